Background: an optimization exercise with open tools, aiming at small area. Do not read the settings as production practice.
Where RTL was checked, it was by simulation tests only, not by an equivalence proof against the original.
The runs stand in the order in which they began. Some may have run side by side, so a run need not build on the results above it, and the first need not be the original design.
The series may have gaps, and a smaller design here may also do less where the tests do not look.
For runs 2 and 4 to 9, only the layout was checked, not whether the RTL still works.
No driver is modelled on the clock port, so clock power and skew are understated where the tree is cut down; a real chip needs a root buffer or a tree.
Power figures rest on the tool's default switching activity, not on a simulated workload.

$ cat flow/config.mk
export PLATFORM = sky130hd
export DESIGN_NAME = sync
export DESIGN_NICKNAME = sync
export VERILOG_FILES = /design/flow/design.v
export SDC_FILE = /design/flow/constraint.sdc
export NUM_CORES = 4
export LEC_CHECK = 0
export CAP_MARGIN = 20
export CORE_MARGIN = 2
export CORE_UTILIZATION = 40
export SLEW_MARGIN = 20
$ cat flow/constraint.sdc
create_clock -name core_clock -period 10.0 [get_ports {clk}]
set_input_delay 2.0000 -clock core_clock [delete_from_list [all_inputs] [get_ports {clk}]]
set_output_delay 2.0000 -clock core_clock [all_outputs]
set_load 0.01 [all_outputs]
$ cat flow/design.v
module sync (
  input  wire       clk,
  output reg        hs,
  output reg        vs,
  input  wire       reset,    
  output reg  [3:0] R,
  output reg  [3:0] G,
  output reg  [3:0] B,
  input  wire       btn       
);
  localparam [1:0] HORIZ_FP = 2'd0, H_SYNC = 2'd1, HORIZ_BP = 2'd2, H_DATA = 2'd3;
  localparam [1:0] VERT_FP = 2'd0, V_SYNC = 2'd1, VERT_BP = 2'd2, V_DATA = 2'd3;
  localparam [2:0] IDLE = 3'd0, COUNT = 3'd1, COUNT2 = 3'd2, TRIG = 3'd3, ACC = 3'd4;
  localparam [2:0] FRANCE = 3'd0, ITALY = 3'd1, IRELAND = 3'd2, BELGIUM = 3'd3,
                   MALI = 3'd4, CHAD = 3'd5, NIGERIA = 3'd6, IVORY_COAST = 3'd7;
  localparam [11:0] RED    = 12'hF00;
  localparam [11:0] WHITE  = 12'hFFF;
  localparam [11:0] BLUE   = 12'h00F;
  localparam [11:0] GREEN  = 12'h0F0;
  localparam [11:0] BLACK  = 12'h000;
  localparam [11:0] ORANGE = 12'hFA0;
  localparam [11:0] YELLOW = 12'hFF0;
  reg  signed [31:0] pixelCount;
  reg  signed [31:0] npixelCount;
  reg  signed [31:0] pixelCount2;
  reg  signed [31:0] npixelCount2;
  reg  signed [31:0] lineCount;
  reg         [1:0]  phs, nhs;
  reg         [1:0]  pvs, nvs;
  reg         [2:0]  flag;
  reg         [2:0]  PS, NS;
  reg         [31:0] timer;
  always @(posedge clk or negedge reset) begin
    if (!reset)
      PS <= IDLE;
    else
      PS <= NS;
  end
  always @(*) begin
    case (PS)
      IDLE:    NS = (btn == 1'b0) ? COUNT : IDLE;
      COUNT:   NS = (timer == 32'h0000FFFF) ? TRIG : COUNT;
      TRIG:    NS = (btn == 1'b1) ? COUNT2 : TRIG;
      COUNT2:  NS = (timer == 32'h0000FFFF) ? ACC : COUNT2;
      ACC:     NS = IDLE;
      default: NS = IDLE;
    endcase
  end
  always @(posedge clk or negedge reset) begin
    if (!reset)
      flag <= FRANCE;
    else if (PS == ACC)
      flag <= flag + 3'd1;
  end
  always @(posedge clk) begin
    if (PS == COUNT || PS == COUNT2) begin
      if (timer != 32'h0000FFFF)
        timer <= timer + 32'd1;
    end else begin
      timer <= 32'd0;
    end
  end
  always @(posedge clk or negedge reset) begin
    if (!reset) begin
      phs         <= HORIZ_FP;
      pvs         <= VERT_FP;
      pixelCount  <= 0;
      lineCount   <= 0;
      pixelCount2 <= 0;
    end else begin
      phs         <= nhs;
      pvs         <= nvs;
      pixelCount  <= npixelCount;
      pixelCount2 <= npixelCount2;
      if (phs == H_DATA && nhs == HORIZ_FP) begin
        if (pvs == V_DATA) begin
          if (lineCount < 480)
            lineCount <= lineCount + 1;
          else
            lineCount <= 0;
        end else begin
          lineCount <= 0;
        end
      end
    end
  end
  always @(posedge clk) begin
    if (reset) begin
      if (phs == H_DATA && pvs == V_DATA) begin
        case (flag)
          FRANCE:      {R, G, B} <= (pixelCount < 213) ? BLUE   : (pixelCount < 426) ? WHITE  : RED;
          ITALY:       {R, G, B} <= (pixelCount < 213) ? GREEN  : (pixelCount < 426) ? WHITE  : RED;
          IRELAND:     {R, G, B} <= (pixelCount < 213) ? GREEN  : (pixelCount < 426) ? WHITE  : ORANGE;
          BELGIUM:     {R, G, B} <= (pixelCount < 213) ? BLACK  : (pixelCount < 426) ? YELLOW : RED;
          MALI:        {R, G, B} <= (pixelCount < 213) ? GREEN  : (pixelCount < 426) ? YELLOW : RED;
          CHAD:        {R, G, B} <= (pixelCount < 213) ? BLUE   : (pixelCount < 426) ? YELLOW : RED;
          NIGERIA:     {R, G, B} <= (pixelCount < 213) ? GREEN  : (pixelCount < 426) ? WHITE  : GREEN;
          default:     {R, G, B} <= (pixelCount < 213) ? ORANGE : (pixelCount < 426) ? WHITE  : GREEN;
        endcase
      end else begin
        {R, G, B} <= 12'h000;
      end
      hs <= (phs == H_SYNC) ? 1'b0 : 1'b1;
      vs <= (pvs == V_SYNC) ? 1'b0 : 1'b1;
    end
  end
  always @(*) begin
    case (phs)
      HORIZ_FP: begin
        if (pixelCount < 16) begin nhs = HORIZ_FP; npixelCount = pixelCount + 1; end
        else                 begin nhs = H_SYNC;   npixelCount = 0; end
      end
      H_SYNC: begin
        if (pixelCount < 96) begin nhs = H_SYNC;   npixelCount = pixelCount + 1; end
        else                 begin nhs = HORIZ_BP; npixelCount = 0; end
      end
      HORIZ_BP: begin
        if (pixelCount < 48) begin nhs = HORIZ_BP; npixelCount = pixelCount + 1; end
        else                 begin nhs = H_DATA;   npixelCount = 0; end
      end
      default: begin
        if (pixelCount < 640) begin nhs = H_DATA;   npixelCount = pixelCount + 1; end
        else                  begin nhs = HORIZ_FP; npixelCount = 0; end
      end
    endcase
    case (pvs)
      VERT_FP: begin
        if (pixelCount2 < 8000) begin nvs = VERT_FP; npixelCount2 = pixelCount2 + 1; end
        else                    begin nvs = V_SYNC;  npixelCount2 = 0; end
      end
      V_SYNC: begin
        if (pixelCount2 < 1600) begin nvs = V_SYNC;  npixelCount2 = pixelCount2 + 1; end
        else                    begin nvs = VERT_BP; npixelCount2 = 0; end
      end
      VERT_BP: begin
        if (pixelCount2 < 26400) begin nvs = VERT_BP; npixelCount2 = pixelCount2 + 1; end
        else                     begin nvs = V_DATA;  npixelCount2 = 0; end
      end
      default: begin
        npixelCount2 = 0;
        nvs = (lineCount < 480) ? V_DATA : VERT_FP;
      end
    endcase
  end
endmodule
$ cat flow/run.sh
#!/bin/bash
# synth_recipe.tcl (not shown) runs the flow's synth.tcl, then flattens the netlist and writes it again
# the make line also repeats each setting of config.mk as NAME=value (left out here)
make -C /OpenROAD-flow-scripts/flow DESIGN_CONFIG=/design/flow/config.mk WORK_HOME=/design/flow/orfs CLKGATE_MAP_FILE= SYNTH_SCRIPT=/design/flow/synth_recipe.tcl finish
==> metrics.md, run 1 <==
| Metric | Value |
|---|---|
| CTS buffer count | `17` |
| Crit path launch type | `primary input` |
| Cells after Synth | `879` |
| Cell variety after synth | `63` |
| Ys Warns | `1` |
| Yosys top cell by area | `dfrtp_1` |
| Pins over their slew limit | `0` |
| Total GRT Usage | `17.6%` |
| I/O pin cnt | `17` |
| Most frequent cells in the layout | `106 x dfrtp_1, 81 x nor3_1, 59 x nor2_1` |
| Worst slew margin | `28.9%` |
| Setup Skew | `0.0102 ns` |
| Async SR Flop Fraction | `73.6%` |
| DR vias | `6,442` |
| CTS HTree Levels | `4` |
| Congestion Overflow GR | `0` |
| Post-CTS Resized | `0` |
| Initial Util | `40.8%` |
| Reg-to-Reg End | `B[2]` |
| Die width | `145 um` |
| Outcome | `no timing/DRC/antenna violations` |
| Syn_area_per_cell | `8.99 um^2` |
| Worst-path clk slew | `0.06 ns` |
| CTS tree | `yes` |
| First drt pass iteration count | `4` |
| Pin count of the biggest net entering global routing | `57` |
| Hold Startpoint | `timer[4]` |
| Initial antenna violation count | `0` |
| Die H | `145 um` |
| Routed wire length | `17,100 um` |
| Hold Path Stages | `2` |
| Layout Cells excl Fill | `1,147` |
| Setup bufs post-CTS | `0` |
| Vias in the first global route | `6,058` |
| Hold_buf cts | `0` |
| Worst r2r path cells | `5` |
| Placed cells | `1,115` |
| Core Region | `0.0194 mm^2` |
| Commonest non-fill, non-tap cell in the layout | `dfrtp_1` |
| Setup repair after global routing missed its margin | `false` |
| DRC viols | `0` |
| Worst Hold Slack | `0.490 ns` |
| HP Class | `reg2reg` |
| Req. time, crit path | `10.06 ns` |
| Final TNS setup | `0 ns` |
| Avg WL per Cell | `14.9 um` |
| CP max FO | `56` |
| Vias/cell | `5.62` |
| Origin of the critical flop-to-flop path | `pixelCount[16]` |
| Post-DP HPWL | `11,100 um` |
| Syn_nets | `892` |
| Clock root buffer | `clkbuf_16` |
| Worst slew pin tran | `1.04 ns` |
| Sequential area share after synthesis | `43.9%` |
| Area of the mapped netlist | `0.00791 mm^2` |
| Post-synth top area share | `33.6%` |
| # diodes | `0` |
| Area of the die | `0.0209 mm^2` |
| Post-layout util | `45.7%` |
| Period utilisation layout | `34.1%` |
| Max-cap viol count | `0` |
| Top_reg_cell synth | `dfrtp_1` |
| Area contributors post-synth | `dfrtp_1 34%, dfxtp_1 8.1%, xnor2_1 5.4%, nor3_1 5.1%, nand4_1 3.3%` |
| Worst setup startpoint | `reset` |
| Ratio of cells with drive above 1 in the final layout | `7.03%` |
| PortBufs | `16` |
| First-pass GRT wire length | `29,800 um` |
| Final Hold Viols | `0` |
| Setup crit end kind | `flop` |
| Upper clock frequency limit | `294 MHz` |
| GPL Wtd Cong | `0.798` |
| Setup-failing EPs final | `0` |
| CP Class | `in2reg` |
| Clock latency (worst-skew pair) | `0.42 ns` |
| CTS sink count | `144` |
| ANT nets after route | `0` |
| Row cnt | `51` |
| Crit path time final | `3.41 ns` |
| Initial DRC Count | `416` |
| CTS max path bufs | `2` |
| Hold EP | `timer[4]` |
| Number of synthesized register bits | `144` |
| EDFF count, synth | `6` |
| Area growth from synthesis to layout | `12.1%` |
| R2R setup slack | `7.33 ns` |
| CP arrival | `3.47 ns` |
| Nets | `882` |
==> flip-flops by register name, indices dropped and copies added (netlist names) <==
| register | flops |
|---|---|
| pixelCount | 32 |
| PS | 3 |
| pvs | 2 |
| vs | 1 |
| flag | 3 |
| R | 1 |
| G | 2 |
| pixelCount2 | 32 |
| B | 1 |
| timer | 32 |
| phs | 2 |
| lineCount | 32 |
| hs | 1 |
==> worst max-delay path, cell delays in order <==
cell,delay [ns]
buf_4,0.17
buf_4,0.60
buf_4,0.64
==> Yosys cell counts, types with 4 or more instances <==
master and instances:
mux2i_1 10, xor2_1 26, o21a_1 4, and4_1 12
nand3_1 39, mux2_2 5, dfxtp_1 32, nor2_1 59
buf_4 9, o21ai_0 41, or4_1 11, nor3_1 81
buf_2 6, nor4_1 36, a211oi_1 11, inv_1 36
nor2b_1 5, dfrtp_1 106, a22o_1 9, and3_1 26
ha_1 10, or3_1 19, a21oi_1 31, o31ai_1 9
xnor2_1 49, clkbuf_1 36, nand2_1 51, a31oi_1 6
edfxtp_1 6, and2_1 6, nand4_1 42, or2_2 4
==> layer usage <==
layer / GRT usage [%] / share of wire (%) / up-vias
li1: - / - / 3206
met5: 0 / 0 / -
met1: 24.8 / 51 / 3164
met4: 4.70 / 0.78 / 0
met3: 3.68 / 2.2 / 10
met2: 27.6 / 46 / 62
==> through the flow <==
step	setup WS, ns	instance area [um^2]
after global placement	6.06	8250
after global routing	6.35	8860
after CTS	6.51	8860
final	6.59	8860
after detailed placement	6.06	8250
after floorplan	7.39	7910
==> worst max-delay path by stage <==
stage | endpoint | slack (ns) | cells past startpoint
after CTS | B[2] | 6.51 | 3
final | B[2] | 6.59 | 3
after global placement | B[2] | 6.06 | 3
after global routing | B[2] | 6.35 | 3
after floorplan | B[1] | 7.39 | 1
after detailed placement | B[2] | 6.06 | 3
==> area by class of cell <==
class	count	area, um^2
inverter	36	135
tap	265	332
clock inverter	9	63.8
clock buffer	23	543
fill	1940	10500
multi-input combinational	645	4090
sequential	144	3470
timing repair buffer	25	225
==> logic make-up (layout without fill, tap and decap cells) <==
logic type                 Yosys count  in the layout  synth area share (%)
buffers and inverters               90             93                  4.89
xor gates and xnor gates            75             75                  8.31
DFF                                144            144                  43.9
muxes                               15             15                  1.98
AOI/OAI and AO/OA                  140            140                  11.4
adders and majority gates           11             11                  1.71
and+or+nand+nor                    404            404                  27.7
Power of run 1 is not shown: the default activity estimate is doubtful for this run.
==> run 2, diff against run 1 <==
==> flow/design.v (replaced) <==
module sync (
  input  wire       clk,
  output reg        hs,
  output reg        vs,
  input  wire       reset,    
  output wire [3:0] R,
  output wire [3:0] G,
  output wire [3:0] B,
  input  wire       btn       
);
  localparam [2:0] S_FP = 3'd0, S_SY = 3'd1, S_BP = 3'd2, S_D0 = 3'd4, S_D1 = 3'd5, S_D2 = 3'd6;
  localparam [1:0] V_FP = 2'd0, V_SY = 2'd1, V_BP = 2'd2, V_DA = 2'd3;
  reg [2:0]  seg;
  reg [7:0]  hc;      
  reg [1:0]  pvs;
  reg [14:0] vc;      
  reg        cnt, ph, acc;    
  reg [15:0] timer;   
  reg [2:0]  flag;
  reg        r_q, gh_q, gl_q, b_q;
  assign R = {4{r_q}};
  assign G = {gh_q, gl_q, gh_q, gl_q};
  assign B = {4{b_q}};
  reg h_end;
  always @(*) begin
    case (seg)
      S_FP:    h_end = (hc == 8'b00111001);
      S_SY:    h_end = (hc == 8'b01001111);
      S_BP:    h_end = (hc == 8'b00111111);
      S_D2:    h_end = (hc == 8'b10101110);
      default: h_end = (hc == 8'b00101011);
    endcase
  end
  wire line_end = h_end & (seg == S_D2);
  always @(posedge clk or negedge reset) begin
    if (!reset) begin
      seg <= S_FP;
      hc  <= 8'd0;
    end else begin
      if (h_end) begin
        hc <= 8'd0;
        case (seg)
          S_FP:    seg <= S_SY;
          S_SY:    seg <= S_BP;
          S_BP:    seg <= S_D0;
          S_D0:    seg <= S_D1;
          S_D1:    seg <= S_D2;
          default: seg <= S_FP;
        endcase
      end else begin
        hc <= {hc[6:0], ~(hc[7] ^ hc[5] ^ hc[4] ^ hc[3])};
      end
    end
  end
  reg v_end;
  always @(*) begin
    case (pvs)
      V_FP:    v_end = (vc == 15'b010101010111001);
      V_SY:    v_end = (vc == 15'b110101101010001);
      V_BP:    v_end = (vc == 15'b011111110100000);
      default: v_end = (vc == 15'b000000000001100);
    endcase
  end
  always @(posedge clk or negedge reset) begin
    if (!reset) begin
      pvs <= V_FP;
      vc  <= 15'd0;
    end else begin
      if (v_end) begin
        vc  <= 15'd0;
        pvs <= pvs + 2'd1;
      end else if (pvs != V_DA || line_end) begin
        vc  <= {vc[13:0], ~(vc[14] ^ vc[13])};
      end
    end
  end
  wire t_zero = (timer[14:0] == 15'd0);
  wire t_end  = timer[15] & t_zero;
  always @(posedge clk or negedge reset) begin
    if (!reset) begin
      cnt <= 1'b0; ph <= 1'b0; acc <= 1'b0;
    end else begin
      acc <= cnt & ph & t_end;
      if (cnt) begin
        if (t_end) begin cnt <= 1'b0; ph <= ~ph; end
      end else if (!acc && (btn == ph)) begin
        cnt <= 1'b1;
      end
    end
  end
  always @(posedge clk) begin
    if (cnt)
      timer <= {timer[14:0], timer[15] ^ timer[14] ^ timer[12] ^ timer[3] ^ t_zero};
    else
      timer <= 16'd0;
  end
  always @(posedge clk or negedge reset) begin
    if (!reset)
      flag <= 3'd0;
    else if (acc)
      flag <= flag + 3'd1;
  end
  localparam [3:0] C_RED = 4'b1000, C_WHITE = 4'b1111, C_BLUE = 4'b0001, C_GREEN = 4'b0110,
                   C_BLACK = 4'b0000, C_ORANGE = 4'b1100, C_YELLOW = 4'b1110;
  reg [3:0] col;
  always @(*) begin
    col = C_BLACK;
    if (pvs == V_DA && seg[2]) begin
      case (flag)
        3'd0: col = (seg == S_D0) ? C_BLUE   : (seg == S_D1) ? C_WHITE  : C_RED;
        3'd1: col = (seg == S_D0) ? C_GREEN  : (seg == S_D1) ? C_WHITE  : C_RED;
        3'd2: col = (seg == S_D0) ? C_GREEN  : (seg == S_D1) ? C_WHITE  : C_ORANGE;
        3'd3: col = (seg == S_D0) ? C_BLACK  : (seg == S_D1) ? C_YELLOW : C_RED;
        3'd4: col = (seg == S_D0) ? C_GREEN  : (seg == S_D1) ? C_YELLOW : C_RED;
        3'd5: col = (seg == S_D0) ? C_BLUE   : (seg == S_D1) ? C_YELLOW : C_RED;
        3'd6: col = (seg == S_D0) ? C_GREEN  : (seg == S_D1) ? C_WHITE  : C_GREEN;
        default: col = (seg == S_D0) ? C_ORANGE : (seg == S_D1) ? C_WHITE : C_GREEN;
      endcase
    end
  end
  always @(posedge clk) begin
    r_q  <= col[3] | (~reset & r_q);
    gh_q <= col[2] | (~reset & gh_q);
    gl_q <= col[1] | (~reset & gl_q);
    b_q  <= col[0] | (~reset & b_q);
    hs   <= (seg != S_SY) & (reset | hs);
    vs   <= (pvs != V_SY) & (reset | vs);
  end
endmodule
==> run 2 against run 1 <==
Register-to-register slack gained 0.12 ns. Critical path depth shrank 2. Die area shrank 65%. Clock skew shrank 0.0017 ns. Synthesized cell count shrank 71%. Area after synthesis shrank 67%. Sequential share of layout area grew 6.0 points. Maximum frequency grew 4.8%. Wire length shrank 75%. Core utilization shrank 0.68 points. Critical path type is now reg2out.
==> metrics.md, run 2 <==
| Metric | Value |
|---|---|
| Reg power frac | `60.6%` |
| Post-synth top area share | `32.3%` |
| Largest family of logic cells by synthesized area | `simple AND/OR/NAND/NOR gates` |
| Outcome | `no timing/DRC/antenna violations` |
| Area of the mapped netlist | `0.00264 mm^2` |
| CTS sink count | `56` |
| GPL Wtd Cong | `0.739` |
| Pwr Total | `461 uW` |
| Setup crit end kind | `output port` |
| Syn_area_per_cell | `10.2 um^2` |
| Top_reg_cell synth | `dfrtp_1` |
| Final Hold Viols | `0` |
| Area contributors post-synth | `dfrtp_1 32%, dfxtp_1 17%, and2_1 5.5%, mux2i_1 5.3%, nor2_1 5.0%` |
| Initial DRC Count | `76` |
| Async SR Flop Fraction | `60.7%` |
| Reg-to-Reg End | `vc[2]` |
| Worst r2r path cells | `6` |
| Yosys top cell by area | `dfrtp_1` |
| Die H | `85.2 um` |
| Routed wire length | `4270 um` |
| # diodes | `0` |
| Switching pwr | `113 uW` |
| Worst Hold Slack | `0.469 ns` |
| Most common cell in the synthesized netlist | `nor2_1` |
| R2R setup slack | `7.45 ns` |
| Area of the die | `0.00726 mm^2` |
| Syn_nets | `271` |
| Part of the power in combinational logic | `10.8%` |
| First drt pass iteration count | `4` |
| Ratio of cells with drive above 1 in the final layout | `6.06%` |
| Ys Warns | `1` |
| PwrDens | `161 mW/mm^2` |
| Congestion Overflow GR | `0` |
| CTS tree | `yes` |
| CP Class | `reg2out` |
| Req. time, crit path | `8.00 ns` |
| Area growth from synthesis to layout | `8.30%` |
| Most frequent cells in the layout | `35 x nor2_1, 34 x dfrtp_1, 23 x and2_1` |
| Mux share of post-synthesis cell area | `7.02%` |
| Crit path launch type | `flop` |
| Synth Area in Compound Gates | `7.92%` |
| CTS max path bufs | `2` |
| Filler cells | `594` |
| Row cnt | `29` |
| First-pass GRT wire length | `7470 um` |
| Adder-Cell Fraction of Synth Area | `4.27%` |
| Worst setup startpoint | `b_q` |
| CTS buffer count | `5` |
| Hold_buf cts | `0` |
| Family with the most delay on the worst path | `buffers and inverters` |
| Sum of buffers and inverters on the critical path | `1` |
| Setup-failing EPs final | `0` |
| Crit path time final | `3.25 ns` |
| P_leak | `0.00127 uW` |
| Cells after Synth | `259` |
| WP depth | `1` |
| Worst slew margin | `36.7%` |
| DR vias | `1,672` |
| HP Class | `reg2reg` |
| Post-Synth XOR/XNOR Area | `4.98%` |
| I/O pin cnt | `17` |
| Sequential area share after synthesis | `49.0%` |
| Synth Area in Simple Gates | `20.1%` |
| Most flop-heavy register | `timer` |
| Origin of the critical flop-to-flop path | `pvs[0]` |
| EDFF count, synth | `0` |
| Max reg flops | `16` |
| Upper clock frequency limit | `308 MHz` |
| CP cell instances | `clkdlybuf4s50_1` |
| Post-DP HPWL | `2870 um` |
| Worst slew pin tran | `0.942 ns` |
| Setup repair after global routing missed its margin | `false` |
| Clock power frac | `28.6%` |
| Top flop regs | `timer x16, vc x15, hc x8` |
| Slowest stage cell, crit path | `clkdlybuf4s50_1` |
| DRC viols | `0` |
| Core Region | `0.00635 mm^2` |
| Total GRT Usage | `12.8%` |
| Number of synthesized register bits | `56` |
| CP max FO | `5` |
| Clock root buffer | `clkbuf_8` |
| Post-CTS Resized | `0` |
| Period utilisation layout | `32.5%` |
| Pins over their slew limit | `0` |
| Clock latency (worst-skew pair) | `0.31 ns` |
| ANT nets after route | `0` |
| P_int | `348 uW` |
| Leading cell types by count after synthesis | `35 x nor2_1, 34 x dfrtp_1, 23 x and2_1` |
| CP arrival | `1.25 ns` |
| Hold Startpoint | `timer[6]` |
| Worst-path clk slew | `0.10 ns` |
| Die width | `85.2 um` |
| Max-cap viol count | `0` |
| Initial antenna violation count | `0` |
| Final TNS setup | `0 ns` |
| Pin count of the biggest net entering global routing | `41` |
| Commonest non-fill, non-tap cell in the layout | `nor2_1` |
| Sw frac | `24.5%` |
| Vias in the first global route | `1,573` |
| Critical path's largest stage delay | `0.56 ns` |
| Initial Util | `41.5%` |
| Peak VDD IR | `102 uV` |
| CTS HTree Levels | `2` |
| PortBufs | `16` |
| Setup Skew | `0.00842 ns` |
| Vias/cell | `4.90` |
| Avg WL per Cell | `12.5 um` |
| End point of the critical path | `B[0]` |
| Nets | `275` |
| Cell variety after synth | `43` |
| Setup bufs post-CTS | `0` |
[run 2: changes by cell type in the layout (fill, tap and decap cells not counted), moves of 25 or more]
cell	before	now
nand4_1	42	1
xnor2_1	49	6
nand3_1	39	3
nand2_1	51	10
nor4_1	36	4
o21ai_0	40	7
nor3_1	81	5
dfrtp_1	106	34
a21oi_1	31	5
inv_1	36	11
[run 2: cell type report]
cell class,instances,area (um^2),area share (%)
sequential,56,1290,45.2
multi-input combinational,172,1170,40.9
timing repair buffer,17,163,5.69
tap,77,96.3,3.37
clock buffer,6,82.6,2.89
inverter,11,41.3,1.45
clock inverter,2,13.8,0.482
[run 2: how the worst min path moves through the flow]
stage,slack (ns),depth (start not counted),endpoint
2_1_floorplan,0.43,1,timer[2]
3_3_place_gp,0.44,1,timer[7]
3_5_place_dp,0.45,1,timer[3]
4_1_cts,0.47,1,timer[3]
5_1_grt,0.49,1,timer[14]
6_report,0.47,1,timer[7]
[run 2: power groups by stage]
stage	logic (uW)	registers (uW)	clock network [uW]
after global placement	49.1	285	0
after detailed placement	51.2	283	0
after global routing	57.8	284	146
final	49.7	279	132
after CTS	51.0	280	139
after floorplan	41.3	278	0
[run 2: cell families after synthesis]
group	Yosys count
compound gates	31
xor+xnor	15
fa+ha+maj	9
buf+inv	31
flops	56
mux	18
simple gates	99
[run 2: through the flow]
stage	setup slack [ns]	area, um^2	std cells	utilization, %
finish	6.75	2860	341	45.0
global route	6.69	2860	341	45.0
CTS	6.72	2860	341	45.0
detailed placement	7.08	2760	333	43.5
global placement	7.08	2760	333	43.5
floorplan	7.52	2640	259	-
[run 2: routing by layer]
metal  global-route usage, %  up-vias  wire length, um
met5                       0        -                0
met4                    4.76        0               59
met3                    2.92        5              129
met2                    20.1       23             1930
met1                    17.3      776             2140
li1                        -      868                -
==> run 3, diff against run 2 <==
==> flow/design.v (replaced) <==
module sync (
  input  wire       clk,
  output reg        hs,
  output reg        vs,
  input  wire       reset,    
  output wire [3:0] R,
  output wire [3:0] G,
  output wire [3:0] B,
  input  wire       btn       
);
  localparam [2:0] S_FP = 3'b000;
  localparam [2:0] S_SY = 3'b001;
  localparam [2:0] S_BP = 3'b011;
  localparam [2:0] S_D0 = 3'b111;
  localparam [2:0] S_D1 = 3'b110;
  localparam [2:0] S_D2 = 3'b100;
  localparam [1:0] V_FP = 2'b00;
  localparam [1:0] V_SY = 2'b01;
  localparam [1:0] V_BP = 2'b11;
  localparam [1:0] V_DA = 2'b10;
  reg [2:0]  seg;
  reg [7:0]  hc;
  reg [1:0]  pvs;
  reg [14:0] vc;
  reg        cnt, ph, acc;    
  reg [15:0] timer;   
  reg [2:0]  flag;
  reg        r_q, gh_q, gl_q, b_q;    
  assign R = {4{r_q}};
  assign G = {gh_q, gl_q, gh_q, gl_q};
  assign B = {4{b_q}};
  wire s_fp = ~seg[2] & ~seg[0];
  wire s_sy = seg[0] & ~seg[1];
  wire s_bp = seg[1] & ~seg[2];
  wire s_d0 = seg[2] & seg[0];
  wire s_d1 = ~seg[0] & seg[1];
  wire s_d2 = ~seg[1] & seg[2];
  wire h_end = (s_fp & (hc == 8'b10000000))
    | (s_sy & (hc == 8'b10000000))
    | (s_bp & (hc == 8'b10000000))
    | (s_d0 & (hc == 8'b10000000))
    | (s_d1 & (hc == 8'b10000000))
    | (s_d2 & (hc == 8'b10000000));
  wire hc_ld0 = 1'b0;
  wire hc_ld1 = s_fp | s_d1 | s_d2;
  wire hc_ld2 = s_fp | s_sy | s_d2;
  wire hc_ld3 = s_sy | s_bp | s_d0 | s_d1;
  wire hc_ld4 = s_fp | s_d1;
  wire hc_ld5 = s_bp | s_d0;
  wire hc_ld6 = s_sy | s_bp | s_d0 | s_d1;
  wire hc_ld7 = s_fp | s_sy | s_d1;
  wire [7:0] hc_ld = {hc_ld7, hc_ld6, hc_ld5, hc_ld4, hc_ld3, hc_ld2, hc_ld1, hc_ld0};
  wire line_end = s_d2 & (hc == 8'b10000000);
  always @(posedge clk or negedge reset) begin
    if (!reset) begin
      seg <= S_FP;
      hc  <= 8'b00000110;
    end else if (h_end) begin
      seg <= {seg[1:0], ~seg[2]};
      hc <= hc_ld;
    end else begin
      hc  <= {hc[6:0], ~(hc[7] ^ hc[5] ^ hc[4] ^ hc[3])};
    end
  end
  wire v_fp = ~pvs[0] & ~pvs[1];
  wire v_sy = pvs[0] & ~pvs[1];
  wire v_bp = pvs[0] & pvs[1];
  wire v_da = ~pvs[0] & pvs[1];
  wire v_end = (v_fp & (vc == 15'b010101010111001))
    | (v_sy & (vc == 15'b110101101010001))
    | (v_bp & (vc == 15'b011111110100000))
    | (v_da & (vc == 15'b000000000001100));
  always @(posedge clk or negedge reset) begin
    if (!reset) begin
      pvs <= V_FP;
      vc  <= 15'b000000000000000;
    end else if (v_end) begin
      pvs <= {pvs[0], ~pvs[1]};
      vc <= 15'd0;
    end else if (~v_da | line_end) begin
      vc  <= {vc[13:0], ~(vc[14] ^ vc[13])};
    end
  end
  wire t_zero = (timer[14:0] == 15'd0);
  wire t_end  = timer[15] & t_zero;
  always @(posedge clk or negedge reset) begin
    if (!reset) begin
      cnt <= 1'b0; ph <= 1'b0; acc <= 1'b0;
    end else begin
      acc <= cnt & ph & t_end;
      if (cnt) begin
        if (t_end) begin cnt <= 1'b0; ph <= ~ph; end
      end else if (!acc && (btn == ph)) begin
        cnt <= 1'b1;
      end
    end
  end
  always @(posedge clk) begin
    if (cnt)
      timer <= {timer[14:0], timer[15] ^ timer[14] ^ timer[12] ^ timer[3] ^ t_zero};
    else
      timer <= 16'd0;
  end
  always @(posedge clk or negedge reset) begin
    if (!reset)
      flag <= 3'd0;
    else if (acc)
      flag <= flag + 3'd1;
  end
  localparam [3:0] C_RED = 4'b1000, C_WHITE = 4'b1111, C_BLUE = 4'b0001, C_GREEN = 4'b0110,
                   C_BLACK = 4'b0000, C_ORANGE = 4'b1100, C_YELLOW = 4'b1110;
  wire st0 = seg[0];             
  wire st1 = seg[1] & ~seg[0];   
  reg [3:0] col;
  always @(*) begin
    col = C_BLACK;
    if (v_da & seg[2]) begin
      case (flag)
        3'd0: col = st0 ? C_BLUE   : st1 ? C_WHITE  : C_RED;
        3'd1: col = st0 ? C_GREEN  : st1 ? C_WHITE  : C_RED;
        3'd2: col = st0 ? C_GREEN  : st1 ? C_WHITE  : C_ORANGE;
        3'd3: col = st0 ? C_BLACK  : st1 ? C_YELLOW : C_RED;
        3'd4: col = st0 ? C_GREEN  : st1 ? C_YELLOW : C_RED;
        3'd5: col = st0 ? C_BLUE   : st1 ? C_YELLOW : C_RED;
        3'd6: col = st0 ? C_GREEN  : st1 ? C_WHITE  : C_GREEN;
        default: col = st0 ? C_ORANGE : st1 ? C_WHITE : C_GREEN;
      endcase
    end
  end
  always @(posedge clk) begin
    r_q  <= col[3] | (~reset & r_q);
    gh_q <= col[2] | (~reset & gh_q);
    gl_q <= col[1] | (~reset & gl_q);
    b_q  <= col[0] | (~reset & b_q);
    hs   <= ~s_sy & (reset | hs);
    vs   <= ~v_sy & (reset | vs);
  end
endmodule
==> run 3 against run 2 <==
Combinational power is essentially flat. Cell count shrank 5.6%. First-iteration DRC count grew 1.3%. Hold slack gained 0.0017 ns. Core utilization shrank 1.1 points. Synthesized cell count shrank 7.3%. Highest routed layer unchanged. Sequential share of layout area grew 1.7 points. Clock power shrank 6%. Global-route usage shrank 0.27 points. Power shrank 1.6%.
==> metrics.md, run 3 <==
| Metric | Value |
|---|---|
| Outcome | `no timing/DRC/antenna violations` |
| Initial DRC Count | `77` |
| Post-synth top area share | `31.2%` |
| Most flop-heavy register | `timer` |
| Setup crit end kind | `output port` |
| Period utilisation layout | `32.6%` |
| ANT nets after route | `0` |
| # diodes | `0` |
| Nets | `252` |
| HP Class | `reg2reg` |
| Setup repair after global routing missed its margin | `false` |
| Final TNS setup | `0 ns` |
| Worst slew pin tran | `0.855 ns` |
| PortBufs | `16` |
| CP max FO | `5` |
| Sum of buffers and inverters on the critical path | `1` |
| First drt pass iteration count | `4` |
| Req. time, crit path | `8.00 ns` |
| Post-CTS Resized | `0` |
| CTS sink count | `56` |
| Vias in the first global route | `1,633` |
| DRC viols | `0` |
| Congestion Overflow GR | `0` |
| CTS tree | `yes` |
| Post-layout util | `43.9%` |
| Leading cell types by count after synthesis | `32 x dfrtp_1, 24 x nor2_1, 22 x dfxtp_1` |
| Cell variety after synth | `47` |
| CTS buffer count | `5` |
| Setup bufs post-CTS | `0` |
| P_leak | `0.00104 uW` |
| Routed wire length | `4090 um` |
| EDFF count, synth | `0` |
| First-pass GRT wire length | `7310 um` |
| Area of the die | `0.00707 mm^2` |
| Area of the mapped netlist | `0.00257 mm^2` |
| Yosys top cell by area | `dfrtp_1` |
| Pins over their slew limit | `0` |
| Most common cell in the synthesized netlist | `dfrtp_1` |
| Syn_nets | `248` |
| Clock latency (worst-skew pair) | `0.30 ns` |
| Setup Skew | `0.00567 ns` |
| Crit path time final | `3.26 ns` |
| Pwr Total | `453 uW` |
| Pin count of the biggest net entering global routing | `41` |
| Initial Util | `40.9%` |
| I/O pin cnt | `17` |
| Total GRT Usage | `12.5%` |
| Top flop regs | `timer x16, vc x15, hc x8` |
| Slowest stage cell, crit path | `clkdlybuf4s50_1` |
| Vias/cell | `5.13` |
| PwrDens | `164 mW/mm^2` |
| Avg WL per Cell | `12.7 um` |
| Number of synthesized register bits | `56` |
| GPL Wtd Cong | `0.802` |
| Area growth from synthesis to layout | `7.41%` |
| CTS max path bufs | `2` |
| Commonest non-fill, non-tap cell in the layout | `dfrtp_1` |
| Max reg flops | `16` |
| Sequential area share after synthesis | `50.4%` |
| Setup WS post-layout | `6.74 ns` |
| Critical path's largest stage delay | `0.56 ns` |
| CP cell instances | `clkdlybuf4s50_1` |
| Cells after Synth | `240` |
| Peak VDD IR | `106 uV` |
| Clock root buffer | `clkbuf_8` |
| DR vias | `1,653` |
| Upper clock frequency limit | `307 MHz` |
| Pre-CTS setup slack | `6.92 ns` |
| Syn_area_per_cell | `10.7 um^2` |
| Finished Cell Area | `0.00276 mm^2` |
| Worst slew margin | `43.0%` |
| Filler cells | `601` |
| Worst-path clk slew | `0.10 ns` |
| Post-DP HPWL | `2760 um` |
| CP arrival | `1.26 ns` |
| Most frequent cells in the layout | `32 x dfrtp_1, 24 x nor2_1, 22 x dfxtp_1` |
| Hold_buf cts | `0` |
| Row cnt | `29` |
| Ratio of cells with drive above 1 in the final layout | `8.57%` |
| Family with the most delay on the worst path | `buffers and inverters` |
| Max-cap viol count | `0` |
| Async SR Flop Fraction | `60.7%` |
| Crit path launch type | `flop` |
| Core Region | `0.00628 mm^2` |
| Ys Warns | `1` |
| CP Class | `reg2out` |
| Die width | `84.1 um` |
| Setup-failing EPs final | `0` |
| Die H | `84.1 um` |
| Final Hold Viols | `0` |
| CTS HTree Levels | `2` |
| Initial antenna violation count | `0` |
| Area contributors post-synth | `dfrtp_1 31%, dfxtp_1 17%, mux2i_1 6.6%, and2_1 3.9%, buf_4 3.8%` |
| Top_reg_cell synth | `dfrtp_1` |
| DP Area | `0.00267 mm^2` |
-- run 3: cell types whose count changed in the layout (fill, tap and decap cells not counted), moves of 3 or more --
| cell | change |
|---|---|
| o211ai_1 | -5 |
| xor2_1 | -5 |
| mux2i_1 | +3 |
| and2_1 | -7 |
| nor2_1 | -11 |
| a21oi_1 | +5 |
| nand3_1 | -3 |
| nand4_1 | +4 |
| ha_1 | -4 |
| o21ai_0 | +3 |
| o21bai_1 | +4 |
-- run 3: area by class of cell --
class                   count  area, um^2  share of cell area [%]
repair buffers             16         155                    5.63
inverters                  11        41.3                    1.50
clock inverters             3        21.3                   0.772
clock buffers               5        68.8                    2.50
multi-input cells         154        1080                    39.2
well taps                  77        96.3                    3.50
flip-flops and latches     56        1290                    46.9
-- run 3: worst paths after layout --
path	startpoint	end	slack, ns	depth (start not counted)
min reg2reg	gl_q	gl_q	0.47	2
min in group asynchronous	reset	hc[0]	1.79	1
max in group asynchronous	reset	vc[10]	7.67	1
min	gl_q	gl_q	0.47	2
max	b_q	B[2]	6.74	1
max reg2reg	vc[4]	vc[4]	7.91	4
-- run 3: per-layer routing --
metal  part of all wire, %  track usage, %  up-vias
li1                      -               -      823
met1                    49            15.9      786
met2                    46            20.5       37
met3                   3.7            3.26        7
met4                   1.2            4.55        0
met5                     0               0        -
-- run 3: report_power, final --
part | leakage [uW] | internal (uW) | switching [uW]
clock | 0.0000490 | 50.2 | 73.6
sequential | 0.000560 | 260 | 19.6
combinational | 0.000436 | 31.4 | 18.1
total | 0.00104 | 342 | 111
-- run 3: logic make-up after synthesis --
group / Yosys count / share of synthesized area (%)
XOR/XNOR: 9 / 3.07
multiplexers: 19 / 7.51
AND/OR/NAND/NOR: 83 / 19.4
adder cells (fa/ha/maj): 5 / 2.44
flip-flops: 56 / 50.4
buffers and inverters: 30 / 7.51
AO/OA/AOI/OAI: 38 / 9.65
-- run 3: per-stage QoR --
stage | hold slack, ns | cells
floorplan | 0.435 | 240
CTS | 0.475 | 322
global route | 0.502 | 322
finish | 0.471 | 322
global placement | 0.446 | 314
detailed placement | 0.450 | 314
==> run 4, diff against run 3 <==
==> flow/design.v (replaced) <==
module sync (
  input  wire       clk,
  output reg        hs,
  output reg        vs,
  input  wire       reset,    
  output wire [3:0] R,
  output wire [3:0] G,
  output wire [3:0] B,
  input  wire       btn       
);
  reg        r_q, gh_q, gl_q, b_q;
  assign R = {4{r_q}};
  assign G = {gh_q, gl_q, gh_q, gl_q};
  assign B = {4{b_q}};
  reg jr;
  always @(posedge clk or negedge reset)
    if (!reset) jr <= 1'b1;
    else        jr <= 1'b0;
  reg [2:0] seg;
  reg [7:0] hc;
  wire s_fp = ~seg[0] & ~seg[2];
  wire s_sy = ~seg[1] & seg[0];
  wire s_bp = ~seg[2] & seg[1];
  wire s_d0 = seg[0] & seg[2];
  wire s_d1 = seg[1] & ~seg[0];
  wire s_d2 = seg[2] & ~seg[1];
  wire h_end = (~hc[7] & ~hc[6] & ~hc[4] & hc[3] & hc[2] & hc[1] & hc[0]);    
  wire line_end = s_d2 & h_end;
  reg [7:0] h_ld;    
  always @(*) begin
    case (seg)
      3'b000: h_ld = 8'b11011101;
      3'b001: h_ld = 8'b10010101;
      3'b011: h_ld = 8'b00011111;
      3'b111: h_ld = 8'b00011111;
      3'b110: h_ld = 8'b01000111;
      3'b100: h_ld = 8'b11010111;
      default: h_ld = 8'bx;
    endcase
  end
  always @(posedge clk or negedge reset) begin
    if (!reset) begin
      seg <= 3'b000;
      hc  <= 8'b11010111;
    end else if (h_end) begin
      seg <= {seg[1:0], ~seg[2]};
      hc  <= h_ld;
    end else begin
      hc  <= {hc[6:0], ~(hc[7] ^ hc[5] ^ hc[4] ^ hc[3])};
    end
  end
  reg [1:0] pvs;    
  wire v_fp = ~pvs[1] & ~pvs[0];
  wire v_sy = ~pvs[1] &  pvs[0];
  wire v_bp =  pvs[1] &  pvs[0];
  wire v_da =  pvs[1] & ~pvs[0];
  reg [9:0] lc;    
  reg f1;              
  wire at_vs = v_fp & (lc[8]) & s_d2 & (f1 ? (hc[7] & ~hc[6] & hc[4] & hc[3] & hc[2] & hc[1] & hc[0]) : (~hc[7] & ~hc[6] & hc[4] & hc[3] & hc[2] & hc[1] & ~hc[0]));
  wire at_bp = v_sy & (lc[0]) & s_d2 & (f1 ? (~hc[7] & hc[6] & ~hc[5] & hc[4] & hc[2] & hc[1] & hc[0]) : (hc[7] & hc[5] & ~hc[4] & hc[3] & hc[2] & hc[1] & ~hc[0]));
  wire at_da = v_bp & (lc[8] & lc[2] & ~lc[1] & ~lc[0]) & s_d2 & (f1 ? (~hc[7] & hc[6] & ~hc[5] & ~hc[4] & hc[3] & ~hc[2] & ~hc[1] & hc[0]) : (hc[7] & ~hc[6] & ~hc[5] & hc[4] & ~hc[3] & ~hc[2] & hc[1] & ~hc[0]));
  wire at_fp = v_da & (~lc[7] & ~lc[6] & ~lc[5] & lc[4] & ~lc[2] & ~lc[1] & lc[0]) & line_end;
  always @(posedge clk or negedge reset) begin
    if (!reset) begin
      pvs <= 2'b00;
      f1  <= 1'b1;
    end else begin
      if (at_vs | at_bp | at_da | at_fp) pvs <= {pvs[0], ~pvs[1]};
      if (at_da) f1 <= 1'b0;
    end
  end
  always @(posedge clk) begin
    if (jr | at_fp) lc <= 10'd0;
    else if (line_end) lc <= {lc[8:0], ~(lc[9] ^ lc[6])};
  end
  reg        cnt, ph, acc;    
  reg [15:0] timer;
  wire t_zero = ~|timer[14:0];
  wire t_end  = timer[15] & t_zero;
  always @(posedge clk or negedge reset) begin
    if (!reset) begin
      cnt <= 1'b0; ph <= 1'b0; acc <= 1'b0;
    end else begin
      acc <= cnt & ph & t_end;
      if (cnt) begin
        if (t_end) begin cnt <= 1'b0; ph <= ~ph; end
      end else if (~acc & (btn == ph)) begin
        cnt <= 1'b1;
      end
    end
  end
  always @(posedge clk) begin
    if (cnt) timer <= {timer[14:0], timer[15] ^ timer[14] ^ timer[12] ^ timer[3] ^ t_zero};
    else     timer <= 16'd0;
  end
  reg [2:0] flag;    
  always @(posedge clk or negedge reset) begin
    if (!reset) flag <= 3'b000;
    else if (acc)
      case (flag)
        3'b000: flag <= 3'b001;
        3'b001: flag <= 3'b010;
        3'b010: flag <= 3'b011;
        3'b011: flag <= 3'b100;
        3'b100: flag <= 3'b101;
        3'b101: flag <= 3'b110;
        3'b110: flag <= 3'b111;
        3'b111: flag <= 3'b000;
      endcase
  end
  reg [3:0] c0, c1, c2;    
  always @(*) begin
    case (flag)
      3'b000: begin c0 = 4'b0001; c1 = 4'b1111; c2 = 4'b1000; end
      3'b001: begin c0 = 4'b0110; c1 = 4'b1111; c2 = 4'b1000; end
      3'b010: begin c0 = 4'b0110; c1 = 4'b1111; c2 = 4'b1100; end
      3'b011: begin c0 = 4'b0000; c1 = 4'b1110; c2 = 4'b1000; end
      3'b100: begin c0 = 4'b0110; c1 = 4'b1110; c2 = 4'b1000; end
      3'b101: begin c0 = 4'b0001; c1 = 4'b1110; c2 = 4'b1000; end
      3'b110: begin c0 = 4'b0110; c1 = 4'b1111; c2 = 4'b0110; end
      3'b111: begin c0 = 4'b1100; c1 = 4'b1111; c2 = 4'b0110; end
      default: begin c0 = 4'bx; c1 = 4'bx; c2 = 4'bx; end
    endcase
  end
  wire vis = v_da & seg[2];
  wire [3:0] col = {4{vis}} & (s_d0 ? c0 : s_d1 ? c1 : c2);
  always @(posedge clk) begin
    r_q  <= col[3] | (~reset & r_q);
    gh_q <= col[2] | (~reset & gh_q);
    gl_q <= col[1] | (~reset & gl_q);
    b_q  <= col[0] | (~reset & b_q);
    hs   <= ~s_sy & (reset | hs);
    vs   <= ~v_sy & (reset | vs);
  end
endmodule
==> flow/flow/run.sh (new file) <==
#!/bin/bash
# Standard ORFS flow (standard.sh, unchanged synthesis), with:
#  - port buffers of the smallest buffer cell (buf_1) instead of the tool's pick
#  - power recovery (downsizing off-critical-path cells) after global routing
#  - CTS without dummy loads
set -o pipefail
bash standard.sh \
  BUFFER_PORTS_ARGS="-buffer_cell sky130_fd_sc_hd__buf_1" \
  RECOVER_POWER=100 \
  CTS_ARGS="-sink_clustering_enable -repair_clock_nets -dont_use_dummy_load" \
  finish > standard.log 2>&1
==> flow/standard.sh (new file) <==
#!/bin/bash
# synth_recipe.tcl (not shown) runs the flow's synth.tcl, then flattens the netlist and writes it again
# the make line also repeats each setting of config.mk as NAME=value (left out here)
make -C /OpenROAD-flow-scripts/flow DESIGN_CONFIG=/design/flow/config.mk WORK_HOME=/design/flow/orfs CLKGATE_MAP_FILE= SYNTH_SCRIPT=/design/flow/synth_recipe.tcl "${@:-finish}"
removed: flow/run.sh
==> run 4 against run 3 <==
Setup slack better by 0.038 ns. Hold slack got worse by 0.026 ns. Highest routed layer unchanged. Clock skew up 0.0077 ns. First-iteration DRC count increased by 18%. Synthesized cell count did not move. Largest cell class unchanged. Non-clock buffer count rose by 1. Global-route usage grew 0.72 points. Register-to-register slack worse by 0.44 ns. Wire length fell by 4.7%. Clock-buffer cell count did not move.
==> metrics.md, run 4 <==
| Metric | Value |
|---|---|
| Outcome | `no timing/DRC/antenna violations` |
| Crit path launch type | `primary input` |
| Leading cell types by count after synthesis | `32 x dfxtp_1, 19 x nand2_1, 18 x nor2_1` |
| Worst slew margin | `9.15%` |
| DP Area | `0.00243 mm^2` |
| Hold EP | `hc[2]` |
| Req. time, crit path | `10.20 ns` |
| Hold Startpoint | `hc[1]` |
| Cell variety after synth | `53` |
| Initial Util | `40.9%` |
| ANT nets after route | `0` |
| Setup Skew | `0.0134 ns` |
| Most common cell in the synthesized netlist | `dfxtp_1` |
| Area of the mapped netlist | `0.00241 mm^2` |
| Core Region | `0.00589 mm^2` |
| Top_reg_cell synth | `dfxtp_1` |
| CP max FO | `27` |
| Pins over their slew limit | `0` |
| Worst-path clk slew | `0.09 ns` |
| Worst r2r path cells | `5` |
| Top flop regs | `timer x16, lc x10, hc x8` |
| Clock root buffer | `clkbuf_8` |
| Number of synthesized register bits | `53` |
| Setup crit end kind | `flop` |
| Nets | `253` |
| Vias in the first global route | `1,446` |
| Max reg flops | `16` |
| Reg-to-Reg End | `lc[6]` |
| Post-synth top area share | `26.6%` |
| Max-cap viol count | `0` |
| Peak VDD IR | `132 uV` |
| Area growth from synthesis to layout | `2.65%` |
| Hold_buf cts | `0` |
| Pin count of the biggest net entering global routing | `28` |
| Upper clock frequency limit | `310 MHz` |
| Die width | `81.6 um` |
| Setup WS post-layout | `6.78 ns` |
| First drt pass iteration count | `4` |
| Hold Path Stages | `0` |
| Avg WL per Cell | `12.3 um` |
| R2R setup slack | `7.47 ns` |
| Filler cells | `591` |
| CTS tree | `yes` |
| Ys Warns | `1` |
| Period utilisation layout | `32.2%` |
| Pre-CTS setup slack | `7.18 ns` |
| Crit path time final | `3.22 ns` |
| Total GRT Usage | `13.2%` |
| Final Hold Viols | `0` |
| CTS buffer count | `5` |
| Worst slew pin tran | `1.36 ns` |
| CP arrival | `3.42 ns` |
| Syn_nets | `249` |
| Area of the die | `0.00666 mm^2` |
| EDFF count, synth | `0` |
| Initial antenna violation count | `0` |
| Area contributors post-synth | `dfxtp_1 27%, dfrtp_1 14%, dfstp_2 8.7%, and2_1 4.2%, mux2i_1 4.2%` |
| Die H | `81.6 um` |
| P_leak | `0.00104 uW` |
| Clock latency (worst-skew pair) | `0.30 ns` |
| Finished Cell Area | `0.00247 mm^2` |
| Origin of the critical flop-to-flop path | `hc[1]` |
| PortBufs | `16` |
| DR vias | `1,590` |
| Post-DP HPWL | `2750 um` |
| CTS sink count | `53` |
| Commonest non-fill, non-tap cell in the layout | `dfxtp_1` |
| Syn_area_per_cell | `10.0 um^2` |
| Async SR Flop Fraction | `39.6%` |
| First-pass GRT wire length | `6760 um` |
| Yosys top cell by area | `dfxtp_1` |
| PwrDens | `171 mW/mm^2` |
| Cells after Synth | `240` |
| Most flop-heavy register | `timer` |
| Row cnt | `28` |
| Sequential area share after synthesis | `48.8%` |
| Final TNS setup | `0 ns` |
| DRC viols | `0` |
| CTS HTree Levels | `2` |
| HP Class | `reg2reg` |
| Routed wire length | `3900 um` |
| I/O pin cnt | `17` |
| Setup repair after global routing missed its margin | `false` |
| Most frequent cells in the layout | `32 x dfxtp_1, 19 x nand2_1, 18 x nor2_1` |
| CTS max path bufs | `2` |
| CP Class | `in2reg` |
| Setup-failing EPs final | `0` |
| Congestion Overflow GR | `0` |
| GPL Wtd Cong | `0.740` |
| Post-CTS Resized | `0` |
| # diodes | `0` |
| Ratio of cells with drive above 1 in the final layout | `6.61%` |
| Initial DRC Count | `91` |
| Setup bufs post-CTS | `0` |
| Vias/cell | `5.02` |
| Worst Hold Slack | `0.445 ns` |
## run 4: changes by cell type in the layout (fill, tap and decap cells not counted), sizes merged, moves of 4 or more
cell,previous run,this run
nor2,24,18
o21ai,11,15
dfstp,2,8
dfrtp,32,13
nand2,10,20
dfxtp,22,32
clkdlybuf4s50,15,0
buf,1,16
o21bai,4,0
mux2i,17,10
## run 4: cell type report
class	instances	area, um^2	share of cell area (%)
inverters	10	37.5	1.52
clock buffers	5	68.8	2.78
multi-input cells	157	1030	41.8
repair buffers	17	63.8	2.58
well taps	75	93.8	3.80
flip-flops and latches	53	1180	47.6
## run 4: per-stage QoR
| step | util, % | cells | total power [uW] |
|---|---|---|---|
| after floorplan | - | 240 | 309 |
| after global placement | 41.4 | 312 | 321 |
| after detailed placement | 41.4 | 312 | 322 |
| after CTS | 42.5 | 317 | 430 |
| after global routing | 42.0 | 317 | 450 |
| final | 42.0 | 317 | 423 |
## run 4: report_power, final
group | switching (uW) | internal [uW] | leakage, uW
Combinational | 17.8 | 30.4 | 0.000486
Clock | 62.0 | 45.3 | 0.0000359
Sequential | 19.5 | 248 | 0.000513
## run 4: worst max path at each step
stage                from   end  cells after the start
floorplan             r_q  R[0]                      1
global placement    reset   b_q                      4
detailed placement  reset   b_q                      4
CTS                   b_q  B[2]                      1
global route        reset   b_q                      4
finish              reset   b_q                      4
## run 4: cell families (layout without fill, tap and decap cells)
family	Yosys count	after routing	share of synthesized area (%)
and+or+nand+nor	92	92	23.2
DFF	53	53	48.8
AOI/OAI and AO/OA	39	39	9.97
buffers and inverters	30	32	7.17
muxes	11	11	4.62
xor gates and xnor gates	8	8	2.91
adders and majority gates	6	6	3.12
other	1	1	0.156
## run 4: layer usage
layer / up-vias / wire length [um] / GRT usage (%)
li1: 810 / - / -
met1: 749 / 1950 / 17.8
met4: 0 / 73 / 5.50
met3: 8 / 145 / 3.30
met5: - / 0 / 0
met2: 23 / 1730 / 20.4
## run 4: critical path, stage by stage
cell	delay (ns)
buf_1	0.06
clkbuf_1	0.99
nor2b_1	0.12
a41o_1	0.25
==> run 5, diff against run 4 <==
==> flow/flow/run.sh (replaced) <==
#!/bin/bash
set -o pipefail
bash standard.sh \
  BUFFER_PORTS_ARGS="-buffer_cell sky130_fd_sc_hd__buf_1" \
  RECOVER_POWER=100 \
  CTS_ARGS="-sink_clustering_enable -repair_clock_nets -dont_use_dummy_load -sink_clustering_size 30 -buf_list {sky130_fd_sc_hd__clkbuf_4 sky130_fd_sc_hd__clkbuf_8}" \
  finish > standard.log 2>&1
==> run 5 against run 4 <==
Still clean. Setup slack stayed put. Flip-flop and latch count is the same. Area after synthesis stayed put. Power stayed put. Synthesized cell count did not move. Non-clock buffer count did not move. Maximum frequency unchanged. Clock power hardly changed. Cell count did not move.
==> metrics.md, run 5 <==
| Metric | Value |
|---|---|
| Outcome | `no timing/DRC/antenna violations` |
| Worst slew pin tran | `1.36 ns` |
| Crit path time final | `3.22 ns` |
| Req. time, crit path | `10.20 ns` |
| Clock power frac | `25.4%` |
| Top flop regs | `timer x16, lc x10, hc x8` |
| CTS buffer count | `5` |
| Total GRT Usage | `13.2%` |
| Worst slew margin | `9.15%` |
| Peak VDD IR | `132 uV` |
| Setup Skew | `0.0134 ns` |
| Pins over their slew limit | `0` |
| Max reg flops | `16` |
| Core Region | `0.00589 mm^2` |
| Pre-CTS setup slack | `7.18 ns` |
| Initial antenna violation count | `0` |
| Row cnt | `28` |
| First-pass GRT wire length | `6760 um` |
| Period utilisation layout | `32.2%` |
| # diodes | `0` |
| Final TNS setup | `0 ns` |
| Yosys top cell by area | `dfxtp_1` |
| Most flop-heavy register | `timer` |
| Clock latency (worst-skew pair) | `0.30 ns` |
| Setup-failing EPs final | `0` |
| Hold_buf cts | `0` |
| P_leak | `0.00104 uW` |
| Setup crit end kind | `flop` |
| P_int | `324 uW` |
| Congestion Overflow GR | `0` |
| Sequential area share after synthesis | `48.8%` |
| Cells after Synth | `240` |
| Cell variety after synth | `53` |
| WL met2 | `1730 um` |
| GPL Wtd Cong | `0.740` |
| Clock root buffer | `clkbuf_8` |
| Max-cap viol count | `0` |
| Nets | `253` |
| Die H | `81.6 um` |
| Ys Warns | `1` |
| CP max FO | `27` |
| Routed wire length | `3900 um` |
| Sw frac | `23.5%` |
| DRC viols | `0` |
| ANT nets after route | `0` |
| Die width | `81.6 um` |
| PwrDens | `171 mW/mm^2` |
| DR vias | `1,590` |
| EDFF count, synth | `0` |
| CP arrival | `3.42 ns` |
| Syn_nets | `249` |
| Initial Util | `40.9%` |
| Post-synth top area share | `26.6%` |
| WL met1 | `1950 um` |
| Area of the die | `0.00666 mm^2` |
| Critical path's largest stage delay | `0.99 ns` |
| Worst-path clk slew | `0.09 ns` |
| Syn_area_per_cell | `10.0 um^2` |
| Initial DRC Count | `91` |
| CTS max path bufs | `2` |
| Leading cell types by count after synthesis | `32 x dfxtp_1, 19 x nand2_1, 18 x nor2_1` |
| HP Class | `reg2reg` |
| Avg WL per Cell | `12.3 um` |
| Area of the mapped netlist | `0.00241 mm^2` |
| CTS tree | `yes` |
| CP cell instances | `buf_1 -> clkbuf_1 -> nor2b_1 -> a41o_1` |
| Final Hold Viols | `0` |
| Most common cell in the synthesized netlist | `dfxtp_1` |
| I/O pin cnt | `17` |
| Pin count of the biggest net entering global routing | `28` |
| Post-CTS Resized | `0` |
| Reg power frac | `63.2%` |
| Vias in the first global route | `1,446` |
| Ratio of cells with drive above 1 in the final layout | `6.61%` |
| Number of synthesized register bits | `53` |
| Async SR Flop Fraction | `39.6%` |
| Most frequent cells in the layout | `32 x dfxtp_1, 19 x nand2_1, 18 x nor2_1` |
| Setup WS post-layout | `6.78 ns` |
| Upper clock frequency limit | `310 MHz` |
| Commonest non-fill, non-tap cell in the layout | `dfxtp_1` |
| CTS sink count | `53` |
| Setup repair after global routing missed its margin | `false` |
| DR WL met3 | `145 um` |
| Area growth from synthesis to layout | `2.65%` |
| Crit path launch type | `primary input` |
| Switching pwr | `99.4 uW` |
| CP Class | `in2reg` |
| Area contributors post-synth | `dfxtp_1 27%, dfrtp_1 14%, dfstp_2 8.7%, and2_1 4.2%, mux2i_1 4.2%` |
| PortBufs | `16` |
| CTS HTree Levels | `2` |
| Top_reg_cell synth | `dfxtp_1` |
| Part of the power in combinational logic | `11.4%` |
| Worst Hold Slack | `0.445 ns` |
| Highest Signal Layer | `met4` |
| Setup bufs post-CTS | `0` |
| First drt pass iteration count | `4` |
| Slowest stage cell, crit path | `clkbuf_1` |
| Vias/cell | `5.02` |
| Post-DP HPWL | `2750 um` |
-- run 5: cell counts after synthesis --
No cell type changed its count.
-- run 5: stage by stage --
stage               area, um^2  std cells  util (%)  total power [uW]
finish                    2470        317      42.0               423
floorplan                 2410        240         -               309
global route              2470        317      42.0               450
global placement          2430        312      41.4               321
detailed placement        2430        312      41.4               322
CTS                       2500        317      42.5               430
-- run 5: worst paths after layout --
| path | slack (ns) | start | cells past startpoint | end |
|---|---|---|---|---|
| max | 6.78 | reset | 4 | b_q |
| min | 0.44 | hc[1] | 0 | hc[2] |
| max reg2reg | 7.47 | hc[1] | 5 | lc[6] |
| min reg2reg | 0.44 | hc[1] | 0 | hc[2] |
| max in group asynchronous | 7.12 | reset | 2 | pvs[1] |
| min in group asynchronous | 2.07 | reset | 2 | ph |
-- run 5: worst max-delay path: cells and delay by family --
| family | cells | cell delay, ns |
|---|---|---|
| AOI/OAI and AO/OA | 1 | 0.25 |
| buffers and inverters | 2 | 1.05 |
| and+or+nand+nor | 1 | 0.12 |
-- run 5: power by group through the flow --
stage               Clock, uW  Sequential [uW]  Combinational [uW]
floorplan                   0              266                43.6
global placement            0              272                48.8
detailed placement          0              272                50.2
CTS                       112              268                50.3
global route              122              272                56.0
finish                    107              268                48.2
-- run 5: cell families (layout without fill, tap and decap cells) --
kind of cell               count (synthesis)  in the layout  share of synthesized area, %
muxes                                     11             11                          4.62
DFF                                       53             53                          48.8
xor gates and xnor gates                   8              8                          2.91
AOI/OAI and AO/OA                         39             39                          9.97
other                                      1              1                         0.156
and+or+nand+nor                           92             92                          23.2
buffers and inverters                     30             32                          7.17
adders and majority gates                  6              6                          3.12
-- run 5: final cells by class --
type / count / area (um^2)
flip-flops and latches: 53 / 1180
fillers: 591 / 3410
well taps: 75 / 93.8
repair buffers: 17 / 63.8
multi-input cells: 157 / 1030
inverters: 10 / 37.5
clock buffers: 5 / 68.8
-- run 5: metal layers --
| metal | track usage, % | up-vias |
|---|---|---|
| met5 | 0 | - |
| met4 | 5.50 | 0 |
| met3 | 3.30 | 8 |
| met2 | 20.4 | 23 |
| met1 | 17.8 | 749 |
| li1 | - | 810 |
==> run 6, diff against run 5 <==
==> flow/flow/run.sh (replaced) <==
#!/bin/bash
set -o pipefail
bash standard.sh \
  BUFFER_PORTS_ARGS="-buffer_cell sky130_fd_sc_hd__buf_1" \
  RECOVER_POWER=100 \
  CTS_ARGS="-sink_clustering_enable -repair_clock_nets -dont_use_dummy_load -sink_clustering_size 60 -buf_list {sky130_fd_sc_hd__clkbuf_8 sky130_fd_sc_hd__clkbuf_16}" \
  finish > standard.log 2>&1
==> run 6 against run 5 <==
Non-clock buffer count stayed put. Clock power is essentially flat. Combinational power about the same. Critical endpoint unchanged. Flip-flop and latch count stayed put. Still clean on timing, DRC and antenna. Critical path type unchanged. Synthesized cell count unchanged. Clock-buffer cell count unchanged.
==> metrics.md, run 6 <==
| Metric | Value |
|---|---|
| Max reg flops | `16` |
| Ratio of cells with drive above 1 in the final layout | `6.61%` |
| Hold_buf cts | `0` |
| Leading cell types by count after synthesis | `32 x dfxtp_1, 19 x nand2_1, 18 x nor2_1` |
| Worst-path clk slew | `0.09 ns` |
| CTS sink count | `53` |
| Total GRT Usage | `13.2%` |
| First-pass GRT wire length | `6760 um` |
| DRC viols | `0` |
| Outcome | `no timing/DRC/antenna violations` |
| CTS max path bufs | `2` |
| PwrDens | `171 mW/mm^2` |
| Most flop-heavy register | `timer` |
| Worst slew margin | `9.15%` |
| Upper clock frequency limit | `310 MHz` |
| I/O pin cnt | `17` |
| Area of the mapped netlist | `0.00241 mm^2` |
| HP Class | `reg2reg` |
| Routed wire length | `3900 um` |
| CTS buffer count | `5` |
| Post-CTS Resized | `0` |
| GPL Wtd Cong | `0.740` |
| Commonest non-fill, non-tap cell in the layout | `dfxtp_1` |
| Critical path's largest stage delay | `0.99 ns` |
| Async SR Flop Fraction | `39.6%` |
| Clock latency (worst-skew pair) | `0.30 ns` |
| Slowest stage cell, crit path | `clkbuf_1` |
| CP cell instances | `buf_1 -> clkbuf_1 -> nor2b_1 -> a41o_1` |
| Req. time, crit path | `10.20 ns` |
| Area of the die | `0.00666 mm^2` |
| Ys Warns | `1` |
| PortBufs | `16` |
| CP Class | `in2reg` |
| Initial Util | `40.9%` |
| Sum of buffers and inverters on the critical path | `2` |
| Setup WS post-layout | `6.78 ns` |
| Most frequent cells in the layout | `32 x dfxtp_1, 19 x nand2_1, 18 x nor2_1` |
| CP arrival | `3.42 ns` |
| Die width | `81.6 um` |
| Vias/cell | `5.02` |
| Setup bufs post-CTS | `0` |
| Congestion Overflow GR | `0` |
| Syn_area_per_cell | `10.0 um^2` |
| Nets | `253` |
| Die H | `81.6 um` |
| Cells after Synth | `240` |
| Area growth from synthesis to layout | `2.65%` |
| Period utilisation layout | `32.2%` |
| Clock root buffer | `clkbuf_8` |
| Crit path time final | `3.22 ns` |
| Number of synthesized register bits | `53` |
| Max-cap viol count | `0` |
| Initial antenna violation count | `0` |
| Pin count of the biggest net entering global routing | `28` |
| Final TNS setup | `0 ns` |
| Setup Skew | `0.0134 ns` |
| Post-layout util | `42.0%` |
| Most common cell in the synthesized netlist | `dfxtp_1` |
| First drt pass iteration count | `4` |
| Pins over their slew limit | `0` |
| Setup repair after global routing missed its margin | `false` |
| Post-synth top area share | `26.6%` |
| Cell variety after synth | `53` |
| Peak VDD IR | `132 uV` |
| Setup-failing EPs final | `0` |
| Worst slew pin tran | `1.36 ns` |
| EDFF count, synth | `0` |
| Top flop regs | `timer x16, lc x10, hc x8` |
| Avg WL per Cell | `12.3 um` |
| P_leak | `0.00104 uW` |
| ANT nets after route | `0` |
| Syn_nets | `249` |
| Post-DP HPWL | `2750 um` |
| Sequential area share after synthesis | `48.8%` |
| Pwr Total | `423 uW` |
| CTS HTree Levels | `2` |
| Final Hold Viols | `0` |
| Row cnt | `28` |
| Setup crit end kind | `flop` |
| CTS tree | `yes` |
| Top_reg_cell synth | `dfxtp_1` |
| Initial DRC Count | `91` |
| Yosys top cell by area | `dfxtp_1` |
| Area contributors post-synth | `dfxtp_1 27%, dfrtp_1 14%, dfstp_2 8.7%, and2_1 4.2%, mux2i_1 4.2%` |
| DR vias | `1,590` |
| Crit path launch type | `primary input` |
| Vias in the first global route | `1,446` |
| # diodes | `0` |
| CP max FO | `27` |
| Pre-CTS setup slack | `7.18 ns` |
| Family with the most delay on the worst path | `buffers and inverters` |
| Core Region | `0.00589 mm^2` |
-- run 6: report_power, final --
group | total, uW | switching [uW] | internal, uW
combinational | 48.2 | 17.8 | 30.4
clock | 107 | 62.0 | 45.3
sequential | 268 | 19.5 | 248
total | 423 | 99.4 | 324
-- run 6: per-layer routing --
metal  track usage (%)  vias to the layer above  part of all wire, %
met3              3.30                        8                  3.7
met4              5.50                        0                  1.9
met2              20.4                       23                   44
li1                  -                      810                    -
met5                 0                        -                    0
met1              17.8                      749                   50
-- run 6: path summary, 6_finish.rpt --
check                            from  cells past startpoint      to  slack, ns
worst max-delay path            reset                      4     b_q       6.78
worst min-delay path            hc[1]                      0   hc[2]       0.44
worst max register to register  hc[1]                      5   lc[6]       7.47
worst min register to register  hc[1]                      0   hc[2]       0.44
max in group asynchronous       reset                      2  pvs[1]       7.12
min in group asynchronous       reset                      2      ph       2.07
-- run 6: cell type report --
type,instances,area [um^2]
Timing Repair Buffer,17,63.8
Sequential cell,53,1180
Clock buffer,5,68.8
Fill cell,591,3410
Tap cell,75,93.8
Inverter,10,37.5
Multi-Input combinational cell,157,1030
-- run 6: logic make-up (layout without fill, tap and decap cells) --
logic type	Yosys count	count (layout)	synth area share, %
AOI/OAI and AO/OA	39	39	9.97
xor gates and xnor gates	8	8	2.91
adders and majority gates	6	6	3.12
buffers and inverters	30	32	7.17
DFF	53	53	48.8
muxes	11	11	4.62
other	1	1	0.156
and+or+nand+nor	92	92	23.2
-- run 6: metrics by stage --
stage          area (um^2)  hold WS [ns]  instances
2_1_floorplan         2410         0.435        240
3_3_place_gp          2430         0.394        312
3_5_place_dp          2430         0.397        312
4_1_cts               2500         0.410        317
5_1_grt               2470         0.464        317
6_report              2470         0.445        317
==> run 7, diff against run 6 <==
--- a/flow/design.v
+++ b/flow/design.v
@@ -13,10 +13,7 @@
   assign G = {gh_q, gl_q, gh_q, gl_q};
   assign B = {4{b_q}};
-  reg jr;
-  always @(posedge clk or negedge reset)
-    if (!reset) jr <= 1'b1;
-    else        jr <= 1'b0;
   reg [2:0] seg;
-  reg [7:0] hc;
+  reg [7:0] hc_p;    
+  wire [7:0] hc = hc_p ^ 8'b10101010;
   wire s_fp = ~seg[0] & ~seg[2];
   wire s_sy = ~seg[1] & seg[0];
@@ -25,28 +22,16 @@
   wire s_d1 = seg[1] & ~seg[0];
   wire s_d2 = seg[2] & ~seg[1];
-  wire h_end = (~hc[7] & ~hc[6] & ~hc[4] & hc[3] & hc[2] & hc[1] & hc[0]);    
-  wire line_end = s_d2 & h_end;
-  reg [7:0] h_ld;    
-  always @(*) begin
-    case (seg)
-      3'b000: h_ld = 8'b11011101;
-      3'b001: h_ld = 8'b10010101;
-      3'b011: h_ld = 8'b00011111;
-      3'b111: h_ld = 8'b00011111;
-      3'b110: h_ld = 8'b01000111;
-      3'b100: h_ld = 8'b11010111;
-      default: h_ld = 8'bx;
-    endcase
+  wire line_end = s_d2 & (~hc[6] & ~hc[5] & ~hc[4] & ~hc[3] & hc[1] & hc[0]);
+  wire h_end = (s_fp & (~hc[4] & ~hc[1])) | (s_sy & (~hc[4] & hc[3] & ~hc[2] & hc[1] & hc[0])) | (s_bp & (~hc[7] & ~hc[4] & hc[3] & hc[1]))
+             | (seg[2] & seg[1] & (hc[7] & ~hc[6] & ~hc[4] & ~hc[3] & ~hc[2] & ~hc[1] & ~hc[0])) | line_end;
+  wire [7:0] h_ld = 8'b10111111;
+  always @(posedge clk or negedge reset) begin
+    if (!reset) seg <= 3'b000;
+    else if (h_end) seg <= {seg[1:0], ~seg[2]};
   end
   always @(posedge clk or negedge reset) begin
-    if (!reset) begin
-      seg <= 3'b000;
-      hc  <= 8'b11010111;
-    end else if (h_end) begin
-      seg <= {seg[1:0], ~seg[2]};
-      hc  <= h_ld;
-    end else begin
-      hc  <= {hc[6:0], ~(hc[7] ^ hc[5] ^ hc[4] ^ hc[3])};
-    end
+    if (!reset)     hc_p <= 8'b00010101;
+    else if (h_end) hc_p <= h_ld ^ 8'b10101010;
+    else            hc_p <= {hc[6:0], ~(hc[7] ^ hc[5] ^ hc[4] ^ hc[3])} ^ 8'b10101010;
   end
   reg [1:0] pvs;    
@@ -57,23 +42,29 @@
   reg [9:0] lc;    
   reg f1;              
-  wire at_vs = v_fp & (lc[8]) & s_d2 & (f1 ? (hc[7] & ~hc[6] & hc[4] & hc[3] & hc[2] & hc[1] & hc[0]) : (~hc[7] & ~hc[6] & hc[4] & hc[3] & hc[2] & hc[1] & ~hc[0]));
-  wire at_bp = v_sy & (lc[0]) & s_d2 & (f1 ? (~hc[7] & hc[6] & ~hc[5] & hc[4] & hc[2] & hc[1] & hc[0]) : (hc[7] & hc[5] & ~hc[4] & hc[3] & hc[2] & hc[1] & ~hc[0]));
-  wire at_da = v_bp & (lc[8] & lc[2] & ~lc[1] & ~lc[0]) & s_d2 & (f1 ? (~hc[7] & hc[6] & ~hc[5] & ~hc[4] & hc[3] & ~hc[2] & ~hc[1] & hc[0]) : (hc[7] & ~hc[6] & ~hc[5] & hc[4] & ~hc[3] & ~hc[2] & hc[1] & ~hc[0]));
+  wire at_vs = v_fp & (lc[8]) & s_d2 & (~hc[7] & ~hc[6] & ~hc[5] & ~hc[4] & ~hc[3] & hc[1]);
+  wire at_bp = v_sy & (lc[0]) & s_d2 & (hc[7] & hc[6] & ~hc[5] & ~hc[4] & ~hc[3] & ~hc[2] & ~hc[0]);
+  wire at_da = v_bp & (lc[8] & lc[2] & ~lc[1] & ~lc[0]) & s_d2 & (hc[6] & hc[5] & ~hc[4] & hc[3] & hc[2] & ~hc[1] & ~hc[0]);
   wire at_fp = v_da & (~lc[7] & ~lc[6] & ~lc[5] & lc[4] & ~lc[2] & ~lc[1] & lc[0]) & line_end;
+  wire at_x = at_vs | at_bp | at_da;
+  reg pend;
   always @(posedge clk or negedge reset) begin
     if (!reset) begin
-      pvs <= 2'b00;
-      f1  <= 1'b1;
+      pvs  <= 2'b00;
+      f1   <= 1'b1;
+      pend <= 1'b0;
     end else begin
-      if (at_vs | at_bp | at_da | at_fp) pvs <= {pvs[0], ~pvs[1]};
+      if ((at_x & f1) | pend | at_fp) pvs <= {pvs[0], ~pvs[1]};
+      pend <= at_x & ~f1;
       if (at_da) f1 <= 1'b0;
     end
   end
-  always @(posedge clk) begin
-    if (jr | at_fp) lc <= 10'd0;
+  always @(posedge clk or negedge reset) begin
+    if (!reset) lc <= 10'd0;
+    else if (at_fp) lc <= 10'd0;
     else if (line_end) lc <= {lc[8:0], ~(lc[9] ^ lc[6])};
   end
   reg        cnt, ph, acc;    
-  reg [15:0] timer;
+  reg [15:0] timer_p;    
+  wire [15:0] timer = timer_p ^ 16'haaaa;
   wire t_zero = ~|timer[14:0];
   wire t_end  = timer[15] & t_zero;
@@ -91,6 +82,5 @@
   end
   always @(posedge clk) begin
-    if (cnt) timer <= {timer[14:0], timer[15] ^ timer[14] ^ timer[12] ^ timer[3] ^ t_zero};
-    else     timer <= 16'd0;
+    timer_p <= ({16{cnt}} & {timer[14:0], timer[15] ^ timer[14] ^ timer[12] ^ timer[3] ^ t_zero}) ^ 16'haaaa;
   end
   reg [2:0] flag;    
==> flow/flow/run.sh (replaced) <==
#!/bin/bash
set -o pipefail
bash standard.sh \
  BUFFER_PORTS_ARGS="-buffer_cell sky130_fd_sc_hd__buf_1" \
  RECOVER_POWER=100 \
  CTS_ARGS="-sink_clustering_enable -repair_clock_nets -dont_use_dummy_load" \
  finish > standard.log 2>&1
==> run 7 against run 6 <==
The layout now fails its checks (max-capacitance violations, max-slew violations). Register-to-register slack worse by 0.14 ns. Power about the same. Area after synthesis down 2.0%. Critical path depth unchanged. Clock-buffer cell count unchanged. Setup slack worse by 0.49 ns. Sequential share of layout area up 2.4 points. Sequential power about the same. Non-clock buffer count unchanged. Clock power about the same. Global-route usage up 0.13 points. Via count down 4.2%. Critical endpoint is now gl_q. Highest routed layer unchanged.
==> metrics.md, run 7 <==
| Metric | Value |
|---|---|
| Outcome | `failed layout checks` |
| Violated checks | `max-capacitance violations, max-slew violations` |
| Syn_nets | `231` |
| CP cell instances | `clkbuf_2 -> clkbuf_1 -> nor2b_1 -> a41o_1` |
| Nets | `236` |
| Pre-CTS setup slack | `7.03 ns` |
| Initial Util | `42.1%` |
| Syn_area_per_cell | `10.6 um^2` |
| Post-DP HPWL | `2750 um` |
| Most frequent cells in the layout | `27 x dfrtp_1, 22 x dfxtp_1, 18 x nand2_1` |
| Routed wire length | `3960 um` |
| Setup bufs post-CTS | `0` |
| Sum of buffers and inverters on the critical path | `2` |
| Slowest stage cell, crit path | `clkbuf_1` |
| Worst-path clk slew | `0.10 ns` |
| Area contributors post-synth | `dfrtp_1 29%, dfxtp_1 19%, dfstp_2 4.5%, buf_4 3.8%, nor2b_1 3.2%` |
| Post-synth top area share | `28.6%` |
| Pin count of the biggest net entering global routing | `38` |
| Top_reg_cell synth | `dfrtp_1` |
| Ratio of cells with drive above 1 in the final layout | `6.64%` |
| Die H | `80.8 um` |
| # diodes | `0` |
| Placed cells | `293` |
| Vias in the first global route | `1,411` |
| Initial DRC Count | `52` |
| Sequential area share after synthesis | `51.7%` |
| Synth Area in Simple Gates | `20.1%` |
| End point of the critical path | `gl_q` |
| GPL Wtd Cong | `0.797` |
| Setup crit end kind | `flop` |
| Reg-to-Reg End | `seg[2]` |
| Layout Cells excl Fill | `298` |
| CTS tree | `yes` |
| Setup repair after global routing missed its margin | `false` |
| PwrDens | `173 mW/mm^2` |
| Largest family of logic cells by synthesized area | `simple AND/OR/NAND/NOR gates` |
| Async SR Flop Fraction | `58.5%` |
| Final TNS setup | `0 ns` |
| Mux share of post-synthesis cell area | `4.29%` |
| Area growth from synthesis to layout | `3.50%` |
| Cell variety after synth | `52` |
| Pwr Total | `423 uW` |
| Setup WS post-layout | `6.29 ns` |
| Origin of the critical flop-to-flop path | `hc_p[3]` |
| Post-CTS Resized | `0` |
| CTS HTree Levels | `2` |
| Worst slew margin | `-29.1%` |
| Row cnt | `27` |
| Number of synthesized register bits | `53` |
| Worst setup startpoint | `reset` |
| Worst slew pin tran | `1.94 ns` |
| Clock latency (worst-skew pair) | `0.31 ns` |
| Setup-failing EPs final | `0` |
| Upper clock frequency limit | `270 MHz` |
| Peak VDD IR | `136 uV` |
| Setup Skew | `0.0236 ns` |
| DR vias | `1,524` |
| Avg WL per Cell | `13.3 um` |
| Worst r2r path cells | `4` |
| P_leak | `0.00102 uW` |
| Pins over their slew limit | `38` |
| ANT nets after route | `0` |
| Initial antenna violation count | `0` |
| CTS sink count | `53` |
| Leading cell types by count after synthesis | `27 x dfrtp_1, 22 x dfxtp_1, 18 x nand2_1` |
| Max-cap viol count | `1` |
| Core Region | `0.00561 mm^2` |
| Critical path's largest stage delay | `1.38 ns` |
| HP Class | `reg2reg` |
| CTS buffer count | `5` |
| Crit path time final | `3.71 ns` |
| Clock root buffer | `clkbuf_8` |
| Congestion Overflow GR | `0` |
| Area of the mapped netlist | `0.00236 mm^2` |
| First-pass GRT wire length | `6780 um` |
| Final Hold Viols | `0` |
| Cells after Synth | `223` |
| Max reg flops | `16` |
| CP Class | `in2reg` |
| Commonest non-fill, non-tap cell in the layout | `dfrtp_1` |
| Crit path launch type | `primary input` |
| Req. time, crit path | `10.18 ns` |
| Family with the most delay on the worst path | `buffers and inverters` |
| DRC viols | `0` |
| First drt pass iteration count | `4` |
| EDFF count, synth | `0` |
| Most flop-heavy register | `timer_p` |
| Vias/cell | `5.11` |
| Finished Cell Area | `0.00244 mm^2` |
| Die width | `80.8 um` |
| Period utilisation layout | `37.1%` |
| Yosys top cell by area | `dfrtp_1` |
| I/O pin cnt | `17` |
| Total GRT Usage | `13.4%` |
| Area of the die | `0.00653 mm^2` |
| Ys Warns | `1` |
| DP Area | `0.00239 mm^2` |
| Top flop regs | `timer_p x16, lc x10, hc_p x8` |
| PortBufs | `16` |
| CP arrival | `3.89 ns` |
| Most common cell in the synthesized netlist | `dfrtp_1` |
| CP max FO | `37` |
| Synth Area in Compound Gates | `10.3%` |
| Post-Synth XOR/XNOR Area | `4.08%` |
| Hold_buf cts | `0` |
| CTS max path bufs | `2` |
| Adder-Cell Fraction of Synth Area | `2.65%` |
| R2R setup slack | `7.33 ns` |
| WP depth | `4` |
-- run 7: cell types whose count changed after synthesis, sizes merged, moves of 6 or more --
cell	change
dfxtp	-10
nor2b	+6
mux2i	-7
o21ai	-8
dfrtp	+14
and2	-14
-- run 7: through the flow --
stage          util (%)  hold slack (ns)
5_1_grt            43.6            0.394
4_1_cts            43.9            0.393
3_3_place_gp       42.7            0.366
6_report           43.6            0.389
3_5_place_dp       42.7            0.369
2_1_floorplan         -            0.361
-- run 7: how the worst min path moves through the flow --
stage	cells past startpoint	slack [ns]	to	start
2_1_floorplan	1	0.36	timer_p[11]	timer_p[10]
3_3_place_gp	1	0.37	timer_p[3]	timer_p[2]
3_5_place_dp	1	0.37	timer_p[3]	timer_p[2]
4_1_cts	1	0.39	timer_p[2]	timer_p[1]
5_1_grt	1	0.39	timer_p[2]	timer_p[1]
6_report	1	0.39	timer_p[2]	timer_p[1]
-- run 7: metal layers --
layer / share of wire [%] / vias up / track usage (%)
met5: 0 / - / 0
met4: 0.91 / 0 / 4.58
met3: 3.1 / 6 / 3.00
met2: 45 / 22 / 20.1
met1: 51 / 724 / 19.0
li1: - / 772 / -
-- run 7: cells by family after synthesis --
family,count (synthesis)
mux,9
xor+xnor,11
compound gates,34
fa+ha+maj,5
buf+inv,29
simple gates,82
flops,53
-- run 7: where the power goes --
| part | switching, uW | internal [uW] | total [uW] |
|---|---|---|---|
| Sequential | 20.0 | 249 | 269 |
| Combinational | 19.2 | 29.1 | 48.3 |
| Clock | 60.7 | 45.3 | 106 |
| Total | 99.8 | 323 | 423 |
-- run 7: cell type report --
cell class              instances  area, um^2
clock buffers                   5        68.8
repair buffers                 17        65.1
well taps                      72        90.1
multi-input cells             141         960
flip-flops and latches         53        1220
inverters                      10        37.5
fillers                       571        3170
==> run 8, diff against run 7 <==
==> flow/flow/run.sh (replaced) <==
#!/bin/bash
set -o pipefail
bash standard.sh \
  BUFFER_PORTS_ARGS="-buffer_cell sky130_fd_sc_hd__buf_1" \
  POST_GLOBAL_PLACE_TCL="$PWD/flow/reset_buf.tcl" \
  RECOVER_POWER=100 \
  CTS_ARGS="-sink_clustering_enable -repair_clock_nets -dont_use_dummy_load" \
  finish > standard.log 2>&1
==> flow/flow/reset_buf.tcl (new file) <==
# The reset input fans out to every asynchronously reset flip-flop: give its
# port buffer (inserted by buffer_ports) more drive than the other ports' buf_1.
foreach port {reset} {
  foreach pin [get_pins -of_objects [get_nets -of_objects [get_ports $port]]] {
    set inst [get_cells -of_objects $pin]
    puts "port $port: [get_full_name $inst] [get_property $inst ref_name] -> sky130_fd_sc_hd__buf_4"
    replace_cell $inst sky130_fd_sc_hd__buf_4
  }
}
==> run 8 against run 7 <==
The flow now stops in global placement. Synthesized cell count stayed put. Area after synthesis stayed put.
==> metrics.md, run 8 <==
| Metric | Value |
|---|---|
| Ys Warns | `1` |
| Syn_area_per_cell | `10.6 um^2` |
| Post-synth top area share | `28.6%` |
| Die width | `80.8 um` |
| Leading cell types by count after synthesis | `27 x dfrtp_1, 22 x dfxtp_1, 18 x nand2_1` |
| Number of synthesized register bits | `53` |
| Top_reg_cell synth | `dfrtp_1` |
| Cell variety after synth | `52` |
| Initial Util | `42.1%` |
| Yosys top cell by area | `dfrtp_1` |
| Row cnt | `27` |
| Area of the mapped netlist | `0.00236 mm^2` |
| PortBufs | `16` |
| Syn_nets | `231` |
| Most common cell in the synthesized netlist | `dfrtp_1` |
| Stopping stage | `global placement` |
| I/O pin cnt | `17` |
| EDFF count, synth | `0` |
| Outcome | `did not finish` |
| Sequential area share after synthesis | `51.7%` |
| Die H | `80.8 um` |
| Area contributors post-synth | `dfrtp_1 29%, dfxtp_1 19%, dfstp_2 4.5%, buf_4 3.8%, nor2b_1 3.2%` |
| Cells after Synth | `223` |
| Stop err | `[ERROR STA-0100] unsupported object type Port.` |
| Async SR Flop Fraction | `58.5%` |
## run 8: cell families after synthesis
logic type | after synthesis | synth area share (%)
DFF | 53 | 51.7
adders and majority gates | 5 | 2.65
AOI/OAI and AO/OA | 34 | 10.3
buffers and inverters | 29 | 6.84
muxes | 9 | 4.29
xor gates and xnor gates | 11 | 4.08
and+or+nand+nor | 82 | 20.1
==> run 9, diff against run 8 <==
==> flow/flow/reset_buf.tcl (replaced) <==
# The reset input fans out to every asynchronously reset flip-flop: give its
# port buffer (inserted by buffer_ports) more drive than the other ports' buf_1.
foreach pin [get_pins -of_objects [get_nets reset]] {
  if {[get_property $pin direction] != "input"} { continue }
  set inst [get_cells -of_objects $pin]
  puts "reset port buffer [get_full_name $inst] [get_property $inst ref_name] -> sky130_fd_sc_hd__buf_4"
  replace_cell $inst sky130_fd_sc_hd__buf_4
}
==> run 9 against run 8 <==
Now fails the layout checks on max-capacitance violations, max-slew violations. Area after synthesis unchanged. Synthesized cell count unchanged.
==> metrics.md, run 9 <==
| Metric | Value |
|---|---|
| Setup-failing EPs final | `0` |
| DRC viols | `0` |
| Leading cell types by count after synthesis | `27 x dfrtp_1, 22 x dfxtp_1, 18 x nand2_1` |
| Worst-path clk slew | `0.10 ns` |
| Core Region | `0.00561 mm^2` |
| Largest family of logic cells by synthesized area | `simple AND/OR/NAND/NOR gates` |
| CTS sink count | `53` |
| Setup crit end kind | `flop` |
| Total GRT Usage | `13.4%` |
| Yosys top cell by area | `dfrtp_1` |
| Final Hold Viols | `0` |
| Initial antenna violation count | `0` |
| Hold EP | `timer_p[9]` |
| Post-synth top area share | `28.6%` |
| ANT nets after route | `0` |
| Pre-CTS setup slack | `7.03 ns` |
| Hold Startpoint | `timer_p[8]` |
| Nets | `236` |
| Initial Util | `42.1%` |
| Synth Area in Simple Gates | `20.1%` |
| CTS HTree Levels | `2` |
| EDFF count, synth | `0` |
| Post-CTS Resized | `0` |
| Most flop-heavy register | `timer_p` |
| Period utilisation layout | `37.0%` |
| Clock latency (worst-skew pair) | `0.31 ns` |
| I/O pin cnt | `17` |
| Outcome | `failed layout checks` |
| R2R setup slack | `7.38 ns` |
| Setup WS post-layout | `6.30 ns` |
| Setup Skew | `0.0167 ns` |
| Finished Cell Area | `0.00244 mm^2` |
| Die H | `80.8 um` |
| Pin count of the biggest net entering global routing | `38` |
| Post-DP HPWL | `2720 um` |
| Max reg flops | `16` |
| Peak VDD IR | `131 uV` |
| Most common cell in the synthesized netlist | `dfrtp_1` |
| Violated checks | `max-capacitance violations, max-slew violations` |
| Upper clock frequency limit | `270 MHz` |
| Hold_buf cts | `0` |
| Req. time, crit path | `10.19 ns` |
| Cells after Synth | `223` |
| Top flop regs | `timer_p x16, lc x10, hc_p x8` |
| Clock root buffer | `clkbuf_8` |
| CTS tree | `yes` |
| CP Class | `in2reg` |
| Top_reg_cell synth | `dfrtp_1` |
| CP max FO | `37` |
| Ys Warns | `1` |
| Async SR Flop Fraction | `58.5%` |
| CTS max path bufs | `2` |
| HP Class | `reg2reg` |
| CP arrival | `3.89 ns` |
| Mux share of post-synthesis cell area | `4.29%` |
| # diodes | `0` |
| Ratio of cells with drive above 1 in the final layout | `6.19%` |
| Worst slew margin | `-27.8%` |
| PwrDens | `174 mW/mm^2` |
| Final TNS setup | `0 ns` |
| Reg area | `0.00122 mm^2` |
| Row cnt | `27` |
| Area of the mapped netlist | `0.00236 mm^2` |
| Vias in the first global route | `1,406` |
| DP Area | `0.00240 mm^2` |
| P_leak | `0.00102 uW` |
| Max-cap viol count | `1` |
| Post-layout util | `43.6%` |
| Avg WL per Cell | `13.3 um` |
| Area of the die | `0.00653 mm^2` |
| Setup repair after global routing missed its margin | `false` |
| Crit path time final | `3.70 ns` |
| Cell variety after synth | `52` |
| First drt pass iteration count | `4` |
| Area growth from synthesis to layout | `3.61%` |
| Sequential area share after synthesis | `51.7%` |
| Initial DRC Count | `57` |
| First-pass GRT wire length | `6710 um` |
| CTS buffer count | `5` |
| Area occupied by multi-input gates | `960 um^2` |
| Most frequent cells in the layout | `27 x dfrtp_1, 22 x dfxtp_1, 18 x nand2_1` |
| Post-Synth XOR/XNOR Area | `4.08%` |
| Syn_area_per_cell | `10.6 um^2` |
| Worst slew pin tran | `1.92 ns` |
| Origin of the critical flop-to-flop path | `hc_p[1]` |
| Synth Area in Compound Gates | `10.3%` |
| Reg-to-Reg End | `seg[2]` |
| Number of synthesized register bits | `53` |
| Routed wire length | `3980 um` |
| Adder-Cell Fraction of Synth Area | `2.65%` |
| Commonest non-fill, non-tap cell in the layout | `dfrtp_1` |
| Crit path launch type | `primary input` |
| Filler cells | `566` |
| Die width | `80.8 um` |
| Congestion Overflow GR | `0` |
| Syn_nets | `231` |
| DR vias | `1,539` |
| Area contributors post-synth | `dfrtp_1 29%, dfxtp_1 19%, dfstp_2 4.5%, buf_4 3.8%, nor2b_1 3.2%` |
| Setup bufs post-CTS | `0` |
| Hold Path Stages | `1` |
| PortBufs | `16` |
| Worst r2r path cells | `4` |
| Vias/cell | `5.16` |
| Pins over their slew limit | `38` |
[run 9: through the flow]
stage | hold slack, ns | instances | power (uW)
6_report | 0.393 | 298 | 426
5_1_grt | 0.409 | 298 | 448
3_3_place_gp | 0.366 | 293 | 322
4_1_cts | 0.394 | 298 | 434
3_5_place_dp | 0.369 | 293 | 324
2_1_floorplan | 0.361 | 223 | 310
[run 9: cell families after synthesis]
group                      count (synthesis)
and+or+nand+nor                           82
AOI/OAI and AO/OA                         34
DFF                                       53
muxes                                      9
adders and majority gates                  5
buffers and inverters                     29
xor gates and xnor gates                  11
[run 9: layout make-up]
cell class | instances | share of cell area [%]
Tap cell | 72 | 3.68
Inverter | 10 | 1.54
Timing Repair Buffer | 17 | 2.76
Clock buffer | 5 | 2.81
Sequential cell | 53 | 49.9
Multi-Input combinational cell | 141 | 39.3
[run 9: critical path, cell delays in order]
cell      delay [ns]
clkbuf_4        0.09
clkbuf_1        1.37
nor2b_1         0.13
a41o_1          0.28
[run 9: worst max path at each step]
stage          start    to  slack, ns
6_report       reset  gl_q       6.30
4_1_cts          r_q  R[3]       7.14
5_1_grt        reset  gl_q       5.93
3_5_place_dp   reset  gl_q       7.03
3_3_place_gp   reset  gl_q       7.08
2_1_floorplan    b_q  B[0]       7.52
[run 9: per-layer routing]
layer / global-route usage [%] / share of wire [%]
met2: 19.9 / 43
met4: 5.08 / 1.5
met5: 0 / 0
met3: 3.00 / 3.0
met1: 18.9 / 52
[run 9: power by group]
group / switching (uW) / internal, uW
Sequential: 20.1 / 249
Combinational: 18.9 / 29.8
Clock: 62.7 / 45.3
Total: 102 / 324
==> run 10, diff against run 9 <==
==> flow/design.v (replaced) <==
module sync (
  input  wire       clk,
  output reg        hs,
  output reg        vs,
  input  wire       reset,    
  output wire [3:0] R,
  output wire [3:0] G,
  output wire [3:0] B,
  input  wire       btn       
);
  reg        r_q, gl_q, c0_q;
  wire gh_q = gl_q | (r_q & c0_q);
  wire b_q  = c0_q & (gl_q | ~r_q);
  assign R = {4{r_q}};
  assign G = {gh_q, gl_q, gh_q, gl_q};
  assign B = {4{b_q}};
  reg [2:0] seg;
  reg [7:0] hc_p;    
  wire [7:0] hc = hc_p ^ 8'b10101010;
  wire s_fp = ~seg[0] & ~seg[2];
  wire s_sy = ~seg[1] & seg[0];
  wire s_bp = ~seg[2] & seg[1];
  wire s_d0 = seg[0] & seg[2];
  wire s_d1 = seg[1] & ~seg[0];
  wire s_d2 = seg[2] & ~seg[1];
  wire h_end = (~hc[7] & ~hc[6] & ~hc[4] & hc[3] & hc[2] & hc[1] & hc[0]);    
  wire line_end = s_d2 & h_end;
  reg [7:0] h_ld;    
  always @(*) begin
    case (seg)
      3'b000: h_ld = 8'b11011101;
      3'b001: h_ld = 8'b10010101;
      3'b011: h_ld = 8'b00011111;
      3'b111: h_ld = 8'b00011111;
      3'b110: h_ld = 8'b01000111;
      3'b100: h_ld = 8'b11010111;
      default: h_ld = 8'bx;
    endcase
  end
  always @(posedge clk or negedge reset) begin
    if (!reset) seg <= 3'b000;
    else if (h_end) seg <= {seg[1:0], ~seg[2]};
  end
  always @(posedge clk or negedge reset) begin
    if (!reset)     hc_p <= 8'b01111101;
    else if (h_end) hc_p <= h_ld ^ 8'b10101010;
    else            hc_p <= {hc[6:0], ~(hc[7] ^ hc[5] ^ hc[4] ^ hc[3])} ^ 8'b10101010;
  end
  reg [1:0] pvs;    
  wire v_fp = ~pvs[1] & ~pvs[0];
  wire v_sy = ~pvs[1] &  pvs[0];
  wire v_bp =  pvs[1] &  pvs[0];
  wire v_da =  pvs[1] & ~pvs[0];
  reg [8:0] lc;    
  reg f1;              
  wire at_vs = v_fp & (lc[8]) & s_d2 & (hc[7] & ~hc[6] & hc[4] & hc[3] & hc[2] & hc[1] & hc[0]);    
  wire at_bp = v_sy & (lc[1]) & s_d2 & (~hc[7] & hc[6] & ~hc[5] & hc[4] & hc[2] & hc[1] & hc[0]);    
  wire at_da = v_bp & (lc[5] & lc[2] & lc[0]) & s_d2 & (~hc[7] & hc[6] & ~hc[5] & ~hc[4] & hc[3] & ~hc[2] & ~hc[1] & hc[0]);    
  wire at_fp = v_da & (~lc[8] & ~lc[7] & ~lc[6] & ~lc[5] & lc[4] & ~lc[3] & ~lc[2] & lc[1] & ~lc[0]) & line_end;    
  wire at_x = at_vs | at_bp | at_da;
  reg pend;
  wire v_adv = (at_x & f1) | pend | at_fp;
  always @(posedge clk or negedge reset) begin
    if (!reset) begin
      pvs  <= 2'b00;
      f1   <= 1'b1;
      pend <= 1'b0;
    end else begin
      if (v_adv) pvs <= {pvs[0], ~pvs[1]};
      pend <= at_x & ~f1;
      if (at_da) f1 <= 1'b0;
    end
  end
  always @(posedge clk or negedge reset) begin
    if (!reset) lc <= 9'd0;
    else if (v_adv) lc <= 9'd0;
    else if (line_end) lc <= {lc[7:0], ~(lc[8] ^ lc[4])};
  end
  reg        cnt, ph, acc;    
  reg [15:0] timer_p;    
  wire [15:0] timer = timer_p ^ 16'haaaa;
  wire t_zero = ~|timer[14:0];
  wire t_end  = timer[15] & t_zero;
  always @(posedge clk or negedge reset) begin
    if (!reset) begin
      cnt <= 1'b0; ph <= 1'b0; acc <= 1'b0;
    end else begin
      acc <= cnt & ph & t_end;
      if (cnt) begin
        if (t_end) begin cnt <= 1'b0; ph <= ~ph; end
      end else if (~acc & (btn == ph)) begin
        cnt <= 1'b1;
      end
    end
  end
  always @(posedge clk) begin
    timer_p <= ({16{cnt}} & {timer[14:0], timer[15] ^ timer[14] ^ timer[12] ^ timer[3] ^ t_zero}) ^ 16'haaaa;
  end
  reg [2:0] flag;    
  always @(posedge clk or negedge reset) begin
    if (!reset) flag <= 3'b000;
    else if (acc)
      case (flag)
        3'b000: flag <= 3'b011;
        3'b011: flag <= 3'b101;
        3'b101: flag <= 3'b010;
        3'b010: flag <= 3'b111;
        3'b111: flag <= 3'b110;
        3'b110: flag <= 3'b001;
        3'b001: flag <= 3'b100;
        3'b100: flag <= 3'b000;
      endcase
  end
  reg [3:0] c0, c1, c2;    
  always @(*) begin
    case (flag)
      3'b000: begin c0 = 4'b0001; c1 = 4'b1111; c2 = 4'b1000; end
      3'b011: begin c0 = 4'b0110; c1 = 4'b1111; c2 = 4'b1000; end
      3'b101: begin c0 = 4'b0110; c1 = 4'b1111; c2 = 4'b1100; end
      3'b010: begin c0 = 4'b0000; c1 = 4'b1110; c2 = 4'b1000; end
      3'b111: begin c0 = 4'b0110; c1 = 4'b1110; c2 = 4'b1000; end
      3'b110: begin c0 = 4'b0001; c1 = 4'b1110; c2 = 4'b1000; end
      3'b001: begin c0 = 4'b0110; c1 = 4'b1111; c2 = 4'b0110; end
      3'b100: begin c0 = 4'b1100; c1 = 4'b1111; c2 = 4'b0110; end
      default: begin c0 = 4'bx; c1 = 4'bx; c2 = 4'bx; end
    endcase
  end
  wire vis = v_da & seg[2];
  wire [3:0] col = {4{vis}} & (s_d0 ? c0 : s_d1 ? c1 : c2);
  always @(posedge clk) begin
    r_q  <= col[3] | (~reset & r_q);
    gl_q <= col[1] | (~reset & gl_q);
    c0_q <= (col[3] & ~col[1] ? col[2] : col[0]) | (~reset & c0_q);
    hs   <= ~s_sy & (reset | hs);
    vs   <= ~v_sy & (reset | vs);
  end
endmodule
==> flow/flow/run.sh (replaced) <==
#!/bin/bash
# The standard layout (standard.sh: the standard synthesis and ORFS flow,
# unchanged), with two changes given on the make command line:
#  - every port buffer is the smallest buffer cell, buf_1, instead of the
#    tool's own pick (each input and output port still gets its buffer); the
#    reset input, which fans out to every asynchronously reset flip-flop,
#    then has its buffer upsized to buf_4 (flow/reset_buf.tcl, run right
#    after buffer_ports and global placement)
#  - the clock tree is built without dummy loads
# ORFS writes each step's full log under orfs/logs; make's output goes to
# standard.log.
set -o pipefail
bash standard.sh \
  BUFFER_PORTS_ARGS="-buffer_cell sky130_fd_sc_hd__buf_1" \
  POST_GLOBAL_PLACE_TCL="$PWD/flow/reset_buf.tcl" \
  CTS_ARGS="-sink_clustering_enable -repair_clock_nets -dont_use_dummy_load" \
  finish > standard.log 2>&1
==> run 10 against run 9 <==
Now clean on timing, DRC and antenna. Area after synthesis is 6.1% lower. Power is 2.1% lower. First-iteration DRC count is 46% higher. Clock skew is 0.010 ns higher. Cell count is 2.7% lower. Clock-buffer cell count stayed put. Highest routed layer unchanged. Largest power group unchanged. Flip-flop and latch count is 2 lower. Sequential share of layout area is 1.4 points higher. Combinational power is 5.3% higher. Synthesized cell count is 2.2% lower.
==> metrics.md, run 10 <==
| Metric | Value |
|---|---|
| Post-synth top area share | `26.0%` |
| PortBufs | `16` |
| Routed wire length | `3470 um` |
| Crit path time final | `3.16 ns` |
| Congestion Overflow GR | `0` |
| Setup crit end kind | `output port` |
| Total GRT Usage | `12.7%` |
| Vias in the first global route | `1,362` |
| Upper clock frequency limit | `317 MHz` |
| Avg WL per Cell | `12.0 um` |
| Worst-path clk slew | `0.10 ns` |
| First-pass GRT wire length | `6060 um` |
| Area of the mapped netlist | `0.00222 mm^2` |
| Die width | `78.4 um` |
| Clock latency (worst-skew pair) | `0.31 ns` |
| CP max FO | `6` |
| Syn_nets | `221` |
| Final Hold Viols | `0` |
| Largest family of logic cells by synthesized area | `simple AND/OR/NAND/NOR gates` |
| P_leak | `0.00101 uW` |
| Ys Warns | `1` |
| Post-CTS Resized | `0` |
| EDFF count, synth | `0` |
| WL met2 | `1580 um` |
| Initial antenna violation count | `0` |
| ANT nets after route | `0` |
| Crit path launch type | `flop` |
| Setup WS post-layout | `6.84 ns` |
| Syn_area_per_cell | `10.2 um^2` |
| Yosys top cell by area | `dfrtp_1` |
| DRC viols | `0` |
| CTS HTree Levels | `2` |
| Most flop-heavy register | `timer_p` |
| Worst slew margin | `59.0%` |
| Most frequent cells in the layout | `23 x nor2_1, 23 x dfrtp_1, 21 x dfxtp_1` |
| Async SR Flop Fraction | `58.8%` |
| Post-Synth XOR/XNOR Area | `4.35%` |
| Die H | `78.4 um` |
| Top flop regs | `timer_p x16, lc x9, hc_p x8` |
| Setup Skew | `0.0271 ns` |
| Pins over their slew limit | `0` |
| Hold_buf cts | `0` |
| Req. time, crit path | `8.00 ns` |
| CTS buffer count | `5` |
| CP Class | `reg2out` |
| Area contributors post-synth | `dfrtp_1 26%, dfxtp_1 19%, dfstp_2 8.3%, buf_4 4.1%, nor2_1 3.9%` |
| CTS tree | `yes` |
| Leading cell types by count after synthesis | `23 x dfrtp_1, 23 x nor2_1, 21 x dfxtp_1` |
| Pre-CTS setup slack | `7.15 ns` |
| Highest Signal Layer | `met4` |
| Row cnt | `27` |
| Synth Area in Compound Gates | `8.87%` |
| Worst slew pin tran | `0.614 ns` |
| Max reg flops | `16` |
| Final TNS setup | `0 ns` |
| Core Region | `0.00544 mm^2` |
| DR vias | `1,425` |
| DR WL met3 | `104 um` |
| CP arrival | `1.16 ns` |
| Max-cap viol count | `0` |
| Adder-Cell Fraction of Synth Area | `0%` |
| First drt pass iteration count | `4` |
| Outcome | `no timing/DRC/antenna violations` |
| CTS sink count | `51` |
| Nets | `223` |
| # diodes | `0` |
| WL met1 | `1720 um` |
| CTS max path bufs | `2` |
| PwrDens | `181 mW/mm^2` |
| Top_reg_cell synth | `dfrtp_1` |
| Area growth from synthesis to layout | `3.67%` |
| Initial Util | `40.7%` |
| Ratio of cells with drive above 1 in the final layout | `8.72%` |
| Number of synthesized register bits | `51` |
| Setup bufs post-CTS | `0` |
| HP Class | `reg2reg` |
| Cell variety after synth | `43` |
| Pin count of the biggest net entering global routing | `36` |
| Peak VDD IR | `124 uV` |
| Initial DRC Count | `83` |
| Synth Area in Simple Gates | `20.2%` |
| Setup repair after global routing missed its margin | `false` |
| Area of the die | `0.00615 mm^2` |
| Sequential area share after synthesis | `53.2%` |
| Clock root buffer | `clkbuf_8` |
| Post-DP HPWL | `2370 um` |
| I/O pin cnt | `17` |
| Vias/cell | `4.91` |
| Setup-failing EPs final | `0` |
| Cells after Synth | `218` |
| Period utilisation layout | `31.6%` |
| Mux share of post-synthesis cell area | `5.31%` |
## run 10: cell count changes after synthesis, sizes merged, moves of 4 or more
| cell | before | now |
|---|---|---|
| a21oi | 6 | 11 |
| a22o | 5 | 0 |
| dfrtp | 27 | 23 |
| ha | 5 | 0 |
| mux2i | 3 | 8 |
| nor2 | 13 | 23 |
| o21ai | 7 | 12 |
## run 10: metal layers
| layer | vias to the layer above | track usage, % |
|---|---|---|
| li1 | 722 | - |
| met1 | 676 | 15.9 |
| met2 | 21 | 19.9 |
| met3 | 6 | 3.10 |
| met4 | 0 | 7.54 |
| met5 | - | 0 |
## run 10: power by group
part / leakage (uW) / internal [uW] / switching (uW)
logic: 0.000428 / 29.9 / 21.5
clock network: 0.0000359 / 45.2 / 59.1
registers: 0.000549 / 241 / 20.1
## run 10: final cells by class
type                            instances  area [um^2]
Fill cell                             553         3140
Multi-Input combinational cell        136          857
Clock buffer                            5         68.8
Inverter                               10         37.5
Timing Repair Buffer                   16         63.8
Sequential cell                        51         1180
Tap cell                               72         90.1
## run 10: metrics by stage
| step | total power, uW | cells | hold slack, ns | area [um^2] | util, % |
|---|---|---|---|---|---|
| after detailed placement | 316 | 285 | 0.375 | 2230 | 41.0 |
| after CTS | 423 | 290 | 0.397 | 2300 | 42.2 |
| after global placement | 315 | 285 | 0.364 | 2230 | 40.9 |
| after floorplan | 302 | 218 | 0.361 | 2220 | - |
| final | 417 | 290 | 0.398 | 2300 | 42.2 |
| after global routing | 438 | 290 | 0.401 | 2300 | 42.2 |
## run 10: critical path, cell delays in order, from the launching register on
cell     delay [ns]
dfxtp_1        0.40
inv_1          0.07
o21ai_0        0.21
buf_1          0.17
## run 10: cell families (layout without fill, tap and decap cells)
logic type,count (synthesis),count (layout)
AND/OR/NAND/NOR,80,80
flip-flops,51,51
AO/OA/AOI/OAI,34,34
buffers and inverters,31,31
XOR/XNOR,11,11
multiplexers,11,11
## run 10: final timing paths
path | endpoint | cells after the start | startpoint | slack [ns]
max | G[3] | 3 | r_q | 6.84
min reg2reg | timer_p[5] | 1 | timer_p[4] | 0.40
max reg2reg | pvs[0] | 5 | seg[2] | 7.53
min in group asynchronous | ph | 1 | reset | 1.62
min | timer_p[5] | 1 | timer_p[4] | 0.40
max in group asynchronous | hc_p[2] | 1 | reset | 8.02
==> run 11, diff against run 10 <==
==> flow/run.sh (new file) <==
#!/bin/bash
# synth_recipe.tcl (not shown) runs the flow's synth.tcl, then flattens the netlist and writes it again
# the make line also repeats each setting of config.mk as NAME=value (left out here)
make -C /OpenROAD-flow-scripts/flow DESIGN_CONFIG=/design/flow/config.mk WORK_HOME=/design/flow/orfs CLKGATE_MAP_FILE= SYNTH_SCRIPT=/design/flow/synth_recipe.tcl finish
removed: flow/flow/run.sh
removed: flow/flow/reset_buf.tcl
removed: flow/standard.sh
==> run 11 against run 10 <==
Critical endpoint is now B[3]. Wire length is 0.98% higher. Core utilization rose by 2.4 points. Largest cell class unchanged. Combinational power is 2% lower. Largest power group unchanged. Clock power grew 24%. Non-clock buffer count is 1 higher. Cell area up 5.8%. Clock-buffer cell count unchanged. First-iteration DRC count increased by 4.8%. Still clean.
==> metrics.md, run 11 <==
| Metric | Value |
|---|---|
| Ys Warns | `1` |
| Cells after Synth | `218` |
| P_leak | `0.00107 uW` |
| Placed cells | `286` |
| Setup-failing EPs final | `0` |
| Top_reg_cell synth | `dfrtp_1` |
| DRC viols | `0` |
| Ratio of cells with drive above 1 in the final layout | `9.91%` |
| PwrDens | `181 mW/mm^2` |
| PortBufs | `16` |
| Max reg flops | `16` |
| Initial DRC Count | `87` |
| Crit path time final | `3.59 ns` |
| Area of the die | `0.00615 mm^2` |
| Syn_nets | `221` |
| # diodes | `0` |
| Post-CTS Resized | `0` |
| Layout Cells excl Fill | `294` |
| Clock power frac | `29.2%` |
| CTS buffer count | `5` |
| Worst slew pin tran | `0.611 ns` |
| Crit path launch type | `flop` |
| I/O pin cnt | `17` |
| CTS tree | `yes` |
| Post-synth top area share | `26.0%` |
| Most frequent cells in the layout | `23 x nor2_1, 23 x dfrtp_1, 21 x dfxtp_1` |
| GPL Wtd Cong | `0.760` |
| Met2 Usage GRT | `21.1%` |
| Area growth from synthesis to layout | `9.66%` |
| Sw frac | `26.3%` |
| Reg power frac | `59.2%` |
| Max-cap viol count | `0` |
| Leading cell types by count after synthesis | `23 x dfrtp_1, 23 x nor2_1, 21 x dfxtp_1` |
| Pins over their slew limit | `0` |
| First drt pass iteration count | `4` |
| Pin count of the biggest net entering global routing | `36` |
| CTS sink count | `51` |
| EDFF count, synth | `0` |
| Hold_buf cts | `0` |
| Met3 usage | `3.10%` |
| Initial Util | `40.7%` |
| Setup Skew | `0.0115 ns` |
| CP Class | `reg2out` |
| Vias/cell | `4.92` |
| Final TNS setup | `0 ns` |
| Switching pwr | `115 uW` |
| Area of the mapped netlist | `0.00222 mm^2` |
| Worst-path clk slew | `0.11 ns` |
| Family with the most delay on the worst path | `buffers and inverters` |
| Worst slew margin | `59.1%` |
| Critical path's largest stage delay | `0.60 ns` |
| Upper clock frequency limit | `278 MHz` |
| Sequential area share after synthesis | `53.2%` |
| Syn_area_per_cell | `10.2 um^2` |
| Setup bufs post-CTS | `0` |
| Vias in the first global route | `1,424` |
| Nets | `224` |
| Die width | `78.4 um` |
| Slowest stage cell, crit path | `clkdlybuf4s50_1` |
| Yosys top cell by area | `dfrtp_1` |
| Area contributors post-synth | `dfrtp_1 26%, dfxtp_1 19%, dfstp_2 8.3%, buf_4 4.1%, nor2_1 3.9%` |
| P_int | `324 uW` |
| Cell variety after synth | `43` |
| Outcome | `no timing/DRC/antenna violations` |
| Avg WL per Cell | `11.9 um` |
| CP arrival | `1.59 ns` |
| Setup repair after global routing missed its margin | `false` |
| Number of synthesized register bits | `51` |
| Async SR Flop Fraction | `58.8%` |
| Part of the power in combinational logic | `11.5%` |
| Clock root buffer | `clkbuf_8` |
| Core Region | `0.00544 mm^2` |
| HP Class | `reg2reg` |
| Met1 Resource Use GR | `15.8%` |
| Req. time, crit path | `8.00 ns` |
| Peak VDD IR | `121 uV` |
| First-pass GRT wire length | `6210 um` |
| Top flop regs | `timer_p x16, lc x9, hc_p x8` |
| Total GRT Usage | `12.8%` |
| Sum of buffers and inverters on the critical path | `2` |
| CP max FO | `4` |
| Congestion Overflow GR | `0` |
| Most flop-heavy register | `timer_p` |
| Routed wire length | `3510 um` |
| Row cnt | `27` |
| CTS HTree Levels | `2` |
| Clock latency (worst-skew pair) | `0.31 ns` |
| CP cell instances | `inv_1 -> a21oi_1 -> clkdlybuf4s50_1` |
| Initial antenna violation count | `0` |
| Period utilisation layout | `35.9%` |
| DR vias | `1,446` |
| Die H | `78.4 um` |
| Final Hold Viols | `0` |
| CTS max path bufs | `2` |
| Setup crit end kind | `output port` |
| ANT nets after route | `0` |
| GR peak layer | `met2` |
| Post-DP HPWL | `2400 um` |
-- run 11: cell count changes in the layout (fill, tap and decap cells not counted) --
cell / previous run / this run
clkdlybuf4s50_1: 0 / 16
buf_1: 15 / 0
inv_6: 0 / 2
inv_8: 0 / 1
-- run 11: cell type report --
class / count / area (um^2)
sequential: 51 / 1180
timing repair buffer: 17 / 168
clock buffer: 5 / 68.8
tap: 72 / 90.1
inverter: 10 / 37.5
multi-input combinational: 136 / 857
fill: 504 / 3010
clock inverter: 3 / 28.8
-- run 11: final timing paths --
check	startpoint	endpoint	slack, ns	cells after the start
max	gl_q	B[3]	6.41	3
min	timer_p[10]	timer_p[11]	0.39	1
max reg2reg	seg[2]	pvs[0]	7.57	5
min reg2reg	timer_p[10]	timer_p[11]	0.39	1
max in group asynchronous	reset	hc_p[3]	7.59	2
min in group asynchronous	reset	pend	2.08	2
-- run 11: routing by layer --
layer  routed length, um  share of wire, %
met1                1700                49
met2                1640                47
met3                 108               3.1
met4                  52               1.5
met5                   0                 0
-- run 11: power groups by stage --
stage               Combinational, uW  Clock (uW)  Sequential, uW
finish                           50.6         129             260
global route                     57.8         142             266
CTS                              52.8         134             261
detailed placement               52.0           0             265
global placement                 50.6           0             266
floorplan                        42.9           0             259
-- run 11: through the flow --
step | cell area, um^2 | power [uW] | setup WS [ns] | utilization, % | hold WS [ns]
global placement | 2330 | 316 | 6.79 | 42.9 | 0.369
finish | 2430 | 440 | 6.41 | 44.7 | 0.394
CTS | 2430 | 448 | 6.37 | 44.7 | 0.402
global route | 2430 | 465 | 6.27 | 44.7 | 0.412
detailed placement | 2330 | 317 | 6.72 | 42.9 | 0.373
floorplan | 2220 | 302 | 7.22 | - | 0.361
-- run 11: kinds of logic (layout without fill, tap and decap cells) --
family,after synthesis,in the layout,share of synthesized area [%]
buffers and inverters,31,35,8.07
DFF,51,51,53.2
and+or+nand+nor,80,80,20.2
xor gates and xnor gates,11,11,4.35
muxes,11,11,5.31
AOI/OAI and AO/OA,34,34,8.87
==> run 12, diff against run 11 <==
==> flow/flow/run.sh (new file) <==
#!/bin/bash
set -o pipefail
bash standard.sh \
  BUFFER_PORTS_ARGS="-buffer_cell sky130_fd_sc_hd__buf_1" \
  POST_GLOBAL_PLACE_TCL="$PWD/flow/reset_buf.tcl" \
  POST_CTS_TCL="$PWD/flow/clk_root.tcl" \
  CTS_ARGS="-sink_clustering_enable -repair_clock_nets -dont_use_dummy_load" \
  finish > standard.log 2>&1
==> flow/flow/clk_root.tcl (new file) <==
set root_pins [get_pins -of_objects [get_nets clk] -filter "direction==input"]
if {[llength $root_pins] == 1} {
  set root [get_cells -of_objects $root_pins]
  set outnet [get_nets -of_objects [get_pins -of_objects $root -filter "direction==output"]]
  set loads [get_pins -of_objects $outnet -filter "direction==input"]
  set ok [expr {[llength $loads] <= 4}]
  foreach pin $loads {
    if {![string match "sky130_fd_sc_hd__clkbuf_*" [get_property [get_cells -of_objects $pin] ref_name]]} { set ok 0 }
  }
  if {$ok} {
    puts "removing clock root buffer [get_full_name $root] ([llength $loads] loads)"
    remove_buffers $root
  } else {
    puts "keeping clock root buffer [get_full_name $root]"
  }
}
==> flow/flow/reset_buf.tcl (new file) <==
# The reset input fans out to every asynchronously reset flip-flop: give its
# port buffer (inserted by buffer_ports) more drive than the other ports' buf_1.
foreach pin [get_pins -of_objects [get_nets reset]] {
  if {[get_property $pin direction] != "input"} { continue }
  set inst [get_cells -of_objects $pin]
  puts "reset port buffer [get_full_name $inst] [get_property $inst ref_name] -> sky130_fd_sc_hd__buf_4"
  replace_cell $inst sky130_fd_sc_hd__buf_4
}
==> flow/standard.sh (new file) <==
#!/bin/bash
# synth_recipe.tcl (not shown) runs the flow's synth.tcl, then flattens the netlist and writes it again
# the make line also repeats each setting of config.mk as NAME=value (left out here)
make -C /OpenROAD-flow-scripts/flow DESIGN_CONFIG=/design/flow/config.mk WORK_HOME=/design/flow/orfs CLKGATE_MAP_FILE= SYNTH_SCRIPT=/design/flow/synth_recipe.tcl "${@:-finish}"
removed: flow/run.sh
==> run 12 against run 11 <==
Still clean. Cell count down 1.7%. Die area unchanged. Sequential share of layout area up 3.1 points. Non-clock buffer count down 1. Clock-buffer cell count down 1. Wire length down 2.1%. Register-to-register slack worse by 0.05 ns. Critical path type unchanged. Largest cell class unchanged.
==> metrics.md, run 12 <==
| Metric | Value |
|---|---|
| Outcome | `no timing/DRC/antenna violations` |
| Final TNS setup | `0 ns` |
| Crit path launch type | `flop` |
| First drt pass iteration count | `4` |
| Area occupied by multi-input gates | `857 um^2` |
| Die H | `78.4 um` |
| Filler cells | `553` |
| ANT nets after route | `0` |
| Vias in the first global route | `1,357` |
| CP Class | `reg2out` |
| Sw frac | `22.8%` |
| Initial Util | `40.7%` |
| P_leak | `0.00101 uW` |
| Setup crit end kind | `output port` |
| Pins over their slew limit | `0` |
| Met2 Usage GRT | `19.9%` |
| Die width | `78.4 um` |
| Async SR Flop Fraction | `58.8%` |
| Worst slew pin tran | `0.626 ns` |
| Area contributors post-synth | `dfrtp_1 26%, dfxtp_1 19%, dfstp_2 8.3%, buf_4 4.1%, nor2_1 3.9%` |
| Worst-path clk slew | `0.10 ns` |
| Row cnt | `27` |
| DR vias | `1,419` |
| Peak VDD IR | `124 uV` |
| Routed wire length | `3440 um` |
| Most frequent cells in the layout | `23 x nor2_1, 23 x dfrtp_1, 21 x dfxtp_1` |
| CP max FO | `6` |
| CTS sink count | `51` |
| Ratio of cells with drive above 1 in the final layout | `8.29%` |
| EDFF count, synth | `0` |
| Sequential area share after synthesis | `53.2%` |
| Pin count of the biggest net entering global routing | `36` |
| Ys Warns | `1` |
| Crit path time final | `3.00 ns` |
| Max-cap viol count | `0` |
| Initial antenna violation count | `0` |
| Total GRT Usage | `12.3%` |
| Met3 usage | `2.41%` |
| Req. time, crit path | `8.00 ns` |
| Area growth from synthesis to layout | `3.05%` |
| Number of synthesized register bits | `51` |
| Reg power frac | `65.5%` |
| Reg area | `0.00118 mm^2` |
| Vias/cell | `4.91` |
| Yosys top cell by area | `dfrtp_1` |
| Congestion Overflow GR | `0` |
| Max reg flops | `16` |
| Final Hold Viols | `0` |
| Clock power frac | `21.6%` |
| Worst slew margin | `58.1%` |
| Leading cell types by count after synthesis | `23 x dfrtp_1, 23 x nor2_1, 21 x dfxtp_1` |
| Top_reg_cell synth | `dfrtp_1` |
| Pwr Total | `398 uW` |
| # diodes | `0` |
| PwrDens | `174 mW/mm^2` |
| First-pass GRT wire length | `6010 um` |
| Avg WL per Cell | `11.9 um` |
| Setup-failing EPs final | `0` |
| Most flop-heavy register | `timer_p` |
| Area of the mapped netlist | `0.00222 mm^2` |
| Part of the power in combinational logic | `12.9%` |
| DRC viols | `0` |
| Syn_nets | `221` |
| Upper clock frequency limit | `333 MHz` |
| I/O pin cnt | `17` |
| Cells after Synth | `218` |
| PortBufs | `16` |
| Post-DP HPWL | `2370 um` |
| Area of the die | `0.00615 mm^2` |
| Post-synth top area share | `26.0%` |
| Initial DRC Count | `69` |
| Met1 Resource Use GR | `15.9%` |
| Switching pwr | `91.0 uW` |
| CP arrival | `1.00 ns` |
| Setup Skew | `0.0273 ns` |
| Nets | `222` |
| P_int | `307 uW` |
| Setup repair after global routing missed its margin | `false` |
| Cell variety after synth | `43` |
| Syn_area_per_cell | `10.2 um^2` |
| Clock latency (worst-skew pair) | `0.15 ns` |
| Core Region | `0.00544 mm^2` |
| Period utilisation layout | `30.0%` |
| GR peak layer | `met2` |
| Top flop regs | `timer_p x16, lc x9, hc_p x8` |
| HP Class | `reg2reg` |
run 12: cells by family (layout without fill, tap and decap cells):
group,count (synthesis),after routing,share of synthesized area (%)
multiplexers,11,11,5.31
flip-flops,51,51,53.2
buffers and inverters,31,30,8.07
AO/OA/AOI/OAI,34,34,8.87
XOR/XNOR,11,11,4.35
AND/OR/NAND/NOR,80,80,20.2
run 12: power by group through the flow:
stage / registers, uW / clock network [uW] / logic (uW)
floorplan: 259 / 0 / 42.9
global placement: 266 / 0 / 49.0
detailed placement: 265 / 0 / 51.2
global route: 265 / 96.8 / 57.1
finish: 261 / 86.2 / 51.3
run 12: layer usage:
metal  wire length (um)  part of all wire, %
met5                  0                    0
met4                 59                  1.7
met3                 88                  2.6
met2               1570                   46
met1               1720                   50
run 12: worst paths after layout:
check	depth (start not counted)	slack (ns)	from	end
worst max-delay path	3	7.00	r_q	G[3]
worst max register to register	5	7.52	seg[2]	pvs[0]
max in group asynchronous	1	7.87	reset	hc_p[2]
worst min register to register	1	0.40	timer_p[4]	timer_p[5]
min in group asynchronous	1	1.78	reset	ph
worst min-delay path	1	0.40	timer_p[4]	timer_p[5]
run 12: metrics by stage:
step | area (um^2) | utilization [%] | setup slack, ns | hold slack (ns) | cells
3_3_place_gp | 2230 | 40.9 | 7.02 | 0.364 | 285
2_1_floorplan | 2220 | - | 7.22 | 0.361 | 218
3_5_place_dp | 2230 | 41.0 | 7.15 | 0.375 | 285
5_1_grt | 2280 | 42.0 | 6.85 | 0.401 | 289
6_report | 2280 | 42.0 | 7.00 | 0.398 | 289
run 12: critical path, stage by stage, from the launching register on:
cell     delay (ns)
dfxtp_1        0.40
inv_1          0.07
o21ai_0        0.21
buf_1          0.17
run 12: final cells by class:
type	count	share of cell area, %
tap	72	3.95
multi-input combinational	136	37.5
timing repair buffer	16	2.79
inverter	10	1.64
sequential	51	51.7
clock buffer	4	2.41
==> run 13, diff against run 12 <==
==> flow/flow/run.sh (replaced) <==
#!/bin/bash
# The standard layout (standard.sh: the standard synthesis script and the
# ORFS flow), with these changes given on the make command line:
#  - synthesis runs synth_recipe.tcl unchanged except that its final
#    technology mapping (ORFS synth.tcl's "abc" call, after dfflibmap, so the
#    registers are exactly the standard synthesis's) uses an area-oriented
#    ABC script, flow/abc_area.script, instead of ORFS's speed script
#  - every port buffer is the smallest buffer cell, buf_1, instead of the
#    tool's own pick (each input and output port still gets its buffer); the
#    reset input, which fans out to every asynchronously reset flip-flop,
#    then has its buffer upsized to buf_4 (flow/reset_buf.tcl, run right
#    after buffer_ports and global placement)
set -o pipefail
here=$PWD
{
  cat <<TCL
# synth_recipe.tcl with the final abc mapping redirected to flow/abc_area.script
proc abc {args} {
  set i [lsearch -exact \$args -script]
  if {\$i >= 0} { set args [lreplace \$args \$i [expr {\$i + 1}]] }
  yosys abc -script $here/flow/abc_area.script {*}\$args
}
TCL
  cat synth_recipe.tcl
} > synth_area.tcl
bash standard.sh \
  SYNTH_SCRIPT="$here/synth_area.tcl" \
  BUFFER_PORTS_ARGS="-buffer_cell sky130_fd_sc_hd__buf_1" \
  POST_GLOBAL_PLACE_TCL="$here/flow/reset_buf.tcl" \
  POST_CTS_TCL="$here/flow/clk_root.tcl" \
  CTS_ARGS="-sink_clustering_enable -repair_clock_nets -dont_use_dummy_load" \
  finish > standard.log 2>&1
==> flow/flow/abc_area.script (new file) <==
strash
dch
map -a
strash
dch
map -a
topo
stime -c
==> run 13 against run 12 <==
Sequential share of layout area is 2.8 points higher. Power is 6.8% lower. Clock power hardly changed. Non-clock buffer count stayed put. Wire length is 1.0% higher. Critical endpoint is now pvs[0]. Via count is 3.6% higher. Sequential power is 8.4% lower. Critical path type is now reg2reg.
==> metrics.md, run 13 <==
| Metric | Value |
|---|---|
| Outcome | `no timing/DRC/antenna violations` |
| WL met2 | `1580 um` |
| Highest Signal Layer | `met4` |
| Most common cell in the synthesized netlist | `nand2_1` |
| DP Area | `0.00211 mm^2` |
| Worst slew pin tran | `0.836 ns` |
| Critical path's largest stage delay | `0.64 ns` |
| Placed cells | `300` |
| WL met1 | `1760 um` |
| Congestion Overflow GR | `0` |
| Core Region | `0.00504 mm^2` |
| Reg area | `0.00118 mm^2` |
| Final Hold Viols | `0` |
| Finished Cell Area | `0.00217 mm^2` |
| Yosys top cell by area | `dfrtp_1` |
| Hold Startpoint | `timer_p[6]` |
| Peak VDD IR | `101 uV` |
| Setup Skew | `0.0313 ns` |
| Worst slew margin | `43.9%` |
| Vias in the first global route | `1,392` |
| Row cnt | `26` |
| PwrDens | `171 mW/mm^2` |
| CP arrival | `3.38 ns` |
| Syn_nets | `229` |
| Layout Cells excl Fill | `304` |
| Area occupied by multi-input gates | `691 um^2` |
| Syn_area_per_cell | `9.07 um^2` |
| Most flop-heavy register | `timer_p` |
| Top_reg_cell synth | `dfrtp_1` |
| EDFF count, synth | `0` |
| Setup repair after global routing missed its margin | `false` |
| Sequential area share after synthesis | `57.5%` |
| Total GRT Usage | `14.1%` |
| Post-layout util | `43.0%` |
| P_leak | `0.000851 uW` |
| Vias/cell | `4.84` |
| First drt pass iteration count | `4` |
| CP Class | `reg2reg` |
| Worst-path clk slew | `0.10 ns` |
| Routed wire length | `3470 um` |
| DRC viols | `0` |
| CTS sink count | `51` |
| Pins over their slew limit | `0` |
| I/O pin cnt | `17` |
| Die width | `75.6 um` |
| Max-cap viol count | `0` |
| Sum of buffers and inverters on the critical path | `2` |
| Post-synth top area share | `28.1%` |
| Async SR Flop Fraction | `58.8%` |
| Area of the die | `0.00572 mm^2` |
| Hold Path Stages | `1` |
| Worst r2r path cells | `9` |
| # diodes | `0` |
| Ys Warns | `1` |
| PortBufs | `16` |
| Initial antenna violation count | `0` |
| Reg-to-Reg End | `pvs[0]` |
| Number of synthesized register bits | `51` |
| Initial DRC Count | `76` |
| Upper clock frequency limit | `295 MHz` |
| Crit path launch type | `flop` |
| Cell variety after synth | `28` |
| Slowest stage cell, crit path | `nor2_1` |
| Setup WS post-layout | `6.61 ns` |
| Origin of the critical flop-to-flop path | `hc_p[0]` |
| Leading cell types by count after synthesis | `38 x nand2_1, 30 x nor2_1, 24 x clkinv_1` |
| CP max FO | `13` |
| Max reg flops | `16` |
| Hold EP | `timer_p[7]` |
| Setup-failing EPs final | `0` |
| Area growth from synthesis to layout | `5.67%` |
| Filler cells | `513` |
| R2R setup slack | `6.61 ns` |
| Area of the mapped netlist | `0.00205 mm^2` |
| Commonest non-fill, non-tap cell in the layout | `nand2_1` |
| DR vias | `1,470` |
| Family with the most delay on the worst path | `simple AND/OR/NAND/NOR gates` |
| Initial Util | `40.7%` |
| Req. time, crit path | `9.99 ns` |
| Pre-CTS setup slack | `6.65 ns` |
| CP cell instances | `clkinv_1 -> nor2_1 -> nand2_1 -> nor4_1 -> clkinv_1 -> nor2_1 -> a41oi_1 -> o21ai_1 -> a21oi_1` |
| Setup crit end kind | `flop` |
| Final TNS setup | `0 ns` |
| DR WL met3 | `102 um` |
| Clock latency (worst-skew pair) | `0.16 ns` |
| Most frequent cells in the layout | `38 x nand2_1, 30 x nor2_1, 24 x clkinv_1` |
| Avg WL per Cell | `11.4 um` |
| Cells after Synth | `226` |
| Post-DP HPWL | `2540 um` |
| Crit path time final | `3.39 ns` |
| Nets | `239` |
| Die H | `75.6 um` |
| Area contributors post-synth | `dfrtp_1 28%, dfxtp_1 21%, dfstp_2 9.0%, nand2_1 7.0%, nor2_1 5.5%` |
| Period utilisation layout | `33.9%` |
| Top flop regs | `timer_p x16, lc x9, hc_p x8` |
| ANT nets after route | `0` |
| HP Class | `reg2reg` |
| Pin count of the biggest net entering global routing | `36` |
| Ratio of cells with drive above 1 in the final layout | `5.56%` |
| First-pass GRT wire length | `6140 um` |
==> run 13: kinds of logic after synthesis <==
logic type	synth area share (%)
DFF	57.5
xor gates and xnor gates	2.99
buffers and inverters	8.79
AOI/OAI and AO/OA	13.2
and+or+nand+nor	17.4
==> run 13: where the power goes <==
part | internal, uW | switching, uW | total, uW
clock | 36.7 | 49.3 | 85.9
combinational | 21.6 | 25.2 | 46.8
sequential | 224 | 14.3 | 239
==> run 13: routing by layer <==
metal	global-route usage, %	vias to the layer above
li1	-	758
met1	19.1	692
met2	22.4	17
met3	3.57	3
met4	4.09	0
met5	0	-
==> run 13: final cells by class <==
cell class	instances	share of cell area, %
Tap cell	70	4.04
Sequential cell	51	54.4
Multi-Input combinational cell	139	31.9
Clock buffer	4	2.54
Timing Repair Buffer	16	2.94
Inverter	24	4.16
==> run 13: through the flow <==
| step | hold slack [ns] | total power, uW |
|---|---|---|
| after global routing | 0.415 | 393 |
| after detailed placement | 0.376 | 289 |
| after global placement | 0.373 | 290 |
| final | 0.400 | 371 |
| after floorplan | 0.366 | 277 |
==> run 13: worst max-delay path by stage <==
stage	startpoint	slack [ns]	to	cells after the start
final	hc_p[0]	6.61	pvs[0]	9
after global routing	hc_p[0]	5.98	pvs[0]	10
after detailed placement	hc_p[0]	6.65	pvs[1]	9
after global placement	hc_p[0]	6.74	pvs[1]	9
after floorplan	hc_p[0]	7.16	pvs[1]	9
==> run 14, diff against run 13 <==
--- a/flow/design.v
+++ b/flow/design.v
@@ -15,4 +15,8 @@
   assign G = {gh_q, gl_q, gh_q, gl_q};
   assign B = {4{b_q}};
+  reg jr;
+  always @(posedge clk or negedge reset)
+    if (!reset) jr <= 1'b1;
+    else        jr <= 1'b0;
   reg [2:0] seg;
   reg [7:0] hc_p;    
@@ -72,7 +76,6 @@
     end
   end
-  always @(posedge clk or negedge reset) begin
-    if (!reset) lc <= 9'd0;
-    else if (v_adv) lc <= 9'd0;
+  always @(posedge clk) begin
+    if (jr | v_adv) lc <= 9'd0;
     else if (line_end) lc <= {lc[7:0], ~(lc[8] ^ lc[4])};
   end
==> run 14 against run 13 <==
Still clean. Clock-buffer cell count did not move. Via count increased by 3.8%. Sequential power grew 13%. Cell count rose by 5.6%. Critical endpoint is now lc[0].
==> metrics.md, run 14 <==
| Metric | Value |
|---|---|
| Most common cell in the synthesized netlist | `nand2_1` |
| Setup Skew | `0.0262 ns` |
| Post-DP HPWL | `2690 um` |
| Initial DRC Count | `53` |
| Ratio of cells with drive above 1 in the final layout | `7.17%` |
| CP arrival | `3.13 ns` |
| Hold Path Stages | `1` |
| Cell variety after synth | `27` |
| Crit path time final | `3.10 ns` |
| Vias/cell | `4.75` |
| Worst-path clk slew | `0.10 ns` |
| Critical path's largest stage delay | `0.60 ns` |
| Leading cell types by count after synthesis | `43 x nand2_1, 32 x nor2_1, 30 x clkinv_1, 30 x dfxtp_1, 17 x a21oi_1` |
| Total GRT Usage | `13.6%` |
| Peak VDD IR | `181 uV` |
| Post-synth top area share | `28.9%` |
| Vias in the first global route | `1,475` |
| Number of synthesized register bits | `52` |
| Routed wire length | `3620 um` |
| Yosys top cell by area | `dfxtp_1` |
| Syn_area_per_cell | `8.60 um^2` |
| Avg WL per Cell | `11.3 um` |
| Final Hold Viols | `0` |
| Finished Cell Area | `0.00220 mm^2` |
| Final TNS setup | `0 ns` |
| CP max FO | `11` |
| Die width | `76.1 um` |
| Upper clock frequency limit | `322 MHz` |
| Slowest stage cell, crit path | `nor4_1` |
| Setup-failing EPs final | `0` |
| Max-cap viol count | `0` |
| # diodes | `0` |
| Async SR Flop Fraction | `42.3%` |
| P_leak | `0.000849 uW` |
| Die H | `76.1 um` |
| Max reg flops | `16` |
| DRC viols | `0` |
| Cells after Synth | `242` |
| Area of the die | `0.00580 mm^2` |
| Most frequent cells in the layout | `43 x nand2_1, 32 x nor2_1, 30 x clkinv_1, 30 x dfxtp_1, 17 x a21oi_1` |
| CTS sink count | `52` |
| Worst slew pin tran | `0.777 ns` |
| Layout Cells excl Fill | `321` |
| Pin count of the biggest net entering global routing | `28` |
| Crit path launch type | `flop` |
| CP cell instances | `clkinv_1 -> nor2_1 -> nand2_1 -> nor4_1 -> clkinv_1 -> nor2_1 -> nand2_1 -> clkinv_1 -> a221o_2 -> or2_2 -> a211oi_1` |
| Req. time, crit path | `10.02 ns` |
| Top flop regs | `timer_p x16, lc x9, hc_p x8` |
| PwrDens | `181 mW/mm^2` |
| Nets | `256` |
| Top_reg_cell synth | `dfxtp_1` |
| EDFF count, synth | `0` |
| Ys Warns | `1` |
| Core Region | `0.00507 mm^2` |
| HP Class | `reg2reg` |
| Area of the mapped netlist | `0.00208 mm^2` |
| Worst r2r path cells | `11` |
| Syn_nets | `245` |
| Area growth from synthesis to layout | `5.95%` |
| Period utilisation layout | `31.0%` |
| DP Area | `0.00215 mm^2` |
| ANT nets after route | `0` |
| Sequential area share after synthesis | `55.8%` |
| PortBufs | `16` |
| Pins over their slew limit | `0` |
| Area contributors post-synth | `dfxtp_1 29%, dfrtp_1 17%, dfstp_2 10%, nand2_1 7.8%, nor2_1 5.8%` |
| Setup WS post-layout | `6.90 ns` |
| Most flop-heavy register | `timer_p` |
| Setup repair after global routing missed its margin | `false` |
| Outcome | `no timing/DRC/antenna violations` |
| Placed cells | `317` |
| Congestion Overflow GR | `0` |
| First drt pass iteration count | `4` |
| Worst slew margin | `47.7%` |
| Clock latency (worst-skew pair) | `0.16 ns` |
| Commonest non-fill, non-tap cell in the layout | `nand2_1` |
| CP dominant cell by count | `clkinv_1` |
| Row cnt | `26` |
| DR vias | `1,526` |
| First-pass GRT wire length | `6410 um` |
| CP Class | `reg2reg` |
| Setup crit end kind | `flop` |
| Initial antenna violation count | `0` |
| I/O pin cnt | `17` |
| Initial Util | `41.0%` |
| Pre-CTS setup slack | `6.95 ns` |
[run 14: layer usage]
metal,share of wire [%],vias up,GRT usage (%)
met5,0,-,0
met3,3.1,9,2.96
met1,48,688,16.4
li1,-,802,-
met4,2.4,0,6.00
met2,46,27,23.4
[run 14: kinds of logic after synthesis]
group	count (synthesis)	synth area share, %
AOI/OAI and AO/OA	44	12.2
xor gates and xnor gates	6	2.53
buffers and inverters	42	9.74
DFF	52	55.8
other	1	0.180
and+or+nand+nor	97	19.5
[run 14: area by class of cell]
type | count | area, um^2
repair buffers | 17 | 71.3
multi-input cells | 148 | 717
flip-flops and latches | 52 | 1160
well taps | 70 | 87.6
fillers | 533 | 2870
clock buffers | 4 | 55.1
inverters | 30 | 113
[run 14: final timing paths]
kind	start	end	slack, ns
max	hc_p[0]	lc[0]	6.90
min	timer_p[7]	timer_p[8]	0.40
max reg2reg	hc_p[0]	lc[0]	6.90
min reg2reg	timer_p[7]	timer_p[8]	0.40
max in group asynchronous	reset	jr	7.87
min in group asynchronous	reset	acc	1.81
[run 14: worst max-delay path: cells and delay by family (launching register included)]
| family | cells | cell delay [ns] |
|---|---|---|
| compound gates | 2 | 0.28 |
| flops | 1 | 0.53 |
| buf+inv | 3 | 0.66 |
| simple gates | 6 | 1.51 |
[run 14: stage by stage]
| stage | util [%] | power, uW | hold slack, ns |
|---|---|---|---|
| after global routing | 43.4 | 425 | 0.414 |
| after floorplan | - | 304 | 0.366 |
| after global placement | 42.3 | 316 | 0.372 |
| final | 43.4 | 400 | 0.400 |
| after detailed placement | 42.4 | 319 | 0.379 |
[run 14: power breakdown]
group          switching [uW]  internal [uW]  total [uW]
clock                    50.7           36.7        87.4
sequential               22.9            246         269
combinational            22.0           22.0        44.0
==> run 15, diff against run 14 <==
--- a/flow/design.v
+++ b/flow/design.v
@@ -15,8 +15,4 @@
   assign G = {gh_q, gl_q, gh_q, gl_q};
   assign B = {4{b_q}};
-  reg jr;
-  always @(posedge clk or negedge reset)
-    if (!reset) jr <= 1'b1;
-    else        jr <= 1'b0;
   reg [2:0] seg;
   reg [7:0] hc_p;    
@@ -58,8 +54,8 @@
   reg [8:0] lc;    
   reg f1;              
-  wire at_vs = v_fp & (lc[8]) & s_d2 & (hc[7] & ~hc[6] & hc[4] & hc[3] & hc[2] & hc[1] & hc[0]);    
-  wire at_bp = v_sy & (lc[1]) & s_d2 & (~hc[7] & hc[6] & ~hc[5] & hc[4] & hc[2] & hc[1] & hc[0]);    
-  wire at_da = v_bp & (lc[5] & lc[2] & lc[0]) & s_d2 & (~hc[7] & hc[6] & ~hc[5] & ~hc[4] & hc[3] & ~hc[2] & ~hc[1] & hc[0]);    
-  wire at_fp = v_da & (~lc[8] & ~lc[7] & ~lc[6] & ~lc[5] & lc[4] & ~lc[3] & ~lc[2] & lc[1] & ~lc[0]) & line_end;    
+  wire at_vs = (~pvs[1] & lc[8]) & s_d2 & (hc[7] & ~hc[6] & hc[4] & hc[3] & hc[2] & hc[1] & hc[0]);    
+  wire at_bp = (~pvs[1] & pvs[0] & lc[1]) & s_d2 & (~hc[7] & hc[6] & ~hc[5] & hc[4] & hc[2] & hc[1] & hc[0]);    
+  wire at_da = (pvs[0] & lc[5] & lc[2] & lc[0]) & s_d2 & (~hc[7] & hc[6] & ~hc[5] & ~hc[4] & hc[3] & ~hc[2] & ~hc[1] & hc[0]);    
+  wire at_fp = (~lc[8] & ~lc[7] & ~lc[6] & ~lc[5] & lc[4] & ~lc[3] & ~lc[2] & lc[1] & ~lc[0]) & line_end;    
   wire at_x = at_vs | at_bp | at_da;
   reg pend;
@@ -76,6 +72,7 @@
     end
   end
-  always @(posedge clk) begin
-    if (jr | v_adv) lc <= 9'd0;
+  always @(posedge clk or negedge reset) begin
+    if (!reset) lc <= 9'd0;
+    else if (v_adv) lc <= 9'd0;
     else if (line_end) lc <= {lc[7:0], ~(lc[8] ^ lc[4])};
   end
==> flow/flow/abc_area.script (replaced) <==
strash
dch
amap
strash
dch
amap
topo
stime -c
==> run 15 against run 14 <==
Still clean. Global-route usage rose by 0.40 points. Die area fell by 3.3%. Hold slack worse by 0.0058 ns. Cell area fell by 3.7%. Clock-buffer cell count stayed put. Cell count shrank 9.7%. Power fell by 3.8%. Critical endpoint is now lc[6]. Largest power group unchanged. Highest routed layer unchanged.
==> metrics.md, run 15 <==
| Metric | Value |
|---|---|
| Avg WL per Cell | `12.1 um` |
| Syn_area_per_cell | `9.35 um^2` |
| Sw frac | `23.5%` |
| Die width | `74.9 um` |
| Cells after Synth | `215` |
| Commonest non-fill, non-tap cell in the layout | `clkinv_1` |
| CP max FO | `9` |
| Nets | `228` |
| Crit path time final | `3.22 ns` |
| Most flop-heavy register | `timer_p` |
| Hold Path Stages | `1` |
| Worst slew margin | `55.6%` |
| Crit path launch type | `flop` |
| Clock latency (worst-skew pair) | `0.16 ns` |
| R2R setup slack | `6.78 ns` |
| Setup crit end kind | `flop` |
| DR vias | `1,458` |
| Sequential area share after synthesis | `58.7%` |
| Switching pwr | `90.4 uW` |
| Die H | `74.9 um` |
| Part of the power in combinational logic | `9.5%` |
| Reg power frac | `67.9%` |
| P_leak | `0.000850 uW` |
| Async SR Flop Fraction | `58.8%` |
| Total GRT Usage | `14.0%` |
| Area growth from synthesis to layout | `5.60%` |
| Ratio of cells with drive above 1 in the final layout | `5.38%` |
| Number of synthesized register bits | `51` |
| Worst-path clk slew | `0.08 ns` |
| Peak VDD IR | `136 uV` |
| Vias in the first global route | `1,304` |
| Most common cell in the synthesized netlist | `clkinv_1` |
| Post-synth top area share | `28.6%` |
| Setup repair after global routing missed its margin | `false` |
| Initial DRC Count | `126` |
| First drt pass iteration count | `4` |
| Setup-failing EPs final | `0` |
| Pin count of the biggest net entering global routing | `36` |
| Area of the die | `0.00561 mm^2` |
| CP Class | `reg2reg` |
| Core Region | `0.00479 mm^2` |
| Final TNS setup | `0 ns` |
| Cell variety after synth | `25` |
| I/O pin cnt | `17` |
| Top flop regs | `timer_p x16, lc x9, hc_p x8` |
| Final Hold Viols | `0` |
| P_int | `295 uW` |
| Initial antenna violation count | `0` |
| Worst slew pin tran | `0.661 ns` |
| Yosys top cell by area | `dfrtp_1` |
| Outcome | `no timing/DRC/antenna violations` |
| ANT nets after route | `0` |
| Clock power frac | `22.5%` |
| Max-cap viol count | `0` |
| Top_reg_cell synth | `dfrtp_1` |
| # diodes | `0` |
| Leading cell types by count after synthesis | `31 x clkinv_1, 28 x nor2_1, 23 x dfrtp_1` |
| Syn_nets | `218` |
| Filler cells | `473` |
| Vias/cell | `5.03` |
| First-pass GRT wire length | `6020 um` |
| DRC viols | `0` |
| Pins over their slew limit | `0` |
| CTS sink count | `51` |
| EDFF count, synth | `0` |
| Area contributors post-synth | `dfrtp_1 29%, dfxtp_1 21%, dfstp_2 9.2%, clkinv_1 5.8%, nor2_1 5.2%` |
| PwrDens | `181 mW/mm^2` |
| Setup Skew | `0.0276 ns` |
| CP arrival | `3.22 ns` |
| Post-DP HPWL | `2500 um` |
| Worst r2r path cells | `11` |
| Initial Util | `42.0%` |
| Req. time, crit path | `10.00 ns` |
| Max reg flops | `16` |
| PortBufs | `16` |
| Ys Warns | `1` |
| Area of the mapped netlist | `0.00201 mm^2` |
| Congestion Overflow GR | `0` |
| HP Class | `reg2reg` |
| Routed wire length | `3520 um` |
| Upper clock frequency limit | `311 MHz` |
| Most frequent cells in the layout | `31 x clkinv_1, 28 x nor2_1, 23 x dfrtp_1` |
| Period utilisation layout | `32.2%` |
| Post-layout util | `44.3%` |
| Row cnt | `25` |
[run 15: cell count changes in the layout (fill, tap and decap cells not counted), moves of 3 or more]
cell     previous run  this run
nor2_1             32        28
o22ai_1             5        15
nand2_1            43        20
a21oi_1            17        12
dfxtp_1            30        21
dfrtp_1            14        23
xor2_1              4         1
[run 15: through the flow]
stage	worst slack (ns)	cell area [um^2]	hold WS, ns	std cells	total power, uW
6_report	6.78	2120	0.394	290	385
5_1_grt	6.39	2120	0.414	290	410
3_5_place_dp	6.80	2070	0.378	286	303
3_3_place_gp	6.92	2060	0.378	286	303
2_1_floorplan	7.18	2010	0.366	215	289
[run 15: logic make-up (layout without fill, tap and decap cells)]
| kind of cell | after synthesis | count (layout) | share of synthesized area [%] |
|---|---|---|---|
| AOI/OAI and AO/OA | 53 | 53 | 15.9 |
| xor gates and xnor gates | 1 | 1 | 0.436 |
| buffers and inverters | 43 | 51 | 10.3 |
| DFF | 51 | 51 | 58.7 |
| and+or+nand+nor | 67 | 67 | 14.6 |
[run 15: worst paths after layout]
path / from / to
setup / recovery: hc_p[0] / lc[6]
max in group asynchronous: reset / hc_p[6]
hold reg to reg: timer_p[2] / timer_p[3]
setup reg to reg: hc_p[0] / lc[6]
hold / removal: timer_p[2] / timer_p[3]
min in group asynchronous: reset / flag[2]
[run 15: layout make-up]
type	instances	area [um^2]	share of cell area, %
clock buffer	4	55.1	2.59
sequential	51	1180	55.6
timing repair buffer	16	63.8	3.01
tap	67	83.8	3.95
multi-input combinational	121	623	29.4
inverter	31	116	5.48
[run 15: per-layer routing]
layer / wire length [um] / vias to the layer above / GRT usage [%]
met1: 1800 / 675 / 20.2
li1: - / 749 / -
met5: 0 / - / 0
met4: 46 / 0 / 4.17
met3: 161 / 5 / 3.88
met2: 1510 / 29 / 20.7
[run 15: power by group through the flow]
| stage | Clock (uW) | Combinational (uW) | Sequential, uW |
|---|---|---|---|
| after floorplan | 0 | 29.8 | 260 |
| after global placement | 0 | 36.2 | 267 |
| after detailed placement | 0 | 37.8 | 265 |
| after global routing | 97.9 | 45.5 | 266 |
| final | 86.7 | 36.7 | 262 |
[run 15: worst max-delay path, stage by stage, from the launching register on]
cell,delay (ns)
dfstp_2,0.55
nand2_1,0.07
nor3_1,0.57
clkinv_1,0.41
nor2_1,0.28
clkinv_1,0.12
nor2_1,0.13
a31oi_1,0.08
o21ai_0,0.20
clkinv_1,0.25
nand2_1,0.30
o22ai_1,0.13
==> run 16, diff against run 15 <==
--- a/flow/design.v
+++ b/flow/design.v
@@ -24,15 +24,15 @@
   wire s_d1 = seg[1] & ~seg[0];
   wire s_d2 = seg[2] & ~seg[1];
-  wire h_end = (~hc[7] & ~hc[6] & ~hc[4] & hc[3] & hc[2] & hc[1] & hc[0]);    
+  wire h_end = (hc[6] & ~hc[5] & hc[4] & hc[3] & ~hc[2] & ~hc[1] & hc[0]);    
   wire line_end = s_d2 & h_end;
   reg [7:0] h_ld;    
   always @(*) begin
     case (seg)
-      3'b000: h_ld = 8'b11011101;
-      3'b001: h_ld = 8'b10010101;
-      3'b011: h_ld = 8'b00011111;
-      3'b111: h_ld = 8'b00011111;
-      3'b110: h_ld = 8'b01000111;
-      3'b100: h_ld = 8'b11010111;
+      3'b000: h_ld = 8'b00000110;
+      3'b001: h_ld = 8'b10000010;
+      3'b011: h_ld = 8'b00101000;
+      3'b111: h_ld = 8'b00101000;
+      3'b110: h_ld = 8'b00001010;
+      3'b100: h_ld = 8'b00000010;
       default: h_ld = 8'bx;
     endcase
@@ -43,7 +43,7 @@
   end
   always @(posedge clk or negedge reset) begin
-    if (!reset)     hc_p <= 8'b01111101;
+    if (!reset)     hc_p <= 8'b10101000;
     else if (h_end) hc_p <= h_ld ^ 8'b10101010;
-    else            hc_p <= {hc[6:0], ~(hc[7] ^ hc[5] ^ hc[4] ^ hc[3])} ^ 8'b10101010;
+    else            hc_p <= {hc[6:0], ~(hc[7] ^ hc[5] ^ hc[4] ^ hc[1])} ^ 8'b10101010;
   end
   reg [1:0] pvs;    
@@ -54,7 +54,7 @@
   reg [8:0] lc;    
   reg f1;              
-  wire at_vs = (~pvs[1] & lc[8]) & s_d2 & (hc[7] & ~hc[6] & hc[4] & hc[3] & hc[2] & hc[1] & hc[0]);    
-  wire at_bp = (~pvs[1] & pvs[0] & lc[1]) & s_d2 & (~hc[7] & hc[6] & ~hc[5] & hc[4] & hc[2] & hc[1] & hc[0]);    
-  wire at_da = (pvs[0] & lc[5] & lc[2] & lc[0]) & s_d2 & (~hc[7] & hc[6] & ~hc[5] & ~hc[4] & hc[3] & ~hc[2] & ~hc[1] & hc[0]);    
+  wire at_vs = (~pvs[1] & lc[8]) & s_d2 & (~hc[6] & hc[5] & ~hc[4] & hc[3] & ~hc[2] & hc[1] & hc[0]);    
+  wire at_bp = (~pvs[1] & pvs[0] & lc[1]) & s_d2 & (~hc[7] & ~hc[6] & ~hc[4] & hc[3] & ~hc[2] & hc[1] & hc[0]);    
+  wire at_da = (pvs[0] & lc[5] & lc[2] & lc[0]) & s_d2 & (hc[6] & hc[5] & ~hc[4] & hc[3] & ~hc[2] & ~hc[1] & ~hc[0]);    
   wire at_fp = (~lc[8] & ~lc[7] & ~lc[6] & ~lc[5] & lc[4] & ~lc[3] & ~lc[2] & lc[1] & ~lc[0]) & line_end;    
   wire at_x = at_vs | at_bp | at_da;
@@ -77,14 +77,15 @@
     else if (line_end) lc <= {lc[7:0], ~(lc[8] ^ lc[4])};
   end
-  reg        cnt, ph, acc;    
-  reg [15:0] timer_p;    
-  wire [15:0] timer = timer_p ^ 16'haaaa;
+  reg        cnt, ph;    
+  reg [15:1] timer_h;
+  reg        timer_0;
+  wire [15:0] timer = {timer_h, timer_0} ^ 16'haaaa;
   wire t_zero = ~|timer[14:0];
   wire t_end  = timer[15] & t_zero;
+  wire acc = ~cnt & ~ph & timer[0];
   always @(posedge clk or negedge reset) begin
     if (!reset) begin
-      cnt <= 1'b0; ph <= 1'b0; acc <= 1'b0;
+      cnt <= 1'b0; ph <= 1'b0;
     end else begin
-      acc <= cnt & ph & t_end;
       if (cnt) begin
         if (t_end) begin cnt <= 1'b0; ph <= ~ph; end
@@ -94,7 +95,9 @@
     end
   end
-  always @(posedge clk) begin
-    timer_p <= ({16{cnt}} & {timer[14:0], timer[15] ^ timer[14] ^ timer[12] ^ timer[3] ^ t_zero}) ^ 16'haaaa;
-  end
+  always @(posedge clk)
+    timer_h <= ({15{cnt}} & timer[14:0]) ^ 15'h5555;
+  always @(posedge clk or negedge reset)
+    if (!reset) timer_0 <= 1'b0;
+    else        timer_0 <= (cnt & ((timer[15] ^ timer[14] ^ timer[12] ^ timer[3] ^ t_zero) | t_end)) ^ 1'b0;
   reg [2:0] flag;    
   always @(posedge clk or negedge reset) begin
==> flow/flow/run.sh (replaced) <==
#!/bin/bash
# The standard layout (standard.sh: the standard synthesis script and the
# ORFS flow), with these changes given on the make command line:
#  - synthesis runs synth_recipe.tcl unchanged except for its final technology
#    mapping (ORFS synth.tcl's "abc" call, after dfflibmap, so the registers
#    are exactly the standard synthesis's): instead of ORFS's speed script it
#    maps with each area-oriented ABC script in flow/abc and keeps the
#    smallest result (flow/abc_best.tcl)
#  - every port buffer is the smallest buffer cell, buf_1, instead of the
#    tool's own pick (each input and output port still gets its buffer); the
#    reset input, which fans out to every asynchronously reset flip-flop,
#    then has its buffer upsized to buf_4 (flow/reset_buf.tcl, run right
#    after buffer_ports and global placement)
set -o pipefail
here=$PWD
{
  echo "set ::abc_scripts_dir $here/flow/abc"
  echo "set ::abc_area_file $here/abc_area.txt"
  cat flow/abc_best.tcl
  cat synth_recipe.tcl
} > synth_best.tcl
bash standard.sh \
  SYNTH_SCRIPT="$here/synth_best.tcl" \
  BUFFER_PORTS_ARGS="-buffer_cell sky130_fd_sc_hd__buf_1" \
  POST_GLOBAL_PLACE_TCL="$here/flow/reset_buf.tcl" \
  POST_CTS_TCL="$here/flow/clk_root.tcl" \
  CTS_ARGS="-sink_clustering_enable -repair_clock_nets -dont_use_dummy_load" \
  finish > standard.log 2>&1
==> flow/flow/abc/b.script (new file) <==
strash
dch
map -a
topo
stime -c
==> flow/flow/abc/g.script (new file) <==
strash
dch
map -a
strash
dch
map -a
topo
stime -c
==> flow/flow/abc/i.script (new file) <==
strash
dch
map -a
strash
dch
map -a
strash
dch
map -a
topo
stime -c
==> flow/flow/abc/m1.script (new file) <==
strash
dch
amap
topo
stime -c
==> flow/flow/abc/m2.script (new file) <==
strash
dch
amap
strash
dch
amap
topo
stime -c
==> flow/flow/abc/m7.script (new file) <==
strash
dch -f
amap
strash
dch -f
amap
topo
stime -c
==> flow/flow/abc/m8.script (new file) <==
strash
dc2
dch
amap
strash
dc2
dch
amap
topo
stime -c
==> flow/flow/abc/m9.script (new file) <==
strash
dch
amap
strash
dch
amap
strash
dch
amap
strash
dch
amap
topo
stime -c
==> flow/flow/abc/n1.script (new file) <==
strash
dc2
dch
amap
strash
dch
amap
topo
stime -c
==> flow/flow/abc/n2.script (new file) <==
strash
balance
rewrite
refactor
balance
rewrite
rewrite -z
balance
refactor -z
rewrite -z
balance
dch
amap
strash
dch
amap
topo
stime -c
==> flow/flow/abc/n3.script (new file) <==
strash
dch -f
amap
strash
dch -f
map -a
strash
dch
amap
topo
stime -c
==> flow/flow/abc/n4.script (new file) <==
strash
fraig
dch
amap
strash
dch -f
amap
strash
dch
amap
topo
stime -c
==> flow/flow/abc/n5.script (new file) <==
strash
dch
amap
strash
dch
amap
strash
dch
amap
strash
dch
amap
strash
dch
amap
topo
stime -c
==> flow/flow/abc_best.tcl (new file) <==
# Replaces the "abc" command used by ORFS synth.tcl for its final technology
# mapping (after dfflibmap, so the registers stay exactly as in the standard
# synthesis): map with each ABC script in flow/abc and keep the smallest result.
proc abc {args} {
  set i [lsearch -exact $args -script]
  if {$i >= 0} { set args [lreplace $args $i [expr {$i + 1}]] }
  set lib [lindex $args [expr {[lsearch -exact $args -liberty] + 1}]]
  yosys design -save before_abc
  set best ""; set best_area 1e30
  foreach s [lsort [glob $::abc_scripts_dir/*.script]] {
    yosys design -load before_abc
    yosys abc -script $s {*}$args
    yosys tee -q -o $::abc_area_file stat -liberty $lib
    set f [open $::abc_area_file]; set t [read $f]; close $f
    regexp {Chip area for module '[^']*': ([0-9.]+)} $t -> area
    puts "abc script [file tail $s]: area $area"
    if {$area < $best_area} { set best_area $area; set best $s }
  }
  puts "abc script chosen: [file tail $best] (area $best_area)"
  yosys design -load before_abc
  yosys abc -script $best {*}$args
}
removed: flow/flow/abc_area.script
==> run 16 against run 15 <==
First-iteration DRC count down 32%. Cell area down 1.7%. Still clean on timing, DRC and antenna. Largest cell class unchanged. Maximum frequency down 4.4%. Clock-buffer cell count unchanged. Flip-flop and latch count down 1. Largest power group unchanged.
==> metrics.md, run 16 <==
| Metric | Value |
|---|---|
| Outcome | `no timing/DRC/antenna violations` |
| Yosys top cell by area | `dfrtp_1` |
| ANT nets after route | `0` |
| Commonest non-fill, non-tap cell in the layout | `nor2_1` |
| CP dominant cell by count | `clkinv_1` |
| Post-DP HPWL | `2450 um` |
| CP arrival | `3.43 ns` |
| Max reg flops | `15` |
| Met1 Resource Use GR | `20.2%` |
| Row cnt | `25` |
| R2R setup slack | `6.63 ns` |
| Cells after Synth | `208` |
| Filler cells | `457` |
| Die width | `74.1 um` |
| Core Region | `0.00472 mm^2` |
| CP Class | `reg2reg` |
| Initial Util | `41.6%` |
| Most frequent cells in the layout | `33 x nor2_1, 26 x dfrtp_1, 23 x clkinv_1` |
| Avg WL per Cell | `12.2 um` |
| Post-synth top area share | `33.1%` |
| Crit path launch type | `flop` |
| Met3 usage | `3.66%` |
| Async SR Flop Fraction | `60.0%` |
| Most common cell in the synthesized netlist | `nor2_1` |
| Peak VDD IR | `119 uV` |
| Setup Skew | `0.0192 ns` |
| Number of synthesized register bits | `50` |
| Die H | `74.1 um` |
| Initial DRC Count | `86` |
| Origin of the critical flop-to-flop path | `hc_p[5]` |
| PortBufs | `16` |
| PwrDens | `178 mW/mm^2` |
| Hold Startpoint | `timer_h[8]` |
| CP max FO | `12` |
| Hold Path Stages | `1` |
| Setup repair after global routing missed its margin | `false` |
| CP cell instances | `clkinv_1 -> nor3_1 -> nand4_1 -> nor3_1 -> clkinv_1 -> nor2_1 -> a41oi_1 -> o21ai_0 -> buf_4 -> clkinv_1 -> o22ai_1` |
| Ratio of cells with drive above 1 in the final layout | `4.61%` |
| Initial antenna violation count | `0` |
| DRC viols | `0` |
| Critical path's largest stage delay | `0.80 ns` |
| Ys Warns | `1` |
| Top_reg_cell synth | `dfrtp_1` |
| Sequential area share after synthesis | `58.8%` |
| CTS sink count | `50` |
| Crit path time final | `3.37 ns` |
| P_leak | `0.000852 uW` |
| Met2 Usage GRT | `22.2%` |
| Pins over their slew limit | `0` |
| HP Class | `reg2reg` |
| Setup crit end kind | `flop` |
| Vias/cell | `5.16` |
| Req. time, crit path | `10.06 ns` |
| Most flop-heavy register | `timer_h` |
| Syn_area_per_cell | `9.45 um^2` |
| Area growth from synthesis to layout | `6.11%` |
| Cell variety after synth | `23` |
| Max-cap viol count | `0` |
| Top flop regs | `timer_h x15, lc x9, hc_p x8` |
| DP Area | `0.00203 mm^2` |
| Switching pwr | `86.1 uW` |
| Worst slew pin tran | `0.925 ns` |
| Routed wire length | `3460 um` |
| Vias in the first global route | `1,356` |
| Slowest stage cell, crit path | `nor3_1` |
| Period utilisation layout | `33.7%` |
| Total GRT Usage | `14.4%` |
| Family with the most delay on the worst path | `simple AND/OR/NAND/NOR gates` |
| Sum of buffers and inverters on the critical path | `4` |
| Area of the mapped netlist | `0.00197 mm^2` |
| Syn_nets | `211` |
| Final Hold Viols | `0` |
| Hold EP | `timer_h[9]` |
| EDFF count, synth | `0` |
| Clock latency (worst-skew pair) | `0.15 ns` |
| First-pass GRT wire length | `6160 um` |
| Worst r2r path cells | `11` |
| # diodes | `0` |
| Final TNS setup | `0 ns` |
| Nets | `222` |
| GR peak layer | `met2` |
| Clock power frac | `23.0%` |
| DR vias | `1,465` |
| Part of the power in combinational logic | `8.2%` |
| P_int | `286 uW` |
| Congestion Overflow GR | `0` |
| Setup-failing EPs final | `0` |
| Worst slew margin | `37.9%` |
| Upper clock frequency limit | `297 MHz` |
| Leading cell types by count after synthesis | `33 x nor2_1, 26 x dfrtp_1, 23 x clkinv_1` |
| Reg power frac | `68.7%` |
| Worst-path clk slew | `0.09 ns` |
| Pin count of the biggest net entering global routing | `36` |
| First drt pass iteration count | `4` |
| I/O pin cnt | `17` |
| Area contributors post-synth | `dfrtp_1 33%, dfxtp_1 20%, nor2_1 6.3%, o22ai_1 5.7%, dfstp_2 5.3%` |
| Reg-to-Reg End | `pvs[0]` |
| Area of the die | `0.00549 mm^2` |
| Finished Cell Area | `0.00209 mm^2` |
| Sw frac | `23.2%` |
-- run 16: how the worst max path moves through the flow --
stage / start / end / depth (start not counted)
floorplan: hc_p[5] / pvs[0] / 10
global placement: hc_p[5] / pvs[1] / 11
detailed placement: hc_p[5] / pvs[0] / 11
global route: hc_p[5] / pvs[0] / 11
finish: hc_p[5] / pvs[0] / 11
-- run 16: cell families (layout without fill, tap and decap cells) --
family,count (synthesis),after routing,synth area share (%)
AOI/OAI and AO/OA,54,54,16.7
and+or+nand+nor,69,69,15.5
buffers and inverters,35,44,8.98
DFF,50,50,58.8
-- run 16: power groups by stage --
stage	Clock, uW	Combinational, uW	Sequential (uW)
detailed placement	0	30.9	259
floorplan	0	24.3	254
global route	96.6	37.9	261
finish	85.6	30.6	256
global placement	0	29.9	260
-- run 16: per-stage QoR --
stage               util [%]  std cells  worst slack (ns)  hold WS (ns)  power [uW]
floorplan                  -        208              6.94         0.361         278
global placement        42.9        280              6.91         0.370         290
detailed placement      43.0        280              6.73         0.374         290
global route            44.2        284              6.28         0.406         396
finish                  44.2        284              6.63         0.391         372
-- run 16: cell type report --
cell class	instances	area [um^2]	area share, %
Clock buffer	4	55.1	2.64
Inverter	23	86.3	4.14
Multi-Input combinational cell	123	633	30.4
Sequential cell	50	1160	55.4
Tap cell	67	83.8	4.02
Timing Repair Buffer	17	71.3	3.42
-- run 16: metal layers --
layer | vias up | share of wire (%)
met3 | 5 | 4.4
li1 | 742 | -
met4 | 0 | 1.2
met5 | - | 0
met1 | 680 | 50
met2 | 38 | 44
==> run 17, diff against run 16 <==
--- a/flow/flow/run.sh
+++ b/flow/flow/run.sh
@@ -25,4 +25,4 @@
   POST_GLOBAL_PLACE_TCL="$here/flow/reset_buf.tcl" \
   POST_CTS_TCL="$here/flow/clk_root.tcl" \
-  CTS_ARGS="-sink_clustering_enable -repair_clock_nets -dont_use_dummy_load" \
+  CTS_ARGS="-sink_clustering_enable -repair_clock_nets -dont_use_dummy_load -buf_list {sky130_fd_sc_hd__clkbuf_8} -sink_buffer_max_cap_derate 0.5" \
   finish > standard.log 2>&1
==> run 17 against run 16 <==
Still clean on timing, DRC and antenna. Setup slack unchanged. Die area unchanged. Power unchanged. Largest cell class unchanged.
==> metrics.md, run 17 <==
| Metric | Value |
|---|---|
| Outcome | `no timing/DRC/antenna violations` |
| Final Hold Viols | `0` |
| Die width | `74.1 um` |
| First-pass GRT wire length | `6160 um` |
| Row cnt | `25` |
| Number of synthesized register bits | `50` |
| Setup repair after global routing missed its margin | `false` |
| Switching pwr | `86.1 uW` |
| Max reg flops | `15` |
| Total GRT Usage | `14.4%` |
| Core Region | `0.00472 mm^2` |
| P_int | `286 uW` |
| Upper clock frequency limit | `297 MHz` |
| Worst slew margin | `37.9%` |
| CTS sink count | `50` |
| Post-Synth XOR/XNOR Area | `0%` |
| Worst slew pin tran | `0.925 ns` |
| DR vias | `1,465` |
| Nets | `222` |
| Worst Hold Slack | `0.391 ns` |
| Clock latency (worst-skew pair) | `0.15 ns` |
| Cells after Synth | `208` |
| Reg area | `0.00116 mm^2` |
| Syn_nets | `211` |
| Max-cap viol count | `0` |
| Final TNS setup | `0 ns` |
| Ratio of cells with drive above 1 in the final layout | `4.61%` |
| Filler cells | `457` |
| Req. time, crit path | `10.06 ns` |
| Congestion Overflow GR | `0` |
| Setup-failing EPs final | `0` |
| First drt pass iteration count | `4` |
| Synth Area in Compound Gates | `16.7%` |
| Top flop regs | `timer_h x15, lc x9, hc_p x8` |
| Commonest non-fill, non-tap cell in the layout | `nor2_1` |
| P_leak | `0.000852 uW` |
| CP max FO | `12` |
| Async SR Flop Fraction | `60.0%` |
| Syn_area_per_cell | `9.45 um^2` |
| CP Class | `reg2reg` |
| CP arrival | `3.43 ns` |
| Synth Area in Simple Gates | `15.5%` |
| Post-DP HPWL | `2450 um` |
| Pins over their slew limit | `0` |
| Most frequent cells in the layout | `33 x nor2_1, 26 x dfrtp_1, 23 x clkinv_1` |
| DRC viols | `0` |
| Area contributors post-synth | `dfrtp_1 33%, dfxtp_1 20%, nor2_1 6.3%, o22ai_1 5.7%, dfstp_2 5.3%` |
| PortBufs | `16` |
| Leading cell types by count after synthesis | `33 x nor2_1, 26 x dfrtp_1, 23 x clkinv_1` |
| PwrDens | `178 mW/mm^2` |
| Cell variety after synth | `23` |
| Clock power frac | `23.0%` |
| Top_reg_cell synth | `dfrtp_1` |
| ANT nets after route | `0` |
| Ys Warns | `1` |
| Sw frac | `23.2%` |
| Initial Util | `41.6%` |
| Setup crit end kind | `flop` |
| Mux share of post-synthesis cell area | `0%` |
| Most flop-heavy register | `timer_h` |
| Largest family of logic cells by synthesized area | `compound AO/OA/AOI/OAI gates` |
| Setup Skew | `0.0192 ns` |
| # diodes | `0` |
| Avg WL per Cell | `12.2 um` |
| Yosys top cell by area | `dfrtp_1` |
| Die H | `74.1 um` |
| Period utilisation layout | `33.7%` |
| Worst-path clk slew | `0.09 ns` |
| Peak VDD IR | `119 uV` |
| Area of the die | `0.00549 mm^2` |
| Area growth from synthesis to layout | `6.11%` |
| Most common cell in the synthesized netlist | `nor2_1` |
| Initial antenna violation count | `0` |
| Vias in the first global route | `1,356` |
| Crit path launch type | `flop` |
| EDFF count, synth | `0` |
| Routed wire length | `3460 um` |
| I/O pin cnt | `17` |
| Part of the power in combinational logic | `8.2%` |
| Crit path time final | `3.37 ns` |
| Sequential area share after synthesis | `58.8%` |
| Adder-Cell Fraction of Synth Area | `0%` |
| Initial DRC Count | `86` |
| Pin count of the biggest net entering global routing | `36` |
| Vias/cell | `5.16` |
| Area of the mapped netlist | `0.00197 mm^2` |
| Area occupied by multi-input gates | `633 um^2` |
| Reg power frac | `68.7%` |
| Post-synth top area share | `33.1%` |
| HP Class | `reg2reg` |
run 17: metal layers:
layer	up-vias	track usage, %	wire length, um
met4	0	4.04	40
met2	38	22.2	1540
met5	-	0	0
met3	5	3.66	153
li1	742	-	-
met1	680	20.2	1730
run 17: worst paths after layout:
path | slack, ns | start | to | depth (start not counted)
setup / recovery | 6.63 | hc_p[5] | pvs[0] | 11
hold / removal | 0.39 | timer_h[8] | timer_h[9] | 1
setup reg to reg | 6.63 | hc_p[5] | pvs[0] | 11
hold reg to reg | 0.39 | timer_h[8] | timer_h[9] | 1
max in group asynchronous | 7.87 | reset | hc_p[7] | 1
min in group asynchronous | 1.78 | reset | lc[3] | 1
run 17: cells by family after synthesis:
| kind of cell | after synthesis |
|---|---|
| flip-flops | 50 |
| AO/OA/AOI/OAI | 54 |
| AND/OR/NAND/NOR | 69 |
| buffers and inverters | 35 |
run 17: power groups by stage:
stage                     registers [uW]  logic, uW  clock network (uW)
final                                256       30.6                85.6
after floorplan                      254       24.3                   0
after global placement               260       29.9                   0
after global routing                 261       37.9                96.6
after detailed placement             259       30.9                   0
run 17: final cells by class:
class | count | area share, %
Clock buffer | 4 | 2.64
Inverter | 23 | 4.14
Multi-Input combinational cell | 123 | 30.4
Sequential cell | 50 | 55.4
Tap cell | 67 | 4.02
Timing Repair Buffer | 17 | 3.42
run 17: critical path: stages (launching register included):
cell	delay [ns]
dfstp_2	0.55
clkinv_1	0.09
nor3_1	0.18
nand4_1	0.29
nor3_1	0.80
clkinv_1	0.49
nor2_1	0.24
a41oi_1	0.13
o21ai_0	0.10
buf_4	0.20
clkinv_1	0.09
o22ai_1	0.12
run 17: through the flow:
stage,power (uW),util [%],area (um^2),std cells,setup slack (ns)
final,372,44.2,2090,284,6.63
after global placement,290,42.9,2030,280,6.91
after detailed placement,290,43.0,2030,280,6.73
after global routing,396,44.2,2090,284,6.28
after floorplan,278,-,1970,208,6.94
==> run 18, diff against run 17 <==
--- a/flow/flow/run.sh
+++ b/flow/flow/run.sh
@@ -25,4 +25,4 @@
   POST_GLOBAL_PLACE_TCL="$here/flow/reset_buf.tcl" \
   POST_CTS_TCL="$here/flow/clk_root.tcl" \
-  CTS_ARGS="-sink_clustering_enable -repair_clock_nets -dont_use_dummy_load -buf_list {sky130_fd_sc_hd__clkbuf_8} -sink_buffer_max_cap_derate 0.5" \
+  CTS_ARGS="-sink_clustering_enable -repair_clock_nets -dont_use_dummy_load -buf_list {sky130_fd_sc_hd__clkbuf_8} -sink_buffer_max_cap_derate 0.8" \
   finish > standard.log 2>&1
==> run 18 against run 17 <==
Still clean on timing, DRC and antenna. Clock-buffer cell count did not move. Cell area stayed put. Clock skew did not move. Register-to-register slack barely moved. Area after synthesis unchanged. Cell count did not move. Clock power about the same. Sequential share of layout area stayed put.
==> metrics.md, run 18 <==
| Metric | Value |
|---|---|
| GR peak layer | `met2` |
| Area of the mapped netlist | `0.00197 mm^2` |
| Total GRT Usage | `14.4%` |
| Avg WL per Cell | `12.2 um` |
| Setup crit end kind | `flop` |
| Final Hold Viols | `0` |
| Worst r2r path cells | `11` |
| Vias in the first global route | `1,356` |
| CTS sink count | `50` |
| First-pass GRT wire length | `6160 um` |
| Vias/cell | `5.16` |
| Reg-to-Reg End | `pvs[0]` |
| Sequential area share after synthesis | `58.8%` |
| Area of the die | `0.00549 mm^2` |
| Met1 Resource Use GR | `20.2%` |
| Sw frac | `23.2%` |
| DR vias | `1,465` |
| Commonest non-fill, non-tap cell in the layout | `nor2_1` |
| Cell variety after synth | `23` |
| Upper clock frequency limit | `297 MHz` |
| Async SR Flop Fraction | `60.0%` |
| Most common cell in the synthesized netlist | `nor2_1` |
| Initial DRC Count | `86` |
| Clock latency (worst-skew pair) | `0.15 ns` |
| HP Class | `reg2reg` |
| Leading cell types by count after synthesis | `33 x nor2_1, 26 x dfrtp_1, 23 x clkinv_1` |
| Setup Skew | `0.0192 ns` |
| Yosys top cell by area | `dfrtp_1` |
| Hold Path Stages | `1` |
| Routed wire length | `3460 um` |
| Ys Warns | `1` |
| R2R setup slack | `6.63 ns` |
| Crit path time final | `3.37 ns` |
| Peak VDD IR | `119 uV` |
| PwrDens | `178 mW/mm^2` |
| Crit path launch type | `flop` |
| Initial Util | `41.6%` |
| P_leak | `0.000852 uW` |
| First drt pass iteration count | `4` |
| Number of synthesized register bits | `50` |
| Part of the power in combinational logic | `8.2%` |
| EDFF count, synth | `0` |
| Hold Startpoint | `timer_h[8]` |
| Cells after Synth | `208` |
| Area growth from synthesis to layout | `6.11%` |
| Area contributors post-synth | `dfrtp_1 33%, dfxtp_1 20%, nor2_1 6.3%, o22ai_1 5.7%, dfstp_2 5.3%` |
| Syn_nets | `211` |
| Congestion Overflow GR | `0` |
| Met2 Usage GRT | `22.2%` |
| Core Region | `0.00472 mm^2` |
| Row cnt | `25` |
| Die width | `74.1 um` |
| Setup repair after global routing missed its margin | `false` |
| Hold EP | `timer_h[9]` |
| Final TNS setup | `0 ns` |
| Req. time, crit path | `10.06 ns` |
| Top flop regs | `timer_h x15, lc x9, hc_p x8` |
| Most flop-heavy register | `timer_h` |
| CP max FO | `12` |
| Switching pwr | `86.1 uW` |
| Worst slew pin tran | `0.925 ns` |
| Clock power frac | `23.0%` |
| Pins over their slew limit | `0` |
| Post-synth top area share | `33.1%` |
| Max reg flops | `15` |
| Origin of the critical flop-to-flop path | `hc_p[5]` |
| DRC viols | `0` |
| Pin count of the biggest net entering global routing | `36` |
| Reg power frac | `68.7%` |
| Syn_area_per_cell | `9.45 um^2` |
| Worst slew margin | `37.9%` |
| PortBufs | `16` |
| P_int | `286 uW` |
| Initial antenna violation count | `0` |
| Top_reg_cell synth | `dfrtp_1` |
| Layout Cells excl Fill | `284` |
| Max-cap viol count | `0` |
| ANT nets after route | `0` |
| Die H | `74.1 um` |
| CP arrival | `3.43 ns` |
| CP Class | `reg2reg` |
| Ratio of cells with drive above 1 in the final layout | `4.61%` |
| Most frequent cells in the layout | `33 x nor2_1, 26 x dfrtp_1, 23 x clkinv_1` |
| Placed cells | `280` |
| Setup-failing EPs final | `0` |
| Outcome | `no timing/DRC/antenna violations` |
| Met3 usage | `3.66%` |
| Period utilisation layout | `33.7%` |
| Nets | `222` |
| I/O pin cnt | `17` |
| # diodes | `0` |
| Post-DP HPWL | `2450 um` |
| Worst-path clk slew | `0.09 ns` |
run 18: worst max-delay path by stage:
stage / from / to / cells past startpoint
floorplan: hc_p[5] / pvs[0] / 10
global placement: hc_p[5] / pvs[1] / 11
detailed placement: hc_p[5] / pvs[0] / 11
global route: hc_p[5] / pvs[0] / 11
finish: hc_p[5] / pvs[0] / 11
run 18: metal layers:
| metal | wire, um | share of wire [%] |
|---|---|---|
| met5 | 0 | 0 |
| met3 | 153 | 4.4 |
| met2 | 1540 | 44 |
| met4 | 40 | 1.2 |
| met1 | 1730 | 50 |
run 18: final cells by class:
cell class	instances	area [um^2]
multi-input combinational	123	633
sequential	50	1160
inverter	23	86.3
clock buffer	4	55.1
tap	67	83.8
fill	457	2640
timing repair buffer	17	71.3
run 18: power by group through the flow:
stage	clock [uW]	combinational (uW)	sequential, uW
6_report	85.6	30.6	256
5_1_grt	96.6	37.9	261
3_5_place_dp	0	30.9	259
3_3_place_gp	0	29.9	260
2_1_floorplan	0	24.3	254
run 18: kinds of logic after synthesis:
logic type             share of synthesized area, %
flip-flops                                     58.8
AND/OR/NAND/NOR                                15.5
buffers and inverters                          8.98
AO/OA/AOI/OAI                                  16.7
run 18: worst max-delay path: stages (launching register included):
cell      delay [ns]
dfstp_2         0.55
clkinv_1        0.09
nor3_1          0.18
nand4_1         0.29
nor3_1          0.80
clkinv_1        0.49
nor2_1          0.24
a41oi_1         0.13
o21ai_0         0.10
buf_4           0.20
clkinv_1        0.09
o22ai_1         0.12
run 18: metrics by stage:
step                hold WS, ns  area, um^2  utilization (%)  power (uW)  worst slack, ns
floorplan                 0.361        1970                -         278             6.94
global placement          0.370        2030             42.9         290             6.91
detailed placement        0.374        2030             43.0         290             6.73
global route              0.406        2090             44.2         396             6.28
finish                    0.391        2090             44.2         372             6.63
==> run 19, diff against run 18 <==
--- a/flow/flow/run.sh
+++ b/flow/flow/run.sh
@@ -25,4 +25,4 @@
   POST_GLOBAL_PLACE_TCL="$here/flow/reset_buf.tcl" \
   POST_CTS_TCL="$here/flow/clk_root.tcl" \
-  CTS_ARGS="-sink_clustering_enable -repair_clock_nets -dont_use_dummy_load -buf_list {sky130_fd_sc_hd__clkbuf_8} -sink_buffer_max_cap_derate 0.8" \
+  CTS_ARGS="-repair_clock_nets -dont_use_dummy_load" \
   finish > standard.log 2>&1
==> run 19 against run 18 <==
Via count unchanged. Wire length stayed put. Die area stayed put. Register-to-register slack about the same. Maximum frequency stayed put. Combinational power about the same. Core utilization unchanged. Sequential power about the same. Still clean on timing, DRC and antenna. Cell count is the same. Synthesized cell count unchanged.
==> metrics.md, run 19 <==
| Metric | Value |
|---|---|
| Outcome | `no timing/DRC/antenna violations` |
| P_leak | `0.000852 uW` |
| Pin count of the biggest net entering global routing | `36` |
| End point of the critical path | `pvs[0]` |
| Filler cells | `457` |
| Upper clock frequency limit | `297 MHz` |
| Max-cap viol count | `0` |
| R2R setup slack | `6.63 ns` |
| Die width | `74.1 um` |
| Initial DRC Count | `86` |
| Setup repair after global routing missed its margin | `false` |
| Period utilisation layout | `33.7%` |
| Post-DP HPWL | `2450 um` |
| Total GRT Usage | `14.4%` |
| Syn_area_per_cell | `9.45 um^2` |
| Ratio of cells with drive above 1 in the final layout | `4.61%` |
| Sequential area share after synthesis | `58.8%` |
| Worst-path clk slew | `0.09 ns` |
| Worst slew margin | `37.9%` |
| CP arrival | `3.43 ns` |
| Core Region | `0.00472 mm^2` |
| CTS sink count | `50` |
| Setup Skew | `0.0192 ns` |
| CP Class | `reg2reg` |
| Worst setup startpoint | `hc_p[5]` |
| Initial antenna violation count | `0` |
| DR vias | `1,465` |
| Area of the mapped netlist | `0.00197 mm^2` |
| Nets | `222` |
| Final Hold Viols | `0` |
| Crit path time final | `3.37 ns` |
| Post-synth top area share | `33.1%` |
| Setup WS post-layout | `6.63 ns` |
| Setup-failing EPs final | `0` |
| Hold Path Stages | `1` |
| Pins over their slew limit | `0` |
| Vias in the first global route | `1,356` |
| Pre-CTS setup slack | `6.73 ns` |
| Most flop-heavy register | `timer_h` |
| PortBufs | `16` |
| Ys Warns | `1` |
| ANT nets after route | `0` |
| Number of synthesized register bits | `50` |
| Worst slew pin tran | `0.925 ns` |
| Setup crit end kind | `flop` |
| Congestion Overflow GR | `0` |
| Most frequent cells in the layout | `33 x nor2_1, 26 x dfrtp_1, 23 x clkinv_1` |
| Avg WL per Cell | `12.2 um` |
| Initial Util | `41.6%` |
| EDFF count, synth | `0` |
| Area contributors post-synth | `dfrtp_1 33%, dfxtp_1 20%, nor2_1 6.3%, o22ai_1 5.7%, dfstp_2 5.3%` |
| CP max FO | `12` |
| Cell variety after synth | `23` |
| Reg-to-Reg End | `pvs[0]` |
| Async SR Flop Fraction | `60.0%` |
| PwrDens | `178 mW/mm^2` |
| First drt pass iteration count | `4` |
| Clock latency (worst-skew pair) | `0.15 ns` |
| Routed wire length | `3460 um` |
| Req. time, crit path | `10.06 ns` |
| Crit path launch type | `flop` |
| Top_reg_cell synth | `dfrtp_1` |
| # diodes | `0` |
| Area of the die | `0.00549 mm^2` |
| Commonest non-fill, non-tap cell in the layout | `nor2_1` |
| HP Class | `reg2reg` |
| Final TNS setup | `0 ns` |
| Row cnt | `25` |
| Worst Hold Slack | `0.391 ns` |
| Worst r2r path cells | `11` |
| Area growth from synthesis to layout | `6.11%` |
| Most common cell in the synthesized netlist | `nor2_1` |
| Yosys top cell by area | `dfrtp_1` |
| Peak VDD IR | `119 uV` |
| Vias/cell | `5.16` |
| I/O pin cnt | `17` |
| Die H | `74.1 um` |
| Max reg flops | `15` |
| First-pass GRT wire length | `6160 um` |
| Cells after Synth | `208` |
| Leading cell types by count after synthesis | `33 x nor2_1, 26 x dfrtp_1, 23 x clkinv_1` |
| Origin of the critical flop-to-flop path | `hc_p[5]` |
| Top flop regs | `timer_h x15, lc x9, hc_p x8` |
| Syn_nets | `211` |
| DRC viols | `0` |
==> run 19: cell counts after synthesis <==
Identical to the previous run, type by type.
==> run 19: metal layers <==
| layer | global-route usage, % | wire [um] | vias to the layer above |
|---|---|---|---|
| met2 | 22.2 | 1540 | 38 |
| met5 | 0 | 0 | - |
| met4 | 4.04 | 40 | 0 |
| met3 | 3.66 | 153 | 5 |
| li1 | - | - | 742 |
| met1 | 20.2 | 1730 | 680 |
==> run 19: logic make-up (layout without fill, tap and decap cells) <==
group | count (synthesis) | after routing | synth area share [%]
and+or+nand+nor | 69 | 69 | 15.5
AOI/OAI and AO/OA | 54 | 54 | 16.7
DFF | 50 | 50 | 58.8
buffers and inverters | 35 | 44 | 8.98
==> run 19: worst min path at each step <==
stage | start | end | slack (ns)
floorplan | timer_h[4] | timer_h[5] | 0.36
global route | timer_h[8] | timer_h[9] | 0.41
global placement | timer_h[4] | timer_h[5] | 0.37
detailed placement | timer_h[6] | timer_h[7] | 0.37
finish | timer_h[8] | timer_h[9] | 0.39
==> run 19: stage by stage <==
stage / cells / cell area [um^2] / power, uW / util (%)
after floorplan: 208 / 1970 / 278 / -
after detailed placement: 280 / 2030 / 290 / 43.0
after global placement: 280 / 2030 / 290 / 42.9
final: 284 / 2090 / 372 / 44.2
after global routing: 284 / 2090 / 396 / 44.2
==> run 19: layout make-up <==
type	instances	area [um^2]	area share [%]
tap	67	83.8	4.02
sequential	50	1160	55.4
clock buffer	4	55.1	2.64
timing repair buffer	17	71.3	3.42
multi-input combinational	123	633	30.4
inverter	23	86.3	4.14
==> run 19: where the power goes <==
part / total [uW] / internal, uW / switching (uW) / leakage [uW]
Combinational: 30.6 / 13.5 / 17.1 / 0.000266
Sequential: 256 / 236 / 20.1 / 0.000557
Clock: 85.6 / 36.7 / 49.0 / 0.0000288
==> run 19: critical path: stages (launching register included) <==
cell,delay [ns]
dfstp_2,0.55
clkinv_1,0.09
nor3_1,0.18
nand4_1,0.29
nor3_1,0.80
clkinv_1,0.49
nor2_1,0.24
a41oi_1,0.13
o21ai_0,0.10
buf_4,0.20
clkinv_1,0.09
o22ai_1,0.12
==> run 20, diff against run 19 <==
--- a/flow/flow/run.sh
+++ b/flow/flow/run.sh
@@ -25,4 +25,4 @@
   POST_GLOBAL_PLACE_TCL="$here/flow/reset_buf.tcl" \
   POST_CTS_TCL="$here/flow/clk_root.tcl" \
-  CTS_ARGS="-repair_clock_nets -dont_use_dummy_load" \
+  CTS_ARGS="-sink_clustering_enable -repair_clock_nets -dont_use_dummy_load -distance_between_buffers 500 -branching_point_buffers_distance 500" \
   finish > standard.log 2>&1
==> run 20 against run 19 <==
Critical endpoint unchanged. Critical path depth unchanged. Cell area unchanged. Setup slack unchanged. Synthesized cell count unchanged. Still clean. Critical path type unchanged.
==> metrics.md, run 20 <==
| Metric | Value |
|---|---|
| Outcome | `no timing/DRC/antenna violations` |
| Period utilisation layout | `33.7%` |
| Final TNS setup | `0 ns` |
| Vias in the first global route | `1,356` |
| Setup Skew | `0.0192 ns` |
| Setup-failing EPs final | `0` |
| Area of the die | `0.00549 mm^2` |
| Initial DRC Count | `86` |
| Top flop regs | `timer_h x15, lc x9, hc_p x8` |
| Post-Synth XOR/XNOR Area | `0%` |
| PwrDens | `178 mW/mm^2` |
| Row cnt | `25` |
| Most flop-heavy register | `timer_h` |
| Max reg flops | `15` |
| Post-synth top area share | `33.1%` |
| Crit path launch type | `flop` |
| Initial Util | `41.6%` |
| Peak VDD IR | `119 uV` |
| DRC viols | `0` |
| CP Class | `reg2reg` |
| Pins over their slew limit | `0` |
| Total GRT Usage | `14.4%` |
| Worst-path clk slew | `0.09 ns` |
| Initial antenna violation count | `0` |
| Leading cell types by count after synthesis | `33 x nor2_1, 26 x dfrtp_1, 23 x clkinv_1` |
| R2R setup slack | `6.63 ns` |
| Worst r2r path cells | `11` |
| Area contributors post-synth | `dfrtp_1 33%, dfxtp_1 20%, nor2_1 6.3%, o22ai_1 5.7%, dfstp_2 5.3%` |
| Setup crit end kind | `flop` |
| Most common cell in the synthesized netlist | `nor2_1` |
| Ratio of cells with drive above 1 in the final layout | `4.61%` |
| Post-DP HPWL | `2450 um` |
| Worst Hold Slack | `0.391 ns` |
| Async SR Flop Fraction | `60.0%` |
| Final Hold Viols | `0` |
| Syn_nets | `211` |
| Setup repair after global routing missed its margin | `false` |
| Number of synthesized register bits | `50` |
| Vias/cell | `5.16` |
| Area of the mapped netlist | `0.00197 mm^2` |
| Hold Path Stages | `1` |
| CTS sink count | `50` |
| Die H | `74.1 um` |
| Synth Area in Simple Gates | `15.5%` |
| EDFF count, synth | `0` |
| Worst slew margin | `37.9%` |
| PortBufs | `16` |
| Ys Warns | `1` |
| I/O pin cnt | `17` |
| Crit path time final | `3.37 ns` |
| Avg WL per Cell | `12.2 um` |
| Routed wire length | `3460 um` |
| Pre-CTS setup slack | `6.73 ns` |
| Congestion Overflow GR | `0` |
| ANT nets after route | `0` |
| Largest family of logic cells by synthesized area | `compound AO/OA/AOI/OAI gates` |
| Clock latency (worst-skew pair) | `0.15 ns` |
| Hold Startpoint | `timer_h[8]` |
| CP max FO | `12` |
| CP arrival | `3.43 ns` |
| Mux share of post-synthesis cell area | `0%` |
| Sequential area share after synthesis | `58.8%` |
| First-pass GRT wire length | `6160 um` |
| Commonest non-fill, non-tap cell in the layout | `nor2_1` |
| P_leak | `0.000852 uW` |
| Nets | `222` |
| Hold EP | `timer_h[9]` |
| Upper clock frequency limit | `297 MHz` |
| Area growth from synthesis to layout | `6.11%` |
| Yosys top cell by area | `dfrtp_1` |
| HP Class | `reg2reg` |
| Req. time, crit path | `10.06 ns` |
| # diodes | `0` |
| Cell variety after synth | `23` |
| Syn_area_per_cell | `9.45 um^2` |
| Cells after Synth | `208` |
| Origin of the critical flop-to-flop path | `hc_p[5]` |
| Core Region | `0.00472 mm^2` |
| Die width | `74.1 um` |
| Pin count of the biggest net entering global routing | `36` |
| Worst slew pin tran | `0.925 ns` |
| DR vias | `1,465` |
| Setup WS post-layout | `6.63 ns` |
| Reg-to-Reg End | `pvs[0]` |
| First drt pass iteration count | `4` |
| Synth Area in Compound Gates | `16.7%` |
| Max-cap viol count | `0` |
| Most frequent cells in the layout | `33 x nor2_1, 26 x dfrtp_1, 23 x clkinv_1` |
| Adder-Cell Fraction of Synth Area | `0%` |
| Top_reg_cell synth | `dfrtp_1` |
| Filler cells | `457` |
[run 20: critical path, stage by stage (launching register included)]
cell and delay, ns:
dfstp_2 0.55, clkinv_1 0.09, nor3_1 0.18, nand4_1 0.29, nor3_1 0.80, clkinv_1 0.49, nor2_1 0.24, a41oi_1 0.13
o21ai_0 0.10, buf_4 0.20, clkinv_1 0.09, o22ai_1 0.12
[run 20: logic make-up after synthesis]
group | after synthesis
AOI/OAI and AO/OA | 54
and+or+nand+nor | 69
DFF | 50
buffers and inverters | 35
[run 20: worst max-delay path by stage]
| stage | startpoint | end | slack (ns) | cells after the start |
|---|---|---|---|---|
| global placement | hc_p[5] | pvs[1] | 6.91 | 11 |
| detailed placement | hc_p[5] | pvs[0] | 6.73 | 11 |
| global route | hc_p[5] | pvs[0] | 6.28 | 11 |
| finish | hc_p[5] | pvs[0] | 6.63 | 11 |
| floorplan | hc_p[5] | pvs[0] | 6.94 | 10 |
[run 20: final cells by class]
type                            count  area, um^2  share of cell area (%)
Clock buffer                        4        55.1                    2.64
Tap cell                           67        83.8                    4.02
Inverter                           23        86.3                    4.14
Multi-Input combinational cell    123         633                    30.4
Sequential cell                    50        1160                    55.4
Timing Repair Buffer               17        71.3                    3.42
[run 20: routing by layer]
metal	routed length, um	vias up	global-route usage (%)
met1	1730	680	20.2
met2	1540	38	22.2
li1	-	742	-
met5	0	-	0
met4	40	0	4.04
met3	153	5	3.66
[run 20: where the power goes]
part           leakage, uW  switching, uW  internal, uW
Sequential        0.000557           20.1           236
Clock            0.0000288           49.0          36.7
Combinational     0.000266           17.1          13.5
[run 20: per-stage QoR]
stage	total power (uW)	instances	utilization (%)	cell area, um^2
2_1_floorplan	278	208	-	1970
3_3_place_gp	290	280	42.9	2030
3_5_place_dp	290	280	43.0	2030
5_1_grt	396	284	44.2	2090
6_report	372	284	44.2	2090
==> run 21, diff against run 20 <==
--- a/flow/flow/run.sh
+++ b/flow/flow/run.sh
@@ -24,5 +24,5 @@
   BUFFER_PORTS_ARGS="-buffer_cell sky130_fd_sc_hd__buf_1" \
   POST_GLOBAL_PLACE_TCL="$here/flow/reset_buf.tcl" \
-  POST_CTS_TCL="$here/flow/clk_root.tcl" \
-  CTS_ARGS="-sink_clustering_enable -repair_clock_nets -dont_use_dummy_load -distance_between_buffers 500 -branching_point_buffers_distance 500" \
+  POST_CTS_TCL="$here/flow/post_cts.tcl" \
+  CTS_ARGS="-sink_clustering_enable -repair_clock_nets -dont_use_dummy_load" \
   finish > standard.log 2>&1
==> flow/flow/clk_merge.tcl (new file) <==
# Merge the clock tree's smallest leaf cluster into the other leaves: each of
# its flip-flops is moved to the nearest remaining leaf buffer, as long as no
# leaf then drives more than max_sinks clock pins, and the emptied leaf
# buffer is deleted.
set max_sinks 18
set leaves {}
foreach inst [get_cells -filter "ref_name =~ sky130_fd_sc_hd__clkbuf_*"] {
  set onet [get_nets -of_objects [get_pins -of_objects $inst -filter "direction==output"]]
  set sinks [get_pins -of_objects $onet -filter "direction==input"]
  set allff 1
  foreach p $sinks {
    if {![string match "sky130_fd_sc_hd__df*" [get_property [get_cells -of_objects $p] ref_name]]} { set allff 0 }
  }
  if {$allff && [llength $sinks] > 0} { lappend leaves [list $inst $onet $sinks] }
}
proc xy {inst} {
  return [[sta::sta_to_db_inst $inst] getLocation]
}
set n [llength $leaves]
set total 0
foreach l $leaves { incr total [llength [lindex $l 2]] }
puts "clock leaves: $n, sinks $total"
if {$n >= 2 && $total <= $max_sinks * ($n - 1)} {
  set leaves [lsort -command {apply {{a b} {expr {[llength [lindex $a 2]] - [llength [lindex $b 2]]}}}} $leaves]
  set victim [lindex $leaves 0]
  set others [lrange $leaves 1 end]
  set count {}
  foreach o $others { lappend count [llength [lindex $o 2]] }
  set moves {}
  foreach p [lindex $victim 2] {
    lassign [xy [get_cells -of_objects $p]] px py
    set best -1; set bd 1e30
    for {set i 0} {$i < [llength $others]} {incr i} {
      if {[lindex $count $i] >= $max_sinks} { continue }
      lassign [xy [lindex [lindex $others $i] 0]] bx by
      set d [expr {abs($bx - $px) + abs($by - $py)}]
      if {$d < $bd} { set bd $d; set best $i }
    }
    lappend moves [list $p $best]
    lset count $best [expr {[lindex $count $best] + 1}]
  }
  set vnet [lindex $victim 1]
  foreach m $moves {
    lassign $m p i
    set tnet [lindex [lindex $others $i] 1]
    disconnect_pin [get_full_name $vnet] $p
    connect_pin [get_full_name $tnet] $p
  }
  set vinst [lindex $victim 0]
  set vname [get_full_name $vinst]
  set inpin [get_pins -of_objects $vinst -filter "direction==input"]
  disconnect_pin [get_full_name [get_nets -of_objects $inpin]] $inpin
  delete_instance $vname
  puts "merged clock leaf $vname ([llength $moves] sinks) into the others: $count"
}
==> flow/flow/post_cts.tcl (new file) <==
set here [file dirname [info script]]
source $here/clk_merge.tcl
source $here/clk_root.tcl
==> run 21 against run 20 <==
Largest power group unchanged. Hold slack about the same. Clock power decreased by 9.3%. Cell count decreased by 0.35%. Non-clock buffer count unchanged. Die area unchanged. Combinational power about the same.
==> metrics.md, run 21 <==
| Metric | Value |
|---|---|
| Congestion Overflow GR | `0` |
| Ys Warns | `1` |
| PortBufs | `16` |
| Setup Skew | `0.0211 ns` |
| Cell variety after synth | `23` |
| Clock power frac | `21.3%` |
| Number of synthesized register bits | `50` |
| Switching pwr | `86.9 uW` |
| Sw frac | `23.9%` |
| Vias/cell | `5.16` |
| GR peak layer | `met2` |
| Max-cap viol count | `0` |
| Area growth from synthesis to layout | `5.41%` |
| Commonest non-fill, non-tap cell in the layout | `nor2_1` |
| Avg WL per Cell | `12.2 um` |
| Initial DRC Count | `74` |
| Part of the power in combinational logic | `8.4%` |
| Crit path time final | `3.40 ns` |
| Initial Util | `41.6%` |
| CP Class | `reg2reg` |
| PwrDens | `176 mW/mm^2` |
| CP arrival | `3.47 ns` |
| Total GRT Usage | `14.4%` |
| Req. time, crit path | `10.07 ns` |
| CP max FO | `12` |
| Max reg flops | `15` |
| Most flop-heavy register | `timer_h` |
| Worst slew margin | `37.8%` |
| Placed cells | `280` |
| Most frequent cells in the layout | `33 x nor2_1, 26 x dfrtp_1, 23 x clkinv_1` |
| Setup WS post-layout | `6.60 ns` |
| Period utilisation layout | `34.0%` |
| Async SR Flop Fraction | `60.0%` |
| First-pass GRT wire length | `6180 um` |
| Peak VDD IR | `124 uV` |
| Vias in the first global route | `1,356` |
| Pin count of the biggest net entering global routing | `36` |
| Core Region | `0.00472 mm^2` |
| Final Hold Viols | `0` |
| Setup-failing EPs final | `0` |
| Worst-path clk slew | `0.11 ns` |
| Setup repair after global routing missed its margin | `false` |
| Pins over their slew limit | `0` |
| Area of the die | `0.00549 mm^2` |
| Top_reg_cell synth | `dfrtp_1` |
| Reg power frac | `70.3%` |
| Worst Hold Slack | `0.391 ns` |
| Yosys top cell by area | `dfrtp_1` |
| Crit path launch type | `flop` |
| Met2 Usage GRT | `22.6%` |
| Top flop regs | `timer_h x15, lc x9, hc_p x8` |
| Post-synth top area share | `33.1%` |
| DR vias | `1,459` |
| I/O pin cnt | `17` |
| Initial antenna violation count | `0` |
| P_int | `277 uW` |
| Die width | `74.1 um` |
| EDFF count, synth | `0` |
| Final TNS setup | `0 ns` |
| Met3 usage | `2.85%` |
| CTS sink count | `50` |
| Pre-CTS setup slack | `6.73 ns` |
| Syn_area_per_cell | `9.45 um^2` |
| ANT nets after route | `0` |
| Area contributors post-synth | `dfrtp_1 33%, dfxtp_1 20%, nor2_1 6.3%, o22ai_1 5.7%, dfstp_2 5.3%` |
| Worst slew pin tran | `0.926 ns` |
| Syn_nets | `211` |
| Row cnt | `25` |
| Upper clock frequency limit | `294 MHz` |
| Routed wire length | `3460 um` |
| Cells after Synth | `208` |
| Met1 Resource Use GR | `20.3%` |
| Ratio of cells with drive above 1 in the final layout | `4.17%` |
| Die H | `74.1 um` |
| Pwr Total | `364 uW` |
| Clock latency (worst-skew pair) | `0.17 ns` |
| First drt pass iteration count | `4` |
| Layout Cells excl Fill | `283` |
| DRC viols | `0` |
| P_leak | `0.000845 uW` |
| Outcome | `no timing/DRC/antenna violations` |
| Most common cell in the synthesized netlist | `nor2_1` |
| Area of the mapped netlist | `0.00197 mm^2` |
| Setup crit end kind | `flop` |
| Sequential area share after synthesis | `58.8%` |
| Post-DP HPWL | `2450 um` |
| HP Class | `reg2reg` |
| Nets | `222` |
| # diodes | `0` |
| Leading cell types by count after synthesis | `33 x nor2_1, 26 x dfrtp_1, 23 x clkinv_1` |
## run 21: cell counts after synthesis
No cell type changed its count.
## run 21: final cells by class
type                            instances  area [um^2]
Sequential cell                        50         1160
Multi-Input combinational cell        123          633
Fill cell                             459         2650
Inverter                               23         86.3
Clock buffer                            3         41.3
Tap cell                               67         83.8
Timing Repair Buffer                   17         71.3
## run 21: cells by family after synthesis
kind of cell           synth area share, %
AND/OR/NAND/NOR                       15.5
AO/OA/AOI/OAI                         16.7
flip-flops                            58.8
buffers and inverters                 8.98
## run 21: per-stage QoR
stage          cell area, um^2  util [%]
5_1_grt                   2070      43.9
3_3_place_gp              2030      42.9
2_1_floorplan             1970         -
3_5_place_dp              2030      43.0
6_report                  2070      43.9
## run 21: final timing paths
kind / startpoint / to / slack [ns] / cells after the start
min in group asynchronous: reset / lc[8] / 1.75 / 1
hold / removal: timer_h[8] / timer_h[9] / 0.39 / 1
hold reg to reg: timer_h[8] / timer_h[9] / 0.39 / 1
max in group asynchronous: reset / hc_p[7] / 7.91 / 1
setup / recovery: hc_p[5] / pvs[0] / 6.60 / 11
setup reg to reg: hc_p[5] / pvs[0] / 6.60 / 11
## run 21: worst max-delay path, stage by stage, from the launching register on
cell,delay [ns]
dfstp_2,0.56
clkinv_1,0.09
nor3_1,0.18
nand4_1,0.29
nor3_1,0.80
clkinv_1,0.49
nor2_1,0.24
a41oi_1,0.13
o21ai_0,0.10
buf_4,0.20
clkinv_1,0.09
o22ai_1,0.12
## run 21: layer usage
| metal | wire, um | share of wire, % |
|---|---|---|
| met4 | 40 | 1.2 |
| met3 | 129 | 3.7 |
| met1 | 1750 | 51 |
| met2 | 1540 | 44 |
| met5 | 0 | 0 |
## run 21: power by group through the flow
stage	logic (uW)	clock network (uW)	registers (uW)
after floorplan	24.3	0	254
after global placement	29.9	0	260
after detailed placement	30.9	0	259
after global routing	37.9	89.4	261
final	30.6	77.6	256
==> run 22, diff against run 21 <==
--- a/flow/flow/run.sh
+++ b/flow/flow/run.sh
@@ -26,3 +26,4 @@
   POST_CTS_TCL="$here/flow/post_cts.tcl" \
   CTS_ARGS="-sink_clustering_enable -repair_clock_nets -dont_use_dummy_load" \
+  SLEW_MARGIN=0 CAP_MARGIN=0 \
   finish > standard.log 2>&1
==> run 22 against run 21 <==
Still clean on timing, DRC and antenna. Flip-flop and latch count stayed put. Sequential share of layout area unchanged. Sequential power about the same. Die area did not move. Setup slack unchanged. Core utilization did not move. Highest routed layer unchanged.
==> metrics.md, run 22 <==
| Metric | Value |
|---|---|
| Most frequent cells in the layout | `33 x nor2_1, 26 x dfrtp_1, 23 x clkinv_1` |
| Reg area | `0.00116 mm^2` |
| Family with the most delay on the worst path | `simple AND/OR/NAND/NOR gates` |
| Routed wire length | `3460 um` |
| Most flop-heavy register | `timer_h` |
| Avg WL per Cell | `12.2 um` |
| First-pass GRT wire length | `6180 um` |
| CP Class | `reg2reg` |
| Initial Util | `41.6%` |
| Syn_area_per_cell | `9.45 um^2` |
| ANT nets after route | `0` |
| Commonest non-fill, non-tap cell in the layout | `nor2_1` |
| Area contributors post-synth | `dfrtp_1 33%, dfxtp_1 20%, nor2_1 6.3%, o22ai_1 5.7%, dfstp_2 5.3%` |
| P_leak | `0.000845 uW` |
| DRC viols | `0` |
| Area growth from synthesis to layout | `5.41%` |
| Max-cap viol count | `0` |
| Final Hold Viols | `0` |
| Sum of buffers and inverters on the critical path | `4` |
| Initial antenna violation count | `0` |
| Row cnt | `25` |
| EDFF count, synth | `0` |
| Total GRT Usage | `14.4%` |
| Critical path's largest stage delay | `0.80 ns` |
| Ratio of cells with drive above 1 in the final layout | `4.17%` |
| Crit path launch type | `flop` |
| PortBufs | `16` |
| Final TNS setup | `0 ns` |
| Req. time, crit path | `10.07 ns` |
| Initial DRC Count | `74` |
| I/O pin cnt | `17` |
| Worst Hold Slack | `0.391 ns` |
| Ys Warns | `1` |
| Worst slew margin | `37.8%` |
| Setup-failing EPs final | `0` |
| Setup crit end kind | `flop` |
| Outcome | `no timing/DRC/antenna violations` |
| Cells after Synth | `208` |
| Filler cells | `459` |
| First drt pass iteration count | `4` |
| HP Class | `reg2reg` |
| Core Region | `0.00472 mm^2` |
| CP arrival | `3.47 ns` |
| Nets | `222` |
| Period utilisation layout | `34.0%` |
| CP dominant cell by count | `clkinv_1` |
| Number of synthesized register bits | `50` |
| Worst slew pin tran | `0.926 ns` |
| Upper clock frequency limit | `294 MHz` |
| # diodes | `0` |
| Peak VDD IR | `124 uV` |
| Pre-CTS setup slack | `6.73 ns` |
| Async SR Flop Fraction | `60.0%` |
| Sequential area share after synthesis | `58.8%` |
| Congestion Overflow GR | `0` |
| Pin count of the biggest net entering global routing | `36` |
| Setup Skew | `0.0211 ns` |
| Syn_nets | `211` |
| Top_reg_cell synth | `dfrtp_1` |
| Die width | `74.1 um` |
| Cell variety after synth | `23` |
| Post-synth top area share | `33.1%` |
| Worst-path clk slew | `0.11 ns` |
| Max reg flops | `15` |
| Area of the mapped netlist | `0.00197 mm^2` |
| Crit path time final | `3.40 ns` |
| Post-DP HPWL | `2450 um` |
| Area occupied by multi-input gates | `633 um^2` |
| Leading cell types by count after synthesis | `33 x nor2_1, 26 x dfrtp_1, 23 x clkinv_1` |
| Area of the die | `0.00549 mm^2` |
| Yosys top cell by area | `dfrtp_1` |
| Top flop regs | `timer_h x15, lc x9, hc_p x8` |
| Most common cell in the synthesized netlist | `nor2_1` |
| Slowest stage cell, crit path | `nor3_1` |
| Die H | `74.1 um` |
| Vias/cell | `5.16` |
| CTS sink count | `50` |
| Pins over their slew limit | `0` |
| DR vias | `1,459` |
| Clock latency (worst-skew pair) | `0.17 ns` |
| CP cell instances | `clkinv_1 -> nor3_1 -> nand4_1 -> nor3_1 -> clkinv_1 -> nor2_1 -> a41oi_1 -> o21ai_0 -> buf_4 -> clkinv_1 -> o22ai_1` |
| Setup repair after global routing missed its margin | `false` |
| CP max FO | `12` |
| PwrDens | `176 mW/mm^2` |
| Vias in the first global route | `1,356` |
| Setup WS post-layout | `6.60 ns` |
[run 22: cell counts in the layout (fill, tap and decap cells not counted)]
No cell type changed its count.
[run 22: through the flow]
stage          std cells  utilization, %  area (um^2)  total power (uW)
6_report             283            43.9         2070               364
5_1_grt              283            43.9         2070               389
3_5_place_dp         280            43.0         2030               290
3_3_place_gp         280            42.9         2030               290
2_1_floorplan        208               -         1970               278
[run 22: final cells by class]
cell class	instances	share of cell area, %
Inverter	23	4.17
Multi-Input combinational cell	123	30.6
Tap cell	67	4.05
Sequential cell	50	55.8
Clock buffer	3	1.99
Timing Repair Buffer	17	3.44
[run 22: cell families (layout without fill, tap and decap cells)]
family / after synthesis / after routing / synth area share, %
and+or+nand+nor: 69 / 69 / 15.5
buffers and inverters: 35 / 43 / 8.98
DFF: 50 / 50 / 58.8
AOI/OAI and AO/OA: 54 / 54 / 16.7
[run 22: where the power goes]
part / switching (uW) / internal [uW]
Sequential: 20.2 / 236
Clock: 49.7 / 27.9
Combinational: 17.0 / 13.5
[run 22: final timing paths]
kind / from / to / slack [ns] / cells past startpoint
worst min register to register: timer_h[8] / timer_h[9] / 0.39 / 1
worst max register to register: hc_p[5] / pvs[0] / 6.60 / 11
max in group asynchronous: reset / hc_p[7] / 7.91 / 1
worst min-delay path: timer_h[8] / timer_h[9] / 0.39 / 1
min in group asynchronous: reset / lc[8] / 1.75 / 1
worst max-delay path: hc_p[5] / pvs[0] / 6.60 / 11
[run 22: routing by layer]
| layer | global-route usage [%] | vias up | part of all wire (%) |
|---|---|---|---|
| li1 | - | 741 | - |
| met1 | 20.3 | 687 | 51 |
| met2 | 22.6 | 26 | 44 |
| met3 | 2.85 | 5 | 3.7 |
| met4 | 4.04 | 0 | 1.2 |
| met5 | 0 | - | 0 |
==> run 23, diff against run 22 <==
--- a/flow/flow/run.sh
+++ b/flow/flow/run.sh
@@ -26,4 +26,4 @@
   POST_CTS_TCL="$here/flow/post_cts.tcl" \
   CTS_ARGS="-sink_clustering_enable -repair_clock_nets -dont_use_dummy_load" \
-  SLEW_MARGIN=0 CAP_MARGIN=0 \
+  GPL_TIMING_DRIVEN=0 \
   finish > standard.log 2>&1
==> run 23 against run 22 <==
Still clean on timing, DRC and antenna. Synthesized cell count unchanged. Cell count increased by 3.9%. Setup slack got worse by 0.37 ns. Die area unchanged. Maximum frequency decreased by 9.9%. Hold slack got worse by 0.018 ns. Sequential power about the same. Wire length increased by 1.1%. Clock skew decreased by 0.0011 ns. Global-route usage decreased by 0.55 points. Clock-buffer cell count unchanged. Largest cell class unchanged. Largest power group unchanged.
==> metrics.md, run 23 <==
| Metric | Value |
|---|---|
| Outcome | `no timing/DRC/antenna violations` |
| Commonest non-fill, non-tap cell in the layout | `nor2_1` |
| Number of synthesized register bits | `50` |
| Upper clock frequency limit | `265 MHz` |
| Layout Cells excl Fill | `294` |
| First drt pass iteration count | `4` |
| Worst Hold Slack | `0.373 ns` |
| Crit path launch type | `flop` |
| Area of the mapped netlist | `0.00197 mm^2` |
| Syn_nets | `211` |
| Die H | `74.1 um` |
| Worst slew pin tran | `0.917 ns` |
| Top_reg_cell synth | `dfrtp_1` |
| Setup Skew | `0.0201 ns` |
| WL met2 | `1610 um` |
| DRC viols | `0` |
| Period utilisation layout | `37.7%` |
| Area of the die | `0.00549 mm^2` |
| Pins over their slew limit | `0` |
| P_leak | `0.000904 uW` |
| DR WL met3 | `93 um` |
| Yosys top cell by area | `dfrtp_1` |
| Leading cell types by count after synthesis | `33 x nor2_1, 26 x dfrtp_1, 23 x clkinv_1` |
| Final Hold Viols | `0` |
| PortBufs | `16` |
| Die width | `74.1 um` |
| Core Region | `0.00472 mm^2` |
| Area contributors post-synth | `dfrtp_1 33%, dfxtp_1 20%, nor2_1 6.3%, o22ai_1 5.7%, dfstp_2 5.3%` |
| Post-DP HPWL | `2490 um` |
| Async SR Flop Fraction | `60.0%` |
| Total GRT Usage | `13.8%` |
| Finished Cell Area | `0.00215 mm^2` |
| I/O pin cnt | `17` |
| EDFF count, synth | `0` |
| Final TNS setup | `0 ns` |
| Filler cells | `472` |
| Initial DRC Count | `60` |
| Setup crit end kind | `flop` |
| WL met1 | `1770 um` |
| Placed cells | `291` |
| Peak VDD IR | `151 uV` |
| Crit path time final | `3.77 ns` |
| Worst-path clk slew | `0.11 ns` |
| Congestion Overflow GR | `0` |
| CTS sink count | `50` |
| Post-synth top area share | `33.1%` |
| DP Area | `0.00211 mm^2` |
| Ratio of cells with drive above 1 in the final layout | `8.81%` |
| Setup-failing EPs final | `0` |
| Initial antenna violation count | `0` |
| # diodes | `0` |
| HP Class | `reg2reg` |
| Syn_area_per_cell | `9.45 um^2` |
| Most common cell in the synthesized netlist | `nor2_1` |
| First-pass GRT wire length | `5960 um` |
| Top flop regs | `timer_h x15, lc x9, hc_p x8` |
| Sequential area share after synthesis | `58.8%` |
| Hold Path Stages | `1` |
| Setup repair after global routing missed its margin | `false` |
| Initial Util | `41.6%` |
| Pin count of the biggest net entering global routing | `36` |
| Worst r2r path cells | `10` |
| Ys Warns | `1` |
| Avg WL per Cell | `11.9 um` |
| Req. time, crit path | `10.09 ns` |
| Nets | `233` |
| PwrDens | `169 mW/mm^2` |
| CP arrival | `3.86 ns` |
| Most frequent cells in the layout | `33 x nor2_1, 26 x dfrtp_1, 23 x clkinv_1` |
| CP max FO | `12` |
| ANT nets after route | `0` |
| Max-cap viol count | `0` |
| Cells after Synth | `208` |
| Vias/cell | `5.00` |
| Cell variety after synth | `23` |
| Clock latency (worst-skew pair) | `0.17 ns` |
| CP Class | `reg2reg` |
| Most flop-heavy register | `timer_h` |
| Vias in the first global route | `1,327` |
| Row cnt | `25` |
| Max reg flops | `15` |
| Routed wire length | `3500 um` |
| Worst slew margin | `38.4%` |
| Area growth from synthesis to layout | `9.61%` |
| Highest Signal Layer | `met4` |
| DR vias | `1,470` |
run 23: cell counts after synthesis:
No cell type changed its count.
run 23: final cells by class:
cell class              count  area, um^2  share of cell area, %
clock buffers               3        41.3                   1.92
plain buffers              12        90.1                   4.18
flip-flops and latches     50        1160                   53.7
inverters                  23        86.3                   4.01
multi-input cells         123         633                   29.4
repair buffers             16        63.8                   2.96
well taps                  67        83.8                   3.89
run 23: worst paths after layout:
path                             from    endpoint  slack [ns]
min reg2reg                timer_h[8]  timer_h[9]        0.37
max                           hc_p[5]      pvs[0]        6.23
min in group asynchronous       reset       lc[4]        1.76
min                        timer_h[8]  timer_h[9]        0.37
max reg2reg                   hc_p[5]      pvs[0]        6.23
max in group asynchronous       reset     hc_p[7]        7.90
run 23: power by group:
part           total (uW)  switching (uW)  internal (uW)
sequential            255            19.5            236
clock                79.1            51.2           27.9
combinational        30.8            17.3           13.6
run 23: logic make-up after synthesis:
group / count (synthesis) / synth area share, %
compound gates: 54 / 16.7
flops: 50 / 58.8
buf+inv: 35 / 8.98
simple gates: 69 / 15.5
run 23: per-stage QoR:
| step | utilization [%] | power, uW | setup WS, ns |
|---|---|---|---|
| floorplan | - | 278 | 6.94 |
| global placement | 44.7 | 290 | 6.16 |
| detailed placement | 44.7 | 291 | 6.31 |
| global route | 45.6 | 385 | 5.77 |
| finish | 45.6 | 365 | 6.23 |
run 23: routing by layer:
layer,track usage [%],vias up
li1,-,763
met4,3.03,0
met1,19.3,683
met3,2.44,2
met5,0,-
met2,22.7,22
run 23: critical path, cell delays in order, from the launching register on:
cell and delay [ns]:
dfstp_2 0.57, clkinv_1 0.10, nor3_1 0.19, nand4_1 0.30
nor3_1 0.80, clkinv_1 0.49, nor2_1 0.28, a41oi_1 0.15
o21ai_1 0.47, clkinv_1 0.20, o22ai_1 0.15
==> run 24, diff against run 23 <==
--- a/flow/design.v
+++ b/flow/design.v
@@ -73,6 +73,6 @@
   end
   always @(posedge clk or negedge reset) begin
-    if (!reset) lc <= 9'd0;
-    else if (v_adv) lc <= 9'd0;
+    if (!reset) lc <= 9'b000000000;
+    else if (v_adv) lc <= 9'b000000000;
     else if (line_end) lc <= {lc[7:0], ~(lc[8] ^ lc[4])};
   end
--- a/flow/flow/run.sh
+++ b/flow/flow/run.sh
@@ -26,4 +26,3 @@
   POST_CTS_TCL="$here/flow/post_cts.tcl" \
   CTS_ARGS="-sink_clustering_enable -repair_clock_nets -dont_use_dummy_load" \
-  GPL_TIMING_DRIVEN=0 \
   finish > standard.log 2>&1
==> run 24 against run 23 <==
Area after synthesis unchanged. Sequential power about the same. Non-clock buffer count down 11. Clock-buffer cell count unchanged. Synthesized cell count unchanged. Register-to-register slack better by 0.37 ns. Critical path depth up 1.
==> metrics.md, run 24 <==
| Metric | Value |
|---|---|
| Sequential area share after synthesis | `58.8%` |
| Row cnt | `25` |
| Avg WL per Cell | `12.2 um` |
| Setup crit end kind | `flop` |
| Commonest non-fill, non-tap cell in the layout | `nor2_1` |
| Critical path's largest stage delay | `0.80 ns` |
| Crit path launch type | `flop` |
| Peak VDD IR | `124 uV` |
| CP cell instances | `clkinv_1 -> nor3_1 -> nand4_1 -> nor3_1 -> clkinv_1 -> nor2_1 -> a41oi_1 -> o21ai_0 -> buf_4 -> clkinv_1 -> o22ai_1` |
| Number of synthesized register bits | `50` |
| Initial DRC Count | `74` |
| Post-Synth XOR/XNOR Area | `0%` |
| Setup Skew | `0.0211 ns` |
| Reg power frac | `70.3%` |
| Ys Warns | `1` |
| Top flop regs | `timer_h x15, lc x9, hc_p x8` |
| Most common cell in the synthesized netlist | `nor2_1` |
| Outcome | `no timing/DRC/antenna violations` |
| CP max FO | `12` |
| Pins over their slew limit | `0` |
| I/O pin cnt | `17` |
| CP arrival | `3.47 ns` |
| Yosys top cell by area | `dfrtp_1` |
| Clock power frac | `21.3%` |
| Switching pwr | `86.9 uW` |
| Congestion Overflow GR | `0` |
| Area growth from synthesis to layout | `5.41%` |
| Most frequent cells in the layout | `33 x nor2_1, 26 x dfrtp_1, 23 x clkinv_1` |
| Core Region | `0.00472 mm^2` |
| Die H | `74.1 um` |
| CP Class | `reg2reg` |
| Leading cell types by count after synthesis | `33 x nor2_1, 26 x dfrtp_1, 23 x clkinv_1` |
| CTS sink count | `50` |
| Final Hold Viols | `0` |
| Worst slew margin | `37.8%` |
| First-pass GRT wire length | `6180 um` |
| Area occupied by multi-input gates | `633 um^2` |
| EDFF count, synth | `0` |
| Vias in the first global route | `1,356` |
| Total GRT Usage | `14.4%` |
| Ratio of cells with drive above 1 in the final layout | `4.17%` |
| Sw frac | `23.9%` |
| DP Area | `0.00203 mm^2` |
| Slowest stage cell, crit path | `nor3_1` |
| R2R setup slack | `6.60 ns` |
| Upper clock frequency limit | `294 MHz` |
| Syn_nets | `211` |
| DRC viols | `0` |
| Req. time, crit path | `10.07 ns` |
| Cell variety after synth | `23` |
| Clock latency (worst-skew pair) | `0.17 ns` |
| Post-DP HPWL | `2450 um` |
| Worst slew pin tran | `0.926 ns` |
| PortBufs | `16` |
| Worst-path clk slew | `0.11 ns` |
| Reg area | `0.00116 mm^2` |
| Family with the most delay on the worst path | `simple AND/OR/NAND/NOR gates` |
| Syn_area_per_cell | `9.45 um^2` |
| Pin count of the biggest net entering global routing | `36` |
| Area of the die | `0.00549 mm^2` |
| Cells after Synth | `208` |
| P_leak | `0.000845 uW` |
| Nets | `222` |
| Most flop-heavy register | `timer_h` |
| HP Class | `reg2reg` |
| Synth Area in Simple Gates | `15.5%` |
| Sum of buffers and inverters on the critical path | `4` |
| Period utilisation layout | `34.0%` |
| Max-cap viol count | `0` |
| Adder-Cell Fraction of Synth Area | `0%` |
| ANT nets after route | `0` |
| Max reg flops | `15` |
| Die width | `74.1 um` |
| Final TNS setup | `0 ns` |
| Mux share of post-synthesis cell area | `0%` |
| Async SR Flop Fraction | `60.0%` |
| Initial antenna violation count | `0` |
| DR vias | `1,459` |
| Setup repair after global routing missed its margin | `false` |
| Top_reg_cell synth | `dfrtp_1` |
| Post-synth top area share | `33.1%` |
| PwrDens | `176 mW/mm^2` |
| Largest family of logic cells by synthesized area | `compound AO/OA/AOI/OAI gates` |
| Area of the mapped netlist | `0.00197 mm^2` |
| Synth Area in Compound Gates | `16.7%` |
| Initial Util | `41.6%` |
| Routed wire length | `3460 um` |
| # diodes | `0` |
| Finished Cell Area | `0.00207 mm^2` |
| P_int | `277 uW` |
| Filler cells | `459` |
| Area contributors post-synth | `dfrtp_1 33%, dfxtp_1 20%, nor2_1 6.3%, o22ai_1 5.7%, dfstp_2 5.3%` |
| Vias/cell | `5.16` |
| Part of the power in combinational logic | `8.4%` |
| Crit path time final | `3.40 ns` |
| Setup-failing EPs final | `0` |
| CP dominant cell by count | `clkinv_1` |
| First drt pass iteration count | `4` |
## run 24: power by group through the flow
stage | clock network [uW] | logic, uW | registers, uW
floorplan | 0 | 24.3 | 254
global placement | 0 | 29.9 | 260
detailed placement | 0 | 30.9 | 259
global route | 89.4 | 37.9 | 261
finish | 77.6 | 30.6 | 256
## run 24: kinds of logic (layout without fill, tap and decap cells)
logic type      after synthesis  after routing
simple gates                 69             69
compound gates               54             54
buf+inv                      35             43
flops                        50             50
## run 24: final cells by class
class / instances / area share, %
clock buffer: 3 / 1.99
inverter: 23 / 4.17
multi-input combinational: 123 / 30.6
sequential: 50 / 55.8
tap: 67 / 4.05
timing repair buffer: 17 / 3.44
## run 24: worst paths after layout
path,startpoint,end,depth (start not counted)
min reg2reg,timer_h[8],timer_h[9],1
max reg2reg,hc_p[5],pvs[0],11
max in group asynchronous,reset,hc_p[7],1
min,timer_h[8],timer_h[9],1
min in group asynchronous,reset,lc[8],1
max,hc_p[5],pvs[0],11
## run 24: through the flow
step / power, uW / hold slack (ns) / setup slack (ns) / utilization, % / instances
floorplan: 278 / 0.361 / 6.94 / - / 208
global placement: 290 / 0.370 / 6.91 / 42.9 / 280
detailed placement: 290 / 0.374 / 6.73 / 43.0 / 280
global route: 389 / 0.402 / 6.24 / 43.9 / 283
finish: 364 / 0.391 / 6.60 / 43.9 / 283
## run 24: worst register-to-register path, stage by stage, from the launching register on
cell and delay [ns]:
dfstp_2 0.56, clkinv_1 0.09, nor3_1 0.18, nand4_1 0.29
nor3_1 0.80, clkinv_1 0.49, nor2_1 0.24, a41oi_1 0.13
o21ai_0 0.10, buf_4 0.20, clkinv_1 0.10, o22ai_1 0.12
## run 24: per-layer routing
layer / track usage [%] / vias to the layer above / part of all wire (%)
met4: 4.04 / 0 / 1.2
met5: 0 / - / 0
met3: 2.85 / 5 / 3.7
met2: 22.6 / 26 / 44
li1: - / 741 / -
met1: 20.3 / 687 / 51

[separate check: timing with driven ports]
In the flow no input, the clock included, has a driving cell. The finished layouts below were timed again as built, in two steps.
Step 1, drivers: a clkbuf_16 drives clk and a buf_2 each remaining input, both assumed.
Step 2 also shifts input and output timing later by t, the mid clock arrival at the registers, as if the neighbouring blocks saw the same clock.
Slacks: ideal / step 1 / step 2; pairs: ideal / step 1.
| run | t, ns | slack for setup (ns) | hold slack, ns |
|---|---|---|---|
| run 1 | 0.464 | 6.593 / 6.580 / 6.143 | 0.490 / 0.490 / 0.490 |
| run 2 | 0.335 | 6.749 / 6.720 / 7.054 | 0.469 / 0.469 / 0.469 |
| run 3 | 0.333 | 6.741 / 6.712 / 6.976 | 0.471 / 0.471 / 0.471 |
| run 4 | 0.321 | 6.779 / 6.784 / 6.463 | 0.445 / 0.445 / 0.445 |
| run 5 | 0.321 | 6.779 / 6.784 / 6.463 | 0.445 / 0.445 / 0.445 |
| run 6 | 0.321 | 6.779 / 6.784 / 6.463 | 0.445 / 0.445 / 0.445 |
| run 7 | 0.320 | 6.294 / 6.298 / 5.978 | 0.389 / 0.389 / 0.389 |
| run 9 | 0.324 | 6.302 / 6.307 / 5.983 | 0.393 / 0.393 / 0.393 |
| run 10 | 0.320 | 6.844 / 6.816 / 7.136 | 0.398 / 0.398 / 0.398 |
| run 11 | 0.331 | 6.405 / 6.380 / 6.711 | 0.394 / 0.394 / 0.394 |
| run 12 | 0.192 | 6.996 / 6.945 / 7.137 | 0.398 / 0.398 / 0.398 |
| run 13 | 0.192 | 6.614 / 6.614 / 6.614 | 0.400 / 0.400 / 0.400 |
| run 14 | 0.199 | 6.895 / 6.895 / 6.895 | 0.400 / 0.400 / 0.400 |
| run 15 | 0.194 | 6.783 / 6.783 / 6.783 | 0.394 / 0.394 / 0.394 |
| run 16 | 0.192 | 6.635 / 6.635 / 6.635 | 0.391 / 0.391 / 0.391 |
| run 17 | 0.192 | 6.635 / 6.635 / 6.635 | 0.391 / 0.391 / 0.391 |
| run 18 | 0.192 | 6.635 / 6.635 / 6.635 | 0.391 / 0.391 / 0.391 |
| run 19 | 0.192 | 6.635 / 6.635 / 6.635 | 0.391 / 0.391 / 0.391 |
| run 20 | 0.192 | 6.635 / 6.635 / 6.635 | 0.391 / 0.391 / 0.391 |
| run 21 | 0.200 | 6.603 / 6.603 / 6.603 | 0.391 / 0.391 / 0.391 |
| run 22 | 0.200 | 6.603 / 6.603 / 6.603 | 0.391 / 0.391 / 0.391 |
| run 23 | 0.197 | 6.229 / 6.229 / 6.229 | 0.373 / 0.373 / 0.373 |
| run 24 | 0.200 | 6.603 / 6.603 / 6.603 | 0.391 / 0.391 / 0.391 |
For run 1, which loses most, drivers alone change the setup slack by -0.013 ns; drivers and shift together by -0.450 ns.
